Background: an optimization exercise with open tools, aiming at a short achievable clock period. Do not read the settings as production practice.
RTL that was checked went through simulation tests only; none was proved equivalent to the original.
The runs stand in the order in which they began. Some may have run side by side, so a run need not build on the results above it, and the first need not be the original design.
The series may have gaps, and a smaller design here may also do less where the tests do not look.
Function not checked in runs 6, 10, 14 to 17, 19 and 21: the RTL went through the layout flow alone.
The clock port is modelled as an ideal driver, which makes a skipped or thinned clock tree look cheaper than it is; a real chip needs a root buffer or a tree.
No activity file was given, so power comes from the tool's default toggle rates.

## design/flow/run.sh

```bash
#!/bin/bash
# synth_recipe.tcl (not shown) runs the flow's synth.tcl, then flattens the netlist and writes it again
# the make line also repeats each setting of config.mk as NAME=value (left out here)
make -C /OpenROAD-flow-scripts/flow DESIGN_CONFIG=/design/flow/config.mk WORK_HOME=/design/flow/orfs CLKGATE_MAP_FILE= SYNTH_SCRIPT=/design/flow/synth_recipe.tcl finish
```

## design/flow/config.mk

```make
export PLATFORM = sky130hd
export DESIGN_NAME = GPU
export DESIGN_NICKNAME = GPU
export VERILOG_FILES = /design/flow/design.v
export SDC_FILE = /design/flow/constraint.sdc
export NUM_CORES = 4
export LEC_CHECK = 0
export CAP_MARGIN = 20
export CORE_AREA = 5 5 245 245
export DIE_AREA = 0 0 250 250
export SETUP_SLACK_MARGIN = 1.5
export SLEW_MARGIN = 20
```

## design/flow/constraint.sdc

```tcl
create_clock -name core_clock -period 3.4 [get_ports {gpu_clk}]
set_input_delay 0.6800 -clock core_clock [delete_from_list [all_inputs] [get_ports {gpu_clk}]]
set_output_delay 0.6800 -clock core_clock [all_outputs]
set_load 0.01 [all_outputs]
```

## design/flow/design.v

```verilog
module GPU(
    input gpu_clk,
    input rst,
    output reg h_sync,
    output reg v_sync,
    output reg color,
    output reg [8:0] address,
    input [639:0] data
    );
    reg [11:0] h_sync_counter;
    reg [11:0] v_sync_counter;
    always @ (posedge gpu_clk) begin
        if (rst) begin
            h_sync_counter <= 1;
            v_sync_counter <= 1;
            address <= 0;
            h_sync <= 0;
            v_sync <= 0;
            color <= 0;
        end else begin
        if(h_sync_counter > 656 && h_sync_counter <= 720)
            h_sync <= 0;
        else
            h_sync <= 1;
        if (v_sync_counter > 481 && v_sync_counter <= 484)
           v_sync <= 1;
        else
           v_sync <= 0;
        if (h_sync_counter <= 639) begin
            color <= data[h_sync_counter[9:0]];
        end else
            color <= 0;  
        if (h_sync_counter > 840) begin
            h_sync_counter <= 1;
            if (v_sync_counter > 500) begin
                v_sync_counter <= 1;
                address <= 0;
            end else begin
                v_sync_counter <= v_sync_counter + 1;
                address <= address + 1;
            end
        end else
            h_sync_counter <= h_sync_counter + 1;
        end
    end
endmodule
```

==> results of run 1 <==
[layer usage]
layer / track usage / routed length, µm
met4: 0.0299 / 946
met1: 0.213 / 23700
met5: 0 / 115
met2: 0.289 / 27400
met3: 0.0471 / 4410
[critical path, cell delays in order]
cell             delay [ns]
clkdlybuf4s50_1        0.48
mux4_2                 0.55
a22oi_1                0.26
o211ai_1               0.22
and4b_1                0.25
nor4_2                 0.30
buf_4                  0.15
o31ai_2                0.06
[synthesized netlist by cell type, drive strengths merged (3+ instances only)]
library cell	count	share of area
a21oi	18	0.013
buf	34	0.032
or2	3	0.0027
ha	6	0.011
a211o	3	0.0038
inv	11	0.0060
mux4	153	0.50
clkbuf	33	0.018
o211ai	4	0.0043
mux2i	45	0.065
nor2b	11	0.010
nand3	16	0.012
a221oi	12	0.015
nand2	33	0.018
nor3	11	0.0080
nand4	10	0.0091
o21ai	14	0.010
a31oi	11	0.010
xnor2	7	0.0089
nor2	41	0.022
xor2	10	0.013
and2	4	0.0036
nor4	5	0.0045
or3	6	0.0054
o21bai	4	0.0043
a211oi	7	0.0076
dfxtp	36	0.10
nand2b	6	0.0054
a22oi	27	0.029
[power groups by stage]
stage	Combinational (W)	Clock (W)	Sequential (W)
after CTS	0.00184	0.000470	0.000453
after global routing	0.00198	0.000482	0.000456
after global placement	0.00167	0	0.000476
after floorplan	0.000673	0	0.000456
after detailed placement	0.00169	0	0.000477
final	0.00187	0.000453	0.000454
[what timing repair did]
| item | in CTS | in global routing |
|---|---|---|
| pin swaps | 18 | 28 |
| gates resized for setup | 80 | 53 |
| cloned | 7 | 3 |
| hold buffers | 0 | 0 |
| buffers inserted | 33 | 16 |
| hold endpoints to repair | 0 | 0 |
| setup endpoints to repair | 41 | 37 |
[flip-flops by register name, indices dropped and copies added, names as in the netlist]
signal          count
h_sync_counter     12
v_sync_counter     12
address             9
color               1
h_sync              1
v_sync              1
[per-stage QoR]
step	area, µm²	utilization	total power (W)
3_3_place_gp	14600	0.255	0.00215
6_report	16000	0.278	0.00278
2_1_floorplan	6990	-	0.00113
3_5_place_dp	14600	0.255	0.00217
4_1_cts	15500	0.271	0.00276
5_1_grt	16000	0.278	0.00292
[area by class of cell]
| class | instances | area (µm²) | area share |
|---|---|---|---|
| tap | 765 | 957 | 0.0599 |
| timing repair buffer | 769 | 7900 | 0.494 |
| antenna | 6 | 15.0 | 0.000940 |
| multi-input combinational | 506 | 6180 | 0.387 |
| inverter | 11 | 41.3 | 0.00258 |
| clock inverter | 3 | 18.8 | 0.00117 |
| sequential | 36 | 739 | 0.0463 |
| clock buffer | 5 | 125 | 0.00783 |
[worst max path at each step]
stage | from | slack (ns) | end | depth (start not counted)
final | data[84] | 0.63 | color | 8
after global placement | data[133] | -0.05 | color | 10
after CTS | h_sync_counter[0] | 0.65 | color | 12
after global routing | h_sync_counter[0] | 0.60 | color | 9
after floorplan | h_sync_counter[0] | 1.01 | color | 9
after detailed placement | data[271] | 0.08 | color | 8
[logic make-up (layout without fill, tap and decap cells)]
kind of cell / count (synthesis) / after routing
other: 1 / 8
XOR/XNOR: 17 / 17
adder cells (fa/ha/maj): 6 / 6
multiplexers: 199 / 199
buffers and inverters: 78 / 788
AND/OR/NAND/NOR: 152 / 153
flip-flops: 36 / 36
AO/OA/AOI/OAI: 128 / 129
==> results.sh, run 1 <==
export IMPL_syn_area_per_cell_um2=11.2
export IMPL_fin_crit_sh=0.814
export IMPL_synthToLayoutAreaGrowth_pct=131
export IMPL_path_clk_slew_ns=0.06
export IMPL_cp_arrival_ns=2.94
export IMPL_max_freq_mhz=361
export IMPL_end_kind="flip-flop"
export IMPL_synth_top_family_by_area="multiplexers"
export IMPL_synth_compound_area_frac=0.133
export IMPL_hold_viol=0
export IMPL_cts_htree_levels=2
export IMPL_cts_root_buf="clkbuf_16"
export IMPL_status="timing/DRC/antenna clean"
export IMPL_dp_cells=2028
export IMPL_ant_nets=0
export IMPL_cts_sinks=36
export IMPL_n_fill_cell=5943
export IMPL_synth_fa_ha_area_frac=0.0109
export IMPL_setup_ws_ns=0.631
export IMPL_async_flop_share=0
export IMPL_cp_max_fo=1
export IMPL_die_width_um=250
export IMPL_power_share_clock=0.163
export IMPL_grt_pass1_wl_um=76400
export IMPL_r2r_end="color"
export IMPL_synth_edf_count=0
export IMPL_swShare=0.298
export IMPL_drv_slew=0
export IMPL_die_area_mm2=0.0625
export IMPL_place_congestion=0.982
export IMPL_rows=88
export IMPL_ir_drop_mv=0.131
export IMPL_first_global_vias=10200
export IMPL_layout_common_cells="clkdlybuf4s50_1, mux4_2, buf_4"
export IMPL_cap_violations=0
export IMPL_synthCells=617
export IMPL_worstMarginPinSlew_ns=0.774
export IMPL_grt_ovfl_total=0
export IMPL_power_switching_w=0.000830
export IMPL_min_from="v_sync_counter[11]"
export IMPL_critPathKind="input port to flip-flop"
export IMPL_fp_dieH_um=250
export IMPL_synth_seq_area_share=0.104
export IMPL_place_hpwl_um=47400
export IMPL_setup_tns_ns=0
export IMPL_leakage_nw=5.79
export IMPL_grt_usage=0.168
export IMPL_cts_buffer_depth=2
export IMPL_drc=0
export IMPL_regToRegSetupSlack_ns=0.66
export IMPL_ys_warn_count=1
export IMPL_start_util=0.120
export IMPL_synthXorXnorAreaFrac=0.0216
export IMPL_cts_buffers=5
export IMPL_hold_depth=2
export IMPL_wl_per_cell_um=26.9
export IMPL_yosys_area_share_simple=0.108
export IMPL_worstSetupStartpointType="input port"
export IMPL_synthMuxAreaShare=0.566
export IMPL_synth_cell_types=59
export IMPL_rr_worst_depth=10
export IMPL_holdPathEnd="v_sync_counter[11]"
export IMPL_relSlewSlack=0.484
export IMPL_synth_seq_cells=36
export IMPL_synth_area_mm2=0.00691
export IMPL_layout_commonest_cell="clkdlybuf4s50_1"
export IMPL_nets=1977
export IMPL_reg2reg_from="h_sync_counter[0]"
export IMPL_power_density_mw_per_mm2=174
export IMPL_synth_ff_type="dfxtp_1"
export IMPL_hold_path_class="flip-flop to flip-flop"
export IMPL_holdWs_ns=0.468
export IMPL_rsz0062_at_grt="yes"
export IMPL_core_area_mm2=0.0574
export IMPL_clk_latency_ns=0.28
export IMPL_wirelength_um=56600
export IMPL_viasPerCell=4.35
export IMPL_vias=9144
export IMPL_grt_max_degree=39
export IMPL_setup_viol=0
export IMPL_dpl_worst_slack_ns=0.0769
export IMPL_p_int_w=0.00195
export IMPL_io_pins=654
export IMPL_drive_above_1_share=0.265
export IMPL_antenna_found_initial=18
export IMPL_first_iter_violations=526
export IMPL_finClkSkew_ns=0.00375
export IMPL_dr_pass1_iters=5
export IMPL_p_comb_frac=0.674
export IMPL_final_cells=2101
export IMPL_portBuffers=653
export IMPL_period_minus_slack_ns=2.77
export IMPL_cp_required_ns=3.57
export IMPL_cts_tree="done"
export IMPL_seqPwrFrac=0.163
==> run 2, diff against run 1 <==
==> design/flow/design.v (replaced) <==
module GPU(
    input gpu_clk,
    input rst,
    output reg h_sync,
    output reg v_sync,
    output reg color,
    output reg [8:0] address,
    input [639:0] data
    );
    reg [31:0] lo0, lo1, lo2, lo3, lo4;   
    reg [26:0] grp;                       
    reg        le;                        
    reg [8:0]  v;                         
    wire [31:0] lo_init = 32'd2;          
    always @(posedge gpu_clk) begin
        if (rst) begin
            lo0 <= lo_init;
            lo1 <= lo_init;
            lo2 <= lo_init;
            lo3 <= lo_init;
            lo4 <= lo_init;
            grp <= 27'd1;
            le <= 1'b0;
        end else begin
            if (le) begin
                lo0 <= lo_init;
                lo1 <= lo_init;
                lo2 <= lo_init;
                lo3 <= lo_init;
                lo4 <= lo_init;
                grp <= 27'd1;
            end else begin
                lo0 <= {lo0[30:0], lo0[31]};
                lo1 <= {lo1[30:0], lo1[31]};
                lo2 <= {lo2[30:0], lo2[31]};
                lo3 <= {lo3[30:0], lo3[31]};
                lo4 <= {lo4[30:0], lo4[31]};
                if (lo0[31])
                    grp <= {grp[25:0], 1'b0};
            end
            le <= grp[26] & lo0[8];       
        end
    end
    wire [639:0] sel = {lo4, lo4, lo4, lo4, lo3, lo3, lo3, lo3,
                        lo2, lo2, lo2, lo2, lo1, lo1, lo1, lo1,
                        lo0, lo0, lo0, lo0};
    wire [319:0] p_n;
    gpu_nand2 u_p0 (.a(data[1]), .b(sel[1]), .y(p_n[0]));
    genvar i;
    generate
        for (i = 1; i < 320; i = i + 1) begin : g_pair
            gpu_a22oi u (.a1(data[2*i]), .a2(sel[2*i]),
                         .b1(data[2*i+1]), .b2(sel[2*i+1]), .y(p_n[i]));
        end
    endgenerate
    wire [79:0] o8, o8_n;
    generate
        for (i = 0; i < 80; i = i + 1) begin : g_o8
            gpu_nand4 u (.a(p_n[4*i]), .b(p_n[4*i+1]), .c(p_n[4*i+2]),
                         .d(p_n[4*i+3]), .y(o8[i]));
            gpu_inv ui (.a(o8[i]), .y(o8_n[i]));
        end
    endgenerate
    wire [19:0] o32, o32_n;
    generate
        for (i = 0; i < 20; i = i + 1) begin : g_o32
            gpu_a41oi u (.a1(o8_n[4*i]), .a2(o8_n[4*i+1]), .a3(o8_n[4*i+2]),
                         .a4(o8_n[4*i+3]), .b1(~grp[i]), .y(o32[i]));
            gpu_inv ui (.a(o32[i]), .y(o32_n[i]));
        end
    endgenerate
    wire [4:0] o128;
    generate
        for (i = 0; i < 5; i = i + 1) begin : g_o128
            gpu_nand4 u (.a(o32_n[4*i]), .b(o32_n[4*i+1]), .c(o32_n[4*i+2]),
                         .d(o32_n[4*i+3]), .y(o128[i]));
        end
    endgenerate
    wire [3:0] q_n;
    gpu_inv u_q0 (.a(o128[0]), .y(q_n[0]));
    gpu_inv u_q1 (.a(o128[1]), .y(q_n[1]));
    gpu_inv u_q2 (.a(o128[2]), .y(q_n[2]));
    gpu_nor2 u_q3 (.a(o128[3]), .b(o128[4]), .y(q_n[3]));
    wire color_d;
    gpu_a41oi u_c (.a1(q_n[0]), .a2(q_n[1]), .a3(q_n[2]), .a4(q_n[3]),
                   .b1(rst), .y(color_d));
    always @(posedge gpu_clk) begin
        color <= color_d;
        if (rst) begin
            v <= 9'd1;
            address <= 9'd0;
            h_sync <= 1'b0;
            v_sync <= 1'b0;
        end else begin
            h_sync <= (grp[22] & lo0[17]) | (grp[0] & lo0[1]) |
                      (h_sync & ~(grp[20] & lo0[17]));
            v_sync <= (v > 9'd481) && (v <= 9'd484);
            if (le) begin
                if (v == 9'd501) begin
                    v <= 9'd1;
                    address <= 9'd0;
                end else begin
                    v <= v + 9'd1;
                    address <= v;
                end
            end
        end
    end
endmodule
module gpu_a22oi(input a1, input a2, input b1, input b2, output y);
    assign y = ~((a1 & a2) | (b1 & b2));
endmodule
module gpu_nand2(input a, input b, output y);
    assign y = ~(a & b);
endmodule
module gpu_nand4(input a, input b, input c, input d, output y);
    assign y = ~(a & b & c & d);
endmodule
module gpu_inv(input a, output y);
    assign y = ~a;
endmodule
module gpu_nor2(input a, input b, output y);
    assign y = ~(a | b);
endmodule
module gpu_a41oi(input a1, input a2, input a3, input a4, input b1, output y);
    assign y = ~((a1 & a2 & a3 & a4) | b1);
endmodule
==> design/flow/flow/run.sh (new file) <==
#!/bin/bash
# Standard ORFS layout with stronger port buffers, free cell sizing and
# pins packed one track apart.
set -euo pipefail
bash standard.sh finish \
  "BUFFER_PORTS_ARGS=-buffer_cell sky130_fd_sc_hd__buf_4" \
  MATCH_CELL_FOOTPRINT=0 \
  SETUP_SLACK_MARGIN=2.5 \
  "PLACE_PINS_ARGS=-min_distance 1 -min_distance_in_tracks" \
  > run_make.log 2>&1
==> design/flow/standard.sh (new file) <==
#!/bin/bash
# synth_recipe.tcl (not shown) runs the flow's synth.tcl, then flattens the netlist and writes it again
# the make line also repeats each setting of config.mk as NAME=value (left out here)
make -C /OpenROAD-flow-scripts/flow DESIGN_CONFIG=/design/flow/config.mk WORK_HOME=/design/flow/orfs CLKGATE_MAP_FILE= SYNTH_SCRIPT=/design/flow/synth_recipe.tcl "${@:-finish}"
--- a/design/flow/config.mk
+++ b/design/flow/config.mk
@@ -6,7 +6,9 @@
 export NUM_CORES = 4
 export LEC_CHECK = 0
 export CAP_MARGIN = 20
-export CORE_AREA = 5 5 245 245
-export DIE_AREA = 0 0 250 250
+export CORE_AREA = 4 4 196 196
+export DIE_AREA = 0 0 200 200
 export SETUP_SLACK_MARGIN = 1.5
 export SLEW_MARGIN = 20
+export SYNTH_HIERARCHICAL = 1
+export SYNTH_MINIMUM_KEEP_SIZE = 0
removed: design/flow/run.sh
==> results.sh, run 2 <==
export IMPL_yosys_area_top_type_share=0.363
export IMPL_synth_common_cells="a22oi_2, dfxtp_1, and2_1"
export IMPL_synth_ff_type="dfxtp_1"
export IMPL_antenna_found_initial=2
export IMPL_wl_per_cell_um=22.7
export IMPL_grt_pass1_wl_um=72800
export IMPL_worst_path_max_delay_cell="dfxtp_2"
export IMPL_cts_root_buf="clkbuf_16"
export IMPL_fin_util=0.530
export IMPL_dr_pass1_iters=7
export IMPL_grt_max_degree=51
export IMPL_cts_htree_levels=1
export IMPL_layout_commonest_cell="buf_4"
export IMPL_n_fill_cell=3321
export IMPL_cts_buffer_depth=3
export IMPL_path_clk_slew_ns=0.06
export IMPL_cts_sinks=209
export IMPL_die_width_um=200
export IMPL_fp_dieH_um=200
export IMPL_cap_violations=0
export IMPL_grt_usage=0.233
export IMPL_place_congestion=0.926
export IMPL_layout_common_cells="buf_4, a22oi_2, dfxtp_1"
export IMPL_start_util=0.316
export IMPL_holdWs_ns=0.493
export IMPL_place_hpwl_um=40000
export IMPL_p_int_w=0.00466
export IMPL_synth_seq_cells=209
export IMPL_power_switching_w=0.00138
export IMPL_regToRegSetupSlack_ns=1.76
export IMPL_ys_warn_count=7
export IMPL_hold_viol=0
export IMPL_hold_buffers=0
export IMPL_first_iter_violations=466
export IMPL_drv_slew=0
export IMPL_cts_buffers=24
export IMPL_clk_latency_ns=0.52
export IMPL_grt_ovfl_total=0
export IMPL_cp_required_ns=2.72
export IMPL_leakage_nw=7.60
export IMPL_cp_cell_sequence="buf_6"
export IMPL_cts_tree="done"
export IMPL_finClkSkew_ns=0.0194
export IMPL_setup_tns_ns=0
export IMPL_period_minus_slack_ns=1.65
export IMPL_swShare=0.228
export IMPL_status="timing/DRC/antenna clean"
export IMPL_synth_most_common_cell="a22oi_2"
export IMPL_fin_area_mm2=0.0193
export IMPL_seqPwrFrac=0.411
export IMPL_viasPerCell=5.26
export IMPL_synthToLayoutAreaGrowth_pct=67.9
export IMPL_nets=2448
export IMPL_fin_crit_sh=0.486
export IMPL_ant_nets=0
export IMPL_drive_above_1_share=0.688
export IMPL_synth_area_top_cells="dfxtp_1, a22oi_2, and2_1"
export IMPL_synth_area_mm2=0.0115
export IMPL_cp_max_fo=2
export IMPL_synth_seq_area_share=0.363
export IMPL_io_pins=654
export IMPL_critPathKind="flip-flop to output port"
export IMPL_wirelength_um=52000
export IMPL_end_kind="output port"
export IMPL_setup_viol=0
export IMPL_cp_arrival_ns=0.97
export IMPL_rows=70
export IMPL_p_comb_frac=0.149
export IMPL_post_synth_top_area_cell="dfxtp_1"
export IMPL_worstSetupStartpointType="flip-flop"
export IMPL_portBuffers=652
export IMPL_first_global_vias=12600
export IMPL_max_stage_delay_ns=0.35
export IMPL_path_delay_family="flip-flops"
export IMPL_die_area_mm2=0.0400
export IMPL_ir_drop_mv=0.260
export IMPL_core_area_mm2=0.0365
export IMPL_drc=0
export IMPL_rsz0062_at_grt="yes"
export IMPL_vias=12000
export IMPL_synthCells=1085
export IMPL_synth_cell_types=35
export IMPL_syn_area_per_cell_um2=10.6
export IMPL_max_freq_mhz=606
export IMPL_crit_buf_inv=1
export IMPL_power_density_mw_per_mm2=312
export IMPL_relSlewSlack=0.714
export IMPL_diodes=0
export IMPL_synth_edf_count=0
export IMPL_worstMarginPinSlew_ns=0.428
export IMPL_power_share_clock=0.440
export IMPL_hold_path_class="input port to flip-flop"
export IMPL_async_flop_share=0
export IMPL_placed_cell_area_mm2=0.0170
run 2: changes by cell type in the layout (fill, tap and decap cells not counted), sizes merged, moves of 79 or more:
| cell | previous run | this run |
|---|---|---|
| and2 | 4 | 155 |
| nand4 | 10 | 89 |
| a22oi | 27 | 319 |
| inv | 11 | 126 |
| dfxtp | 36 | 209 |
| buf | 110 | 704 |
| clkdlybuf4s50 | 627 | 0 |
| mux4 | 153 | 0 |
run 2: cell families after synthesis:
group | Yosys count | synth area share
flip-flops | 209 | 0.363
AO/OA/AOI/OAI | 365 | 0.391
AND/OR/NAND/NOR | 320 | 0.164
adder cells (fa/ha/maj) | 3 | 0.00326
buffers and inverters | 158 | 0.0528
XOR/XNOR | 3 | 0.00228
multiplexers | 27 | 0.0235
run 2: repair_timing:
item / CTS / global route
gates cloned: 21 / 8
pin swaps: 34 / 38
gates resized for setup: 121 / 86
hold endpoints to repair: 0 / 0
endpoints found under the setup margin: 221 / 220
buffers inserted: 22 / 17
run 2: worst paths after layout:
path | startpoint | end | depth (start not counted)
worst max register to register | lo3[14] | color | 8
worst min-delay path | rst | h_sync | 2
worst min register to register | address[8] | address[8] | 2
worst max-delay path | address[7] | address[7] | 1
run 2: modules after synthesis, one instance, submodules excluded:
module     area, µm²  copies in the design  flip-flops and latches
gpu_nand2       3.75                     1                       0
gpu_inv         3.75                   103                       0
gpu_a41oi       16.3                    21                       0
GPU             6270                     1                     209
gpu_a22oi       12.5                   319                       0
gpu_nand4       6.26                    85                       0
gpu_nor2        3.75                     1                       0
run 2: layout make-up:
class / instances / area (µm²) / share of cell area
Clock buffer: 33 / 717 / 0.0371
Timing Repair inverter: 1 / 7.51 / 0.000388
Timing Repair Buffer: 719 / 5960 / 0.308
Sequential cell: 209 / 4260 / 0.220
Tap cell: 468 / 586 / 0.0303
Clock inverter: 10 / 109 / 0.00563
Multi-Input combinational cell: 721 / 7220 / 0.373
Inverter: 127 / 485 / 0.0251
run 2: per-stage QoR:
stage	std cells	total power (W)	setup slack [ns]
floorplan	1085	0.00266	1.85
CTS	2263	0.00608	1.72
detailed placement	2177	0.00333	1.30
finish	2288	0.00604	1.75
global route	2288	0.00626	1.68
global placement	2177	0.00332	1.32
run 2: routing by layer:
layer	part of all wire	GRT usage	vias up
met5	0.00054	0	-
met4	0.043	0.0845	4
met3	0.075	0.0545	145
met2	0.48	0.403	543
met1	0.40	0.285	5752
li1	-	-	5584
run 2: power by group through the flow:
| stage | Combinational (W) | Clock, W | Sequential [W] |
|---|---|---|---|
| floorplan | 0.000123 | 0 | 0.00254 |
| global placement | 0.000775 | 0 | 0.00254 |
| detailed placement | 0.000789 | 0 | 0.00254 |
| CTS | 0.000869 | 0.00273 | 0.00248 |
| global route | 0.000951 | 0.00283 | 0.00248 |
| finish | 0.000898 | 0.00266 | 0.00248 |
==> run 3, diff against run 2 <==
--- a/design/flow/config.mk
+++ b/design/flow/config.mk
@@ -7,6 +7,8 @@
 export LEC_CHECK = 0
 export CAP_MARGIN = 20
 export CORE_AREA = 4 4 196 196
+export CTS_CLUSTER_DIAMETER = 100
+export CTS_CLUSTER_SIZE = 16
 export DIE_AREA = 0 0 200 200
 export SETUP_SLACK_MARGIN = 1.5
 export SLEW_MARGIN = 20
==> results.sh, run 3 <==
export IMPL_cts_buffers=17
export IMPL_drv_slew=0
export IMPL_cts_tree="done"
export IMPL_grt_usage=0.234
export IMPL_synth_area_mm2=0.0115
export IMPL_max_stage_delay_ns=0.36
export IMPL_path_clk_slew_ns=0.08
export IMPL_hold_path_class="flip-flop to flip-flop"
export IMPL_core_area_mm2=0.0365
export IMPL_yosys_area_top_type_share=0.363
export IMPL_cts_buffer_depth=3
export IMPL_rr_worst_depth=8
export IMPL_rsz0062_at_grt="yes"
export IMPL_cp_required_ns=2.72
export IMPL_worst_path_max_delay_cell="dfxtp_2"
export IMPL_crit_buf_inv=1
export IMPL_grt_max_degree=29
export IMPL_async_flop_share=0
export IMPL_synth_area_top_cells="dfxtp_1, a22oi_2, and2_1"
export IMPL_reg2reg_from="lo3[14]"
export IMPL_synth_top_family_by_area="compound AO/OA/AOI/OAI gates"
export IMPL_drive_above_1_share=0.667
export IMPL_critPathKind="flip-flop to output port"
export IMPL_setup_ws_ns=1.77
export IMPL_dr_pass1_iters=5
export IMPL_rows=70
export IMPL_synth_seq_area_share=0.363
export IMPL_die_area_mm2=0.0400
export IMPL_wl_per_cell_um=23.2
export IMPL_wirelength_um=52500
export IMPL_synthCells=1085
export IMPL_antenna_found_initial=2
export IMPL_cp_max_fo=2
export IMPL_post_synth_top_area_cell="dfxtp_1"
export IMPL_first_global_vias=12500
export IMPL_synth_edf_count=0
export IMPL_holdPathEnd="address[8]"
export IMPL_cap_violations=0
export IMPL_synth_cell_types=35
export IMPL_nets=2440
export IMPL_cp_arrival_ns=0.95
export IMPL_fp_dieH_um=200
export IMPL_layout_common_cells="buf_4, a22oi_2, dfxtp_1"
export IMPL_cts_sinks=209
export IMPL_place_congestion=0.926
export IMPL_worstMarginPinSlew_ns=0.420
export IMPL_finClkSkew_ns=0.0155
export IMPL_drc=0
export IMPL_worstSetupStartpointType="flip-flop"
export IMPL_path_delay_family="flip-flops"
export IMPL_io_pins=654
export IMPL_synth_common_cells="a22oi_2, dfxtp_1, and2_1"
export IMPL_regToRegSetupSlack_ns=1.77
export IMPL_hold_buffers=0
export IMPL_synthXorXnorAreaFrac=0.00228
export IMPL_leakage_nw=7.40
export IMPL_start_util=0.316
export IMPL_grt_pass1_wl_um=72700
export IMPL_period_minus_slack_ns=1.63
export IMPL_place_hpwl_um=40000
export IMPL_portBuffers=652
export IMPL_cts_htree_levels=1
export IMPL_relSlewSlack=0.719
export IMPL_synthMuxAreaShare=0.0235
export IMPL_status="timing/DRC/antenna clean"
export IMPL_yosys_area_share_simple=0.164
export IMPL_die_width_um=200
export IMPL_dpl_worst_slack_ns=1.30
export IMPL_fin_crit_sh=0.480
export IMPL_cts_root_buf="clkbuf_16"
export IMPL_grt_ovfl_total=0
export IMPL_synth_fa_ha_area_frac=0.00326
export IMPL_synthToLayoutAreaGrowth_pct=64.3
export IMPL_end_kind="output port"
export IMPL_holdWs_ns=0.503
export IMPL_synth_ff_type="dfxtp_1"
export IMPL_final_cells=2267
export IMPL_ys_warn_count=7
export IMPL_setup_tns_ns=0
export IMPL_dp_cells=2177
export IMPL_r2r_end="color"
export IMPL_first_iter_violations=494
export IMPL_viasPerCell=5.27
export IMPL_n_fill_cell=3371
export IMPL_max_freq_mhz=612
export IMPL_synth_compound_area_frac=0.391
export IMPL_clk_latency_ns=0.48
export IMPL_ir_drop_mv=0.289
export IMPL_hold_depth=2
export IMPL_cp_cell_sequence="buf_6"
export IMPL_setup_viol=0
export IMPL_synth_most_common_cell="a22oi_2"
export IMPL_vias=11900
export IMPL_synth_seq_cells=209
export IMPL_power_density_mw_per_mm2=279
export IMPL_hold_viol=0
export IMPL_layout_commonest_cell="buf_4"
export IMPL_min_from="address[8]"
export IMPL_ant_nets=0
export IMPL_syn_area_per_cell_um2=10.6
## run 3: repair_timing
action                                 in CTS  in global routing
gates resized for setup                    83                 95
setup buffers                              27                 10
pin swaps                                  21                 25
endpoints found under the hold margin       0                  0
setup endpoints to repair                 221                220
gates cloned                               19                 11
## run 3: how the worst max path moves through the flow
stage / cells after the start / slack [ns] / endpoint / startpoint
floorplan: 8 / 1.85 / color / data[426]
global placement: 9 / 1.32 / color / data[608]
detailed placement: 9 / 1.30 / color / data[608]
CTS: 1 / 1.75 / address[4] / address[4]
global route: 8 / 1.69 / color / lo3[10]
finish: 1 / 1.77 / address[4] / address[4]
## run 3: cells by family (layout without fill, tap and decap cells)
group,count (synthesis),count (layout)
compound gates,365,365
mux,27,27
fa+ha+maj,3,3
simple gates,320,323
other cells,0,1
xor+xnor,3,3
flops,209,209
buf+inv,158,868
## run 3: final cells by class
cell class	instances	area (µm²)	share of cell area
timing repair buffer	718	5990	0.316
tap	468	586	0.0309
sequential	209	4260	0.225
timing repair inverter	1	7.51	0.000396
antenna	1	2.50	0.000132
inverter	127	485	0.0256
clock inverter	2	41.3	0.00218
multi-input combinational	721	7130	0.376
clock buffer	20	447	0.0236
## run 3: where the power goes
part	switching, W	internal, W
logic	0.000323	0.000595
clock network	0.000888	0.00101
registers	0.0000275	0.00245
total	0.00124	0.00405
## run 3: per-module statistics from Yosys, one instance, submodules excluded
module / cell area [µm²] / cells inside
GPU: 6270 / 555
gpu_a22oi: 12.5 / 1
gpu_a41oi: 16.3 / 1
gpu_inv: 3.75 / 1
gpu_nand2: 3.75 / 1
gpu_nand4: 6.26 / 1
gpu_nor2: 3.75 / 1
## run 3: layer usage
layer	GRT usage	wire length, µm
met4	0.0818	2170
met3	0.0522	3970
met5	0	23
met1	0.288	21000
met2	0.403	25300
## run 3: stage by stage
stage	total power, W	utilization	instance area, µm²
floorplan	0.00266	-	11800
global placement	0.00332	0.466	17000
detailed placement	0.00333	0.466	17000
CTS	0.00531	0.501	18300
global route	0.00549	0.518	18900
finish	0.00529	0.519	18900
==> run 4, diff against run 3 <==
--- a/design/flow/config.mk
+++ b/design/flow/config.mk
@@ -7,8 +7,8 @@
 export LEC_CHECK = 0
 export CAP_MARGIN = 20
 export CORE_AREA = 4 4 196 196
-export CTS_CLUSTER_DIAMETER = 100
-export CTS_CLUSTER_SIZE = 16
+export CTS_CLUSTER_DIAMETER = 120
+export CTS_CLUSTER_SIZE = 18
 export DIE_AREA = 0 0 200 200
 export SETUP_SLACK_MARGIN = 1.5
 export SLEW_MARGIN = 20
==> results.sh, run 4 <==
export IMPL_cts_root_buf="clkbuf_16"
export IMPL_yosys_area_top_type_share=0.363
export IMPL_grt_usage=0.229
export IMPL_relSlewSlack=0.769
export IMPL_ant_nets=0
export IMPL_fp_dieH_um=200
export IMPL_clk_latency_ns=0.48
export IMPL_status="timing/DRC/antenna clean"
export IMPL_placed_cell_area_mm2=0.0170
export IMPL_start_util=0.316
export IMPL_rsz0062_at_grt="yes"
export IMPL_power_density_mw_per_mm2=268
export IMPL_cts_htree_levels=1
export IMPL_cp_cell_sequence="buf_6"
export IMPL_synth_most_common_cell="a22oi_2"
export IMPL_post_synth_top_area_cell="dfxtp_1"
export IMPL_worstSetupStartpointType="flip-flop"
export IMPL_layout_commonest_cell="buf_4"
export IMPL_power_total_w=0.00506
export IMPL_first_global_vias=12400
export IMPL_async_flop_share=0
export IMPL_multi_input_area_mm2=0.00717
export IMPL_cp_max_fo=2
export IMPL_synthToLayoutAreaGrowth_pct=63.6
export IMPL_die_width_um=200
export IMPL_wirelength_um=52500
export IMPL_regToRegSetupSlack_ns=1.79
export IMPL_cp_required_ns=2.72
export IMPL_cts_buffers=15
export IMPL_path_delay_family="flip-flops"
export IMPL_leakage_nw=7.36
export IMPL_synth_area_top_cells="dfxtp_1, a22oi_2, and2_1"
export IMPL_syn_area_per_cell_um2=10.6
export IMPL_setup_viol=0
export IMPL_drc=0
export IMPL_core_area_mm2=0.0365
export IMPL_die_area_mm2=0.0400
export IMPL_final_seq_area_mm2=0.00426
export IMPL_portBuffers=652
export IMPL_synth_ff_type="dfxtp_1"
export IMPL_worstMarginPinSlew_ns=0.346
export IMPL_cts_buffer_depth=3
export IMPL_ir_drop_mv=0.283
export IMPL_max_stage_delay_ns=0.36
export IMPL_worst_path_max_delay_cell="dfxtp_2"
export IMPL_grt_max_degree=54
export IMPL_startpoint="address[2]"
export IMPL_synthCells=1085
export IMPL_finClkSkew_ns=0.0158
export IMPL_drv_slew=0
export IMPL_synth_common_cells="a22oi_2, dfxtp_1, and2_1"
export IMPL_rows=70
export IMPL_wl_per_cell_um=23.3
export IMPL_synth_cell_types=35
export IMPL_antenna_found_initial=3
export IMPL_nets=2431
export IMPL_place_congestion=0.926
export IMPL_vias=12000
export IMPL_synth_seq_cells=209
export IMPL_cap_violations=0
export IMPL_cp_arrival_ns=0.95
export IMPL_synth_seq_area_share=0.363
export IMPL_io_pins=654
export IMPL_grt_pass1_wl_um=71500
export IMPL_fin_crit_sh=0.478
export IMPL_min_from="grp[26]"
export IMPL_drive_above_1_share=0.679
export IMPL_first_iter_violations=469
export IMPL_cts_tree="done"
export IMPL_setup_tns_ns=0
export IMPL_grt_ovfl_total=0
export IMPL_max_freq_mhz=615
export IMPL_n_fill_cell=3362
export IMPL_synth_edf_count=0
export IMPL_period_minus_slack_ns=1.63
export IMPL_place_hpwl_um=40000
export IMPL_layout_common_cells="buf_4, a22oi_2, dfxtp_1"
export IMPL_hold_buffers=0
export IMPL_path_clk_slew_ns=0.08
export IMPL_crit_buf_inv=1
export IMPL_ys_warn_count=7
export IMPL_hold_viol=0
export IMPL_viasPerCell=5.29
export IMPL_critPathKind="flip-flop to output port"
export IMPL_end_kind="output port"
export IMPL_dr_pass1_iters=7
export IMPL_cts_sinks=209
export IMPL_hold_path_class="flip-flop to flip-flop"
export IMPL_reg2reg_from="lo1[6]"
export IMPL_fin_area_mm2=0.0189
export IMPL_synth_area_mm2=0.0115
[run 4: per-module statistics from Yosys, one instance, submodules excluded]
module / flip-flops and latches / times used / cells
gpu_nand2: 0 / 1 / 1
gpu_a41oi: 0 / 21 / 1
gpu_inv: 0 / 103 / 1
GPU: 209 / 1 / 555
gpu_nor2: 0 / 1 / 1
gpu_nand4: 0 / 85 / 1
gpu_a22oi: 0 / 319 / 1
[run 4: final timing paths]
| path | end | depth (start not counted) |
|---|---|---|
| worst max-delay path | address[2] | 1 |
| worst max register to register | color | 8 |
| worst min-delay path | le | 1 |
| worst min register to register | le | 1 |
[run 4: per-stage QoR]
step / worst slack (ns) / hold slack (ns) / std cells / utilization
final: 1.77 / 0.500 / 2257 / 0.516
after CTS: 1.75 / 0.477 / 2233 / 0.495
after global routing: 1.68 / 0.488 / 2255 / 0.516
after global placement: 1.32 / 0.457 / 2177 / 0.466
after floorplan: 1.85 / 0.465 / 1085 / -
after detailed placement: 1.30 / 0.467 / 2177 / 0.466
[run 4: logic make-up after synthesis]
kind of cell               after synthesis  synth area share
DFF                                    209             0.363
adders and majority gates                3           0.00326
buffers and inverters                  158            0.0528
xor gates and xnor gates                 3           0.00228
AOI/OAI and AO/OA                      365             0.391
and+or+nand+nor                        320             0.164
muxes                                   27            0.0235
[run 4: layout make-up]
cell class              count  share of cell area
repair buffers            711               0.316
diodes                      2            0.000265
clock buffers              17              0.0203
inverters                 127              0.0256
repair inverters            1            0.000398
well taps                 468              0.0311
multi-input cells         721               0.380
flip-flops and latches    209               0.226
clock inverters             1            0.000465
[run 4: report_power, final]
group / total [W] / switching [W] / internal [W]
clock: 0.00166 / 0.000856 / 0.000803
sequential: 0.00248 / 0.0000274 / 0.00245
combinational: 0.000921 / 0.000325 / 0.000596
[run 4: what timing repair did]
action | in CTS | in global routing
cloned | 17 | 13
buffers inserted | 21 | 9
pin swaps | 17 | 25
setup endpoints to repair | 221 | 221
gates resized for setup | 72 | 126
[run 4: layer usage]
metal | vias to the layer above | track usage | part of all wire
met5 | - | 0 | 0.00061
met4 | 6 | 0.0845 | 0.043
met3 | 146 | 0.0505 | 0.072
met2 | 524 | 0.395 | 0.48
met1 | 5744 | 0.280 | 0.41
li1 | 5530 | - | -
==> run 5, diff against run 4 <==
==> design/flow/flow/run.sh (replaced) <==
#!/bin/bash
# Standard ORFS layout with stronger port buffers, free cell sizing, pins
# packed one track apart and an extra setup repair pass after CTS.
set -euo pipefail
bash standard.sh finish \
  "BUFFER_PORTS_ARGS=-buffer_cell sky130_fd_sc_hd__buf_4" \
  MATCH_CELL_FOOTPRINT=0 \
  SETUP_SLACK_MARGIN=2.5 \
  "PLACE_PINS_ARGS=-min_distance 1 -min_distance_in_tracks" \
  "POST_CTS_TCL=$PWD/flow/post_cts.tcl" \
  > run_make.log 2>&1
==> design/flow/flow/post_cts.tcl (new file) <==
# Extra setup repair after CTS.  The register-to-output paths are set by the
# clock latency and cannot be shortened by sizing, and they stop the standard
# repair early; relax them for this pass only so that the resizer keeps
# working on the pixel-select paths, then restore the design's constraint.
set outs [all_outputs]
set_output_delay 0.0 -clock core_clock $outs
estimate_parasitics -placement
repair_timing -setup -setup_margin 2.5 -repair_tns 100 -verbose
set_output_delay [expr {0.2 * $::env(FLOW_PERIOD_NS)}] -clock core_clock $outs
detailed_placement
estimate_parasitics -placement
report_worst_slack -max
==> results.sh, run 5 <==
export IMPL_status="timing/DRC/antenna clean"
export IMPL_synth_seq_cells=209
export IMPL_post_synth_top_area_cell="dfxtp_1"
export IMPL_synthToLayoutAreaGrowth_pct=64.0
export IMPL_holdPathEnd="le"
export IMPL_synth_top_family_by_area="compound AO/OA/AOI/OAI gates"
export IMPL_end_kind="output port"
export IMPL_first_global_vias=12500
export IMPL_worstSetupStartpointType="flip-flop"
export IMPL_cp_cell_sequence="buf_6"
export IMPL_yosys_area_share_simple=0.164
export IMPL_wl_per_cell_um=22.9
export IMPL_rows=70
export IMPL_worstMarginPinSlew_ns=0.368
export IMPL_fin_crit_sh=0.477
export IMPL_synth_fa_ha_area_frac=0.00326
export IMPL_synth_area_top_cells="dfxtp_1, a22oi_2, and2_1"
export IMPL_wirelength_um=51800
export IMPL_hold_path_class="flip-flop to flip-flop"
export IMPL_max_stage_delay_ns=0.36
export IMPL_min_from="grp[26]"
export IMPL_synth_edf_count=0
export IMPL_period_minus_slack_ns=1.62
export IMPL_cp_required_ns=2.72
export IMPL_ir_drop_mv=0.283
export IMPL_grt_pass1_wl_um=73200
export IMPL_place_hpwl_um=40000
export IMPL_io_pins=654
export IMPL_nets=2436
export IMPL_cp_max_fo=2
export IMPL_dr_pass1_iters=5
export IMPL_async_flop_share=0
export IMPL_start_util=0.316
export IMPL_synth_cell_types=35
export IMPL_grt_max_degree=29
export IMPL_synth_common_cells="a22oi_2, dfxtp_1, and2_1"
export IMPL_synth_most_common_cell="a22oi_2"
export IMPL_setup_tns_ns=0
export IMPL_first_iter_violations=465
export IMPL_power_density_mw_per_mm2=267
export IMPL_clk_latency_ns=0.48
export IMPL_core_area_mm2=0.0365
export IMPL_cts_sinks=209
export IMPL_cap_violations=0
export IMPL_wl_met2_um=24800
export IMPL_ant_nets=0
export IMPL_drc=0
export IMPL_die_width_um=200
export IMPL_synth_compound_area_frac=0.391
export IMPL_synthXorXnorAreaFrac=0.00228
export IMPL_critPathKind="flip-flop to output port"
export IMPL_synthMuxAreaShare=0.0235
export IMPL_layout_commonest_cell="buf_4"
export IMPL_viasPerCell=5.26
export IMPL_max_freq_mhz=617
export IMPL_n_fill_cell=3348
export IMPL_synthCells=1085
export IMPL_dr_max_layer_used="met5"
export IMPL_grt_usage=0.235
export IMPL_leakage_nw=7.39
export IMPL_syn_area_per_cell_um2=10.6
export IMPL_rsz0062_at_grt="yes"
export IMPL_drv_slew=0
export IMPL_finClkSkew_ns=0.0163
export IMPL_crit_buf_inv=1
export IMPL_reg2reg_from="lo3[8]"
export IMPL_synth_ff_type="dfxtp_1"
export IMPL_rr_worst_depth=8
export IMPL_wirelength_met1_um=21000
export IMPL_antenna_found_initial=2
export IMPL_fp_dieH_um=200
export IMPL_path_clk_slew_ns=0.08
export IMPL_ys_warn_count=7
export IMPL_hold_depth=1
export IMPL_worst_path_max_delay_cell="dfxtp_2"
export IMPL_place_congestion=0.926
export IMPL_hold_viol=0
export IMPL_wl_met3_um=3670
export IMPL_setup_viol=0
export IMPL_diodes=0
export IMPL_layout_common_cells="buf_4, a22oi_2, dfxtp_1"
export IMPL_synth_area_mm2=0.0115
export IMPL_cts_tree="done"
export IMPL_grt_ovfl_total=0
export IMPL_die_area_mm2=0.0400
export IMPL_drive_above_1_share=0.674
export IMPL_yosys_area_top_type_share=0.363
export IMPL_regToRegSetupSlack_ns=1.79
export IMPL_portBuffers=652
export IMPL_synth_seq_area_share=0.363
export IMPL_power_total_w=0.00505
export IMPL_r2r_end="color"
export IMPL_path_delay_family="flip-flops"
export IMPL_setup_ws_ns=1.78
export IMPL_dpl_worst_slack_ns=1.30
export IMPL_vias=11900
export IMPL_relSlewSlack=0.755
export IMPL_cp_arrival_ns=0.94
==> run 5: cell counts after synthesis <==
No cell type changed its count.
==> run 5: worst max-delay path by stage <==
stage,from,to,cells after the start
2_1_floorplan,data[426],color,8
3_3_place_gp,data[608],color,9
3_5_place_dp,data[608],color,9
5_1_grt,lo3[10],color,8
6_report,address[4],address[4],1
==> run 5: per-stage QoR <==
step / hold slack (ns) / cells / util / instance area (µm²)
6_report: 0.499 / 2260 / 0.517 / 18900
3_5_place_dp: 0.467 / 2177 / 0.466 / 17000
5_1_grt: 0.488 / 2260 / 0.517 / 18900
3_3_place_gp: 0.457 / 2177 / 0.466 / 17000
2_1_floorplan: 0.465 / 1085 / - / 11800
==> run 5: per-module statistics from Yosys (local to each module, per instance) <==
module / flip-flops and latches / cells inside / copies in the design / cell area, µm²
GPU: 209 / 555 / 1 / 6270
gpu_a41oi: 0 / 1 / 21 / 16.3
gpu_a22oi: 0 / 1 / 319 / 12.5
gpu_nand4: 0 / 1 / 85 / 6.26
gpu_inv: 0 / 1 / 103 / 3.75
gpu_nand2: 0 / 1 / 1 / 3.75
gpu_nor2: 0 / 1 / 1 / 3.75
==> run 5: cell type report <==
class	instances	area [µm²]	share of cell area
clock buffer	17	383	0.0203
clock inverter	1	8.76	0.000463
inverter	127	483	0.0256
multi-input combinational	721	7140	0.378
sequential	209	4260	0.225
tap	468	586	0.0310
timing repair buffer	716	6030	0.319
timing repair inverter	1	7.51	0.000397
==> run 5: routing by layer <==
| layer | vias to the layer above | global-route usage |
|---|---|---|
| met4 | 4 | 0.0830 |
| met2 | 500 | 0.404 |
| met5 | - | 0 |
| met1 | 5697 | 0.291 |
| met3 | 149 | 0.0514 |
| li1 | 5541 | - |
==> run 5: logic make-up (layout without fill, tap and decap cells) <==
logic type	Yosys count	count (layout)
AOI/OAI and AO/OA	365	365
xor gates and xnor gates	3	3
adders and majority gates	3	3
buffers and inverters	158	862
DFF	209	209
muxes	27	27
and+or+nand+nor	320	323
==> run 5: power breakdown <==
group,internal [W],switching [W]
combinational,0.000597,0.000320
clock,0.000802,0.000849
sequential,0.00245,0.0000276
total,0.00385,0.00120
==> run 6, diff against run 5 <==
--- a/design/flow/design.v
+++ b/design/flow/design.v
@@ -7,43 +7,36 @@
     output reg [8:0] address,
     input [639:0] data
     );
-    reg [31:0] lo0, lo1, lo2, lo3, lo4;   
+    reg [319:0] lo;                       
+    wire [31:0] lo0 = lo[31:0];
     reg [26:0] grp;                       
     reg        le;                        
     reg [8:0]  v;                         
     wire [31:0] lo_init = 32'd2;          
+    integer c;
     always @(posedge gpu_clk) begin
         if (rst) begin
-            lo0 <= lo_init;
-            lo1 <= lo_init;
-            lo2 <= lo_init;
-            lo3 <= lo_init;
-            lo4 <= lo_init;
+            for (c = 0; c < 10; c = c + 1)
+                lo[32*c +: 32] <= lo_init;
             grp <= 27'd1;
             le <= 1'b0;
         end else begin
             if (le) begin
-                lo0 <= lo_init;
-                lo1 <= lo_init;
-                lo2 <= lo_init;
-                lo3 <= lo_init;
-                lo4 <= lo_init;
+                for (c = 0; c < 10; c = c + 1)
+                    lo[32*c +: 32] <= lo_init;
                 grp <= 27'd1;
             end else begin
-                lo0 <= {lo0[30:0], lo0[31]};
-                lo1 <= {lo1[30:0], lo1[31]};
-                lo2 <= {lo2[30:0], lo2[31]};
-                lo3 <= {lo3[30:0], lo3[31]};
-                lo4 <= {lo4[30:0], lo4[31]};
+                for (c = 0; c < 10; c = c + 1)
+                    lo[32*c +: 32] <= {lo[32*c +: 31], lo[32*c+31]};
                 if (lo0[31])
                     grp <= {grp[25:0], 1'b0};
             end
             le <= grp[26] & lo0[8];       
         end
     end
-    wire [639:0] sel = {lo4, lo4, lo4, lo4, lo3, lo3, lo3, lo3,
-                        lo2, lo2, lo2, lo2, lo1, lo1, lo1, lo1,
-                        lo0, lo0, lo0, lo0};
+    wire [639:0] sel = {lo[319:288], lo[319:288], lo[287:256], lo[287:256], lo[255:224], lo[255:224], lo[223:192], lo[223:192],
+                        lo[191:160], lo[191:160], lo[159:128], lo[159:128], lo[127:96], lo[127:96], lo[95:64], lo[95:64],
+                        lo[63:32], lo[63:32], lo[31:0], lo[31:0]};
     wire [319:0] p_n;
     gpu_nand2 u_p0 (.a(data[1]), .b(sel[1]), .y(p_n[0]));
     genvar i;
==> design/flow/flow/run.sh (replaced) <==
#!/bin/bash
# Standard ORFS layout with stronger port buffers, free cell sizing and
# pins packed one track apart.
set -euo pipefail
bash standard.sh finish \
  "BUFFER_PORTS_ARGS=-buffer_cell sky130_fd_sc_hd__buf_4" \
  MATCH_CELL_FOOTPRINT=0 \
  SETUP_SLACK_MARGIN=2.5 \
  "PLACE_PINS_ARGS=-min_distance 1 -min_distance_in_tracks" \
  > run_make.log 2>&1
removed: design/flow/flow/post_cts.tcl
==> results.sh, run 6 <==
export IMPL_start_util=0.433
export IMPL_synth_cell_types=36
export IMPL_largest_register="lo"
export IMPL_synth_common_cells="dfxtp_1, a22oi_2, and2_1"
export IMPL_syn_area_per_cell_um2=11.1
export IMPL_viasPerCell=5.39
export IMPL_cp_cell_sequence="buf_6"
export IMPL_portBuffers=652
export IMPL_worstMarginPinSlew_ns=0.262
export IMPL_regToRegSetupSlack_ns=1.77
export IMPL_synthCells=1424
export IMPL_synthMuxAreaShare=0.0171
export IMPL_cp_arrival_ns=1.00
export IMPL_critPathKind="flip-flop to output port"
export IMPL_grt_pass1_wl_um=83900
export IMPL_ys_warn_count=7
export IMPL_dp_cells=2498
export IMPL_end_kind="output port"
export IMPL_clk_latency_ns=0.54
export IMPL_synth_fa_ha_area_frac=0.00237
export IMPL_leakage_nw=9.76
export IMPL_setup_ws_ns=1.72
export IMPL_path_delay_family="flip-flops"
export IMPL_rsz0062_at_grt="yes"
export IMPL_endpoint="address[5]"
export IMPL_crit_buf_inv=1
export IMPL_setup_viol=0
export IMPL_reg2reg_from="lo[266]"
export IMPL_grt_max_degree=33
export IMPL_cp_max_fo=2
export IMPL_max_stage_delay_ns=0.35
export IMPL_cap_violations=0
export IMPL_reg_top3="lo x320, grp x27"
export IMPL_async_flop_share=0
export IMPL_synth_top_family_by_area="compound AO/OA/AOI/OAI gates"
export IMPL_io_pins=654
export IMPL_startpoint="address[5]"
export IMPL_largest_register_ffs=320
export IMPL_cp_num_cells=1
export IMPL_synth_edf_count=0
export IMPL_cts_tree="done"
export IMPL_period_minus_slack_ns=1.68
export IMPL_rr_worst_depth=8
export IMPL_power_density_mw_per_mm2=336
export IMPL_synthXorXnorAreaFrac=0.00166
export IMPL_max_freq_mhz=595
export IMPL_fp_dieH_um=200
export IMPL_layout_common_cells="buf_4, dfxtp_1, a22oi_2"
export IMPL_antenna_found_initial=8
export IMPL_nets=2801
export IMPL_fin_util=0.665
export IMPL_drv_slew=0
export IMPL_grt_ovfl_total=0
export IMPL_r2r_end="color"
export IMPL_dr_pass1_iters=5
export IMPL_die_area_mm2=0.0400
export IMPL_wl_per_cell_um=22.8
export IMPL_placed_cell_area_mm2=0.0212
export IMPL_cts_buffers=24
export IMPL_core_area_mm2=0.0365
export IMPL_synth_most_common_cell="dfxtp_1"
export IMPL_vias=14200
export IMPL_synth_area_mm2=0.0158
export IMPL_cts_buffer_depth=3
export IMPL_place_hpwl_um=41400
export IMPL_final_cells=2630
export IMPL_rows=70
export IMPL_cts_htree_levels=1
export IMPL_cts_root_buf="clkbuf_16"
export IMPL_yosys_area_top_type_share=0.467
export IMPL_synth_seq_cells=369
export IMPL_grt_usage=0.271
export IMPL_first_iter_violations=605
export IMPL_synth_seq_area_share=0.467
export IMPL_worst_path_max_delay_cell="dfxtp_2"
export IMPL_die_width_um=200
export IMPL_post_synth_top_area_cell="dfxtp_1"
export IMPL_finClkSkew_ns=0.0121
export IMPL_layout_commonest_cell="buf_4"
export IMPL_ant_nets=0
export IMPL_cp_required_ns=2.72
export IMPL_hold_viol=0
export IMPL_relSlewSlack=0.820
export IMPL_fin_area_mm2=0.0243
export IMPL_wirelength_um=59900
export IMPL_synth_ff_type="dfxtp_1"
export IMPL_hold_path_class="input port to flip-flop"
export IMPL_yosys_area_share_simple=0.183
export IMPL_ir_drop_mv=0.339
export IMPL_status="timing/DRC/antenna clean"
export IMPL_worstSetupStartpointType="flip-flop"
export IMPL_cts_sinks=369
export IMPL_setup_tns_ns=0
export IMPL_first_global_vias=14700
export IMPL_drive_above_1_share=0.624
export IMPL_synth_compound_area_frac=0.285
export IMPL_fin_crit_sh=0.495
export IMPL_synthToLayoutAreaGrowth_pct=53.7
export IMPL_path_clk_slew_ns=0.08
export IMPL_drc=0
export IMPL_place_congestion=0.882
export IMPL_dpl_worst_slack_ns=1.35
export IMPL_synth_area_top_cells="dfxtp_1, a22oi_2, and2_1"
==> run 6: report_power, final <==
group	internal [W]	switching, W
sequential	0.00434	0.0000339
clock	0.00132	0.00144
combinational	0.000675	0.000376
total	0.00633	0.00184
==> run 6: worst min path at each step <==
stage	from	endpoint	slack, ns	depth (start not counted)
floorplan	lo[0]	lo[1]	0.43	1
global placement	address[8]	address[8]	0.46	2
detailed placement	address[8]	address[8]	0.46	2
CTS	rst	h_sync	0.45	2
global route	rst	color	0.44	2
finish	rst	h_sync	0.44	2
==> run 6: stage by stage <==
step / total power, W / hold WS [ns]
global route: 0.00845 / 0.445
CTS: 0.00817 / 0.449
finish: 0.00817 / 0.440
detailed placement: 0.00529 / 0.458
floorplan: 0.00464 / 0.434
global placement: 0.00527 / 0.459
==> run 6: layout make-up <==
| class | count | area, µm² |
|---|---|---|
| diodes | 4 | 10.0 |
| clock buffers | 27 | 633 |
| clock inverters | 1 | 11.3 |
| fillers | 2937 | 12200 |
| inverters | 127 | 483 |
| multi-input cells | 881 | 8410 |
| flip-flops and latches | 369 | 7460 |
| well taps | 468 | 586 |
| repair buffers | 753 | 6710 |
==> run 6: logic make-up after synthesis <==
group | after synthesis
xor+xnor | 3
fa+ha+maj | 3
compound gates | 365
buf+inv | 177
mux | 27
simple gates | 480
flops | 369
==> run 6: layer usage <==
metal | part of all wire | up-vias | routed length (µm) | track usage
met5 | 0.00058 | - | 35 | 0
met4 | 0.029 | 6 | 1760 | 0.0727
met3 | 0.093 | 114 | 5550 | 0.0831
met2 | 0.47 | 583 | 27900 | 0.449
met1 | 0.41 | 6838 | 24600 | 0.344
li1 | - | 6638 | - | -
==> run 6: modules after synthesis, one instance, submodules excluded <==
| module | times used | flip-flops and latches |
|---|---|---|
| gpu_nand4 | 85 | 0 |
| gpu_nor2 | 1 | 0 |
| gpu_nand2 | 1 | 0 |
| gpu_a22oi | 319 | 0 |
| gpu_inv | 103 | 0 |
| GPU | 1 | 369 |
| gpu_a41oi | 21 | 0 |
==> run 6: what timing repair did <==
action | in CTS | in global routing
pin swaps | 32 | 18
gates resized for setup | 188 | 142
setup endpoints to repair | 381 | 381
buffers inserted | 31 | 15
gates cloned | 40 | 14
hold buffers | 0 | 0
==> run 7, diff against run 6 <==
--- a/design/flow/design.v
+++ b/design/flow/design.v
@@ -7,36 +7,43 @@
     output reg [8:0] address,
     input [639:0] data
     );
-    reg [319:0] lo;                       
-    wire [31:0] lo0 = lo[31:0];
+    reg [31:0] lo0, lo1, lo2, lo3, lo4;   
     reg [26:0] grp;                       
     reg        le;                        
     reg [8:0]  v;                         
     wire [31:0] lo_init = 32'd2;          
-    integer c;
     always @(posedge gpu_clk) begin
         if (rst) begin
-            for (c = 0; c < 10; c = c + 1)
-                lo[32*c +: 32] <= lo_init;
+            lo0 <= lo_init;
+            lo1 <= lo_init;
+            lo2 <= lo_init;
+            lo3 <= lo_init;
+            lo4 <= lo_init;
             grp <= 27'd1;
             le <= 1'b0;
         end else begin
             if (le) begin
-                for (c = 0; c < 10; c = c + 1)
-                    lo[32*c +: 32] <= lo_init;
+                lo0 <= lo_init;
+                lo1 <= lo_init;
+                lo2 <= lo_init;
+                lo3 <= lo_init;
+                lo4 <= lo_init;
                 grp <= 27'd1;
             end else begin
-                for (c = 0; c < 10; c = c + 1)
-                    lo[32*c +: 32] <= {lo[32*c +: 31], lo[32*c+31]};
+                lo0 <= {lo0[30:0], lo0[31]};
+                lo1 <= {lo1[30:0], lo1[31]};
+                lo2 <= {lo2[30:0], lo2[31]};
+                lo3 <= {lo3[30:0], lo3[31]};
+                lo4 <= {lo4[30:0], lo4[31]};
                 if (lo0[31])
                     grp <= {grp[25:0], 1'b0};
             end
             le <= grp[26] & lo0[8];       
         end
     end
-    wire [639:0] sel = {lo[319:288], lo[319:288], lo[287:256], lo[287:256], lo[255:224], lo[255:224], lo[223:192], lo[223:192],
-                        lo[191:160], lo[191:160], lo[159:128], lo[159:128], lo[127:96], lo[127:96], lo[95:64], lo[95:64],
-                        lo[63:32], lo[63:32], lo[31:0], lo[31:0]};
+    wire [639:0] sel = {lo4, lo4, lo4, lo4, lo3, lo3, lo3, lo3,
+                        lo2, lo2, lo2, lo2, lo1, lo1, lo1, lo1,
+                        lo0, lo0, lo0, lo0};
     wire [319:0] p_n;
     gpu_nand2 u_p0 (.a(data[1]), .b(sel[1]), .y(p_n[0]));
     genvar i;
--- a/design/flow/config.mk
+++ b/design/flow/config.mk
@@ -6,10 +6,10 @@
 export NUM_CORES = 4
 export LEC_CHECK = 0
 export CAP_MARGIN = 20
-export CORE_AREA = 4 4 196 196
+export CORE_AREA = 4 4 171 171
 export CTS_CLUSTER_DIAMETER = 120
 export CTS_CLUSTER_SIZE = 18
-export DIE_AREA = 0 0 200 200
+export DIE_AREA = 0 0 175 175
 export SETUP_SLACK_MARGIN = 1.5
 export SLEW_MARGIN = 20
 export SYNTH_HIERARCHICAL = 1
==> results.sh, run 7 <==
export IMPL_synth_common_cells="a22oi_2, dfxtp_1, and2_1"
export IMPL_die_area_mm2=0.0306
export IMPL_hold_viol=0
export IMPL_drc=0
export IMPL_finClkSkew_ns=0.0295
export IMPL_viasPerCell=5.58
export IMPL_cts_htree_levels=1
export IMPL_die_width_um=175
export IMPL_placed_cell_area_mm2=0.0169
export IMPL_drv_slew=0
export IMPL_synth_edf_count=0
export IMPL_crit_buf_inv=1
export IMPL_synth_top_family_by_area="compound AO/OA/AOI/OAI gates"
export IMPL_nets=2447
export IMPL_cts_buffers=15
export IMPL_period_minus_slack_ns=1.62
export IMPL_cts_root_buf="clkbuf_16"
export IMPL_io_pins=654
export IMPL_ant_nets=0
export IMPL_grt_max_degree=29
export IMPL_synth_ff_type="dfxtp_1"
export IMPL_ys_warn_count=7
export IMPL_first_iter_violations=562
export IMPL_worstMarginPinSlew_ns=0.354
export IMPL_layout_commonest_cell="buf_4"
export IMPL_grt_ovfl_total=0
export IMPL_place_hpwl_um=37600
export IMPL_fp_dieH_um=175
export IMPL_synth_seq_area_share=0.363
export IMPL_yosys_area_top_type_share=0.363
export IMPL_vias=12200
export IMPL_path_delay_family="flip-flops"
export IMPL_wl_per_cell_um=22.8
export IMPL_end_kind="output port"
export IMPL_fin_area_mm2=0.0192
export IMPL_cts_sinks=209
export IMPL_yosys_area_share_simple=0.164
export IMPL_critPathKind="flip-flop to output port"
export IMPL_worstSetupStartpointType="flip-flop"
export IMPL_synthXorXnorAreaFrac=0.00228
export IMPL_synth_area_top_cells="dfxtp_1, a22oi_2, and2_1"
export IMPL_core_area_mm2=0.0272
export IMPL_drive_above_1_share=0.724
export IMPL_max_freq_mhz=617
export IMPL_synthMuxAreaShare=0.0235
export IMPL_synth_fa_ha_area_frac=0.00326
export IMPL_path_clk_slew_ns=0.09
export IMPL_cp_max_fo=2
export IMPL_rsz0062_at_grt="yes"
export IMPL_portBuffers=652
export IMPL_antenna_found_initial=3
export IMPL_synthCells=1085
export IMPL_cts_tree="done"
export IMPL_power_density_mw_per_mm2=263
export IMPL_setup_viol=0
export IMPL_async_flop_share=0
export IMPL_cp_required_ns=2.72
export IMPL_synth_area_mm2=0.0115
export IMPL_synth_cell_types=35
export IMPL_syn_area_per_cell_um2=10.6
export IMPL_hold_buffers=0
export IMPL_status="timing/DRC/antenna clean"
export IMPL_rows=60
export IMPL_worst_path_max_delay_cell="dfxtp_2"
export IMPL_layout_common_cells="buf_4, a22oi_2, dfxtp_1"
export IMPL_wirelength_um=49800
export IMPL_fin_crit_sh=0.477
export IMPL_clk_latency_ns=0.49
export IMPL_cts_buffer_depth=3
export IMPL_max_stage_delay_ns=0.35
export IMPL_relSlewSlack=0.764
export IMPL_dr_pass1_iters=5
export IMPL_ir_drop_mv=0.335
export IMPL_synthToLayoutAreaGrowth_pct=66.2
export IMPL_post_synth_top_area_cell="dfxtp_1"
export IMPL_grt_usage=0.290
export IMPL_synth_seq_cells=209
export IMPL_cp_cell_sequence="buf_6"
export IMPL_cap_violations=0
export IMPL_grt_pass1_wl_um=70100
export IMPL_cp_arrival_ns=0.94
export IMPL_synth_most_common_cell="a22oi_2"
export IMPL_synth_compound_area_frac=0.391
export IMPL_hold_path_class="input port to flip-flop"
export IMPL_leakage_nw=7.61
export IMPL_place_congestion=0.931
export IMPL_setup_tns_ns=0
export IMPL_start_util=0.424
export IMPL_first_global_vias=12500
-- run 7: cell types whose count changed after synthesis, sizes merged --
cell,before,now
and2,310,155
buf,14,9
clkbuf,36,22
dfxtp,369,209
or3,14,9
-- run 7: final timing paths --
kind                            startpoint         end  slack (ns)  cells after the start
worst max-delay path            address[8]  address[8]        1.78                      1
worst min register to register     grp[23]     grp[24]        0.51                      2
worst min-delay path                   rst      h_sync        0.50                      2
worst max register to register      lo3[0]       color        1.79                      8
-- run 7: report_power, final --
part / internal [W] / leakage (nW) / switching, W
combinational: 0.000605 / 5.71 / 0.000306
sequential: 0.00245 / 1.71 / 0.0000289
clock: 0.000804 / 0.195 / 0.000836
-- run 7: final cells by class --
type / instances / area (µm²)
flip-flops and latches: 209 / 4270
clock inverters: 2 / 17.5
well taps: 372 / 465
inverters: 127 / 485
multi-input cells: 721 / 7390
fillers: 2175 / 8020
clock buffers: 16 / 379
repair buffers: 727 / 6140
diodes: 3 / 7.51
repair inverters: 1 / 7.51
-- run 7: repair_timing --
action,in CTS,in global routing
hold endpoints to repair,0,0
resized for setup,89,195
endpoints found under the setup margin,221,220
buffers inserted,28,10
cloned,26,12
pin swaps,21,47
-- run 7: cells by family (layout without fill, tap and decap cells) --
logic type / count (synthesis) / after routing
compound gates: 365 / 365
simple gates: 320 / 323
flops: 209 / 209
buf+inv: 158 / 873
mux: 27 / 27
fa+ha+maj: 3 / 3
xor+xnor: 3 / 3
other cells: 0 / 3
-- run 7: per-layer routing --
metal | GRT usage | share of wire | routed length, µm
met1 | 0.315 | 0.35 | 17600
met2 | 0.522 | 0.51 | 25400
met3 | 0.0656 | 0.071 | 3560
met4 | 0.160 | 0.064 | 3190
met5 | 0 | 0 | 0
-- run 7: stage by stage --
stage	worst slack, ns	instances	total power (W)	util	hold WS [ns]
floorplan	1.85	1085	0.00266	-	0.465
global placement	1.33	2081	0.00330	0.621	0.453
detailed placement	1.30	2081	0.00331	0.621	0.456
CTS	1.77	2153	0.00499	0.671	0.459
global route	1.66	2178	0.00520	0.705	0.501
finish	1.78	2178	0.00503	0.705	0.501
-- run 7: modules after synthesis (local to each module, per instance) --
module,times used,flip-flops and latches
gpu_inv,103,0
gpu_nand2,1,0
gpu_nand4,85,0
GPU,1,209
gpu_nor2,1,0
gpu_a41oi,21,0
gpu_a22oi,319,0
==> run 8, diff against run 7 <==
--- a/design/flow/config.mk
+++ b/design/flow/config.mk
@@ -6,10 +6,11 @@
 export NUM_CORES = 4
 export LEC_CHECK = 0
 export CAP_MARGIN = 20
-export CORE_AREA = 4 4 171 171
+export CORE_AREA = 4 4 196 196
 export CTS_CLUSTER_DIAMETER = 120
 export CTS_CLUSTER_SIZE = 18
-export DIE_AREA = 0 0 175 175
+export DIE_AREA = 0 0 200 200
+export PLACE_DENSITY = 0.8
 export SETUP_SLACK_MARGIN = 1.5
 export SLEW_MARGIN = 20
 export SYNTH_HIERARCHICAL = 1
==> results.sh, run 8 <==
export IMPL_synth_seq_cells=209
export IMPL_fp_dieH_um=200
export IMPL_fin_crit_sh=0.487
export IMPL_drv_slew=0
export IMPL_cts_sinks=209
export IMPL_first_global_vias=12600
export IMPL_synth_most_common_cell="a22oi_2"
export IMPL_layout_common_cells="buf_4, a22oi_2, dfxtp_1"
export IMPL_power_density_mw_per_mm2=272
export IMPL_ant_nets=0
export IMPL_setup_viol=0
export IMPL_finClkSkew_ns=0.0126
export IMPL_place_hpwl_um=40600
export IMPL_status="timing/DRC/antenna clean"
export IMPL_grt_pass1_wl_um=73000
export IMPL_synth_edf_count=0
export IMPL_yosys_area_top_type_share=0.363
export IMPL_path_clk_slew_ns=0.08
export IMPL_drc=0
export IMPL_nets=2424
export IMPL_dpl_worst_slack_ns=1.20
export IMPL_viasPerCell=5.39
export IMPL_die_area_mm2=0.0400
export IMPL_rows=70
export IMPL_place_congestion=0.936
export IMPL_portBuffers=652
export IMPL_cts_buffer_depth=3
export IMPL_cts_buffers=15
export IMPL_cts_root_buf="clkbuf_16"
export IMPL_synth_area_top_cells="dfxtp_1, a22oi_2, and2_1"
export IMPL_synth_area_mm2=0.0115
export IMPL_max_freq_mhz=604
export IMPL_cap_violations=0
export IMPL_synth_ff_type="dfxtp_1"
export IMPL_setup_ws_ns=1.74
export IMPL_cts_tree="done"
export IMPL_async_flop_share=0
export IMPL_grt_max_degree=69
export IMPL_ir_drop_mv=0.225
export IMPL_hold_viol=0
export IMPL_synthToLayoutAreaGrowth_pct=61.0
export IMPL_hold_buffers=0
export IMPL_ys_warn_count=7
export IMPL_worstMarginPinSlew_ns=0.359
export IMPL_hold_path_class="flip-flop to flip-flop"
export IMPL_critPathKind="flip-flop to flip-flop"
export IMPL_cp_arrival_ns=2.01
export IMPL_drive_above_1_share=0.660
export IMPL_relSlewSlack=0.760
export IMPL_vias=12100
export IMPL_cp_max_fo=5
export IMPL_synth_seq_area_share=0.363
export IMPL_end_kind="flip-flop"
export IMPL_syn_area_per_cell_um2=10.6
export IMPL_period_minus_slack_ns=1.66
export IMPL_layout_commonest_cell="buf_4"
export IMPL_synth_cell_types=35
export IMPL_setup_tns_ns=0
export IMPL_antenna_found_initial=1
export IMPL_wirelength_um=54000
export IMPL_clk_latency_ns=0.47
export IMPL_grt_usage=0.235
export IMPL_rsz0062_at_grt="yes"
export IMPL_dr_pass1_iters=6
export IMPL_synth_common_cells="a22oi_2, dfxtp_1, and2_1"
export IMPL_synthCells=1085
export IMPL_first_iter_violations=543
export IMPL_core_area_mm2=0.0365
export IMPL_start_util=0.316
export IMPL_io_pins=654
export IMPL_post_synth_top_area_cell="dfxtp_1"
export IMPL_die_width_um=200
export IMPL_worstSetupStartpointType="flip-flop"
export IMPL_grt_ovfl_total=0
export IMPL_cts_htree_levels=1
export IMPL_cp_required_ns=3.76
export IMPL_leakage_nw=7.22
export IMPL_wl_per_cell_um=24.0
run 8: changes by cell type in the layout (fill, tap and decap cells not counted), sizes merged:
cell	delta
inv	-1
clkbuf	-7
buf	-15
run 8: timing repair:
item | in CTS | in global routing
buffers inserted | 17 | 9
cloned | 16 | 11
gates resized for setup | 81 | 76
setup endpoints to repair | 221 | 220
pin swaps | 28 | 23
run 8: final cells by class:
cell class / count / area [µm²]
Fill cell: 3240 / 18000
Multi-Input combinational cell: 721 / 7070
Timing Repair Buffer: 704 / 5770
Sequential cell: 209 / 4250
Tap cell: 468 / 586
Inverter: 127 / 485
Clock buffer: 17 / 383
Clock inverter: 1 / 8.76
Timing Repair inverter: 1 / 7.51
Antenna cell: 3 / 7.51
run 8: final timing paths:
kind / from / end / slack (ns) / depth (start not counted)
min: address[8] / address[8] / 0.48 / 2
min reg2reg: address[8] / address[8] / 0.48 / 2
max reg2reg: lo1[6] / color / 1.74 / 8
max: lo1[6] / color / 1.74 / 8
run 8: where the power goes:
part	internal (W)	switching [W]
registers	0.00245	0.0000284
logic	0.000579	0.000330
clock network	0.000803	0.000849
total	0.00384	0.00121
run 8: modules after synthesis (local to each module, per instance):
module     cells inside  flops+latches  cell area (µm²)  times used
gpu_a22oi             1              0             12.5         319
GPU                 555            209             6270           1
gpu_nand4             1              0             6.26          85
gpu_nor2              1              0             3.75           1
gpu_nand2             1              0             3.75           1
gpu_inv               1              0             3.75         103
gpu_a41oi             1              0             16.3          21
run 8: cells by family after synthesis:
kind of cell             count (synthesis)  share of synthesized area
buffers and inverters                  158                     0.0528
AND/OR/NAND/NOR                        320                      0.164
multiplexers                            27                     0.0235
adder cells (fa/ha/maj)                  3                    0.00326
XOR/XNOR                                 3                    0.00228
AO/OA/AOI/OAI                          365                      0.391
flip-flops                             209                      0.363
run 8: layer usage:
metal  up-vias  wire length [µm]  track usage
met5         -                 0            0
met4         0              2360       0.0893
met3       176              4620       0.0634
met2       592             26200        0.410
met1      5867             20900        0.276
li1       5503                 -            -
run 8: through the flow:
| step | instance area [µm²] | power, W | hold slack, ns | util | std cells |
|---|---|---|---|---|---|
| detailed placement | 17000 | 0.00334 | 0.463 | 0.466 | 2177 |
| finish | 18600 | 0.00504 | 0.483 | 0.508 | 2251 |
| CTS | 18100 | 0.00505 | 0.487 | 0.494 | 2228 |
| floorplan | 11800 | 0.00266 | 0.465 | - | 1085 |
| global route | 18600 | 0.00524 | 0.502 | 0.508 | 2248 |
| global placement | 17000 | 0.00332 | 0.460 | 0.466 | 2177 |
run 8: worst max-delay path: stages, from the launching register on:
cell and delay (ns):
dfxtp_4 0.37, a22oi_2 0.27, nand4_1 0.24, inv_2 0.12, a41oi_2 0.08, inv_1 0.06
nand4_1 0.18, inv_2 0.11, a41oi_2 0.10
==> run 9, diff against run 8 <==
--- a/design/flow/config.mk
+++ b/design/flow/config.mk
@@ -10,7 +10,7 @@
 export CTS_CLUSTER_DIAMETER = 120
 export CTS_CLUSTER_SIZE = 18
 export DIE_AREA = 0 0 200 200
-export PLACE_DENSITY = 0.8
+export GPL_ROUTABILITY_DRIVEN = 0
 export SETUP_SLACK_MARGIN = 1.5
 export SLEW_MARGIN = 20
 export SYNTH_HIERARCHICAL = 1
==> results.sh, run 9 <==
export IMPL_ant_nets=0
export IMPL_synthCells=1085
export IMPL_setup_tns_ns=0
export IMPL_synth_ff_type="dfxtp_1"
export IMPL_post_synth_top_area_cell="dfxtp_1"
export IMPL_worstMarginPinSlew_ns=0.326
export IMPL_power_density_mw_per_mm2=266
export IMPL_cts_root_buf="clkbuf_16"
export IMPL_hold_buffers=0
export IMPL_path_delay_family="flip-flops"
export IMPL_grt_usage=0.232
export IMPL_first_iter_violations=459
export IMPL_syn_area_per_cell_um2=10.6
export IMPL_io_pins=654
export IMPL_layout_commonest_cell="buf_4"
export IMPL_ir_drop_mv=0.242
export IMPL_portBuffers=652
export IMPL_period_minus_slack_ns=1.64
export IMPL_grt_pass1_wl_um=72300
export IMPL_relSlewSlack=0.782
export IMPL_async_flop_share=0
export IMPL_synth_most_common_cell="a22oi_2"
export IMPL_grt_ovfl_total=0
export IMPL_layout_common_cells="buf_4, a22oi_2, dfxtp_1"
export IMPL_drc=0
export IMPL_cts_buffer_depth=3
export IMPL_cts_sinks=209
export IMPL_hold_viol=0
export IMPL_worst_path_max_delay_cell="dfxtp_2"
export IMPL_wl_per_cell_um=22.9
export IMPL_max_stage_delay_ns=0.37
export IMPL_diodes=0
export IMPL_fin_crit_sh=0.482
export IMPL_synth_seq_cells=209
export IMPL_rsz0062_at_grt="yes"
export IMPL_finClkSkew_ns=0.0154
export IMPL_cp_max_fo=2
export IMPL_drv_slew=0
export IMPL_core_area_mm2=0.0365
export IMPL_synth_common_cells="a22oi_2, dfxtp_1, and2_1"
export IMPL_synth_cell_types=35
export IMPL_ys_warn_count=7
export IMPL_drive_above_1_share=0.685
export IMPL_critPathKind="flip-flop to output port"
export IMPL_synth_area_top_cells="dfxtp_1, a22oi_2, and2_1"
export IMPL_cts_tree="done"
export IMPL_hold_path_class="input port to flip-flop"
export IMPL_start_util=0.316
export IMPL_fp_dieH_um=200
export IMPL_fin_util=0.518
export IMPL_viasPerCell=5.30
export IMPL_die_area_mm2=0.0400
export IMPL_grt_max_degree=51
export IMPL_synth_area_mm2=0.0115
export IMPL_vias=12000
export IMPL_end_kind="output port"
export IMPL_first_global_vias=12400
export IMPL_worstSetupStartpointType="flip-flop"
export IMPL_rows=70
export IMPL_die_width_um=200
export IMPL_synthToLayoutAreaGrowth_pct=64.2
export IMPL_status="timing/DRC/antenna clean"
export IMPL_yosys_area_top_type_share=0.363
export IMPL_clk_latency_ns=0.48
export IMPL_nets=2441
export IMPL_synth_seq_area_share=0.363
export IMPL_setup_viol=0
export IMPL_synth_edf_count=0
export IMPL_leakage_nw=7.41
export IMPL_max_freq_mhz=610
export IMPL_wirelength_um=51800
export IMPL_cp_cell_sequence="buf_6"
export IMPL_cts_htree_levels=1
export IMPL_cap_violations=0
export IMPL_cp_arrival_ns=0.96
export IMPL_cp_required_ns=2.72
export IMPL_antenna_found_initial=2
export IMPL_dr_pass1_iters=7
export IMPL_place_hpwl_um=39900
export IMPL_path_clk_slew_ns=0.09
export IMPL_crit_buf_inv=1
export IMPL_cts_buffers=15
run 9: cell families after synthesis:
kind of cell | synth area share
compound gates | 0.391
simple gates | 0.164
flops | 0.363
buf+inv | 0.0528
mux | 0.0235
xor+xnor | 0.00228
fa+ha+maj | 0.00326
run 9: per-module statistics from Yosys, one instance, submodules excluded:
module,flip-flops and latches,area [µm²]
gpu_nor2,0,3.75
gpu_inv,0,3.75
gpu_nand4,0,6.26
gpu_a41oi,0,16.3
gpu_a22oi,0,12.5
GPU,209,6270
gpu_nand2,0,3.75
run 9: final timing paths:
kind                   start  cells past startpoint    endpoint  slack (ns)
setup / recovery  address[8]                      1  address[8]        1.76
hold / removal           rst                      2  address[8]        0.48
setup reg to reg      lo1[6]                      8       color        1.77
hold reg to reg   address[8]                      2  address[8]        0.49
run 9: metrics by stage:
| stage | std cells | instance area (µm²) | hold slack [ns] | setup slack (ns) | power [W] |
|---|---|---|---|---|---|
| 6_report | 2264 | 18900 | 0.481 | 1.76 | 0.00504 |
| 5_1_grt | 2264 | 18900 | 0.475 | 1.66 | 0.00524 |
| 4_1_cts | 2242 | 18400 | 0.478 | 1.75 | 0.00507 |
| 3_5_place_dp | 2177 | 17000 | 0.468 | 1.32 | 0.00333 |
| 3_3_place_gp | 2177 | 17000 | 0.457 | 1.30 | 0.00332 |
| 2_1_floorplan | 1085 | 11800 | 0.465 | 1.85 | 0.00266 |
run 9: power breakdown:
group          internal [W]  switching, W  leakage [nW]
Clock              0.000798      0.000855         0.191
Sequential          0.00245     0.0000280          1.71
Combinational      0.000593      0.000316          5.51
Total               0.00384       0.00120          7.41
run 9: final cells by class:
| class | instances | area [µm²] |
|---|---|---|
| clock inverter | 1 | 8.76 |
| clock buffer | 16 | 379 |
| fill | 3372 | 17600 |
| inverter | 127 | 483 |
| timing repair buffer | 721 | 6050 |
| timing repair inverter | 1 | 7.51 |
| multi-input combinational | 721 | 7130 |
| tap | 468 | 586 |
| sequential | 209 | 4280 |
run 9: timing repair:
action	CTS	global route
endpoints found under the setup margin	221	221
cloned	22	7
gates resized for setup	121	84
buffers inserted	26	15
pin swaps	26	31
run 9: layer usage:
layer | vias up | GRT usage | wire (µm)
met3 | 152 | 0.0545 | 3590
met2 | 517 | 0.399 | 24900
met4 | 4 | 0.0964 | 2540
met5 | - | 0 | 33
met1 | 5766 | 0.278 | 20700
li1 | 5552 | - | -
==> run 10, diff against run 9 <==
--- a/design/flow/design.v
+++ b/design/flow/design.v
@@ -84,6 +84,8 @@
     wire color_d;
     gpu_a41oi u_c (.a1(q_n[0]), .a2(q_n[1]), .a3(q_n[2]), .a4(q_n[3]),
                    .b1(rst), .y(color_d));
+    wire [8:0] v_next = le ? ((v == 9'd501) ? 9'd1 : v + 9'd1) : v;
+    wire h_blank = (grp[20] & |lo0[31:17]) | grp[21] | (grp[22] & |lo0[16:0]);
     always @(posedge gpu_clk) begin
         color <= color_d;
         if (rst) begin
@@ -92,18 +94,10 @@
             h_sync <= 1'b0;
             v_sync <= 1'b0;
         end else begin
-            h_sync <= (grp[22] & lo0[17]) | (grp[0] & lo0[1]) |
-                      (h_sync & ~(grp[20] & lo0[17]));
+            h_sync <= ~h_blank;
             v_sync <= (v > 9'd481) && (v <= 9'd484);
-            if (le) begin
-                if (v == 9'd501) begin
-                    v <= 9'd1;
-                    address <= 9'd0;
-                end else begin
-                    v <= v + 9'd1;
-                    address <= v;
-                end
-            end
+            v <= v_next;
+            address <= v_next - 9'd1;
         end
     end
 endmodule
--- a/design/flow/config.mk
+++ b/design/flow/config.mk
@@ -10,7 +10,6 @@
 export CTS_CLUSTER_DIAMETER = 120
 export CTS_CLUSTER_SIZE = 18
 export DIE_AREA = 0 0 200 200
-export GPL_ROUTABILITY_DRIVEN = 0
 export SETUP_SLACK_MARGIN = 1.5
 export SLEW_MARGIN = 20
 export SYNTH_HIERARCHICAL = 1
==> results.sh, run 10 <==
export IMPL_first_global_vias=12600
export IMPL_critPathKind="flip-flop to flip-flop"
export IMPL_power_share_clock=0.324
export IMPL_clk_latency_ns=0.48
export IMPL_async_flop_share=0
export IMPL_ant_nets=0
export IMPL_rsz0062_at_grt="yes"
export IMPL_antenna_found_initial=11
export IMPL_wirelength_um=52400
export IMPL_max_stage_delay_ns=0.36
export IMPL_cp_max_fo=3
export IMPL_power_switching_w=0.00122
export IMPL_status="timing/DRC/antenna clean"
export IMPL_regToRegSetupSlack_ns=1.22
export IMPL_setup_viol=0
export IMPL_first_iter_violations=522
export IMPL_portBuffers=652
export IMPL_holdWs_ns=0.439
export IMPL_die_width_um=200
export IMPL_cap_violations=0
export IMPL_synth_edf_count=0
export IMPL_p_int_w=0.00388
export IMPL_post_synth_top_area_cell="dfxtp_1"
export IMPL_power_density_mw_per_mm2=266
export IMPL_synth_area_mm2=0.0118
export IMPL_dr_pass1_iters=5
export IMPL_max_freq_mhz=458
export IMPL_hold_buffers=0
export IMPL_swShare=0.239
export IMPL_drc=0
export IMPL_path_clk_slew_ns=0.08
export IMPL_layout_commonest_cell="buf_4"
export IMPL_ys_warn_count=7
export IMPL_cts_sinks=209
export IMPL_fin_area_mm2=0.0191
export IMPL_synth_seq_cells=209
export IMPL_fp_dieH_um=200
export IMPL_synth_seq_area_share=0.355
export IMPL_cp_required_ns=3.76
export IMPL_ir_drop_mv=0.305
export IMPL_endpoint="address[4]"
export IMPL_setup_tns_ns=0
export IMPL_p_comb_frac=0.186
export IMPL_cts_htree_levels=1
export IMPL_synth_common_cells="a22oi_2, dfxtp_1, and2_1"
export IMPL_cts_root_buf="clkbuf_16"
export IMPL_core_area_mm2=0.0365
export IMPL_seqPwrFrac=0.490
export IMPL_start_util=0.323
export IMPL_rows=70
export IMPL_power_total_w=0.00509
export IMPL_fin_util=0.523
export IMPL_nets=2475
export IMPL_cts_buffers=15
export IMPL_wl_per_cell_um=22.7
export IMPL_synth_area_top_cells="dfxtp_1, a22oi_2, and2_1"
export IMPL_worst_path_max_delay_cell="dfxtp_4"
export IMPL_synth_ff_type="dfxtp_1"
export IMPL_placed_cell_area_mm2=0.0172
export IMPL_drive_above_1_share=0.662
export IMPL_grt_max_degree=30
export IMPL_yosys_area_top_type_share=0.355
export IMPL_end_kind="flip-flop"
export IMPL_startpoint="v[1]"
export IMPL_cp_cell_sequence="inv_4 > ha_4 > and3_4 > and2_4 > nand2_4 > a31oi_4 > ha_4 > and3_1 > o31a_1 > buf_4 > nand2_1 > xnor2_1 > nor2_1"
export IMPL_viasPerCell=5.19
export IMPL_io_pins=654
export IMPL_synth_cell_types=51
export IMPL_rr_worst_depth=13
export IMPL_grt_pass1_wl_um=73600
export IMPL_r2r_end="address[4]"
export IMPL_synthToLayoutAreaGrowth_pct=62.2
export IMPL_worstSetupStartpointType="flip-flop"
export IMPL_fin_crit_sh=0.642
export IMPL_place_congestion=0.920
export IMPL_grt_usage=0.239
export IMPL_period_minus_slack_ns=2.18
export IMPL_synth_most_common_cell="a22oi_2"
export IMPL_cp_arrival_ns=2.54
export IMPL_vias=12000
export IMPL_hold_viol=0
export IMPL_syn_area_per_cell_um2=10.6
export IMPL_cts_buffer_depth=3
export IMPL_drv_slew=0
export IMPL_crit_top_cell="ha_4"
export IMPL_grt_ovfl_total=0
export IMPL_finClkSkew_ns=0.0103
export IMPL_synthCells=1115
export IMPL_die_area_mm2=0.0400
export IMPL_place_hpwl_um=39700
export IMPL_layout_common_cells="buf_4, a22oi_2, dfxtp_1"
export IMPL_hold_path_class="flip-flop to flip-flop"
export IMPL_relSlewSlack=0.712
export IMPL_reg2reg_from="v[1]"
export IMPL_worstMarginPinSlew_ns=0.432
export IMPL_cts_tree="done"
export IMPL_leakage_nw=7.53
## run 10: worst min-delay path by stage
stage                  from  endpoint  slack (ns)  cells past startpoint
detailed placement  grp[26]        le        0.43                      2
CTS                 grp[26]        le        0.44                      2
global route        grp[26]        le        0.47                      2
global placement    grp[26]        le        0.43                      2
floorplan           grp[26]        le        0.41                      2
finish              grp[26]        le        0.44                      2
## run 10: worst max-delay path, delay by kind of cell (launching register included)
| family | cells | cell delay (ns) |
|---|---|---|
| and+or+nand+nor | 6 | 0.64 |
| AOI/OAI and AO/OA | 2 | 0.42 |
| DFF | 1 | 0.36 |
| adders and majority gates | 2 | 0.28 |
| buffers and inverters | 2 | 0.20 |
| xor gates and xnor gates | 1 | 0.15 |
## run 10: logic make-up after synthesis
kind of cell / synth area share
compound gates: 0.386
mux: 0.0234
buf+inv: 0.0529
flops: 0.355
xor+xnor: 0.00595
fa+ha+maj: 0.00425
simple gates: 0.172
## run 10: area by class of cell
class / count / area (µm²)
multi-input combinational: 745 / 7310
antenna: 9 / 22.5
sequential: 209 / 4260
fill: 3371 / 17400
inverter: 129 / 487
timing repair buffer: 729 / 6060
clock buffer: 16 / 379
clock inverter: 1 / 8.76
tap: 468 / 586
## run 10: power groups by stage
| stage | clock (W) | combinational [W] | sequential [W] |
|---|---|---|---|
| detailed placement | 0 | 0.000808 | 0.00256 |
| global route | 0.00179 | 0.00101 | 0.00250 |
| CTS | 0.00172 | 0.000939 | 0.00250 |
| global placement | 0 | 0.000794 | 0.00256 |
| finish | 0.00165 | 0.000949 | 0.00249 |
| floorplan | 0 | 0.000145 | 0.00255 |
## run 10: layer usage
layer,up-vias,GRT usage,part of all wire
met4,4,0.0868,0.043
met2,487,0.407,0.48
met3,125,0.0551,0.074
met5,-,0,0.00042
li1,5655,-,-
met1,5691,0.296,0.40
## run 10: Yosys stat by module, one instance, submodules excluded
| module | cells | flip-flops and latches | area, µm² | copies in the design |
|---|---|---|---|---|
| gpu_a22oi | 1 | 0 | 12.5 | 319 |
| GPU | 585 | 209 | 6530 | 1 |
| gpu_nand2 | 1 | 0 | 3.75 | 1 |
| gpu_nor2 | 1 | 0 | 3.75 | 1 |
| gpu_nand4 | 1 | 0 | 6.26 | 85 |
| gpu_inv | 1 | 0 | 3.75 | 103 |
| gpu_a41oi | 1 | 0 | 16.3 | 21 |
## run 10: stage by stage
| stage | instances | setup WS (ns) |
|---|---|---|
| after floorplan | 1115 | 1.32 |
| after global placement | 2207 | 0.957 |
| after detailed placement | 2207 | 0.902 |
| after CTS | 2287 | 1.20 |
| after global routing | 2305 | 1.12 |
| final | 2306 | 1.22 |
## run 10: what timing repair did
action	CTS	global route
setup buffers	42	8
pin swaps	30	20
hold endpoints to repair	0	0
gates resized for setup	113	50
endpoints found under the setup margin	220	221
gates cloned	21	2
==> run 11, diff against run 10 <==
--- a/design/flow/design.v
+++ b/design/flow/design.v
@@ -84,8 +84,6 @@
     wire color_d;
     gpu_a41oi u_c (.a1(q_n[0]), .a2(q_n[1]), .a3(q_n[2]), .a4(q_n[3]),
                    .b1(rst), .y(color_d));
-    wire [8:0] v_next = le ? ((v == 9'd501) ? 9'd1 : v + 9'd1) : v;
-    wire h_blank = (grp[20] & |lo0[31:17]) | grp[21] | (grp[22] & |lo0[16:0]);
     always @(posedge gpu_clk) begin
         color <= color_d;
         if (rst) begin
@@ -94,10 +92,18 @@
             h_sync <= 1'b0;
             v_sync <= 1'b0;
         end else begin
-            h_sync <= ~h_blank;
+            h_sync <= (grp[22] & lo0[17]) | (grp[0] & lo0[1]) |
+                      (h_sync & ~(grp[20] & lo0[17]));
             v_sync <= (v > 9'd481) && (v <= 9'd484);
-            v <= v_next;
-            address <= v_next - 9'd1;
+            if (le) begin
+                if (v == 9'd501) begin
+                    v <= 9'd1;
+                    address <= 9'd0;
+                end else begin
+                    v <= v + 9'd1;
+                    address <= v;
+                end
+            end
         end
     end
 endmodule
==> design/flow/flow/run.sh (replaced) <==
#!/bin/bash
# Standard ORFS layout with stronger port buffers, free cell sizing, pins
# packed one track apart and an extra setup repair pass after CTS.
set -euo pipefail
bash standard.sh finish \
  "BUFFER_PORTS_ARGS=-buffer_cell sky130_fd_sc_hd__buf_4" \
  MATCH_CELL_FOOTPRINT=0 \
  SETUP_SLACK_MARGIN=2.5 \
  "PLACE_PINS_ARGS=-min_distance 1 -min_distance_in_tracks" \
  "POST_CTS_TCL=$PWD/flow/post_cts.tcl" \
  > run_make.log 2>&1
==> design/flow/flow/post_cts.tcl (new file) <==
# Useful skew for the pixel-select registers (lo*): they launch the select
# lines of the pixel multiplexer, a register-to-register path into color.
# Give them a clock subtree of their own, straight from the clock port, so
# their clock arrives earlier than the balanced tree's.  Only lo registers
# move; they have no input or output port paths.
set blk [ord::get_db_block]
set db [ord::get_db]
set buf_master [$db findMaster sky130_fd_sc_hd__clkbuf_16]
set clk_net [$blk findNet gpu_clk]

proc centroid {insts} {
  set x 0; set y 0
  foreach i $insts { set l [$i getLocation]; set x [expr {$x + [lindex $l 0]}]; set y [expr {$y + [lindex $l 1]}] }
  set n [llength $insts]
  return [list [expr {int($x / $n)}] [expr {int($y / $n)}]]
}
# split a list of instances into groups of at most max by halving along the longer side
proc bisect {insts max} {
  if {[llength $insts] <= $max} { return [list $insts] }
  set xs {}; set ys {}
  foreach i $insts { set l [$i getLocation]; lappend xs [lindex $l 0]; lappend ys [lindex $l 1] }
  set dx [expr {[tcl::mathfunc::max {*}$xs] - [tcl::mathfunc::min {*}$xs]}]
  set dy [expr {[tcl::mathfunc::max {*}$ys] - [tcl::mathfunc::min {*}$ys]}]
  set k [expr {$dx >= $dy ? 0 : 1}]
  set sorted [lsort -command [list cmp_loc $k] $insts]
  set h [expr {[llength $sorted] / 2}]
  return [concat [bisect [lrange $sorted 0 [expr {$h - 1}]] $max] [bisect [lrange $sorted $h end] $max]]
}
proc cmp_loc {k a b} {
  set va [lindex [$a getLocation] $k]; set vb [lindex [$b getLocation] $k]
  return [expr {$va < $vb ? -1 : ($va > $vb ? 1 : 0)}]
}

set flops {}
foreach inst [$blk getInsts] {
  if {[regexp {^lo} [$inst getName]] && [[$inst getMaster] isSequential]} { lappend flops $inst }
}
puts "skew: [llength $flops] lo registers"

set old_leaf_nets {}
set leaves {}
set n 0
foreach grp [bisect $flops 16] {
  set b [odb::dbInst_create $blk $buf_master "clkbuf_lo_leaf_$n"]
  set net [odb::dbNet_create $blk "clknet_lo_leaf_$n"]
  $net setSigType CLOCK
  [$b findITerm X] connect $net
  foreach f $grp {
    set it [$f findITerm CLK]
    set on [$it getNet]
    if {$on ne "NULL"} { dict set old_leaf_nets [$on getName] 1 }
    $it disconnect
    $it connect $net
  }
  set c [centroid $grp]
  $b setLocation [lindex $c 0] [lindex $c 1]
  $b setPlacementStatus PLACED
  lappend leaves $b
  incr n
}
puts "skew: $n leaf buffers"

set m 0
foreach grp [bisect $leaves [expr {int(ceil($n / 2.0))}]] {
  set b [odb::dbInst_create $blk $buf_master "clkbuf_lo_mid_$m"]
  set net [odb::dbNet_create $blk "clknet_lo_mid_$m"]
  $net setSigType CLOCK
  [$b findITerm X] connect $net
  [$b findITerm A] connect $clk_net
  foreach l $grp { [$l findITerm A] connect $net }
  set c [centroid $grp]
  $b setLocation [lindex $c 0] [lindex $c 1]
  $b setPlacementStatus PLACED
  incr m
}
puts "skew: $m mid buffers"

# drop clock buffers of the balanced tree left without loads
set changed 1
while {$changed} {
  set changed 0
  foreach inst [$blk getInsts] {
    if {![string match "clkbuf_*" [$inst getName]] && ![string match "clkload*" [$inst getName]]} { continue }
    set x [$inst findITerm X]
    if {$x eq "NULL"} { continue }
    set on [$x getNet]
    if {$on eq "NULL"} { continue }
    set loads 0
    foreach it [$on getITerms] { if {[$it isInputSignal] || [$it getIoType] eq "INPUT"} { incr loads } }
    if {$loads == 0 && [llength [$on getBTerms]] == 0} {
      puts "skew: removing [$inst getName]"
      odb::dbInst_destroy $inst
      odb::dbNet_destroy $on
      set changed 1
    }
  }
}

detailed_placement
estimate_parasitics -placement
report_clock_min_period
report_worst_slack -max
report_worst_slack -min
==> results.sh, run 11 <==
export IMPL_status="timing/DRC/antenna clean"
export IMPL_post_synth_top_area_cell="dfxtp_1"
export IMPL_die_area_mm2=0.0400
export IMPL_ir_drop_mv=0.237
export IMPL_worst_path_max_delay_cell="dfxtp_2"
export IMPL_max_stage_delay_ns=0.36
export IMPL_rsz0062_at_grt="yes"
export IMPL_cp_cell_sequence="buf_6"
export IMPL_cp_required_ns=2.72
export IMPL_synth_seq_area_share=0.363
export IMPL_io_pins=654
export IMPL_max_freq_mhz=623
export IMPL_drc=0
export IMPL_layout_commonest_cell="buf_4"
export IMPL_period_minus_slack_ns=1.61
export IMPL_synth_fa_ha_area_frac=0.00326
export IMPL_synth_area_top_cells="dfxtp_1, a22oi_2, and2_1"
export IMPL_synth_edf_count=0
export IMPL_grt_pass1_wl_um=72400
export IMPL_core_area_mm2=0.0365
export IMPL_synthToLayoutAreaGrowth_pct=66.7
export IMPL_portBuffers=652
export IMPL_dr_pass1_iters=5
export IMPL_worstMarginPinSlew_ns=0.348
export IMPL_yosys_area_top_type_share=0.363
export IMPL_drive_above_1_share=0.683
export IMPL_ant_nets=0
export IMPL_ys_warn_count=7
export IMPL_setup_viol=0
export IMPL_synth_compound_area_frac=0.391
export IMPL_synthCells=1085
export IMPL_hold_path_class="flip-flop to flip-flop"
export IMPL_wirelength_um=52700
export IMPL_synthMuxAreaShare=0.0235
export IMPL_fp_dieH_um=200
export IMPL_rows=70
export IMPL_async_flop_share=0
export IMPL_path_delay_family="flip-flops"
export IMPL_synth_ff_type="dfxtp_1"
export IMPL_setup_tns_ns=0
export IMPL_end_kind="output port"
export IMPL_synth_top_family_by_area="compound AO/OA/AOI/OAI gates"
export IMPL_antenna_found_initial=2
export IMPL_cp_max_fo=2
export IMPL_yosys_area_share_simple=0.164
export IMPL_drv_slew=0
export IMPL_vias=12000
export IMPL_worstSetupStartpointType="flip-flop"
export IMPL_place_congestion=0.926
export IMPL_power_density_mw_per_mm2=309
export IMPL_grt_usage=0.232
export IMPL_clk_latency_ns=0.46
export IMPL_synth_common_cells="a22oi_2, dfxtp_1, and2_1"
export IMPL_grt_ovfl_total=0
export IMPL_regToRegSetupSlack_ns=1.86
export IMPL_die_width_um=200
export IMPL_grt_max_degree=54
export IMPL_synthXorXnorAreaFrac=0.00228
export IMPL_crit_buf_inv=1
export IMPL_leakage_nw=7.55
export IMPL_first_iter_violations=465
export IMPL_path_clk_slew_ns=0.08
export IMPL_viasPerCell=5.28
export IMPL_synth_most_common_cell="a22oi_2"
export IMPL_start_util=0.316
export IMPL_critPathKind="flip-flop to output port"
export IMPL_fin_crit_sh=0.472
export IMPL_synth_area_mm2=0.0115
export IMPL_holdWs_ns=0.459
export IMPL_finClkSkew_ns=0.128
export IMPL_nets=2447
export IMPL_synth_seq_cells=209
export IMPL_layout_common_cells="buf_4, a22oi_2, dfxtp_1"
export IMPL_wl_per_cell_um=23.2
export IMPL_cap_violations=0
export IMPL_relSlewSlack=0.768
export IMPL_fin_util=0.526
export IMPL_cp_arrival_ns=0.93
export IMPL_cts_sinks=209
export IMPL_syn_area_per_cell_um2=10.6
export IMPL_place_hpwl_um=40000
export IMPL_hold_viol=0
export IMPL_synth_cell_types=35
export IMPL_first_global_vias=12600
-- run 11: changes by cell type after synthesis, moves of 6 or more --
cell | previous run | this run
nand2_1 | 9 | 15
nand3b_1 | 1 | 7
o31ai_1 | 1 | 7
xnor2_1 | 7 | 0
nor2_1 | 47 | 34
nor4_1 | 7 | 0
-- run 11: cell families after synthesis --
| group | count (synthesis) |
|---|---|
| AO/OA/AOI/OAI | 365 |
| AND/OR/NAND/NOR | 320 |
| flip-flops | 209 |
| buffers and inverters | 158 |
| multiplexers | 27 |
| XOR/XNOR | 3 |
| adder cells (fa/ha/maj) | 3 |
-- run 11: layout make-up, without the clock buffers --
| class | count | area (µm²) |
|---|---|---|
| diodes | 1 | 2.50 |
| plain buffers | 18 | 450 |
| clock inverters | 1 | 8.76 |
| fillers | 3324 | 17300 |
| inverters | 127 | 483 |
| multi-input cells | 721 | 7190 |
| flip-flops and latches | 209 | 4250 |
| well taps | 468 | 586 |
| repair buffers | 713 | 5950 |
| repair inverters | 1 | 7.51 |
-- run 11: path summary, 6_finish.rpt --
| path | startpoint | endpoint | cells past startpoint |
|---|---|---|---|
| hold reg to reg | grp[26] | le | 1 |
| hold / removal | grp[26] | le | 1 |
| setup reg to reg | lo3[12] | color | 8 |
| setup / recovery | address[4] | address[4] | 1 |
-- run 11: power breakdown --
group	internal (W)	switching (W)	total, W	leakage [nW]
registers	0.00246	0.0000273	0.00249	1.71
logic	0.000595	0.000320	0.000915	5.48
clock network	0.00151	0.00102	0.00253	0.364
total	0.00456	0.00137	0.00593	7.55
-- run 11: per-stage QoR --
stage | instance area [µm²] | instances | power [W] | setup slack [ns]
global placement | 17000 | 2177 | 0.00332 | 1.32
global route | 19200 | 2271 | 0.00616 | 1.74
floorplan | 11800 | 1085 | 0.00266 | 1.85
detailed placement | 17000 | 2177 | 0.00333 | 1.30
finish | 19200 | 2272 | 0.00593 | 1.79
-- run 11: routing by layer --
metal	global-route usage	vias to the layer above	part of all wire
met5	0	-	0.00042
met4	0.0926	4	0.046
met3	0.0596	154	0.078
met2	0.398	554	0.48
met1	0.279	5715	0.40
li1	-	5566	-
-- run 11: Yosys stat by module, one instance, submodules excluded, a selection --
module	cells	times used	area, µm²
gpu_nand4	1	85	6.26
gpu_a22oi	1	319	12.5
GPU	555	1	6270
gpu_nand2	1	1	3.75
gpu_a41oi	1	21	16.3
gpu_inv	1	103	3.75
==> run 12, diff against run 11 <==
--- a/design/flow/flow/post_cts.tcl
+++ b/design/flow/flow/post_cts.tcl
@@ -96,6 +96,67 @@
   }
 }
 
+estimate_parasitics -placement
+
+# Greedy sizing of the cells on the worst paths into color: try each drive
+# strength of each cell on those paths and keep the one that helps most.
+proc size_variants {master_name} {
+  if {![regexp {^(sky130_fd_sc_hd__[a-z0-9]+)_([0-9]+)$} $master_name -> base sz]} { return {} }
+  set out {}
+  foreach s {1 2 4 6 8 12 16} {
+    set m [[ord::get_db] findMaster "${base}_$s"]
+    if {$m ne "NULL"} { lappend out "${base}_$s" }
+  }
+  return $out
+}
+proc endpoint_slack {pin} {
+  return [get_property [get_pins $pin] slack_max]
+}
+proc worst_color_slack {} {
+  set p [find_timing_paths -to [get_pins color*/D] -sort_by_slack]
+  return [get_property $p slack]
+}
+proc size_pass {} {
+  set improved 0
+  set paths [find_timing_paths -to [get_pins color*/D] -sort_by_slack -group_path_count 20 -endpoint_path_count 20 -unique_paths_to_endpoint]
+  set cells {}
+  foreach p $paths {
+    foreach ref [get_property $p points] {
+      set pin [get_property $ref pin]
+      set inst [get_property $pin full_name]
+      set c [get_cells -of_objects $pin]
+      if {$c eq ""} continue
+      set cn [get_full_name $c]
+      if {[lsearch -exact $cells $cn] < 0} { lappend cells $cn }
+    }
+  }
+  foreach cn $cells {
+    set cell [get_cells $cn]
+    set lc [get_property $cell ref_name]
+    if {[string match "*df*" $lc] || [string match "*clkbuf*" $lc]} continue
+    set vars [size_variants $lc]
+    if {[llength $vars] < 2} continue
+    set base [worst_color_slack]
+    set best $lc; set bestv $base
+    foreach v $vars {
+      if {$v eq $lc} continue
+      replace_cell $cell $v
+      estimate_parasitics -placement
+      set s [worst_color_slack]
+      if {$s > $bestv + 0.0005} { set best $v; set bestv $s }
+    }
+    replace_cell $cell $best
+    estimate_parasitics -placement
+    if {$best ne $lc} { incr improved; puts "size: $cn $lc -> $best  [format %.3f $base] -> [format %.3f $bestv]" }
+  }
+  return $improved
+}
+for {set i 0} {$i < 3} {incr i} {
+  set n [size_pass]
+  puts "size: pass $i changed $n, color slack [format %.3f [worst_color_slack]]"
+  if {$n == 0} break
+}
+
 detailed_placement
 estimate_parasitics -placement
 report_clock_min_period
==> results.sh, run 12 <==
export IMPL_synth_ff_type="dfxtp_1"
export IMPL_portBuffers=652
export IMPL_die_width_um=200
export IMPL_end_kind="output port"
export IMPL_synth_edf_count=0
export IMPL_cp_cell_sequence="buf_6"
export IMPL_setup_ws_ns=1.80
export IMPL_setup_tns_ns=0
export IMPL_fin_util=0.520
export IMPL_dr_pass1_iters=6
export IMPL_holdPathEnd="le"
export IMPL_place_congestion=0.926
export IMPL_viasPerCell=5.25
export IMPL_synth_area_mm2=0.0115
export IMPL_fp_dieH_um=200
export IMPL_hold_depth=1
export IMPL_rr_worst_depth=8
export IMPL_rows=70
export IMPL_synthToLayoutAreaGrowth_pct=64.9
export IMPL_synth_common_cells="a22oi_2, dfxtp_1, and2_1"
export IMPL_synth_seq_cells=209
export IMPL_clk_latency_ns=0.46
export IMPL_grt_ovfl_total=0
export IMPL_drc=0
export IMPL_dpl_worst_slack_ns=1.30
export IMPL_crit_buf_inv=1
export IMPL_antenna_found_initial=2
export IMPL_wirelength_um=52000
export IMPL_hold_viol=0
export IMPL_first_iter_violations=524
export IMPL_diodes=0
export IMPL_worstMarginPinSlew_ns=0.329
export IMPL_r2r_end="color"
export IMPL_async_flop_share=0
export IMPL_fin_area_mm2=0.0190
export IMPL_critPathKind="flip-flop to output port"
export IMPL_grt_max_degree=54
export IMPL_power_density_mw_per_mm2=311
export IMPL_reg2reg_from="lo1[6]"
export IMPL_layout_common_cells="buf_4, a22oi_2, dfxtp_1"
export IMPL_layout_commonest_cell="buf_4"
export IMPL_worstSetupStartpointType="flip-flop"
export IMPL_cp_required_ns=2.72
export IMPL_grt_pass1_wl_um=72500
export IMPL_die_area_mm2=0.0400
export IMPL_max_freq_mhz=624
export IMPL_start_util=0.316
export IMPL_synth_area_top_cells="dfxtp_1, a22oi_2, and2_1"
export IMPL_path_delay_family="flip-flops"
export IMPL_cp_max_fo=2
export IMPL_path_clk_slew_ns=0.08
export IMPL_setup_viol=0
export IMPL_n_fill_cell=3352
export IMPL_min_from="grp[26]"
export IMPL_relSlewSlack=0.781
export IMPL_place_hpwl_um=40000
export IMPL_drv_slew=0
export IMPL_period_minus_slack_ns=1.60
export IMPL_vias=11900
export IMPL_ir_drop_mv=0.244
export IMPL_core_area_mm2=0.0365
export IMPL_finClkSkew_ns=0.126
export IMPL_yosys_area_top_type_share=0.363
export IMPL_cp_arrival_ns=0.92
export IMPL_nets=2443
export IMPL_status="timing/DRC/antenna clean"
export IMPL_placed_cell_area_mm2=0.0170
export IMPL_synth_most_common_cell="a22oi_2"
export IMPL_drive_above_1_share=0.669
export IMPL_io_pins=654
export IMPL_ys_warn_count=7
export IMPL_hold_path_class="flip-flop to flip-flop"
export IMPL_regToRegSetupSlack_ns=1.93
export IMPL_cap_violations=0
export IMPL_synthCells=1085
export IMPL_post_synth_top_area_cell="dfxtp_1"
export IMPL_rsz0062_at_grt="yes"
export IMPL_first_global_vias=12600
export IMPL_grt_usage=0.233
export IMPL_leakage_nw=7.46
export IMPL_fin_crit_sh=0.471
export IMPL_syn_area_per_cell_um2=10.6
export IMPL_synth_seq_area_share=0.363
export IMPL_cts_sinks=209
export IMPL_worst_path_max_delay_cell="dfxtp_2"
export IMPL_ant_nets=0
export IMPL_wl_per_cell_um=22.9
export IMPL_synth_cell_types=35
export IMPL_max_stage_delay_ns=0.35
run 12: cell counts after synthesis:
No cell type changed its count.
run 12: worst max-delay path by stage:
| stage | startpoint | endpoint | cells past startpoint |
|---|---|---|---|
| after global placement | data[608] | color | 9 |
| after global routing | address[4] | address[4] | 1 |
| after floorplan | data[426] | color | 8 |
| final | address[2] | address[2] | 1 |
| after detailed placement | data[608] | color | 9 |
run 12: cell families (layout without fill, tap and decap cells):
group	after synthesis	count (layout)	share of synthesized area
compound gates	365	365	0.391
flops	209	209	0.363
fa+ha+maj	3	3	0.00326
xor+xnor	3	3	0.00228
mux	27	27	0.0235
buf+inv	158	869	0.0528
simple gates	320	323	0.164
run 12: area by class of cell, without the clock buffers:
class | instances | area (µm²) | share of cell area
Tap cell | 468 | 586 | 0.0308
Timing Repair Buffer | 709 | 5810 | 0.306
Multi-Input combinational cell | 721 | 7120 | 0.374
Buffer | 18 | 450 | 0.0237
Inverter | 127 | 483 | 0.0254
Timing Repair inverter | 1 | 7.51 | 0.000395
Sequential cell | 209 | 4270 | 0.224
Clock inverter | 1 | 8.76 | 0.000461
run 12: modules after synthesis (local to each module, per instance):
module	cells	flops+latches	copies in the design
GPU	555	209	1
gpu_a41oi	1	0	21
gpu_a22oi	1	0	319
gpu_nand4	1	0	85
gpu_inv	1	0	103
gpu_nand2	1	0	1
gpu_nor2	1	0	1
run 12: metal layers:
metal,track usage,vias up,wire length [µm]
li1,-,5549,-
met1,0.279,5696,20900
met2,0.399,516,24900
met3,0.0592,148,3800
met4,0.0926,4,2400
met5,0,-,22
run 12: stage by stage:
stage                     power (W)  instances  hold slack [ns]
after global routing        0.00613       2267            0.479
after floorplan             0.00266       1085            0.465
final                       0.00590       2267            0.454
after global placement      0.00332       2177            0.457
after detailed placement    0.00333       2177            0.467
run 12: power by group:
group / leakage, nW / switching [W] / internal, W
sequential: 1.71 / 0.0000273 / 0.00246
clock: 0.364 / 0.00102 / 0.00151
combinational: 5.39 / 0.000313 / 0.000579
total: 7.46 / 0.00136 / 0.00454
==> run 13, diff against run 12 <==
--- a/design/flow/design.v
+++ b/design/flow/design.v
@@ -84,6 +84,8 @@
     wire color_d;
     gpu_a41oi u_c (.a1(q_n[0]), .a2(q_n[1]), .a3(q_n[2]), .a4(q_n[3]),
                    .b1(rst), .y(color_d));
+    wire [8:0] v_next = le ? ((v == 9'd501) ? 9'd1 : v + 9'd1) : v;
+    wire h_blank = (grp[20] & |lo0[31:17]) | grp[21] | (grp[22] & |lo0[16:0]);
     always @(posedge gpu_clk) begin
         color <= color_d;
         if (rst) begin
@@ -92,18 +94,10 @@
             h_sync <= 1'b0;
             v_sync <= 1'b0;
         end else begin
-            h_sync <= (grp[22] & lo0[17]) | (grp[0] & lo0[1]) |
-                      (h_sync & ~(grp[20] & lo0[17]));
+            h_sync <= ~h_blank;
             v_sync <= (v > 9'd481) && (v <= 9'd484);
-            if (le) begin
-                if (v == 9'd501) begin
-                    v <= 9'd1;
-                    address <= 9'd0;
-                end else begin
-                    v <= v + 9'd1;
-                    address <= v;
-                end
-            end
+            v <= v_next;
+            address <= le ? ((v == 9'd501) ? 9'd0 : v) : v - 9'd1;
         end
     end
 endmodule
==> results.sh, run 13 <==
export IMPL_status="timing/DRC/antenna clean"
export IMPL_r2r_end="color"
export IMPL_hold_depth=2
export IMPL_ant_nets=0
export IMPL_startpoint="h_sync"
export IMPL_dr_pass1_iters=5
export IMPL_drv_slew=0
export IMPL_cp_arrival_ns=0.92
export IMPL_place_hpwl_um=38500
export IMPL_nets=2474
export IMPL_leakage_nw=7.73
export IMPL_regToRegSetupSlack_ns=1.92
export IMPL_worstMarginPinSlew_ns=0.350
export IMPL_synth_most_common_cell="a22oi_2"
export IMPL_fp_dieH_um=200
export IMPL_synth_common_cells="a22oi_2, dfxtp_1, and2_1"
export IMPL_hold_viol=0
export IMPL_rsz0062_at_grt="yes"
export IMPL_place_congestion=0.856
export IMPL_worstSetupStartpointType="flip-flop"
export IMPL_reg2reg_from="lo3[0]"
export IMPL_synth_area_mm2=0.0116
export IMPL_holdWs_ns=0.437
export IMPL_cp_max_fo=1
export IMPL_cp_cell_sequence="buf_6"
export IMPL_portBuffers=652
export IMPL_ir_drop_mv=0.259
export IMPL_start_util=0.318
export IMPL_relSlewSlack=0.766
export IMPL_final_cells=2299
export IMPL_ys_warn_count=7
export IMPL_critPathKind="flip-flop to output port"
export IMPL_io_pins=654
export IMPL_rr_worst_depth=8
export IMPL_core_area_mm2=0.0365
export IMPL_async_flop_share=0
export IMPL_dp_cells=2189
export IMPL_syn_area_per_cell_um2=10.6
export IMPL_synth_seq_cells=209
export IMPL_n_fill_cell=3255
export IMPL_rows=70
export IMPL_grt_ovfl_total=0
export IMPL_synth_cell_types=41
export IMPL_grt_max_degree=22
export IMPL_worst_path_max_delay_cell="dfxtp_2"
export IMPL_synth_ff_type="dfxtp_1"
export IMPL_max_stage_delay_ns=0.32
export IMPL_post_synth_top_area_cell="dfxtp_1"
export IMPL_cap_violations=0
export IMPL_layout_common_cells="buf_4, a22oi_2, dfxtp_1"
export IMPL_period_minus_slack_ns=1.60
export IMPL_layout_commonest_cell="buf_4"
export IMPL_cts_sinks=209
export IMPL_vias=12000
export IMPL_holdPathEnd="le"
export IMPL_end_kind="output port"
export IMPL_finClkSkew_ns=0.129
export IMPL_path_clk_slew_ns=0.06
export IMPL_setup_tns_ns=0
export IMPL_wirelength_um=53800
export IMPL_first_iter_violations=486
export IMPL_hold_path_class="flip-flop to flip-flop"
export IMPL_first_global_vias=12300
export IMPL_grt_usage=0.242
export IMPL_drive_above_1_share=0.692
export IMPL_setup_viol=0
export IMPL_max_freq_mhz=625
export IMPL_yosys_area_top_type_share=0.360
export IMPL_drc=0
export IMPL_cts_tree="done"
export IMPL_min_from="grp[26]"
export IMPL_synth_area_top_cells="dfxtp_1, a22oi_2, and2_1"
export IMPL_path_delay_family="flip-flops"
export IMPL_fin_util=0.540
export IMPL_grt_pass1_wl_um=74400
export IMPL_crit_buf_inv=1
export IMPL_viasPerCell=5.24
export IMPL_wl_per_cell_um=23.4
export IMPL_fin_crit_sh=0.470
export IMPL_synth_edf_count=0
export IMPL_die_width_um=200
export IMPL_power_density_mw_per_mm2=310
export IMPL_clk_latency_ns=0.47
export IMPL_synthCells=1098
export IMPL_die_area_mm2=0.0400
export IMPL_synth_seq_area_share=0.360
export IMPL_cp_required_ns=2.72
export IMPL_synthToLayoutAreaGrowth_pct=69.5
export IMPL_antenna_found_initial=1
==> run 13: area by class of cell, without the clock buffers <==
type | instances | area [µm²] | share of cell area
multi-input combinational | 732 | 7350 | 0.373
inverter | 125 | 474 | 0.0241
sequential | 209 | 4270 | 0.217
clock inverter | 1 | 8.76 | 0.000444
timing repair buffer | 729 | 6230 | 0.316
buffer | 18 | 450 | 0.0229
antenna | 3 | 7.51 | 0.000381
tap | 468 | 586 | 0.0297
==> run 13: logic make-up after synthesis <==
logic type,count (synthesis),synth area share
buffers and inverters,158,0.0527
muxes,26,0.0224
adders and majority gates,4,0.00430
xor gates and xnor gates,10,0.00753
AOI/OAI and AO/OA,353,0.381
and+or+nand+nor,338,0.172
DFF,209,0.360
==> run 13: modules after synthesis (local to each module, per instance), excerpt <==
module     cells  flip-flops and latches  area (µm²)  times used
GPU          568                     209        6370           1
gpu_a41oi      1                       0        16.3          21
gpu_nand2      1                       0        3.75           1
gpu_a22oi      1                       0        12.5         319
gpu_nor2       1                       0        3.75           1
gpu_nand4      1                       0        6.26          85
==> run 13: power breakdown <==
part	total [W]	internal, W	switching (W)
combinational	0.000954	0.000622	0.000332
sequential	0.00249	0.00246	0.0000281
clock	0.00267	0.00160	0.00107
==> run 13: per-stage QoR <==
stage | setup WS (ns) | cell area (µm²) | total power [W]
after floorplan | 1.85 | 11900 | 0.00266
after global placement | 1.10 | 17100 | 0.00332
after detailed placement | 1.10 | 17100 | 0.00333
after global routing | 1.77 | 19700 | 0.00634
final | 1.80 | 19700 | 0.00611
==> run 13: worst min-delay path, delay by kind of cell (launching register included) <==
family           cells  cell delay [ns]
DFF                  1             0.31
and+or+nand+nor      2             0.09
==> run 13: worst max-delay path by stage <==
| stage | end | cells after the start |
|---|---|---|
| final | h_sync | 1 |
| after global routing | h_sync | 1 |
| after detailed placement | color | 9 |
| after global placement | color | 9 |
| after floorplan | color | 8 |
==> run 13: per-layer routing <==
layer | wire (µm) | track usage | vias to the layer above
met5 | 0 | 0 | -
met4 | 2390 | 0.0989 | 0
met3 | 4010 | 0.0653 | 146
met2 | 26200 | 0.407 | 534
met1 | 21200 | 0.295 | 5738
li1 | - | - | 5631
==> run 14, diff against run 13 <==
--- a/design/flow/design.v
+++ b/design/flow/design.v
@@ -61,11 +61,12 @@
             gpu_inv ui (.a(o8[i]), .y(o8_n[i]));
         end
     endgenerate
+    wire [19:0] gate_n = ~grp[19:0] | {20{rst}};
     wire [19:0] o32, o32_n;
     generate
         for (i = 0; i < 20; i = i + 1) begin : g_o32
             gpu_a41oi u (.a1(o8_n[4*i]), .a2(o8_n[4*i+1]), .a3(o8_n[4*i+2]),
-                         .a4(o8_n[4*i+3]), .b1(~grp[i]), .y(o32[i]));
+                         .a4(o8_n[4*i+3]), .b1(gate_n[i]), .y(o32[i]));
             gpu_inv ui (.a(o32[i]), .y(o32_n[i]));
         end
     endgenerate
@@ -76,14 +77,12 @@
                          .d(o32_n[4*i+3]), .y(o128[i]));
         end
     endgenerate
-    wire [3:0] q_n;
-    gpu_inv u_q0 (.a(o128[0]), .y(q_n[0]));
-    gpu_inv u_q1 (.a(o128[1]), .y(q_n[1]));
-    gpu_inv u_q2 (.a(o128[2]), .y(q_n[2]));
-    gpu_nor2 u_q3 (.a(o128[3]), .b(o128[4]), .y(q_n[3]));
+    wire [2:0] q_n;
+    gpu_nor2 u_q0 (.a(o128[0]), .b(o128[1]), .y(q_n[0]));
+    gpu_nor2 u_q1 (.a(o128[2]), .b(o128[3]), .y(q_n[1]));
+    gpu_inv  u_q2 (.a(o128[4]), .y(q_n[2]));
     wire color_d;
-    gpu_a41oi u_c (.a1(q_n[0]), .a2(q_n[1]), .a3(q_n[2]), .a4(q_n[3]),
-                   .b1(rst), .y(color_d));
+    gpu_nand3 u_c (.a(q_n[0]), .b(q_n[1]), .c(q_n[2]), .y(color_d));
     wire [8:0] v_next = le ? ((v == 9'd501) ? 9'd1 : v + 9'd1) : v;
     wire h_blank = (grp[20] & |lo0[31:17]) | grp[21] | (grp[22] & |lo0[16:0]);
     always @(posedge gpu_clk) begin
@@ -107,6 +106,9 @@
 module gpu_nand2(input a, input b, output y);
     assign y = ~(a & b);
 endmodule
+module gpu_nand3(input a, input b, input c, output y);
+    assign y = ~(a & b & c);
+endmodule
 module gpu_nand4(input a, input b, input c, input d, output y);
     assign y = ~(a & b & c & d);
 endmodule
==> design/flow/flow/run.sh (replaced) <==
#!/bin/bash
# Standard ORFS layout with stronger port buffers, free cell sizing and
# extra steps after CTS (flow/post_cts.tcl).
set -euo pipefail
bash standard.sh finish \
  "BUFFER_PORTS_ARGS=-buffer_cell sky130_fd_sc_hd__buf_4" \
  MATCH_CELL_FOOTPRINT=0 \
  SETUP_SLACK_MARGIN=2.5 \
  "POST_CTS_TCL=$PWD/flow/post_cts.tcl" \
  > run_make.log 2>&1
--- a/design/flow/flow/post_cts.tcl
+++ b/design/flow/flow/post_cts.tcl
@@ -1,3 +1,6 @@
+# Extra steps after CTS: useful skew for the pixel-select registers, output
+# registers pulled next to their pins, and greedy sizing of the pixel path.
+#
 # Useful skew for the pixel-select registers (lo*): they launch the select
 # lines of the pixel multiplexer, a register-to-register path into color.
 # Give them a clock subtree of their own, straight from the clock port, so
@@ -96,6 +99,40 @@
   }
 }
 
+
+# Pull the output registers that feed only an output buffer, and those
+# buffers, next to their pins: their inputs come from the counters, which
+# have slack to spare, while the clock-to-output path has none.
+proc pin_center {bt} {
+  set bb [$bt getBBox]
+  return [list [expr {([$bb xMin] + [$bb xMax]) / 2}] [expr {([$bb yMin] + [$bb yMax]) / 2}]]
+}
+set die [$blk getDieArea]
+set cx [expr {([$die xMin] + [$die xMax]) / 2}]
+set cy [expr {([$die yMin] + [$die yMax]) / 2}]
+foreach bt [$blk getBTerms] {
+  if {[$bt getIoType] ne "OUTPUT"} continue
+  set name [$bt getName]
+  if {$name eq "color"} continue
+  set onet [$bt getNet]
+  set buf ""
+  foreach it [$onet getITerms] { if {[$it isOutputSignal]} { set buf [$it getInst] } }
+  if {$buf eq ""} continue
+  set ff ""
+  set bnet [[$buf findITerm A] getNet]
+  foreach it [$bnet getITerms] { if {[$it isOutputSignal]} { set ff [$it getInst] } }
+  if {$ff eq "" || ![[$ff getMaster] isSequential]} continue
+  if {[llength [$bnet getITerms]] != 2} continue
+  lassign [pin_center $bt] px py
+  # unit step from the pin toward the die centre
+  set dx [expr {$cx - $px}]; set dy [expr {$cy - $py}]
+  set d [expr {sqrt($dx*$dx + $dy*$dy)}]
+  set ux [expr {$dx / $d}]; set uy [expr {$dy / $d}]
+  $buf setLocation [expr {int($px + $ux * 15000)}] [expr {int($py + $uy * 15000)}]
+  $ff setLocation [expr {int($px + $ux * 22000)}] [expr {int($py + $uy * 22000)}]
+  puts "pull: $name [$buf getName] [$ff getName]"
+}
+detailed_placement
 estimate_parasitics -placement
 
 # Greedy sizing of the cells on the worst paths into color: try each drive
==> results.sh, run 14 <==
export IMPL_placed_cell_area_mm2=0.0171
export IMPL_die_area_mm2=0.0400
export IMPL_worstMarginPinSlew_ns=0.437
export IMPL_synth_cell_types=40
export IMPL_min_from="grp[0]"
export IMPL_synth_common_cells="a22oi_2, dfxtp_1, and2_1"
export IMPL_wl_per_cell_um=25.7
export IMPL_core_area_mm2=0.0365
export IMPL_drive_above_1_share=0.690
export IMPL_startpoint="data[336]"
export IMPL_grt_pass1_wl_um=76700
export IMPL_grt_usage=0.257
export IMPL_dpl_worst_slack_ns=1.09
export IMPL_cp_required_ns=3.65
export IMPL_fin_area_mm2=0.0194
export IMPL_ir_drop_mv=0.280
export IMPL_synthCells=1100
export IMPL_rows=70
export IMPL_nets=2450
export IMPL_wirelength_um=58400
export IMPL_cts_sinks=209
export IMPL_syn_area_per_cell_um2=10.6
export IMPL_die_width_um=200
export IMPL_setup_tns_ns=0
export IMPL_cp_arrival_ns=1.95
export IMPL_dp_cells=2187
export IMPL_leakage_nw=7.65
export IMPL_layout_common_cells="buf_4, a22oi_2, dfxtp_1"
export IMPL_setup_ws_ns=1.71
export IMPL_final_cells=2274
export IMPL_yosys_area_top_type_share=0.358
export IMPL_rr_worst_depth=8
export IMPL_first_iter_violations=495
export IMPL_cap_violations=0
export IMPL_post_synth_top_area_cell="dfxtp_1"
export IMPL_use_met1=0.302
export IMPL_finClkSkew_ns=0.127
export IMPL_critPathKind="input port to flip-flop"
export IMPL_synth_area_mm2=0.0117
export IMPL_layout_commonest_cell="buf_4"
export IMPL_fp_dieH_um=200
export IMPL_regToRegSetupSlack_ns=1.72
export IMPL_synthToLayoutAreaGrowth_pct=65.5
export IMPL_grt_use_met3=0.0626
export IMPL_ys_warn_count=7
export IMPL_synth_area_top_cells="dfxtp_1, a22oi_2, and2_1"
export IMPL_synth_seq_area_share=0.358
export IMPL_vias=11800
export IMPL_drc=0
export IMPL_synth_most_common_cell="a22oi_2"
export IMPL_hold_viol=0
export IMPL_dr_pass1_iters=5
export IMPL_setup_viol=0
export IMPL_status="timing/DRC/antenna clean"
export IMPL_clk_latency_ns=0.47
export IMPL_async_flop_share=0
export IMPL_power_density_mw_per_mm2=310
export IMPL_hold_path_class="flip-flop to flip-flop"
export IMPL_busiest_layer="met2"
export IMPL_r2r_end="color"
export IMPL_grt_max_degree=48
export IMPL_synth_edf_count=0
export IMPL_period_minus_slack_ns=1.69
export IMPL_drv_slew=0
export IMPL_start_util=0.320
export IMPL_rsz0062_at_grt="yes"
export IMPL_io_pins=654
export IMPL_ant_nets=0
export IMPL_synth_ff_type="dfxtp_1"
export IMPL_end_kind="flip-flop"
export IMPL_relSlewSlack=0.708
export IMPL_viasPerCell=5.20
export IMPL_first_global_vias=12300
export IMPL_portBuffers=652
export IMPL_endpoint="color"
export IMPL_place_hpwl_um=44600
export IMPL_path_clk_slew_ns=0.04
export IMPL_synth_seq_cells=209
export IMPL_worstSetupStartpointType="input port"
export IMPL_place_congestion=0.925
export IMPL_max_freq_mhz=591
export IMPL_fin_crit_sh=0.498
export IMPL_grt_ovfl_total=0
export IMPL_use_met2=0.470
export IMPL_reg2reg_from="lo4[24]"
export IMPL_antenna_found_initial=4
export IMPL_cp_max_fo=1
## run 14: layout make-up, without the clock buffers
cell class | count | area (µm²)
Multi-Input combinational cell | 754 | 7550
Inverter | 105 | 402
Tap cell | 468 | 586
Clock inverter | 2 | 17.5
Timing Repair Buffer | 705 | 5830
Sequential cell | 209 | 4250
Buffer | 18 | 450
Antenna cell | 1 | 2.50
Fill cell | 3372 | 17200
## run 14: worst max-delay path, cell delays in order
cell and delay [ns]:
buf_4 0.11, a22oi_2 0.17, nand4_1 0.18, inv_1 0.11, a41oi_2 0.11, inv_1 0.06
nand4_1 0.20, nor2_2 0.24, nand3_2 0.07
## run 14: kinds of logic (layout without fill, tap and decap cells)
| logic type | Yosys count | in the layout | share of synthesized area |
|---|---|---|---|
| AOI/OAI and AO/OA | 354 | 354 | 0.377 |
| adders and majority gates | 4 | 4 | 0.00428 |
| muxes | 26 | 26 | 0.0222 |
| and+or+nand+nor | 356 | 360 | 0.183 |
| xor gates and xnor gates | 10 | 10 | 0.00749 |
| other | 0 | 1 | 0 |
| DFF | 209 | 209 | 0.358 |
| buffers and inverters | 141 | 842 | 0.0479 |
## run 14: metrics by stage
| step | hold WS (ns) | total power, W | utilization |
|---|---|---|---|
| after detailed placement | 0.466 | 0.00336 | 0.469 |
| after global placement | 0.454 | 0.00335 | 0.469 |
| final | 0.482 | 0.00601 | 0.530 |
| after global routing | 0.507 | 0.00623 | 0.530 |
| after floorplan | 0.431 | 0.00266 | - |
## run 14: worst min path at each step
stage	slack [ns]	endpoint	cells after the start
2_1_floorplan	0.43	h_sync	1
3_3_place_gp	0.45	grp[0]	2
3_5_place_dp	0.47	h_sync	1
5_1_grt	0.51	h_sync	1
6_report	0.48	grp[0]	2
## run 14: layer usage
layer / up-vias / share of wire
li1: 5591 / -
met1: 5704 / 0.39
met2: 459 / 0.52
met3: 75 / 0.074
met4: 2 / 0.025
met5: - / 0.00022
## run 14: Yosys stat by module, one instance, submodules excluded, excerpt
module	cells inside	times used	area, µm²	flip-flops and latches
GPU	571	1	6460	209
gpu_nand2	1	1	3.75	0
gpu_a22oi	1	319	12.5	0
gpu_a41oi	1	20	16.3	0
gpu_nor2	1	2	3.75	0
gpu_nand3	1	1	5.00	0
gpu_inv	1	101	3.75	0
## run 14: power by group
| group | switching (W) | internal (W) | leakage, nW |
|---|---|---|---|
| clock | 0.00106 | 0.00151 | 0.368 |
| combinational | 0.000351 | 0.000597 | 5.57 |
| sequential | 0.0000295 | 0.00246 | 1.71 |
==> run 15, diff against run 14 <==
--- a/design/flow/flow/post_cts.tcl
+++ b/design/flow/flow/post_cts.tcl
@@ -1,5 +1,5 @@
-# Extra steps after CTS: useful skew for the pixel-select registers, output
-# registers pulled next to their pins, and greedy sizing of the pixel path.
+# Extra steps after CTS: useful skew for the pixel-select registers and
+# greedy sizing of the pixel path.
 #
 # Useful skew for the pixel-select registers (lo*): they launch the select
 # lines of the pixel multiplexer, a register-to-register path into color.
@@ -99,40 +99,6 @@
   }
 }
 
-
-# Pull the output registers that feed only an output buffer, and those
-# buffers, next to their pins: their inputs come from the counters, which
-# have slack to spare, while the clock-to-output path has none.
-proc pin_center {bt} {
-  set bb [$bt getBBox]
-  return [list [expr {([$bb xMin] + [$bb xMax]) / 2}] [expr {([$bb yMin] + [$bb yMax]) / 2}]]
-}
-set die [$blk getDieArea]
-set cx [expr {([$die xMin] + [$die xMax]) / 2}]
-set cy [expr {([$die yMin] + [$die yMax]) / 2}]
-foreach bt [$blk getBTerms] {
-  if {[$bt getIoType] ne "OUTPUT"} continue
-  set name [$bt getName]
-  if {$name eq "color"} continue
-  set onet [$bt getNet]
-  set buf ""
-  foreach it [$onet getITerms] { if {[$it isOutputSignal]} { set buf [$it getInst] } }
-  if {$buf eq ""} continue
-  set ff ""
-  set bnet [[$buf findITerm A] getNet]
-  foreach it [$bnet getITerms] { if {[$it isOutputSignal]} { set ff [$it getInst] } }
-  if {$ff eq "" || ![[$ff getMaster] isSequential]} continue
-  if {[llength [$bnet getITerms]] != 2} continue
-  lassign [pin_center $bt] px py
-  # unit step from the pin toward the die centre
-  set dx [expr {$cx - $px}]; set dy [expr {$cy - $py}]
-  set d [expr {sqrt($dx*$dx + $dy*$dy)}]
-  set ux [expr {$dx / $d}]; set uy [expr {$dy / $d}]
-  $buf setLocation [expr {int($px + $ux * 15000)}] [expr {int($py + $uy * 15000)}]
-  $ff setLocation [expr {int($px + $ux * 22000)}] [expr {int($py + $uy * 22000)}]
-  puts "pull: $name [$buf getName] [$ff getName]"
-}
-detailed_placement
 estimate_parasitics -placement
 
 # Greedy sizing of the cells on the worst paths into color: try each drive
==> results.sh, run 15 <==
export IMPL_post_synth_top_area_cell="dfxtp_1"
export IMPL_ant_nets=0
export IMPL_setup_tns_ns=0
export IMPL_synthCells=1100
export IMPL_cp_cell_sequence="buf_6 > a22oi_2 > nand4_1 > inv_1 > a41oi_2 > inv_2 > nand4_4 > nor2_4 > nand3_2"
export IMPL_multi_input_area_mm2=0.00750
export IMPL_dr_pass1_iters=4
export IMPL_yosys_area_top_type_share=0.358
export IMPL_synth_common_cells="a22oi_2, dfxtp_1, and2_1"
export IMPL_cts_sinks=209
export IMPL_synth_cell_types=40
export IMPL_die_area_mm2=0.0400
export IMPL_fin_crit_sh=0.499
export IMPL_layout_common_cells="buf_4, a22oi_2, dfxtp_1"
export IMPL_end_kind="flip-flop"
export IMPL_worstSetupStartpointType="input port"
export IMPL_hold_viol=0
export IMPL_drive_above_1_share=0.689
export IMPL_status="timing/DRC/antenna clean"
export IMPL_ys_warn_count=7
export IMPL_first_iter_violations=518
export IMPL_holdPathEnd="h_sync"
export IMPL_power_density_mw_per_mm2=309
export IMPL_holdWs_ns=0.441
export IMPL_path_delay_family="simple AND/OR/NAND/NOR gates"
export IMPL_drc=0
export IMPL_io_pins=654
export IMPL_path_clk_slew_ns=0.07
export IMPL_finClkSkew_ns=0.124
export IMPL_critPathKind="input port to flip-flop"
export IMPL_fp_dieH_um=200
export IMPL_crit_buf_inv=3
export IMPL_synth_most_common_cell="a22oi_2"
export IMPL_start_util=0.320
export IMPL_core_area_mm2=0.0365
export IMPL_min_from="grp[21]"
export IMPL_syn_area_per_cell_um2=10.6
export IMPL_rsz0062_at_grt="yes"
export IMPL_place_congestion=0.925
export IMPL_max_freq_mhz=589
export IMPL_synth_seq_cells=209
export IMPL_drv_slew=0
export IMPL_synth_ff_type="dfxtp_1"
export IMPL_wirelength_um=57900
export IMPL_final_seq_area_mm2=0.00425
export IMPL_setup_viol=0
export IMPL_regToRegSetupSlack_ns=1.73
export IMPL_worstMarginPinSlew_ns=0.429
export IMPL_layout_commonest_cell="buf_4"
export IMPL_cp_required_ns=3.65
export IMPL_async_flop_share=0
export IMPL_grt_pass1_wl_um=76200
export IMPL_synth_area_mm2=0.0117
export IMPL_cap_violations=0
export IMPL_viasPerCell=5.17
export IMPL_portBuffers=652
export IMPL_cp_max_fo=1
export IMPL_vias=11800
export IMPL_die_width_um=200
export IMPL_synthToLayoutAreaGrowth_pct=65.1
export IMPL_relSlewSlack=0.714
export IMPL_antenna_found_initial=3
export IMPL_nets=2449
export IMPL_ir_drop_mv=0.281
export IMPL_rows=70
export IMPL_rr_worst_depth=8
export IMPL_clk_latency_ns=0.46
export IMPL_first_global_vias=12200
export IMPL_grt_max_degree=48
export IMPL_hold_depth=1
export IMPL_wl_per_cell_um=25.5
export IMPL_grt_usage=0.256
export IMPL_place_hpwl_um=44600
export IMPL_synth_seq_area_share=0.358
export IMPL_hold_path_class="flip-flop to flip-flop"
export IMPL_period_minus_slack_ns=1.70
export IMPL_r2r_end="color"
export IMPL_max_stage_delay_ns=0.33
export IMPL_cp_arrival_ns=1.95
export IMPL_reg2reg_from="lo1[18]"
export IMPL_n_fill_cell=3376
export IMPL_grt_ovfl_total=0
export IMPL_synth_area_top_cells="dfxtp_1, a22oi_2, and2_1"
export IMPL_leakage_nw=7.64
export IMPL_worst_path_max_delay_cell="a22oi_2"
export IMPL_synth_edf_count=0
[run 15: cell counts after synthesis]
No cell type changed its count.
[run 15: kinds of logic (layout without fill, tap and decap cells)]
logic type                 Yosys count  count (layout)  synth area share
xor gates and xnor gates            10              10           0.00749
adders and majority gates            4               4           0.00428
other                                0               2                 0
buffers and inverters              141             841            0.0479
DFF                                209             209             0.358
muxes                               26              26            0.0222
AOI/OAI and AO/OA                  354             354             0.377
and+or+nand+nor                    356             360             0.183
[run 15: routing by layer]
metal  global-route usage  share of wire  vias up
li1                     -              -     5592
met1                0.301           0.39     5665
met2                0.468           0.52      437
met3               0.0626          0.071       70
met4               0.0616          0.024        0
met5                    0              0        -
[run 15: worst reg2reg max path, delay by kind of cell (launching register included)]
family	cells	cell delay (ns)
DFF	1	0.38
AOI/OAI and AO/OA	2	0.51
and+or+nand+nor	4	0.51
buffers and inverters	2	0.19
[run 15: worst max-delay path by stage]
stage / depth (start not counted) / to / start / slack, ns
3_5_place_dp: 9 / color / data[148] / 1.09
3_3_place_gp: 9 / color / data[148] / 1.11
6_report: 9 / color / data[146] / 1.70
2_1_floorplan: 5 / address[6] / v[1] / 1.86
5_1_grt: 9 / color / data[146] / 1.66
[run 15: final cells by class, without the clock buffers]
cell class	instances	share of cell area
repair buffers	704	0.302
plain buffers	18	0.0233
well taps	468	0.0303
clock inverters	2	0.000907
inverters	105	0.0208
diodes	2	0.000259
flip-flops and latches	209	0.220
multi-input cells	754	0.388
[run 15: report_power, final]
group,switching [W],internal [W],total [W]
logic,0.000349,0.000598,0.000947
registers,0.0000298,0.00246,0.00249
clock network,0.00103,0.00151,0.00254
[run 15: per-module statistics from Yosys (local to each module, per instance)]
module	cells inside	flip-flops and latches	cell area [µm²]	times used
GPU	571	209	6460	1
gpu_nand2	1	0	3.75	1
gpu_inv	1	0	3.75	101
gpu_a41oi	1	0	16.3	20
gpu_nand3	1	0	5.00	1
gpu_nand4	1	0	6.26	85
gpu_nor2	1	0	3.75	2
gpu_a22oi	1	0	12.5	319
[run 15: per-stage QoR]
stage / util / area (µm²) / std cells / power (W) / setup slack (ns)
2_1_floorplan: - / 12000 / 1100 / 0.00266 / 1.86
3_3_place_gp: 0.469 / 17100 / 2187 / 0.00335 / 1.11
3_5_place_dp: 0.469 / 17100 / 2187 / 0.00336 / 1.09
5_1_grt: 0.529 / 19300 / 2272 / 0.00620 / 1.66
6_report: 0.529 / 19300 / 2274 / 0.00597 / 1.70
==> run 16, diff against run 15 <==
==> design/flow/flow/run.sh (replaced) <==
#!/bin/bash
# Standard ORFS layout with stronger port buffers, free cell sizing, data
# pins kept in order (flow/pre_io.tcl) and extra steps after CTS
# (flow/post_cts.tcl).
set -euo pipefail
bash standard.sh finish \
  "BUFFER_PORTS_ARGS=-buffer_cell sky130_fd_sc_hd__buf_4" \
  MATCH_CELL_FOOTPRINT=0 \
  SETUP_SLACK_MARGIN=2.5 \
  "PRE_IO_PLACEMENT_TCL=$PWD/flow/pre_io.tcl" \
  "POST_CTS_TCL=$PWD/flow/post_cts.tcl" \
  > run_make.log 2>&1
==> design/flow/flow/pre_io.tcl (new file) <==
# Keep the data pins of each 32-pixel group together and in order, so that
# each branch of the pixel-select tree sits by a stretch of the die edge.
for {set g 0} {$g < 20} {incr g} {
  set pins {}
  for {set i [expr {32 * $g}]} {$i < 32 * ($g + 1)} {incr i} { lappend pins [get_ports "data\[$i\]"] }
  set_io_pin_constraint -group -order -pin_names $pins
}
==> results.sh, run 16 <==
export IMPL_dp_cells=2188
export IMPL_viasPerCell=5.45
export IMPL_synthMuxAreaShare=0.0222
export IMPL_cp_max_fo=7
export IMPL_power_density_mw_per_mm2=317
export IMPL_async_flop_share=0
export IMPL_cap_violations=0
export IMPL_yosys_area_share_simple=0.183
export IMPL_syn_area_per_cell_um2=10.6
export IMPL_hold_path_class="flip-flop to flip-flop"
export IMPL_ant_nets=0
export IMPL_layout_commonest_cell="buf_4"
export IMPL_worstMarginPinSlew_ns=0.603
export IMPL_synthToLayoutAreaGrowth_pct=65.4
export IMPL_holdWs_ns=0.506
export IMPL_synth_compound_area_frac=0.377
export IMPL_drc=0
export IMPL_relSlewSlack=0.597
export IMPL_cp_cell_sequence="buf_6 > buf_12 > nor2_4 > buf_12 > buf_6 > buf_8 > buf_6 > and2_1"
export IMPL_io_pins=654
export IMPL_start_util=0.320
export IMPL_place_hpwl_um=47700
export IMPL_worst_path_max_delay_cell="dfxtp_4"
export IMPL_status="timing/DRC/antenna clean"
export IMPL_synth_edf_count=0
export IMPL_final_cells=2289
export IMPL_synth_top_family_by_area="compound AO/OA/AOI/OAI gates"
export IMPL_synth_area_top_cells="dfxtp_1, a22oi_2, and2_1"
export IMPL_place_congestion=0.938
export IMPL_setup_viol=0
export IMPL_dr_pass1_iters=5
export IMPL_grt_max_degree=63
export IMPL_synth_cell_types=40
export IMPL_vias=12500
export IMPL_setup_tns_ns=0
export IMPL_synthXorXnorAreaFrac=0.00749
export IMPL_grt_pass1_wl_um=83100
export IMPL_critPathKind="flip-flop to flip-flop"
export IMPL_reg2reg_from="le"
export IMPL_max_stage_delay_ns=0.37
export IMPL_wl_per_cell_um=27.6
export IMPL_nets=2466
export IMPL_synth_area_mm2=0.0117
export IMPL_cts_sinks=209
export IMPL_dpl_worst_slack_ns=1.37
export IMPL_wirelength_um=63100
export IMPL_path_delay_family="buffers and inverters"
export IMPL_hold_depth=2
export IMPL_finClkSkew_ns=0.126
export IMPL_synth_common_cells="a22oi_2, dfxtp_1, and2_1"
export IMPL_first_global_vias=12900
export IMPL_crit_buf_inv=6
export IMPL_die_area_mm2=0.0400
export IMPL_rr_worst_depth=8
export IMPL_end_kind="flip-flop"
export IMPL_drv_slew=0
export IMPL_crit_top_cell="buf_6"
export IMPL_setup_ws_ns=1.76
export IMPL_cp_arrival_ns=1.92
export IMPL_synth_most_common_cell="a22oi_2"
export IMPL_portBuffers=652
export IMPL_clk_latency_ns=0.47
export IMPL_synth_seq_cells=209
export IMPL_antenna_found_initial=1
export IMPL_drive_above_1_share=0.681
export IMPL_max_freq_mhz=611
export IMPL_holdPathEnd="grp[0]"
export IMPL_grt_ovfl_total=0
export IMPL_min_from="grp[0]"
export IMPL_rows=70
export IMPL_post_synth_top_area_cell="dfxtp_1"
export IMPL_fin_crit_sh=0.481
export IMPL_die_width_um=200
export IMPL_ir_drop_mv=0.277
export IMPL_n_fill_cell=3359
export IMPL_fp_dieH_um=200
export IMPL_cp_required_ns=3.68
export IMPL_worstSetupStartpointType="flip-flop"
export IMPL_layout_common_cells="buf_4, a22oi_2, dfxtp_1"
export IMPL_placed_cell_area_mm2=0.0171
export IMPL_first_iter_violations=640
export IMPL_rsz0062_at_grt="yes"
export IMPL_synth_ff_type="dfxtp_1"
export IMPL_diodes=0
export IMPL_regToRegSetupSlack_ns=1.76
export IMPL_period_minus_slack_ns=1.64
export IMPL_fin_area_mm2=0.0194
export IMPL_ys_warn_count=7
export IMPL_synthCells=1100
export IMPL_r2r_end="lo0[28]"
export IMPL_cts_tree="done"
export IMPL_leakage_nw=7.64
export IMPL_path_clk_slew_ns=0.05
export IMPL_yosys_area_top_type_share=0.358
export IMPL_core_area_mm2=0.0365
export IMPL_synth_seq_area_share=0.358
export IMPL_grt_usage=0.282
export IMPL_synth_fa_ha_area_frac=0.00428
export IMPL_hold_viol=0
==> run 16: cell counts after synthesis <==
Identical to the previous run, type by type.
==> run 16: worst max path at each step <==
| stage | end | cells after the start | startpoint |
|---|---|---|---|
| after floorplan | address[6] | 5 | v[1] |
| after global placement | color | 7 | rst |
| after global routing | color | 8 | lo4[11] |
| after detailed placement | color | 7 | rst |
| final | lo0[28] | 8 | le |
==> run 16: worst reg2reg max path: stages (launching register included) <==
cell and delay [ns]:
dfxtp_4 0.37, buf_6 0.13, buf_12 0.12, nor2_4 0.23, buf_12 0.18, buf_6 0.10
buf_8 0.11, buf_6 0.12, and2_1 0.11
==> run 16: layout make-up, without the clock buffers <==
| class | instances | area [µm²] | share of cell area |
|---|---|---|---|
| sequential | 209 | 4270 | 0.221 |
| inverter | 105 | 402 | 0.0207 |
| clock inverter | 2 | 17.5 | 0.000905 |
| buffer | 18 | 450 | 0.0233 |
| timing repair buffer | 718 | 5940 | 0.307 |
| tap | 468 | 586 | 0.0303 |
| multi-input combinational | 754 | 7330 | 0.379 |
==> run 16: stage by stage <==
stage | power (W) | util
global route | 0.00635 | 0.530
detailed placement | 0.00334 | 0.469
finish | 0.00614 | 0.530
floorplan | 0.00266 | -
global placement | 0.00332 | 0.469
==> run 16: where the power goes <==
group	switching, W	internal (W)	leakage, nW	total [W]
clock network	0.00107	0.00166	0.405	0.00273
registers	0.0000463	0.00246	1.72	0.00251
logic	0.000308	0.000591	5.52	0.000899
total	0.00142	0.00471	7.64	0.00614
==> run 16: routing by layer <==
metal | GRT usage | routed length, µm | vias to the layer above
met5 | 0 | 0 | -
met4 | 0.173 | 4320 | 0
met3 | 0.0512 | 4400 | 202
met2 | 0.501 | 31800 | 660
met1 | 0.312 | 22500 | 5976
li1 | - | - | 5640
==> run 16: per-module statistics from Yosys (local to each module, per instance) <==
module,cells inside,times used,area (µm²),flip-flops and latches
gpu_inv,1,101,3.75,0
GPU,571,1,6460,209
gpu_nor2,1,2,3.75,0
gpu_a22oi,1,319,12.5,0
gpu_nand2,1,1,3.75,0
gpu_nand3,1,1,5.00,0
gpu_a41oi,1,20,16.3,0
gpu_nand4,1,85,6.26,0
==> run 16: kinds of logic after synthesis <==
logic type / after synthesis
adders and majority gates: 4
AOI/OAI and AO/OA: 354
muxes: 26
buffers and inverters: 141
xor gates and xnor gates: 10
and+or+nand+nor: 356
DFF: 209
==> run 17, diff against run 16 <==
==> design/flow/flow/pre_io.tcl (replaced) <==
# Keep the data pins of each 128-pixel branch together and in order, so that
# each branch of the pixel-select tree sits by a stretch of the die edge.
for {set g 0} {$g < 5} {incr g} {
  set pins {}
  for {set i [expr {128 * $g}]} {$i < 128 * ($g + 1)} {incr i} { lappend pins [get_ports "data\[$i\]"] }
  set_io_pin_constraint -group -order -pin_names $pins
}
==> results.sh, run 17 <==
export IMPL_stop_stage="I/O pin placement"
export IMPL_ys_warn_count=7
export IMPL_synth_area_mm2=0.0117
export IMPL_fp_dieH_um=200
export IMPL_rows=70
export IMPL_synth_seq_cells=209
export IMPL_die_width_um=200
export IMPL_synth_most_common_cell="a22oi_2"
export IMPL_synthCells=1100
export IMPL_synth_common_cells="a22oi_2, dfxtp_1, and2_1"
export IMPL_synth_ff_type="dfxtp_1"
export IMPL_syn_area_per_cell_um2=10.6
export IMPL_synth_seq_area_share=0.358
export IMPL_start_util=0.320
export IMPL_yosys_area_top_type_share=0.358
export IMPL_status="aborted with a tool error"
export IMPL_async_flop_share=0
export IMPL_tool_error="[ERROR PPL-0039] Assigned 526 pins out of 654 IO pins."
export IMPL_synth_cell_types=40
export IMPL_post_synth_top_area_cell="dfxtp_1"
export IMPL_synth_area_top_cells="dfxtp_1, a22oi_2, and2_1"
export IMPL_synth_edf_count=0
==> run 17: cell counts after synthesis <==
Identical to the previous run, type by type.
==> run 17: logic make-up after synthesis <==
kind of cell	after synthesis	share of synthesized area
fa+ha+maj	4	0.00428
simple gates	356	0.183
flops	209	0.358
mux	26	0.0222
buf+inv	141	0.0479
xor+xnor	10	0.00749
compound gates	354	0.377
==> run 17: per-module statistics from Yosys (local to each module, per instance), a selection <==
module	times used	area, µm²
gpu_nor2	2	3.75
gpu_nand4	85	6.26
gpu_a41oi	20	16.3
gpu_nand3	1	5.00
gpu_nand2	1	3.75
gpu_inv	101	3.75
GPU	1	6460
==> run 18, diff against run 17 <==
--- a/design/flow/design.v
+++ b/design/flow/design.v
@@ -61,12 +61,11 @@
             gpu_inv ui (.a(o8[i]), .y(o8_n[i]));
         end
     endgenerate
-    wire [19:0] gate_n = ~grp[19:0] | {20{rst}};
     wire [19:0] o32, o32_n;
     generate
         for (i = 0; i < 20; i = i + 1) begin : g_o32
             gpu_a41oi u (.a1(o8_n[4*i]), .a2(o8_n[4*i+1]), .a3(o8_n[4*i+2]),
-                         .a4(o8_n[4*i+3]), .b1(gate_n[i]), .y(o32[i]));
+                         .a4(o8_n[4*i+3]), .b1(~grp[i]), .y(o32[i]));
             gpu_inv ui (.a(o32[i]), .y(o32_n[i]));
         end
     endgenerate
@@ -77,12 +76,14 @@
                          .d(o32_n[4*i+3]), .y(o128[i]));
         end
     endgenerate
-    wire [2:0] q_n;
-    gpu_nor2 u_q0 (.a(o128[0]), .b(o128[1]), .y(q_n[0]));
-    gpu_nor2 u_q1 (.a(o128[2]), .b(o128[3]), .y(q_n[1]));
-    gpu_inv  u_q2 (.a(o128[4]), .y(q_n[2]));
+    wire [3:0] q_n;
+    gpu_inv u_q0 (.a(o128[0]), .y(q_n[0]));
+    gpu_inv u_q1 (.a(o128[1]), .y(q_n[1]));
+    gpu_inv u_q2 (.a(o128[2]), .y(q_n[2]));
+    gpu_nor2 u_q3 (.a(o128[3]), .b(o128[4]), .y(q_n[3]));
     wire color_d;
-    gpu_nand3 u_c (.a(q_n[0]), .b(q_n[1]), .c(q_n[2]), .y(color_d));
+    gpu_a41oi u_c (.a1(q_n[0]), .a2(q_n[1]), .a3(q_n[2]), .a4(q_n[3]),
+                   .b1(rst), .y(color_d));
     wire [8:0] v_next = le ? ((v == 9'd501) ? 9'd1 : v + 9'd1) : v;
     wire h_blank = (grp[20] & |lo0[31:17]) | grp[21] | (grp[22] & |lo0[16:0]);
     always @(posedge gpu_clk) begin
@@ -106,9 +107,6 @@
 module gpu_nand2(input a, input b, output y);
     assign y = ~(a & b);
 endmodule
-module gpu_nand3(input a, input b, input c, output y);
-    assign y = ~(a & b & c);
-endmodule
 module gpu_nand4(input a, input b, input c, input d, output y);
     assign y = ~(a & b & c & d);
 endmodule
--- a/design/flow/flow/post_cts.tcl
+++ b/design/flow/flow/post_cts.tcl
@@ -103,6 +103,12 @@
 
 # Greedy sizing of the cells on the worst paths into color: try each drive
 # strength of each cell on those paths and keep the one that helps most.
+# Wire loads are estimated from a trial global route, which is closer to
+# the routed layout than the placement estimate; the flow's own global
+# route runs again afterwards.
+source $::env(FASTROUTE_TCL)
+global_route -allow_congestion
+estimate_parasitics -global_routing
 proc size_variants {master_name} {
   if {![regexp {^(sky130_fd_sc_hd__[a-z0-9]+)_([0-9]+)$} $master_name -> base sz]} { return {} }
   set out {}
@@ -144,12 +150,12 @@
     foreach v $vars {
       if {$v eq $lc} continue
       replace_cell $cell $v
-      estimate_parasitics -placement
+      estimate_parasitics -global_routing
       set s [worst_color_slack]
       if {$s > $bestv + 0.0005} { set best $v; set bestv $s }
     }
     replace_cell $cell $best
-    estimate_parasitics -placement
+    estimate_parasitics -global_routing
     if {$best ne $lc} { incr improved; puts "size: $cn $lc -> $best  [format %.3f $base] -> [format %.3f $bestv]" }
   }
   return $improved
==> design/flow/flow/pre_io.tcl (replaced) <==
# Keep the data pins of each 32-pixel group together and in order, so that
# each branch of the pixel-select tree sits by a stretch of the die edge.
for {set g 0} {$g < 20} {incr g} {
  set pins {}
  for {set i [expr {32 * $g}]} {$i < 32 * ($g + 1)} {incr i} { lappend pins [get_ports "data\[$i\]"] }
  set_io_pin_constraint -group -order -pin_names $pins
}
==> results.sh, run 18 <==
export IMPL_status="aborted with a tool error"
export IMPL_stop_stage="clock tree synthesis"
export IMPL_tool_error="Error: cts.tcl, 90 can't read \"::env(MIN_ROUTING_LAYER)\": no such variable"
export IMPL_ys_warn_count=7
export IMPL_syn_area_per_cell_um2=10.6
export IMPL_place_hpwl_um=42500
export IMPL_portBuffers=652
export IMPL_synth_common_cells="a22oi_2, dfxtp_1, and2_1"
export IMPL_synthCells=1098
export IMPL_synth_edf_count=0
export IMPL_synth_area_top_cells="dfxtp_1, a22oi_2, and2_1"
export IMPL_cts_sinks=209
export IMPL_die_width_um=200
export IMPL_synth_seq_area_share=0.360
export IMPL_post_synth_top_area_cell="dfxtp_1"
export IMPL_rows=70
export IMPL_synth_most_common_cell="a22oi_2"
export IMPL_fp_dieH_um=200
export IMPL_yosys_area_top_type_share=0.360
export IMPL_async_flop_share=0
export IMPL_start_util=0.318
export IMPL_synth_ff_type="dfxtp_1"
export IMPL_place_congestion=0.870
export IMPL_synth_cell_types=41
export IMPL_synth_area_mm2=0.0116
export IMPL_io_pins=654
export IMPL_synth_seq_cells=209
-- run 18: Yosys stat by module (local to each module, per instance) --
| module | cells inside | area, µm² |
|---|---|---|
| gpu_a22oi | 1 | 12.5 |
| gpu_nor2 | 1 | 3.75 |
| gpu_nand2 | 1 | 3.75 |
| gpu_nand4 | 1 | 6.26 |
| GPU | 568 | 6370 |
| gpu_inv | 1 | 3.75 |
| gpu_a41oi | 1 | 16.3 |
-- run 18: stage by stage --
| stage | area, µm² | utilization | setup slack (ns) | cells | power, W |
|---|---|---|---|---|---|
| detailed placement | 17100 | 0.468 | 1.16 | 2189 | 0.00333 |
| global placement | 17100 | 0.468 | 1.15 | 2189 | 0.00331 |
| floorplan | 11900 | - | 1.85 | 1098 | 0.00266 |
-- run 18: worst max path at each step --
stage	slack, ns	depth (start not counted)	startpoint	endpoint
after floorplan	1.85	8	data[426]	color
after global placement	1.15	9	data[388]	color
after detailed placement	1.16	9	data[440]	color
-- run 18: cell families after synthesis --
group	count (synthesis)	synth area share
adders and majority gates	4	0.00430
and+or+nand+nor	338	0.172
DFF	209	0.360
xor gates and xnor gates	10	0.00753
muxes	26	0.0224
buffers and inverters	158	0.0527
AOI/OAI and AO/OA	353	0.381
-- run 18: power groups by stage --
stage / Combinational [W] / Sequential, W / Clock, W
floorplan: 0.000125 / 0.00254 / 0
detailed placement: 0.000771 / 0.00256 / 0
global placement: 0.000756 / 0.00256 / 0
==> run 19, diff against run 18 <==
--- a/design/flow/design.v
+++ b/design/flow/design.v
@@ -61,11 +61,12 @@
             gpu_inv ui (.a(o8[i]), .y(o8_n[i]));
         end
     endgenerate
+    wire [19:0] gate_n = ~grp[19:0] | {20{rst}};
     wire [19:0] o32, o32_n;
     generate
         for (i = 0; i < 20; i = i + 1) begin : g_o32
             gpu_a41oi u (.a1(o8_n[4*i]), .a2(o8_n[4*i+1]), .a3(o8_n[4*i+2]),
-                         .a4(o8_n[4*i+3]), .b1(~grp[i]), .y(o32[i]));
+                         .a4(o8_n[4*i+3]), .b1(gate_n[i]), .y(o32[i]));
             gpu_inv ui (.a(o32[i]), .y(o32_n[i]));
         end
     endgenerate
@@ -76,14 +77,12 @@
                          .d(o32_n[4*i+3]), .y(o128[i]));
         end
     endgenerate
-    wire [3:0] q_n;
-    gpu_inv u_q0 (.a(o128[0]), .y(q_n[0]));
-    gpu_inv u_q1 (.a(o128[1]), .y(q_n[1]));
-    gpu_inv u_q2 (.a(o128[2]), .y(q_n[2]));
-    gpu_nor2 u_q3 (.a(o128[3]), .b(o128[4]), .y(q_n[3]));
+    wire [2:0] q_n;
+    gpu_nor2 u_q0 (.a(o128[0]), .b(o128[1]), .y(q_n[0]));
+    gpu_nor2 u_q1 (.a(o128[2]), .b(o128[3]), .y(q_n[1]));
+    gpu_inv  u_q2 (.a(o128[4]), .y(q_n[2]));
     wire color_d;
-    gpu_a41oi u_c (.a1(q_n[0]), .a2(q_n[1]), .a3(q_n[2]), .a4(q_n[3]),
-                   .b1(rst), .y(color_d));
+    gpu_nand3 u_c (.a(q_n[0]), .b(q_n[1]), .c(q_n[2]), .y(color_d));
     wire [8:0] v_next = le ? ((v == 9'd501) ? 9'd1 : v + 9'd1) : v;
     wire h_blank = (grp[20] & |lo0[31:17]) | grp[21] | (grp[22] & |lo0[16:0]);
     always @(posedge gpu_clk) begin
@@ -107,6 +106,9 @@
 module gpu_nand2(input a, input b, output y);
     assign y = ~(a & b);
 endmodule
+module gpu_nand3(input a, input b, input c, output y);
+    assign y = ~(a & b & c);
+endmodule
 module gpu_nand4(input a, input b, input c, input d, output y);
     assign y = ~(a & b & c & d);
 endmodule
==> results.sh, run 19 <==
export IMPL_synthMuxAreaShare=0.0222
export IMPL_synth_cell_types=40
export IMPL_ys_warn_count=7
export IMPL_synth_common_cells="a22oi_2, dfxtp_1, and2_1"
export IMPL_synth_top_family_by_area="compound AO/OA/AOI/OAI gates"
export IMPL_io_pins=654
export IMPL_synth_area_mm2=0.0117
export IMPL_fp_dieH_um=200
export IMPL_synth_seq_cells=209
export IMPL_place_congestion=0.938
export IMPL_rows=70
export IMPL_placed_cell_area_mm2=0.0171
export IMPL_dpl_worst_slack_ns=1.37
export IMPL_place_hpwl_um=47700
export IMPL_start_util=0.320
export IMPL_synth_compound_area_frac=0.377
export IMPL_dp_cells=2188
export IMPL_synthXorXnorAreaFrac=0.00749
export IMPL_post_synth_top_area_cell="dfxtp_1"
export IMPL_die_width_um=200
export IMPL_yosys_area_top_type_share=0.358
export IMPL_async_flop_share=0
export IMPL_synth_edf_count=0
export IMPL_synth_fa_ha_area_frac=0.00428
export IMPL_status="aborted with a tool error"
export IMPL_synth_most_common_cell="a22oi_2"
export IMPL_synthCells=1100
export IMPL_synth_area_top_cells="dfxtp_1, a22oi_2, and2_1"
export IMPL_tool_error="Error: cts.tcl, 90 can't read \"::env(MIN_ROUTING_LAYER)\": no such variable"
export IMPL_cts_sinks=209
export IMPL_yosys_area_share_simple=0.183
export IMPL_synth_seq_area_share=0.358
export IMPL_stop_stage="clock tree synthesis"
export IMPL_synth_ff_type="dfxtp_1"
export IMPL_portBuffers=652
export IMPL_syn_area_per_cell_um2=10.6
## run 19: changes by cell type after synthesis, moves of 2 or more
cell / change
nor2_1: -3
buf_1: +2
nand2_1: -2
or3_1: +2
clkbuf_1: +5
nand2b_1: +20
buf_6: +3
or2_2: +4
inv_1: -20
buf_2: -6
o211ai_1: +3
## run 19: how the worst min path moves through the flow
stage | cells past startpoint | slack [ns] | end
2_1_floorplan | 1 | 0.43 | h_sync
3_3_place_gp | 1 | 0.46 | h_sync
3_5_place_dp | 1 | 0.46 | h_sync
## run 19: Yosys stat by module, one instance, submodules excluded
module	flip-flops and latches	copies in the design
GPU	209	1
gpu_a41oi	0	20
gpu_a22oi	0	319
gpu_nand4	0	85
gpu_nand3	0	1
gpu_inv	0	101
gpu_nand2	0	1
gpu_nor2	0	2
## run 19: power groups by stage
stage	clock [W]	combinational, W	sequential, W
detailed placement	0	0.000779	0.00256
global placement	0	0.000763	0.00256
floorplan	0	0.000128	0.00254
## run 19: logic make-up after synthesis
kind of cell               count (synthesis)
AOI/OAI and AO/OA                        354
xor gates and xnor gates                  10
adders and majority gates                  4
buffers and inverters                    141
DFF                                      209
muxes                                     26
and+or+nand+nor                          356
## run 19: metrics by stage
| stage | utilization | hold slack (ns) |
|---|---|---|
| 2_1_floorplan | - | 0.431 |
| 3_3_place_gp | 0.469 | 0.462 |
| 3_5_place_dp | 0.469 | 0.464 |
==> run 20, diff against run 19 <==
--- a/design/flow/design.v
+++ b/design/flow/design.v
@@ -61,12 +61,11 @@
             gpu_inv ui (.a(o8[i]), .y(o8_n[i]));
         end
     endgenerate
-    wire [19:0] gate_n = ~grp[19:0] | {20{rst}};
     wire [19:0] o32, o32_n;
     generate
         for (i = 0; i < 20; i = i + 1) begin : g_o32
             gpu_a41oi u (.a1(o8_n[4*i]), .a2(o8_n[4*i+1]), .a3(o8_n[4*i+2]),
-                         .a4(o8_n[4*i+3]), .b1(gate_n[i]), .y(o32[i]));
+                         .a4(o8_n[4*i+3]), .b1(~grp[i]), .y(o32[i]));
             gpu_inv ui (.a(o32[i]), .y(o32_n[i]));
         end
     endgenerate
@@ -77,12 +76,14 @@
                          .d(o32_n[4*i+3]), .y(o128[i]));
         end
     endgenerate
-    wire [2:0] q_n;
-    gpu_nor2 u_q0 (.a(o128[0]), .b(o128[1]), .y(q_n[0]));
-    gpu_nor2 u_q1 (.a(o128[2]), .b(o128[3]), .y(q_n[1]));
-    gpu_inv  u_q2 (.a(o128[4]), .y(q_n[2]));
+    wire [3:0] q_n;
+    gpu_inv u_q0 (.a(o128[0]), .y(q_n[0]));
+    gpu_inv u_q1 (.a(o128[1]), .y(q_n[1]));
+    gpu_inv u_q2 (.a(o128[2]), .y(q_n[2]));
+    gpu_nor2 u_q3 (.a(o128[3]), .b(o128[4]), .y(q_n[3]));
     wire color_d;
-    gpu_nand3 u_c (.a(q_n[0]), .b(q_n[1]), .c(q_n[2]), .y(color_d));
+    gpu_a41oi u_c (.a1(q_n[0]), .a2(q_n[1]), .a3(q_n[2]), .a4(q_n[3]),
+                   .b1(rst), .y(color_d));
     wire [8:0] v_next = le ? ((v == 9'd501) ? 9'd1 : v + 9'd1) : v;
     wire h_blank = (grp[20] & |lo0[31:17]) | grp[21] | (grp[22] & |lo0[16:0]);
     always @(posedge gpu_clk) begin
@@ -106,9 +107,6 @@
 module gpu_nand2(input a, input b, output y);
     assign y = ~(a & b);
 endmodule
-module gpu_nand3(input a, input b, input c, output y);
-    assign y = ~(a & b & c);
-endmodule
 module gpu_nand4(input a, input b, input c, input d, output y);
     assign y = ~(a & b & c & d);
 endmodule
--- a/design/flow/flow/post_cts.tcl
+++ b/design/flow/flow/post_cts.tcl
@@ -106,7 +106,11 @@
 # Wire loads are estimated from a trial global route, which is closer to
 # the routed layout than the placement estimate; the flow's own global
 # route runs again afterwards.
-source $::env(FASTROUTE_TCL)
+# the platform's routing layers (fastroute.tcl; its variables are not set
+# in the CTS step)
+set_global_routing_layer_adjustment met1-met5 0.2
+set_routing_layers -clock met3-met5
+set_routing_layers -signal met1-met5
 global_route -allow_congestion
 estimate_parasitics -global_routing
 proc size_variants {master_name} {
==> results.sh, run 20 <==
export IMPL_status="timing/DRC/antenna clean"
export IMPL_cts_tree="done"
export IMPL_place_congestion=0.870
export IMPL_end_kind="output port"
export IMPL_die_width_um=200
export IMPL_grt_pass1_wl_um=79000
export IMPL_synth_most_common_cell="a22oi_2"
export IMPL_cp_arrival_ns=0.90
export IMPL_fin_area_mm2=0.0199
export IMPL_nets=2485
export IMPL_path_clk_slew_ns=0.05
export IMPL_use_met1=0.329
export IMPL_cp_required_ns=2.72
export IMPL_power_share_clock=0.450
export IMPL_period_minus_slack_ns=1.58
export IMPL_cap_violations=0
export IMPL_clk_latency_ns=0.44
export IMPL_wl_per_cell_um=25.1
export IMPL_grt_ovfl_total=0
export IMPL_power_density_mw_per_mm2=310
export IMPL_power_switching_w=0.00141
export IMPL_synth_cell_types=41
export IMPL_syn_area_per_cell_um2=10.6
export IMPL_die_area_mm2=0.0400
export IMPL_first_global_vias=12700
export IMPL_use_met2=0.451
export IMPL_crit_buf_inv=1
export IMPL_setup_tns_ns=0
export IMPL_worstMarginPinSlew_ns=0.592
export IMPL_rows=70
export IMPL_cp_max_fo=1
export IMPL_layout_common_cells="buf_4, a22oi_2, dfxtp_1"
export IMPL_drv_slew=0
export IMPL_layout_commonest_cell="buf_4"
export IMPL_swShare=0.228
export IMPL_synthCells=1098
export IMPL_final_cells=2309
export IMPL_synthToLayoutAreaGrowth_pct=71.1
export IMPL_drc=0
export IMPL_synth_area_mm2=0.0116
export IMPL_max_stage_delay_ns=0.33
export IMPL_seqPwrFrac=0.404
export IMPL_cp_cell_sequence="buf_6"
export IMPL_cts_sinks=209
export IMPL_drive_above_1_share=0.709
export IMPL_ant_nets=0
export IMPL_synth_ff_type="dfxtp_1"
export IMPL_synth_area_top_cells="dfxtp_1, a22oi_2, and2_1"
export IMPL_place_hpwl_um=42500
export IMPL_leakage_nw=7.81
export IMPL_placed_cell_area_mm2=0.0171
export IMPL_grt_usage=0.264
export IMPL_diodes=0
export IMPL_viasPerCell=5.24
export IMPL_relSlewSlack=0.605
export IMPL_start_util=0.318
export IMPL_async_flop_share=0
export IMPL_yosys_area_top_type_share=0.360
export IMPL_fp_dieH_um=200
export IMPL_worst_path_max_delay_cell="dfxtp_2"
export IMPL_grt_use_met3=0.0569
export IMPL_holdWs_ns=0.421
export IMPL_synth_seq_cells=209
export IMPL_setup_viol=0
export IMPL_grt_max_degree=23
export IMPL_wirelength_um=57800
export IMPL_vias=12100
export IMPL_hold_viol=0
export IMPL_rsz0062_at_grt="yes"
export IMPL_worstSetupStartpointType="flip-flop"
export IMPL_ir_drop_mv=0.249
export IMPL_fin_crit_sh=0.464
export IMPL_core_area_mm2=0.0365
export IMPL_ys_warn_count=7
export IMPL_p_comb_frac=0.147
export IMPL_io_pins=654
export IMPL_p_int_w=0.00476
export IMPL_synth_seq_area_share=0.360
export IMPL_dp_cells=2189
export IMPL_antenna_found_initial=0
export IMPL_synth_edf_count=0
export IMPL_critPathKind="flip-flop to output port"
export IMPL_fin_util=0.545
export IMPL_busiest_layer="met2"
export IMPL_max_freq_mhz=633
export IMPL_synth_common_cells="a22oi_2, dfxtp_1, and2_1"
export IMPL_first_iter_violations=509
export IMPL_portBuffers=652
export IMPL_finClkSkew_ns=0.104
export IMPL_dr_pass1_iters=4
export IMPL_hold_path_class="flip-flop to flip-flop"
export IMPL_path_delay_family="flip-flops"
export IMPL_post_synth_top_area_cell="dfxtp_1"
[run 20: final cells by class, without the clock buffers]
cell class	instances	area [µm²]
inverter	125	472
fill	3248	16600
clock inverter	2	17.5
multi-input combinational	732	7450
sequential	209	4350
tap	468	586
timing repair buffer	738	6190
buffer	18	450
[run 20: metal layers]
metal	vias to the layer above	routed length, µm
li1	5637	-
met1	5731	23000
met2	599	28400
met3	122	4470
met4	0	2040
met5	-	0
[run 20: final timing paths]
check             start         end  slack [ns]  depth (start not counted)
min reg2reg     grp[26]          le        0.42                          2
min             grp[26]          le        0.42                          2
max reg2reg     lo0[30]       color        1.83                          8
max          address[8]  address[8]        1.82                          1
[run 20: worst reg2reg max path, cell delays in order, from the launching register on]
cell and delay (ns):
dfxtp_1 0.64, a22oi_2 0.15, nand4_1 0.11, inv_1 0.06
a41oi_2 0.16, inv_1 0.11, nand4_1 0.15, inv_1 0.08
a41oi_2 0.12
[run 20: per-module statistics from Yosys, one instance, submodules excluded]
module | flops+latches | cells inside
gpu_nor2 | 0 | 1
GPU | 209 | 568
gpu_nand2 | 0 | 1
gpu_nand4 | 0 | 1
gpu_inv | 0 | 1
gpu_a41oi | 0 | 1
gpu_a22oi | 0 | 1
[run 20: per-stage QoR]
| step | setup WS [ns] | total power [W] |
|---|---|---|
| after floorplan | 1.85 | 0.00266 |
| after global placement | 1.15 | 0.00331 |
| after detailed placement | 1.16 | 0.00333 |
| after global routing | 1.79 | 0.00639 |
| final | 1.82 | 0.00616 |
[run 20: cell families after synthesis]
kind of cell / synth area share
multiplexers: 0.0224
XOR/XNOR: 0.00753
AO/OA/AOI/OAI: 0.381
adder cells (fa/ha/maj): 0.00430
buffers and inverters: 0.0527
flip-flops: 0.360
AND/OR/NAND/NOR: 0.172
[run 20: power groups by stage]
stage	clock network [W]	registers, W	logic (W)
floorplan	0	0.00254	0.000125
global placement	0	0.00256	0.000756
detailed placement	0	0.00256	0.000771
global route	0.00294	0.00249	0.000955
finish	0.00277	0.00249	0.000903
==> run 21, diff against run 20 <==
--- a/design/flow/design.v
+++ b/design/flow/design.v
@@ -61,11 +61,12 @@
             gpu_inv ui (.a(o8[i]), .y(o8_n[i]));
         end
     endgenerate
+    wire [19:0] gate_n = ~grp[19:0] | {20{rst}};
     wire [19:0] o32, o32_n;
     generate
         for (i = 0; i < 20; i = i + 1) begin : g_o32
             gpu_a41oi u (.a1(o8_n[4*i]), .a2(o8_n[4*i+1]), .a3(o8_n[4*i+2]),
-                         .a4(o8_n[4*i+3]), .b1(~grp[i]), .y(o32[i]));
+                         .a4(o8_n[4*i+3]), .b1(gate_n[i]), .y(o32[i]));
             gpu_inv ui (.a(o32[i]), .y(o32_n[i]));
         end
     endgenerate
@@ -76,14 +77,12 @@
                          .d(o32_n[4*i+3]), .y(o128[i]));
         end
     endgenerate
-    wire [3:0] q_n;
-    gpu_inv u_q0 (.a(o128[0]), .y(q_n[0]));
-    gpu_inv u_q1 (.a(o128[1]), .y(q_n[1]));
-    gpu_inv u_q2 (.a(o128[2]), .y(q_n[2]));
-    gpu_nor2 u_q3 (.a(o128[3]), .b(o128[4]), .y(q_n[3]));
+    wire [2:0] q_n;
+    gpu_nor2 u_q0 (.a(o128[0]), .b(o128[1]), .y(q_n[0]));
+    gpu_nor2 u_q1 (.a(o128[2]), .b(o128[3]), .y(q_n[1]));
+    gpu_inv  u_q2 (.a(o128[4]), .y(q_n[2]));
     wire color_d;
-    gpu_a41oi u_c (.a1(q_n[0]), .a2(q_n[1]), .a3(q_n[2]), .a4(q_n[3]),
-                   .b1(rst), .y(color_d));
+    gpu_nand3 u_c (.a(q_n[0]), .b(q_n[1]), .c(q_n[2]), .y(color_d));
     wire [8:0] v_next = le ? ((v == 9'd501) ? 9'd1 : v + 9'd1) : v;
     wire h_blank = (grp[20] & |lo0[31:17]) | grp[21] | (grp[22] & |lo0[16:0]);
     always @(posedge gpu_clk) begin
@@ -107,6 +106,9 @@
 module gpu_nand2(input a, input b, output y);
     assign y = ~(a & b);
 endmodule
+module gpu_nand3(input a, input b, input c, output y);
+    assign y = ~(a & b & c);
+endmodule
 module gpu_nand4(input a, input b, input c, input d, output y);
     assign y = ~(a & b & c & d);
 endmodule
==> results.sh, run 21 <==
export IMPL_status="timing/DRC/antenna clean"
export IMPL_rsz0062_at_grt="yes"
export IMPL_fin_util=0.537
export IMPL_p_comb_frac=0.148
export IMPL_ant_nets=0
export IMPL_place_hpwl_um=47700
export IMPL_hold_path_class="flip-flop to flip-flop"
export IMPL_max_freq_mhz=618
export IMPL_drive_above_1_share=0.736
export IMPL_dp_cells=2188
export IMPL_drv_slew=0
export IMPL_syn_area_per_cell_um2=10.6
export IMPL_crit_buf_inv=1
export IMPL_synth_common_cells="a22oi_2, dfxtp_1, and2_1"
export IMPL_synthCells=1100
export IMPL_die_width_um=200
export IMPL_nets=2467
export IMPL_grt_max_degree=63
export IMPL_clk_latency_ns=0.47
export IMPL_cp_cell_sequence="inv_4 > ha_4 > or4b_4 > nor4_4 > xnor2_1 > nor2_1"
export IMPL_swShare=0.233
export IMPL_power_share_clock=0.445
export IMPL_synth_edf_count=0
export IMPL_die_area_mm2=0.0400
export IMPL_yosys_area_top_type_share=0.358
export IMPL_critPathKind="flip-flop to flip-flop"
export IMPL_viasPerCell=5.44
export IMPL_layout_common_cells="buf_4, a22oi_2, and2_1"
export IMPL_core_area_mm2=0.0365
export IMPL_start_util=0.320
export IMPL_cts_sinks=209
export IMPL_worst_path_max_delay_cell="or4b_4"
export IMPL_ys_warn_count=7
export IMPL_wirelength_um=63300
export IMPL_synth_most_common_cell="a22oi_2"
export IMPL_fin_crit_sh=0.476
export IMPL_first_global_vias=12900
export IMPL_path_delay_family="simple AND/OR/NAND/NOR gates"
export IMPL_hold_viol=0
export IMPL_setup_tns_ns=0
export IMPL_post_synth_top_area_cell="dfxtp_1"
export IMPL_final_cells=2291
export IMPL_synthToLayoutAreaGrowth_pct=67.8
export IMPL_synth_area_top_cells="dfxtp_1, a22oi_2, and2_1"
export IMPL_cp_max_fo=5
export IMPL_synth_seq_area_share=0.358
export IMPL_grt_usage=0.282
export IMPL_grt_ovfl_total=0
export IMPL_ir_drop_mv=0.280
export IMPL_p_int_w=0.00471
export IMPL_setup_viol=0
export IMPL_cap_violations=0
export IMPL_synth_area_mm2=0.0117
export IMPL_place_congestion=0.938
export IMPL_antenna_found_initial=1
export IMPL_period_minus_slack_ns=1.62
export IMPL_synth_ff_type="dfxtp_1"
export IMPL_async_flop_share=0
export IMPL_power_switching_w=0.00143
export IMPL_cts_tree="done"
export IMPL_cp_required_ns=3.71
export IMPL_worstMarginPinSlew_ns=0.515
export IMPL_grt_pass1_wl_um=83200
export IMPL_dr_pass1_iters=7
export IMPL_layout_commonest_cell="buf_4"
export IMPL_end_kind="flip-flop"
export IMPL_max_stage_delay_ns=0.50
export IMPL_synth_cell_types=40
export IMPL_rows=70
export IMPL_portBuffers=652
export IMPL_fp_dieH_um=200
export IMPL_power_density_mw_per_mm2=313
export IMPL_relSlewSlack=0.656
export IMPL_cp_arrival_ns=1.93
export IMPL_seqPwrFrac=0.407
export IMPL_vias=12500
export IMPL_leakage_nw=7.73
export IMPL_finClkSkew_ns=0.123
export IMPL_drc=0
export IMPL_worstSetupStartpointType="flip-flop"
export IMPL_wl_per_cell_um=27.6
export IMPL_path_clk_slew_ns=0.05
export IMPL_io_pins=654
export IMPL_first_iter_violations=702
export IMPL_synth_seq_cells=209
-- run 21: cell types whose count changed after synthesis, moves of 4 or more --
cell	previous run	this run
inv_1	125	105
nand2b_1	5	25
buf_2	10	4
clkbuf_1	21	26
or2_2	0	4
-- run 21: cell families (layout without fill, tap and decap cells) --
family | count (synthesis) | count (layout) | share of synthesized area
AND/OR/NAND/NOR | 356 | 360 | 0.183
AO/OA/AOI/OAI | 354 | 354 | 0.377
flip-flops | 209 | 209 | 0.358
buffers and inverters | 141 | 859 | 0.0479
multiplexers | 26 | 26 | 0.0222
XOR/XNOR | 10 | 10 | 0.00749
adder cells (fa/ha/maj) | 4 | 4 | 0.00428
other | 0 | 1 | 0
-- run 21: layout make-up, without the clock buffers --
type / count / area [µm²]
inverters: 105 / 402
well taps: 468 / 586
multi-input cells: 754 / 7400
diodes: 1 / 2.50
flip-flops and latches: 209 / 4400
clock inverters: 2 / 17.5
repair buffers: 719 / 6020
fillers: 3341 / 16900
plain buffers: 18 / 450
-- run 21: power by group through the flow --
stage / clock [W] / combinational (W) / sequential, W
2_1_floorplan: 0 / 0.000128 / 0.00254
3_3_place_gp: 0 / 0.000763 / 0.00256
3_5_place_dp: 0 / 0.000779 / 0.00256
5_1_grt: 0.00290 / 0.000961 / 0.00250
6_report: 0.00273 / 0.000911 / 0.00250
-- run 21: worst paths after layout --
kind | startpoint | endpoint | slack, ns | cells past startpoint
worst max-delay path | v[0] | address[8] | 1.78 | 6
worst min-delay path | grp[21] | h_sync | 0.48 | 1
worst max register to register | v[0] | address[8] | 1.78 | 6
worst min register to register | grp[21] | h_sync | 0.48 | 1
-- run 21: modules after synthesis (local to each module, per instance) --
module	area, µm²	cells
GPU	6460	571
gpu_a22oi	12.5	1
gpu_a41oi	16.3	1
gpu_inv	3.75	1
gpu_nand2	3.75	1
gpu_nand3	5.00	1
gpu_nand4	6.26	1
gpu_nor2	3.75	1
-- run 21: per-layer routing --
| layer | share of wire | track usage | vias to the layer above |
|---|---|---|---|
| met4 | 0.065 | 0.173 | 0 |
| met3 | 0.071 | 0.0505 | 202 |
| met1 | 0.36 | 0.313 | 5954 |
| met2 | 0.51 | 0.502 | 671 |
| li1 | - | - | 5634 |
| met5 | 0 | 0 | - |
-- run 21: through the flow --
step / setup slack, ns / total power (W) / hold slack [ns] / area (µm²)
after floorplan: 1.86 / 0.00266 / 0.431 / 12000
after global placement: 1.37 / 0.00332 / 0.462 / 17100
after detailed placement: 1.37 / 0.00334 / 0.464 / 17100
after global routing: 1.74 / 0.00636 / 0.519 / 19600
final: 1.78 / 0.00615 / 0.478 / 19600
==> run 22, diff against run 21 <==
--- a/design/flow/design.v
+++ b/design/flow/design.v
@@ -61,12 +61,11 @@
             gpu_inv ui (.a(o8[i]), .y(o8_n[i]));
         end
     endgenerate
-    wire [19:0] gate_n = ~grp[19:0] | {20{rst}};
     wire [19:0] o32, o32_n;
     generate
         for (i = 0; i < 20; i = i + 1) begin : g_o32
             gpu_a41oi u (.a1(o8_n[4*i]), .a2(o8_n[4*i+1]), .a3(o8_n[4*i+2]),
-                         .a4(o8_n[4*i+3]), .b1(gate_n[i]), .y(o32[i]));
+                         .a4(o8_n[4*i+3]), .b1(~grp[i]), .y(o32[i]));
             gpu_inv ui (.a(o32[i]), .y(o32_n[i]));
         end
     endgenerate
@@ -77,12 +76,14 @@
                          .d(o32_n[4*i+3]), .y(o128[i]));
         end
     endgenerate
-    wire [2:0] q_n;
-    gpu_nor2 u_q0 (.a(o128[0]), .b(o128[1]), .y(q_n[0]));
-    gpu_nor2 u_q1 (.a(o128[2]), .b(o128[3]), .y(q_n[1]));
-    gpu_inv  u_q2 (.a(o128[4]), .y(q_n[2]));
+    wire [3:0] q_n;
+    gpu_inv u_q0 (.a(o128[0]), .y(q_n[0]));
+    gpu_inv u_q1 (.a(o128[1]), .y(q_n[1]));
+    gpu_inv u_q2 (.a(o128[2]), .y(q_n[2]));
+    gpu_nor2 u_q3 (.a(o128[3]), .b(o128[4]), .y(q_n[3]));
     wire color_d;
-    gpu_nand3 u_c (.a(q_n[0]), .b(q_n[1]), .c(q_n[2]), .y(color_d));
+    gpu_a41oi u_c (.a1(q_n[0]), .a2(q_n[1]), .a3(q_n[2]), .a4(q_n[3]),
+                   .b1(rst), .y(color_d));
     wire [8:0] v_next = le ? ((v == 9'd501) ? 9'd1 : v + 9'd1) : v;
     wire h_blank = (grp[20] & |lo0[31:17]) | grp[21] | (grp[22] & |lo0[16:0]);
     always @(posedge gpu_clk) begin
@@ -106,9 +107,6 @@
 module gpu_nand2(input a, input b, output y);
     assign y = ~(a & b);
 endmodule
-module gpu_nand3(input a, input b, input c, output y);
-    assign y = ~(a & b & c);
-endmodule
 module gpu_nand4(input a, input b, input c, input d, output y);
     assign y = ~(a & b & c & d);
 endmodule
--- a/design/flow/flow/post_cts.tcl
+++ b/design/flow/flow/post_cts.tcl
@@ -146,7 +146,9 @@
   foreach cn $cells {
     set cell [get_cells $cn]
     set lc [get_property $cell ref_name]
-    if {[string match "*df*" $lc] || [string match "*clkbuf*" $lc]} continue
+    if {[string match "*clkbuf*" $lc]} continue
+    # of the registers, only the select registers are sized here
+    if {[string match "*df*" $lc] && ![string match "lo*" $cn]} continue
     set vars [size_variants $lc]
     if {[llength $vars] < 2} continue
     set base [worst_color_slack]
==> results.sh, run 22 <==
export IMPL_synth_common_cells="a22oi_2, dfxtp_1, and2_1"
export IMPL_viasPerCell=5.25
export IMPL_multi_input_area_mm2=0.00742
export IMPL_die_area_mm2=0.0400
export IMPL_die_width_um=200
export IMPL_synth_seq_cells=209
export IMPL_max_freq_mhz=633
export IMPL_grt_pass1_wl_um=78900
export IMPL_syn_area_per_cell_um2=10.6
export IMPL_wl_per_cell_um=25.0
export IMPL_cp_required_ns=2.72
export IMPL_end_kind="output port"
export IMPL_wirelength_um=57800
export IMPL_dp_cells=2189
export IMPL_synthMuxAreaShare=0.0224
export IMPL_period_minus_slack_ns=1.58
export IMPL_final_seq_area_mm2=0.00435
export IMPL_drc=0
export IMPL_synth_area_top_cells="dfxtp_1, a22oi_2, and2_1"
export IMPL_portBuffers=652
export IMPL_final_cells=2310
export IMPL_start_util=0.318
export IMPL_rr_worst_depth=8
export IMPL_status="timing/DRC/antenna clean"
export IMPL_first_global_vias=12700
export IMPL_reg2reg_from="lo0[30]"
export IMPL_dr_pass1_iters=5
export IMPL_path_delay_family="flip-flops"
export IMPL_layout_common_cells="buf_4, a22oi_2, dfxtp_1"
export IMPL_hold_viol=0
export IMPL_nets=2485
export IMPL_synthXorXnorAreaFrac=0.00753
export IMPL_synth_most_common_cell="a22oi_2"
export IMPL_first_iter_violations=442
export IMPL_max_stage_delay_ns=0.33
export IMPL_regToRegSetupSlack_ns=1.82
export IMPL_core_area_mm2=0.0365
export IMPL_io_pins=654
export IMPL_n_fill_cell=3248
export IMPL_rows=70
export IMPL_synth_fa_ha_area_frac=0.00430
export IMPL_synth_top_family_by_area="compound AO/OA/AOI/OAI gates"
export IMPL_synth_compound_area_frac=0.381
export IMPL_worstSetupStartpointType="flip-flop"
export IMPL_vias=12100
export IMPL_hold_path_class="flip-flop to flip-flop"
export IMPL_hold_depth=2
export IMPL_cap_violations=0
export IMPL_synth_edf_count=0
export IMPL_antenna_found_initial=0
export IMPL_r2r_end="color"
export IMPL_clk_latency_ns=0.44
export IMPL_worstMarginPinSlew_ns=0.607
export IMPL_drive_above_1_share=0.708
export IMPL_leakage_nw=7.79
export IMPL_ir_drop_mv=0.249
export IMPL_yosys_area_top_type_share=0.360
export IMPL_place_congestion=0.870
export IMPL_ys_warn_count=7
export IMPL_ant_nets=0
export IMPL_cp_arrival_ns=0.90
export IMPL_synthCells=1098
export IMPL_grt_max_degree=23
export IMPL_synth_cell_types=41
export IMPL_synth_area_mm2=0.0116
export IMPL_relSlewSlack=0.595
export IMPL_path_clk_slew_ns=0.05
export IMPL_cts_sinks=209
export IMPL_yosys_area_share_simple=0.172
export IMPL_synth_ff_type="dfxtp_1"
export IMPL_cts_tree="done"
export IMPL_layout_commonest_cell="buf_4"
export IMPL_power_density_mw_per_mm2=310
export IMPL_post_synth_top_area_cell="dfxtp_1"
export IMPL_synthToLayoutAreaGrowth_pct=70.9
export IMPL_crit_buf_inv=1
export IMPL_drv_slew=0
export IMPL_fp_dieH_um=200
export IMPL_fin_crit_sh=0.464
export IMPL_setup_tns_ns=0
export IMPL_finClkSkew_ns=0.104
export IMPL_critPathKind="flip-flop to output port"
export IMPL_holdPathEnd="le"
export IMPL_cp_cell_sequence="buf_6"
export IMPL_place_hpwl_um=42500
export IMPL_grt_usage=0.264
export IMPL_worst_path_max_delay_cell="dfxtp_2"
export IMPL_setup_viol=0
export IMPL_min_from="grp[26]"
export IMPL_grt_ovfl_total=0
export IMPL_async_flop_share=0
export IMPL_cp_max_fo=1
export IMPL_rsz0062_at_grt="yes"
export IMPL_synth_seq_area_share=0.360
-- run 22: cell count changes after synthesis, sizes merged, moves of 2 or more --
cell,previous run,this run
o211ai,3,0
inv,105,125
or2,5,2
a21oi,7,5
clkbuf,26,21
nand2b,25,5
nor2,41,44
or3,8,6
buf,10,12
nand2,7,9
-- run 22: modules after synthesis (local to each module, per instance) --
module     cells inside  copies in the design  flops+latches
gpu_a41oi             1                    21              0
gpu_nand4             1                    85              0
GPU                 568                     1            209
gpu_a22oi             1                   319              0
gpu_inv               1                   103              0
gpu_nor2              1                     1              0
gpu_nand2             1                     1              0
-- run 22: layout make-up, without the clock buffers --
cell class / count / share of cell area
Multi-Input combinational cell: 732 / 0.374
Timing Repair Buffer: 738 / 0.312
Sequential cell: 209 / 0.219
Tap cell: 468 / 0.0295
Inverter: 125 / 0.0237
Buffer: 18 / 0.0227
Clock inverter: 2 / 0.000881
Antenna cell: 1 / 0.000126
-- run 22: worst max path at each step --
stage / from / to / slack [ns] / depth (start not counted)
6_report: address[8] / address[8] / 1.82 / 1
2_1_floorplan: data[426] / color / 1.85 / 8
3_3_place_gp: data[388] / color / 1.15 / 9
3_5_place_dp: data[440] / color / 1.16 / 9
5_1_grt: address[3] / address[3] / 1.79 / 1
-- run 22: cell families (layout without fill, tap and decap cells) --
| group | after synthesis | in the layout |
|---|---|---|
| AO/OA/AOI/OAI | 353 | 353 |
| AND/OR/NAND/NOR | 338 | 339 |
| flip-flops | 209 | 209 |
| buffers and inverters | 158 | 900 |
| multiplexers | 26 | 26 |
| XOR/XNOR | 10 | 10 |
| adder cells (fa/ha/maj) | 4 | 4 |
| other | 0 | 1 |
-- run 22: through the flow --
| stage | instance area (µm²) | total power (W) | worst slack [ns] | hold slack, ns | utilization |
|---|---|---|---|---|---|
| floorplan | 11900 | 0.00266 | 1.85 | 0.414 | - |
| global placement | 17100 | 0.00331 | 1.15 | 0.420 | 0.468 |
| detailed placement | 17100 | 0.00333 | 1.16 | 0.425 | 0.468 |
| global route | 19900 | 0.00639 | 1.79 | 0.450 | 0.544 |
| finish | 19900 | 0.00616 | 1.82 | 0.421 | 0.544 |
-- run 22: report_power, final --
group	total (W)	switching [W]	internal, W
Clock	0.00277	0.00106	0.00171
Sequential	0.00249	0.0000412	0.00245
Combinational	0.000902	0.000302	0.000600
-- run 22: routing by layer --
layer / share of wire / wire length [µm] / global-route usage / vias to the layer above
li1: - / - / - / 5643
met2: 0.49 / 28400 / 0.450 / 572
met3: 0.076 / 4370 / 0.0566 / 129
met4: 0.036 / 2090 / 0.0981 / 0
met5: 0 / 0 / 0 / -
met1: 0.40 / 23000 / 0.329 / 5795
==> run 23, diff against run 22 <==
--- a/design/flow/design.v
+++ b/design/flow/design.v
@@ -7,43 +7,38 @@
     output reg [8:0] address,
     input [639:0] data
     );
-    reg [31:0] lo0, lo1, lo2, lo3, lo4;   
+    reg [319:0] lo;                       
+    wire [31:0] lo0 = lo[31:0];
     reg [26:0] grp;                       
     reg        le;                        
     reg [8:0]  v;                         
     wire [31:0] lo_init = 32'd2;          
+    integer c;
     always @(posedge gpu_clk) begin
         if (rst) begin
-            lo0 <= lo_init;
-            lo1 <= lo_init;
-            lo2 <= lo_init;
-            lo3 <= lo_init;
-            lo4 <= lo_init;
+            for (c = 0; c < 10; c = c + 1)
+                lo[32*c +: 32] <= lo_init;
             grp <= 27'd1;
             le <= 1'b0;
         end else begin
             if (le) begin
-                lo0 <= lo_init;
-                lo1 <= lo_init;
-                lo2 <= lo_init;
-                lo3 <= lo_init;
-                lo4 <= lo_init;
+                for (c = 0; c < 10; c = c + 1)
+                    lo[32*c +: 32] <= lo_init;
                 grp <= 27'd1;
             end else begin
-                lo0 <= {lo0[30:0], lo0[31]};
-                lo1 <= {lo1[30:0], lo1[31]};
-                lo2 <= {lo2[30:0], lo2[31]};
-                lo3 <= {lo3[30:0], lo3[31]};
-                lo4 <= {lo4[30:0], lo4[31]};
+                for (c = 0; c < 10; c = c + 1)
+                    lo[32*c +: 32] <= {lo[32*c +: 31], lo[32*c+31]};
                 if (lo0[31])
                     grp <= {grp[25:0], 1'b0};
             end
             le <= grp[26] & lo0[8];       
         end
     end
-    wire [639:0] sel = {lo4, lo4, lo4, lo4, lo3, lo3, lo3, lo3,
-                        lo2, lo2, lo2, lo2, lo1, lo1, lo1, lo1,
-                        lo0, lo0, lo0, lo0};
+    wire [639:0] sel = {lo[319:288], lo[319:288], lo[287:256], lo[287:256],
+                        lo[255:224], lo[255:224], lo[223:192], lo[223:192],
+                        lo[191:160], lo[191:160], lo[159:128], lo[159:128],
+                        lo[127:96], lo[127:96], lo[95:64], lo[95:64],
+                        lo[63:32], lo[63:32], lo[31:0], lo[31:0]};
     wire [319:0] p_n;
     gpu_nand2 u_p0 (.a(data[1]), .b(sel[1]), .y(p_n[0]));
     genvar i;
@@ -61,11 +56,12 @@
             gpu_inv ui (.a(o8[i]), .y(o8_n[i]));
         end
     endgenerate
+    wire [19:0] gate_n = ~grp[19:0] | {20{rst}};
     wire [19:0] o32, o32_n;
     generate
         for (i = 0; i < 20; i = i + 1) begin : g_o32
             gpu_a41oi u (.a1(o8_n[4*i]), .a2(o8_n[4*i+1]), .a3(o8_n[4*i+2]),
-                         .a4(o8_n[4*i+3]), .b1(~grp[i]), .y(o32[i]));
+                         .a4(o8_n[4*i+3]), .b1(gate_n[i]), .y(o32[i]));
             gpu_inv ui (.a(o32[i]), .y(o32_n[i]));
         end
     endgenerate
@@ -76,14 +72,12 @@
                          .d(o32_n[4*i+3]), .y(o128[i]));
         end
     endgenerate
-    wire [3:0] q_n;
-    gpu_inv u_q0 (.a(o128[0]), .y(q_n[0]));
-    gpu_inv u_q1 (.a(o128[1]), .y(q_n[1]));
-    gpu_inv u_q2 (.a(o128[2]), .y(q_n[2]));
-    gpu_nor2 u_q3 (.a(o128[3]), .b(o128[4]), .y(q_n[3]));
+    wire [2:0] q_n;
+    gpu_nor2 u_q0 (.a(o128[0]), .b(o128[1]), .y(q_n[0]));
+    gpu_nor2 u_q1 (.a(o128[2]), .b(o128[3]), .y(q_n[1]));
+    gpu_inv  u_q2 (.a(o128[4]), .y(q_n[2]));
     wire color_d;
-    gpu_a41oi u_c (.a1(q_n[0]), .a2(q_n[1]), .a3(q_n[2]), .a4(q_n[3]),
-                   .b1(rst), .y(color_d));
+    gpu_nand3 u_c (.a(q_n[0]), .b(q_n[1]), .c(q_n[2]), .y(color_d));
     wire [8:0] v_next = le ? ((v == 9'd501) ? 9'd1 : v + 9'd1) : v;
     wire h_blank = (grp[20] & |lo0[31:17]) | grp[21] | (grp[22] & |lo0[16:0]);
     always @(posedge gpu_clk) begin
@@ -107,6 +101,9 @@
 module gpu_nand2(input a, input b, output y);
     assign y = ~(a & b);
 endmodule
+module gpu_nand3(input a, input b, input c, output y);
+    assign y = ~(a & b & c);
+endmodule
 module gpu_nand4(input a, input b, input c, input d, output y);
     assign y = ~(a & b & c & d);
 endmodule
==> results.sh, run 23 <==
export IMPL_status="timing/DRC/antenna clean"
export IMPL_power_density_mw_per_mm2=372
export IMPL_synthCells=1440
export IMPL_holdPathEnd="h_sync"
export IMPL_setup_viol=0
export IMPL_placed_cell_area_mm2=0.0213
export IMPL_async_flop_share=0
export IMPL_largest_register="lo"
export IMPL_dr_pass1_iters=5
export IMPL_end_kind="output port"
export IMPL_first_iter_violations=707
export IMPL_yosys_area_top_type_share=0.463
export IMPL_cp_max_fo=1
export IMPL_min_from="grp[21]"
export IMPL_synth_most_common_cell="dfxtp_1"
export IMPL_hold_depth=1
export IMPL_place_hpwl_um=46200
export IMPL_p_comb_frac=0.117
export IMPL_wirelength_um=67700
export IMPL_wl_per_cell_um=25.2
export IMPL_fp_dieH_um=200
export IMPL_synth_seq_cells=369
export IMPL_drc=0
export IMPL_diodes=0
export IMPL_viasPerCell=5.48
export IMPL_rr_worst_depth=8
export IMPL_synth_seq_area_share=0.463
export IMPL_leakage_nw=10.5
export IMPL_antenna_found_initial=1
export IMPL_reg2reg_from="lo[254]"
export IMPL_fin_area_mm2=0.0257
export IMPL_grt_ovfl_total=0
export IMPL_synth_cell_types=41
export IMPL_power_switching_w=0.00211
export IMPL_n_fill_cell=2684
export IMPL_grt_max_degree=50
export IMPL_worstMarginPinSlew_ns=0.312
export IMPL_seqPwrFrac=0.458
export IMPL_place_congestion=0.920
export IMPL_rows=70
export IMPL_swShare=0.220
export IMPL_synth_edf_count=0
export IMPL_cp_required_ns=2.72
export IMPL_holdWs_ns=0.467
export IMPL_drive_above_1_share=0.709
export IMPL_period_minus_slack_ns=1.58
export IMPL_ant_nets=0
export IMPL_p_int_w=0.00747
export IMPL_path_delay_family="flip-flops"
export IMPL_synth_common_cells="dfxtp_1, a22oi_2, and2_1"
export IMPL_reg_top3="lo x320, grp x27"
export IMPL_ir_drop_mv=0.367
export IMPL_worst_path_max_delay_cell="dfxtp_2"
export IMPL_cap_violations=0
export IMPL_core_area_mm2=0.0365
export IMPL_setup_tns_ns=0
export IMPL_relSlewSlack=0.792
export IMPL_cp_arrival_ns=0.90
export IMPL_layout_commonest_cell="buf_4"
export IMPL_cts_sinks=369
export IMPL_final_cells=2683
export IMPL_cp_cell_sequence="buf_6"
export IMPL_first_global_vias=15600
export IMPL_die_width_um=200
export IMPL_layout_common_cells="buf_4, dfxtp_1, a22oi_2"
export IMPL_max_freq_mhz=632
export IMPL_dp_cells=2508
export IMPL_start_util=0.437
export IMPL_ys_warn_count=7
export IMPL_hold_path_class="flip-flop to flip-flop"
export IMPL_grt_usage=0.307
export IMPL_synth_ff_type="dfxtp_1"
export IMPL_post_synth_top_area_cell="dfxtp_1"
export IMPL_die_area_mm2=0.0400
export IMPL_fin_crit_sh=0.465
export IMPL_drv_slew=0
export IMPL_path_clk_slew_ns=0.06
export IMPL_clk_latency_ns=0.45
export IMPL_critPathKind="flip-flop to output port"
export IMPL_worstSetupStartpointType="flip-flop"
export IMPL_crit_buf_inv=1
export IMPL_power_share_clock=0.425
export IMPL_grt_pass1_wl_um=94500
export IMPL_nets=2861
export IMPL_synthToLayoutAreaGrowth_pct=61.5
export IMPL_hold_viol=0
export IMPL_synth_area_top_cells="dfxtp_1, a22oi_2, and2_1"
export IMPL_max_stage_delay_ns=0.33
export IMPL_rsz0062_at_grt="yes"
export IMPL_finClkSkew_ns=0.0337
export IMPL_io_pins=654
export IMPL_r2r_end="color"
export IMPL_regToRegSetupSlack_ns=1.85
export IMPL_multi_input_area_mm2=0.00906
export IMPL_portBuffers=652
export IMPL_syn_area_per_cell_um2=11.1
export IMPL_vias=14700
export IMPL_final_seq_area_mm2=0.00747
export IMPL_largest_register_ffs=320
export IMPL_synth_area_mm2=0.0159
[run 23: cell types whose count changed after synthesis, moves of 4 or more]
| cell | delta |
|---|---|
| dfxtp_1 | +160 |
| and2_1 | +155 |
| inv_1 | -21 |
| nand2b_1 | +20 |
| clkbuf_1 | +19 |
| nand3_1 | +4 |
| or3_1 | +4 |
[run 23: worst max-delay path by stage]
stage                          start         end  slack (ns)  cells after the start
after floorplan            data[298]       color        1.91                      8
after global placement           rst       color        1.23                      7
after detailed placement         rst       color        1.22                      7
after global routing           lo[6]       color        1.79                      8
final                     address[7]  address[7]        1.82                      1
[run 23: area by class of cell, without the clock buffers]
cell class / count / share of cell area
Clock inverter: 2 / 0.00107
Tap cell: 468 / 0.0227
Inverter: 104 / 0.0154
Multi-Input combinational cell: 916 / 0.352
Sequential cell: 369 / 0.290
Buffer: 34 / 0.0330
Timing Repair Buffer: 777 / 0.273
[run 23: layer usage]
metal  wire, µm  GRT usage  vias to the layer above
met5          0          0                        -
met4       1370     0.0694                        0
met3       4320     0.0522                       98
met2      35000      0.556                      577
met1      27000      0.384                     7241
li1           -          -                     6779
[run 23: power groups by stage]
stage / combinational [W] / clock [W] / sequential [W]
after floorplan: 0.000146 / 0 / 0.00447
after global routing: 0.00117 / 0.00432 / 0.00439
after global placement: 0.000819 / 0 / 0.00448
final: 0.00112 / 0.00408 / 0.00439
after detailed placement: 0.000829 / 0 / 0.00448
[run 23: cell families (layout without fill, tap and decap cells)]
logic type / after synthesis / after routing / synth area share
AND/OR/NAND/NOR: 519 / 523 / 0.196
flip-flops: 369 / 369 / 0.463
AO/OA/AOI/OAI: 353 / 353 / 0.277
buffers and inverters: 159 / 930 / 0.0391
multiplexers: 26 / 26 / 0.0163
XOR/XNOR: 10 / 10 / 0.00549
adder cells (fa/ha/maj): 4 / 4 / 0.00314
[run 23: through the flow]
step	utilization	setup slack [ns]	power, W
2_1_floorplan	-	1.91	0.00461
3_3_place_gp	0.584	1.23	0.00530
3_5_place_dp	0.584	1.22	0.00531
5_1_grt	0.705	1.79	0.00988
6_report	0.705	1.82	0.00959
[run 23: Yosys stat by module (local to each module, per instance)]
module	flops+latches	copies in the design	cell area [µm²]
GPU	369	1	10700
gpu_inv	0	101	3.75
gpu_a41oi	0	20	16.3
gpu_a22oi	0	319	12.5
gpu_nand2	0	1	3.75
gpu_nor2	0	2	3.75
gpu_nand4	0	85	6.26
gpu_nand3	0	1	5.00
==> run 24, diff against run 23 <==
--- a/design/flow/config.mk
+++ b/design/flow/config.mk
@@ -6,10 +6,10 @@
 export NUM_CORES = 4
 export LEC_CHECK = 0
 export CAP_MARGIN = 20
-export CORE_AREA = 4 4 196 196
+export CORE_AREA = 4 4 181 181
 export CTS_CLUSTER_DIAMETER = 120
 export CTS_CLUSTER_SIZE = 18
-export DIE_AREA = 0 0 200 200
+export DIE_AREA = 0 0 185 185
 export SETUP_SLACK_MARGIN = 1.5
 export SLEW_MARGIN = 20
 export SYNTH_HIERARCHICAL = 1
==> results.sh, run 24 <==
export IMPL_status="timing/DRC/antenna clean"
export IMPL_power_density_mw_per_mm2=376
export IMPL_worstMarginPinSlew_ns=0.444
export IMPL_synth_edf_count=0
export IMPL_viasPerCell=5.82
export IMPL_grt_usage=0.336
export IMPL_ant_nets=0
export IMPL_cp_arrival_ns=1.93
export IMPL_layout_commonest_cell="buf_4"
export IMPL_synth_common_cells="dfxtp_1, a22oi_2, and2_1"
export IMPL_cp_required_ns=3.69
export IMPL_core_area_mm2=0.0307
export IMPL_max_freq_mhz=613
export IMPL_seqPwrFrac=0.466
export IMPL_fin_util=0.815
export IMPL_p_int_w=0.00735
export IMPL_synth_seq_area_share=0.463
export IMPL_drive_above_1_share=0.678
export IMPL_end_kind="flip-flop"
export IMPL_synth_most_common_cell="dfxtp_1"
export IMPL_setup_viol=0
export IMPL_worstSetupStartpointType="input port"
export IMPL_drv_slew=0
export IMPL_syn_area_per_cell_um2=11.1
export IMPL_relSlewSlack=0.704
export IMPL_path_clk_slew_ns=0.05
export IMPL_cap_violations=0
export IMPL_vias=15000
export IMPL_post_synth_top_area_cell="dfxtp_1"
export IMPL_synth_area_top_cells="dfxtp_1, a22oi_2, and2_1"
export IMPL_first_global_vias=15300
export IMPL_portBuffers=652
export IMPL_diodes=0
export IMPL_io_pins=654
export IMPL_reg_top3="lo x320, grp x27"
export IMPL_leakage_nw=10.2
export IMPL_power_total_w=0.00942
export IMPL_swShare=0.220
export IMPL_layout_common_cells="buf_4, dfxtp_1, a22oi_2"
export IMPL_first_iter_violations=1163
export IMPL_die_width_um=185
export IMPL_place_congestion=0.968
export IMPL_async_flop_share=0
export IMPL_fp_dieH_um=185
export IMPL_hold_viol=0
export IMPL_drc=0
export IMPL_die_area_mm2=0.0342
export IMPL_rsz0062_at_grt="yes"
export IMPL_antenna_found_initial=1
export IMPL_period_minus_slack_ns=1.63
export IMPL_power_share_clock=0.418
export IMPL_synthCells=1440
export IMPL_p_comb_frac=0.117
export IMPL_grt_pass1_wl_um=89200
export IMPL_clk_latency_ns=0.45
export IMPL_critPathKind="input port to flip-flop"
export IMPL_ys_warn_count=7
export IMPL_cp_max_fo=1
export IMPL_cts_sinks=369
export IMPL_rows=64
export IMPL_start_util=0.519
export IMPL_grt_max_degree=50
export IMPL_synth_seq_cells=369
export IMPL_grt_ovfl_total=0
export IMPL_synth_ff_type="dfxtp_1"
export IMPL_ir_drop_mv=0.447
export IMPL_power_switching_w=0.00208
export IMPL_wl_per_cell_um=26.3
export IMPL_synthToLayoutAreaGrowth_pct=57.2
export IMPL_synth_cell_types=41
export IMPL_wirelength_um=67900
export IMPL_dr_pass1_iters=6
export IMPL_nets=2829
export IMPL_setup_tns_ns=0
export IMPL_yosys_area_top_type_share=0.463
export IMPL_largest_register="lo"
export IMPL_place_hpwl_um=45700
export IMPL_fin_crit_sh=0.480
export IMPL_finClkSkew_ns=0.0597
export IMPL_largest_register_ffs=320
export IMPL_synth_area_mm2=0.0159
export IMPL_hold_path_class="flip-flop to flip-flop"
run 24: changes by cell type in the layout (fill, tap and decap cells not counted), moves of 6 or more:
cell     previous run  this run
dfxtp_2            39        32
dfxtp_1           321       330
and2_4            279       244
buf_8              23        17
buf_6              36        23
buf_4             661       652
and2_1             30        66
run 24: kinds of logic after synthesis:
group	synth area share
fa+ha+maj	0.00314
compound gates	0.277
mux	0.0163
flops	0.463
buf+inv	0.0391
xor+xnor	0.00549
simple gates	0.196
run 24: power by group through the flow:
stage                     Clock (W)  Combinational [W]  Sequential [W]
after floorplan                   0           0.000146         0.00447
after global placement            0           0.000810         0.00448
after detailed placement          0           0.000823         0.00448
after global routing        0.00410            0.00114         0.00439
final                       0.00393            0.00110         0.00439
run 24: Yosys stat by module (local to each module, per instance):
module     cells inside  cell area [µm²]  flip-flops and latches
gpu_inv               1             3.75                       0
gpu_nand2             1             3.75                       0
gpu_a22oi             1             12.5                       0
gpu_a41oi             1             16.3                       0
gpu_nor2              1             3.75                       0
gpu_nand4             1             6.26                       0
gpu_nand3             1             5.00                       0
GPU                 911            10700                     369
run 24: layout make-up, without the clock buffers:
cell class | instances | area [µm²]
plain buffers | 34 | 851
clock inverters | 1 | 11.3
fillers | 1811 | 5680
inverters | 104 | 398
multi-input cells | 916 | 8880
flip-flops and latches | 369 | 7450
well taps | 396 | 495
repair buffers | 748 | 6710
run 24: critical path: stages:
cell     delay, ns
buf_4         0.12
a22oi_2       0.17
nand4_1       0.16
inv_1         0.10
a41oi_2       0.11
inv_1         0.07
nand4_1       0.23
nor2_4        0.20
nand3_2       0.08
run 24: per-stage QoR:
stage                     area (µm²)  setup WS [ns]  hold WS, ns  std cells
after floorplan                16200           1.91        0.432       1440
after global placement         21200           1.26        0.458       2437
after detailed placement       21200           1.21        0.466       2437
after global routing           25100           1.72        0.518       2579
final                          25100           1.77        0.495       2579
run 24: metal layers:
layer | track usage | up-vias | wire length [µm]
met5 | 0 | - | 0
met4 | 0.0984 | 0 | 2690
met3 | 0.0709 | 191 | 5050
met2 | 0.601 | 823 | 34400
met1 | 0.408 | 7304 | 25800
li1 | - | 6702 | -
run 24: path summary, 6_finish.rpt:
| path | start | cells after the start | endpoint | slack (ns) |
|---|---|---|---|---|
| setup / recovery | data[216] | 9 | color | 1.77 |
| hold reg to reg | grp[21] | 1 | h_sync | 0.50 |
| setup reg to reg | lo[68] | 8 | color | 1.78 |
| hold / removal | grp[21] | 1 | h_sync | 0.50 |
==> run 25, diff against run 24 <==
--- a/design/flow/flow/post_cts.tcl
+++ b/design/flow/flow/post_cts.tcl
@@ -131,7 +131,7 @@
 }
 proc size_pass {} {
   set improved 0
-  set paths [find_timing_paths -to [get_pins color*/D] -sort_by_slack -group_path_count 20 -endpoint_path_count 20 -unique_paths_to_endpoint]
+  set paths [find_timing_paths -to [get_pins color*/D] -sort_by_slack -group_path_count 60 -endpoint_path_count 60 -unique_paths_to_endpoint]
   set cells {}
   foreach p $paths {
     foreach ref [get_property $p points] {
@@ -166,7 +166,7 @@
   }
   return $improved
 }
-for {set i 0} {$i < 3} {incr i} {
+for {set i 0} {$i < 6} {incr i} {
   set n [size_pass]
   puts "size: pass $i changed $n, color slack [format %.3f [worst_color_slack]]"
   if {$n == 0} break
--- a/design/flow/config.mk
+++ b/design/flow/config.mk
@@ -6,10 +6,10 @@
 export NUM_CORES = 4
 export LEC_CHECK = 0
 export CAP_MARGIN = 20
-export CORE_AREA = 4 4 181 181
+export CORE_AREA = 4 4 196 196
 export CTS_CLUSTER_DIAMETER = 120
 export CTS_CLUSTER_SIZE = 18
-export DIE_AREA = 0 0 185 185
+export DIE_AREA = 0 0 200 200
 export SETUP_SLACK_MARGIN = 1.5
 export SLEW_MARGIN = 20
 export SYNTH_HIERARCHICAL = 1
==> results.sh, run 25 <==
export IMPL_status="timing/DRC/antenna clean"
export IMPL_die_width_um=200
export IMPL_first_global_vias=15500
export IMPL_antenna_found_initial=1
export IMPL_synth_most_common_cell="dfxtp_1"
export IMPL_fin_crit_sh=0.465
export IMPL_cts_sinks=369
export IMPL_r2r_end="color"
export IMPL_cp_max_fo=1
export IMPL_worstSetupStartpointType="flip-flop"
export IMPL_nets=2861
export IMPL_first_iter_violations=663
export IMPL_rows=70
export IMPL_vias=14800
export IMPL_synthToLayoutAreaGrowth_pct=61.5
export IMPL_layout_common_cells="buf_4, dfxtp_1, a22oi_2"
export IMPL_synth_seq_cells=369
export IMPL_rr_worst_depth=8
export IMPL_die_area_mm2=0.0400
export IMPL_path_delay_family="flip-flops"
export IMPL_min_from="grp[21]"
export IMPL_hold_path_class="flip-flop to flip-flop"
export IMPL_synth_edf_count=0
export IMPL_viasPerCell=5.50
export IMPL_drc=0
export IMPL_post_synth_top_area_cell="dfxtp_1"
export IMPL_synth_ff_type="dfxtp_1"
export IMPL_start_util=0.437
export IMPL_max_freq_mhz=632
export IMPL_grt_pass1_wl_um=94500
export IMPL_rsz0062_at_grt="yes"
export IMPL_synth_area_top_cells="dfxtp_1, a22oi_2, and2_1"
export IMPL_critPathKind="flip-flop to output port"
export IMPL_relSlewSlack=0.791
export IMPL_crit_buf_inv=1
export IMPL_clk_latency_ns=0.45
export IMPL_drive_above_1_share=0.710
export IMPL_reg2reg_from="lo[191]"
export IMPL_yosys_area_top_type_share=0.463
export IMPL_synth_cell_types=41
export IMPL_hold_viol=0
export IMPL_wl_per_cell_um=25.2
export IMPL_place_congestion=0.920
export IMPL_ir_drop_mv=0.366
export IMPL_regToRegSetupSlack_ns=1.85
export IMPL_portBuffers=652
export IMPL_final_cells=2683
export IMPL_ant_nets=0
export IMPL_syn_area_per_cell_um2=11.1
export IMPL_grt_max_degree=50
export IMPL_period_minus_slack_ns=1.58
export IMPL_power_density_mw_per_mm2=372
export IMPL_synthCells=1440
export IMPL_synth_common_cells="dfxtp_1, a22oi_2, and2_1"
export IMPL_largest_register="lo"
export IMPL_holdPathEnd="h_sync"
export IMPL_layout_commonest_cell="buf_4"
export IMPL_cp_required_ns=2.72
export IMPL_end_kind="output port"
export IMPL_setup_viol=0
export IMPL_dr_pass1_iters=5
export IMPL_dp_cells=2508
export IMPL_holdWs_ns=0.466
export IMPL_grt_ovfl_total=0
export IMPL_worstMarginPinSlew_ns=0.313
export IMPL_core_area_mm2=0.0365
export IMPL_synth_area_mm2=0.0159
export IMPL_drv_slew=0
export IMPL_hold_depth=1
export IMPL_place_hpwl_um=46200
export IMPL_path_clk_slew_ns=0.06
export IMPL_diodes=0
export IMPL_cp_arrival_ns=0.90
export IMPL_synth_seq_area_share=0.463
export IMPL_grt_usage=0.307
export IMPL_finClkSkew_ns=0.0359
export IMPL_async_flop_share=0
export IMPL_max_stage_delay_ns=0.33
export IMPL_cap_violations=0
export IMPL_fp_dieH_um=200
export IMPL_io_pins=654
export IMPL_ys_warn_count=7
export IMPL_setup_tns_ns=0
export IMPL_reg_top3="lo x320, grp x27"
export IMPL_worst_path_max_delay_cell="dfxtp_2"
export IMPL_wirelength_um=67600
export IMPL_leakage_nw=10.5
export IMPL_largest_register_ffs=320
export IMPL_cp_cell_sequence="buf_6"
==> run 25: metal layers <==
metal / wire length (µm) / track usage / vias up / share of wire
li1: - / - / 6781 / -
met1: 27000 / 0.385 / 7265 / 0.40
met2: 35000 / 0.556 / 615 / 0.52
met3: 4210 / 0.0522 / 99 / 0.062
met4: 1380 / 0.0694 / 0 / 0.020
met5: 0 / 0 / - / 0
==> run 25: power breakdown <==
group | total (W) | internal [W] | switching (W)
sequential | 0.00439 | 0.00435 | 0.0000409
clock | 0.00407 | 0.00241 | 0.00166
combinational | 0.00113 | 0.000718 | 0.000407
==> run 25: metrics by stage <==
stage	cell area, µm²	setup slack, ns	util	total power (W)
global route	25800	1.78	0.705	0.00988
global placement	21300	1.23	0.584	0.00530
floorplan	16200	1.91	-	0.00461
finish	25800	1.82	0.705	0.00958
detailed placement	21300	1.22	0.584	0.00531
==> run 25: area by class of cell, without the clock buffers <==
cell class	instances	area, µm²
Multi-Input combinational cell	916	9070
Inverter	104	395
Timing Repair Buffer	777	7040
Clock inverter	2	27.5
Fill cell	2680	10800
Sequential cell	369	7470
Buffer	34	851
Tap cell	468	586
==> run 25: how the worst max path moves through the flow <==
stage | startpoint | endpoint | slack, ns | cells past startpoint
2_1_floorplan | data[298] | color | 1.91 | 8
5_1_grt | lo[191] | color | 1.78 | 8
6_report | address[7] | address[7] | 1.82 | 1
3_5_place_dp | rst | color | 1.22 | 7
3_3_place_gp | rst | color | 1.23 | 7
==> run 25: worst reg2reg max path: cells and delay by family (launching register included) <==
| family | cells | cell delay (ns) |
|---|---|---|
| simple gates | 4 | 0.54 |
| buf+inv | 2 | 0.24 |
| compound gates | 2 | 0.26 |
| flops | 1 | 0.38 |
==> run 25: cells by family after synthesis <==
group,synth area share
xor+xnor,0.00549
buf+inv,0.0391
simple gates,0.196
fa+ha+maj,0.00314
mux,0.0163
flops,0.463
compound gates,0.277
==> run 25: modules after synthesis (local to each module, per instance) <==
module,area (µm²),cells
GPU,10700,911
gpu_nand2,3.75,1
gpu_a41oi,16.3,1
gpu_nand4,6.26,1
gpu_nand3,5.00,1
gpu_nor2,3.75,1
gpu_inv,3.75,1
gpu_a22oi,12.5,1
==> run 26, diff against run 25 <==
--- a/design/flow/flow/post_cts.tcl
+++ b/design/flow/flow/post_cts.tcl
@@ -131,7 +131,7 @@
 }
 proc size_pass {} {
   set improved 0
-  set paths [find_timing_paths -to [get_pins color*/D] -sort_by_slack -group_path_count 60 -endpoint_path_count 60 -unique_paths_to_endpoint]
+  set paths [find_timing_paths -to [get_pins color*/D] -sort_by_slack -group_path_count 20 -endpoint_path_count 20 -unique_paths_to_endpoint]
   set cells {}
   foreach p $paths {
     foreach ref [get_property $p points] {
@@ -166,7 +166,7 @@
   }
   return $improved
 }
-for {set i 0} {$i < 6} {incr i} {
+for {set i 0} {$i < 3} {incr i} {
   set n [size_pass]
   puts "size: pass $i changed $n, color slack [format %.3f [worst_color_slack]]"
   if {$n == 0} break
--- a/design/flow/config.mk
+++ b/design/flow/config.mk
@@ -7,8 +7,8 @@
 export LEC_CHECK = 0
 export CAP_MARGIN = 20
 export CORE_AREA = 4 4 196 196
-export CTS_CLUSTER_DIAMETER = 120
-export CTS_CLUSTER_SIZE = 18
+export CTS_CLUSTER_DIAMETER = 80
+export CTS_CLUSTER_SIZE = 12
 export DIE_AREA = 0 0 200 200
 export SETUP_SLACK_MARGIN = 1.5
 export SLEW_MARGIN = 20
==> results.sh, run 26 <==
export IMPL_min_from="grp[20]"
export IMPL_post_synth_top_area_cell="dfxtp_1"
export IMPL_dr_max_layer_used="met4"
export IMPL_die_area_mm2=0.0400
export IMPL_dr_pass1_iters=6
export IMPL_die_width_um=200
export IMPL_rsz0062_at_grt="yes"
export IMPL_leakage_nw=10.3
export IMPL_grt_ovfl_total=0
export IMPL_wl_met3_um=4570
export IMPL_setup_tns_ns=0
export IMPL_core_area_mm2=0.0365
export IMPL_cp_arrival_ns=0.92
export IMPL_critPathKind="flip-flop to output port"
export IMPL_synth_ff_type="dfxtp_1"
export IMPL_reg_top3="lo x320, grp x27"
export IMPL_hold_viol=0
export IMPL_end_kind="output port"
export IMPL_first_iter_violations=672
export IMPL_max_stage_delay_ns=0.32
export IMPL_cp_max_fo=1
export IMPL_max_freq_mhz=624
export IMPL_synth_area_mm2=0.0159
export IMPL_fp_dieH_um=200
export IMPL_power_total_w=0.00986
export IMPL_synth_most_common_cell="dfxtp_1"
export IMPL_regToRegSetupSlack_ns=1.84
export IMPL_n_fill_cell=2733
export IMPL_synth_seq_area_share=0.463
export IMPL_synthToLayoutAreaGrowth_pct=59.5
export IMPL_r2r_end="color"
export IMPL_io_pins=654
export IMPL_yosys_area_top_type_share=0.463
export IMPL_path_delay_family="flip-flops"
export IMPL_hold_path_class="flip-flop to flip-flop"
export IMPL_first_global_vias=15700
export IMPL_nets=2861
export IMPL_synth_common_cells="dfxtp_1, a22oi_2, and2_1"
export IMPL_drive_above_1_share=0.632
export IMPL_ant_nets=0
export IMPL_synth_seq_cells=369
export IMPL_synth_area_top_cells="dfxtp_1, a22oi_2, and2_1"
export IMPL_power_density_mw_per_mm2=388
export IMPL_holdPathEnd="h_sync"
export IMPL_syn_area_per_cell_um2=11.1
export IMPL_dp_cells=2508
export IMPL_multi_input_area_mm2=0.00866
export IMPL_status="timing/DRC/antenna clean"
export IMPL_portBuffers=652
export IMPL_worst_path_max_delay_cell="dfxtp_2"
export IMPL_place_hpwl_um=46200
export IMPL_setup_viol=0
export IMPL_worstMarginPinSlew_ns=0.326
export IMPL_viasPerCell=5.51
export IMPL_async_flop_share=0
export IMPL_wl_met2_um=34600
export IMPL_worstSetupStartpointType="flip-flop"
export IMPL_synth_cell_types=41
export IMPL_ir_drop_mv=0.445
export IMPL_antenna_found_initial=1
export IMPL_grt_usage=0.315
export IMPL_finClkSkew_ns=0.0654
export IMPL_start_util=0.437
export IMPL_cp_required_ns=2.72
export IMPL_diodes=0
export IMPL_cap_violations=0
export IMPL_final_cells=2685
export IMPL_grt_max_degree=27
export IMPL_relSlewSlack=0.782
export IMPL_crit_buf_inv=1
export IMPL_rr_worst_depth=8
export IMPL_drc=0
export IMPL_path_clk_slew_ns=0.06
export IMPL_cp_cell_sequence="buf_6"
export IMPL_layout_commonest_cell="buf_4"
export IMPL_period_minus_slack_ns=1.60
export IMPL_largest_register="lo"
export IMPL_fin_crit_sh=0.471
export IMPL_largest_register_ffs=320
export IMPL_wirelength_um=67600
export IMPL_place_congestion=0.920
export IMPL_hold_depth=1
export IMPL_wirelength_met1_um=26600
export IMPL_wl_per_cell_um=25.2
export IMPL_reg2reg_from="lo[142]"
export IMPL_vias=14800
export IMPL_rows=70
export IMPL_synthCells=1440
export IMPL_startpoint="address[3]"
export IMPL_final_seq_area_mm2=0.00746
export IMPL_grt_pass1_wl_um=96200
export IMPL_ys_warn_count=7
export IMPL_clk_latency_ns=0.47
export IMPL_layout_common_cells="buf_4, dfxtp_1, a22oi_2"
export IMPL_drv_slew=0
export IMPL_synth_edf_count=0
export IMPL_cts_sinks=369
==> run 26: cell count changes in the layout (fill, tap and decap cells not counted), moves of 5 or more <==
| cell | previous run | this run |
|---|---|---|
| buf_6 | 36 | 31 |
| nor2_2 | 25 | 19 |
| and2_4 | 280 | 113 |
| dfxtp_2 | 42 | 35 |
| clkbuf_16 | 82 | 89 |
| dfxtp_1 | 319 | 325 |
| and2_1 | 29 | 197 |
==> run 26: stage by stage <==
stage / hold slack [ns] / cell area [µm²] / setup slack, ns / utilization
final: 0.478 / 25400 / 1.80 / 0.696
after floorplan: 0.432 / 16200 / 1.91 / -
after detailed placement: 0.461 / 21300 / 1.22 / 0.584
after global placement: 0.459 / 21300 / 1.23 / 0.584
after global routing: 0.491 / 25400 / 1.78 / 0.696
==> run 26: cells by family (layout without fill, tap and decap cells) <==
kind of cell               Yosys count  after routing  share of synthesized area
and+or+nand+nor                    519            523                      0.196
DFF                                369            369                      0.463
AOI/OAI and AO/OA                  353            353                      0.277
buffers and inverters              159            932                     0.0391
muxes                               26             26                     0.0163
xor gates and xnor gates            10             10                    0.00549
adders and majority gates            4              4                    0.00314
==> run 26: layer usage <==
layer,GRT usage,vias to the layer above
met3,0.0634,136
li1,-,6781
met5,0,-
met4,0.0881,0
met2,0.560,639
met1,0.389,7239
==> run 26: power by group <==
part / total (W) / switching (W) / internal [W] / leakage, nW
Clock: 0.00437 / 0.00171 / 0.00266 / 0.654
Combinational: 0.00110 / 0.000399 / 0.000704 / 6.64
Sequential: 0.00439 / 0.0000393 / 0.00435 / 3.00
Total: 0.00986 / 0.00215 / 0.00771 / 10.3
==> run 26: worst max path at each step <==
stage	end	slack, ns	cells past startpoint
after floorplan	color	1.91	8
after global placement	color	1.23	7
after detailed placement	color	1.22	7
after global routing	address[3]	1.78	1
final	address[3]	1.80	1
==> run 26: Yosys stat by module (local to each module, per instance) <==
module     flops+latches  copies in the design  cells
gpu_nand4              0                    85      1
GPU                  369                     1    911
gpu_nand2              0                     1      1
gpu_inv                0                   101      1
gpu_a41oi              0                    20      1
gpu_nand3              0                     1      1
gpu_nor2               0                     2      1
gpu_a22oi              0                   319      1
==> run 26: cell type report, without the clock buffers <==
class / count / share of cell area
multi-input cells: 916 / 0.341
flip-flops and latches: 369 / 0.294
repair buffers: 773 / 0.275
plain buffers: 34 / 0.0335
well taps: 468 / 0.0230
inverters: 104 / 0.0155
clock inverters: 3 / 0.000886
==> run 27, diff against run 26 <==
--- a/design/flow/flow/pre_io.tcl
+++ b/design/flow/flow/pre_io.tcl
@@ -5,3 +5,11 @@
   for {set i [expr {32 * $g}]} {$i < 32 * ($g + 1)} {incr i} { lappend pins [get_ports "data\[$i\]"] }
   set_io_pin_constraint -group -order -pin_names $pins
 }
+
+# Keep the output pins (but color, whose register sits by the pixel-select
+# tree) together on one edge, so that their registers and output buffers
+# are placed next to them rather than in the middle of the die.
+set outs {}
+foreach p {h_sync v_sync} { lappend outs [get_ports $p] }
+for {set i 0} {$i < 9} {incr i} { lappend outs [get_ports "address\[$i\]"] }
+set_io_pin_constraint -pin_names $outs -region left:90-110
--- a/design/flow/config.mk
+++ b/design/flow/config.mk
@@ -7,8 +7,8 @@
 export LEC_CHECK = 0
 export CAP_MARGIN = 20
 export CORE_AREA = 4 4 196 196
-export CTS_CLUSTER_DIAMETER = 80
-export CTS_CLUSTER_SIZE = 12
+export CTS_CLUSTER_DIAMETER = 120
+export CTS_CLUSTER_SIZE = 18
 export DIE_AREA = 0 0 200 200
 export SETUP_SLACK_MARGIN = 1.5
 export SLEW_MARGIN = 20
==> results.sh, run 27 <==
export IMPL_clk_latency_ns=0.45
export IMPL_synthToLayoutAreaGrowth_pct=61.6
export IMPL_critPathKind="flip-flop to output port"
export IMPL_power_share_clock=0.423
export IMPL_portBuffers=652
export IMPL_synth_most_common_cell="dfxtp_1"
export IMPL_reg2reg_from="lo[4]"
export IMPL_place_hpwl_um=46100
export IMPL_yosys_area_top_type_share=0.463
export IMPL_startpoint="address[3]"
export IMPL_synth_edf_count=0
export IMPL_wirelength_um=66900
export IMPL_grt_ovfl_total=0
export IMPL_min_from="grp[0]"
export IMPL_synth_area_top_cells="dfxtp_1, a22oi_2, and2_1"
export IMPL_drv_slew=0
export IMPL_fin_area_mm2=0.0258
export IMPL_io_pins=654
export IMPL_layout_commonest_cell="buf_4"
export IMPL_max_freq_mhz=627
export IMPL_setup_ws_ns=1.81
export IMPL_core_area_mm2=0.0365
export IMPL_leakage_nw=10.5
export IMPL_finClkSkew_ns=0.0459
export IMPL_max_stage_delay_ns=0.34
export IMPL_fin_util=0.705
export IMPL_syn_area_per_cell_um2=11.1
export IMPL_viasPerCell=5.43
export IMPL_p_int_w=0.00747
export IMPL_cts_sinks=369
export IMPL_period_minus_slack_ns=1.59
export IMPL_worstSetupStartpointType="flip-flop"
export IMPL_seqPwrFrac=0.458
export IMPL_end_kind="output port"
export IMPL_synth_ff_type="dfxtp_1"
export IMPL_fp_dieH_um=200
export IMPL_swShare=0.220
export IMPL_relSlewSlack=0.756
export IMPL_ir_drop_mv=0.370
export IMPL_setup_tns_ns=0
export IMPL_drive_above_1_share=0.723
export IMPL_p_comb_frac=0.118
export IMPL_worst_path_max_delay_cell="dfxtp_2"
export IMPL_reg_top3="lo x320, grp x27"
export IMPL_synth_area_mm2=0.0159
export IMPL_rsz0062_at_grt="yes"
export IMPL_path_delay_family="flip-flops"
export IMPL_synthCells=1440
export IMPL_power_total_w=0.00957
export IMPL_grt_max_degree=50
export IMPL_post_synth_top_area_cell="dfxtp_1"
export IMPL_n_fill_cell=2673
export IMPL_largest_register="lo"
export IMPL_worstMarginPinSlew_ns=0.364
export IMPL_synth_cell_types=41
export IMPL_path_clk_slew_ns=0.06
export IMPL_cp_max_fo=1
export IMPL_cp_required_ns=2.72
export IMPL_dpl_worst_slack_ns=1.27
export IMPL_layout_common_cells="buf_4, a22oi_2, dfxtp_1"
export IMPL_largest_register_ffs=320
export IMPL_grt_pass1_wl_um=91700
export IMPL_die_width_um=200
export IMPL_hold_viol=0
export IMPL_drc=0
export IMPL_multi_input_area_mm2=0.00911
export IMPL_synth_seq_cells=369
export IMPL_setup_viol=0
export IMPL_wl_per_cell_um=25.0
export IMPL_async_flop_share=0
export IMPL_dr_pass1_iters=7
export IMPL_final_seq_area_mm2=0.00749
export IMPL_cp_cell_sequence="buf_6"
export IMPL_vias=14500
export IMPL_start_util=0.437
export IMPL_fin_crit_sh=0.469
export IMPL_first_iter_violations=586
export IMPL_power_density_mw_per_mm2=372
export IMPL_cap_violations=0
export IMPL_nets=2852
export IMPL_cp_arrival_ns=0.91
export IMPL_hold_path_class="flip-flop to flip-flop"
export IMPL_synth_seq_area_share=0.463
export IMPL_antenna_found_initial=2
export IMPL_ant_nets=0
export IMPL_die_area_mm2=0.0400
export IMPL_status="timing/DRC/antenna clean"
export IMPL_crit_buf_inv=1
export IMPL_placed_cell_area_mm2=0.0213
export IMPL_synth_common_cells="dfxtp_1, a22oi_2, and2_1"
export IMPL_place_congestion=0.925
export IMPL_rows=70
export IMPL_first_global_vias=15300
export IMPL_ys_warn_count=7
export IMPL_power_switching_w=0.00210
export IMPL_grt_usage=0.298
run 27: power by group through the flow:
stage / Sequential, W / Clock (W) / Combinational (W)
after floorplan: 0.00447 / 0 / 0.000146
after global placement: 0.00448 / 0 / 0.000818
after detailed placement: 0.00448 / 0 / 0.000832
after global routing: 0.00439 / 0.00426 / 0.00118
final: 0.00439 / 0.00405 / 0.00113
run 27: final cells by class, without the clock buffers:
| class | instances | area share |
|---|---|---|
| antenna | 1 | 0.0000971 |
| sequential | 369 | 0.291 |
| clock inverter | 1 | 0.000437 |
| inverter | 104 | 0.0153 |
| buffer | 34 | 0.0330 |
| multi-input combinational | 916 | 0.353 |
| timing repair buffer | 769 | 0.271 |
| tap | 468 | 0.0227 |
run 27: cells by family (layout without fill, tap and decap cells):
group / Yosys count / count (layout) / synth area share
buffers and inverters: 159 / 921 / 0.0391
AO/OA/AOI/OAI: 353 / 353 / 0.277
other: 0 / 1 / 0
XOR/XNOR: 10 / 10 / 0.00549
multiplexers: 26 / 26 / 0.0163
flip-flops: 369 / 369 / 0.463
AND/OR/NAND/NOR: 519 / 523 / 0.196
adder cells (fa/ha/maj): 4 / 4 / 0.00314
run 27: modules after synthesis, one instance, submodules excluded, excerpt:
module | cells | area (µm²)
gpu_inv | 1 | 3.75
gpu_nand2 | 1 | 3.75
gpu_nand3 | 1 | 5.00
gpu_nand4 | 1 | 6.26
gpu_a41oi | 1 | 16.3
gpu_nor2 | 1 | 3.75
run 27: worst paths after layout:
check | to | slack [ns] | cells past startpoint
setup / recovery | address[3] | 1.81 | 1
hold reg to reg | grp[0] | 0.50 | 2
setup reg to reg | h_sync | 1.86 | 4
hold / removal | grp[0] | 0.50 | 2
run 27: layer usage:
layer / share of wire / track usage
met1: 0.39 / 0.364
met2: 0.52 / 0.531
met3: 0.070 / 0.0722
met4: 0.025 / 0.0752
met5: 0 / 0
run 27: stage by stage:
stage               std cells  hold WS (ns)
floorplan                1440         0.432
detailed placement       2509         0.463
global placement         2509         0.461
finish                   2675         0.502
global route             2675         0.504
==> run 28, diff against run 27 <==
--- a/design/flow/flow/post_cts.tcl
+++ b/design/flow/flow/post_cts.tcl
@@ -1,5 +1,5 @@
-# Extra steps after CTS: useful skew for the pixel-select registers and
-# greedy sizing of the pixel path.
+# Extra steps after CTS: useful skew for the pixel-select registers, placement
+# of the color register, and greedy sizing of the pixel path.
 #
 # Useful skew for the pixel-select registers (lo*): they launch the select
 # lines of the pixel multiplexer, a register-to-register path into color.
@@ -100,6 +100,58 @@
 }
 
 estimate_parasitics -placement
+
+
+# Place the color register (and the gate that feeds it) on the line from the
+# pixel-select tree's last stage to the color output buffer, at the point
+# that gives the best worst slack of the paths into and out of it.
+proc inst_xy {inst} { set l [$inst getLocation]; return [list [lindex $l 0] [lindex $l 1]] }
+proc color_slack {} {
+  set a [get_property [find_timing_paths -to [get_pins color*/D] -sort_by_slack] slack]
+  set b [get_property [find_timing_paths -to [get_ports color] -sort_by_slack] slack]
+  return [expr {min($a, $b)}]
+}
+set cff ""
+foreach inst [$blk getInsts] { if {[string match "color*" [$inst getName]] && [[$inst getMaster] isSequential]} { set cff $inst } }
+if {$cff ne ""} {
+  set dgate ""
+  foreach it [[[$cff findITerm D] getNet] getITerms] { if {[$it isOutputSignal]} { set dgate [$it getInst] } }
+  set obuf ""
+  foreach it [[[$cff findITerm Q] getNet] getITerms] { if {[$it isInputSignal]} { set obuf [$it getInst] } }
+  set srcs {}
+  foreach it [$dgate getITerms] {
+    if {![$it isInputSignal]} continue
+    set n [$it getNet]
+    if {$n eq "NULL"} continue
+    foreach jt [$n getITerms] { if {[$jt isOutputSignal]} { lappend srcs [$jt getInst] } }
+  }
+  if {$dgate ne "" && $obuf ne "" && [llength $srcs] > 0} {
+    lassign [centroid $srcs] x0 y0
+    lassign [inst_xy $obuf] x1 y1
+    lassign [inst_xy $cff] fx fy
+    lassign [inst_xy $dgate] gx gy
+    estimate_parasitics -placement
+    set best_xy [list $fx $fy $gx $gy]
+    set best [color_slack]
+    puts "color place: now [format %.3f $best]"
+    for {set k 0} {$k <= 10} {incr k} {
+      set t [expr {$k / 10.0}]
+      set px [expr {int($x0 + $t * ($x1 - $x0))}]
+      set py [expr {int($y0 + $t * ($y1 - $y0))}]
+      $dgate setLocation $px $py
+      $cff setLocation [expr {$px + 3000}] $py
+      estimate_parasitics -placement
+      set s [color_slack]
+      if {$s > $best + 0.001} { set best $s; set best_xy [list [expr {$px + 3000}] $py $px $py] }
+    }
+    lassign $best_xy fx fy gx gy
+    $cff setLocation $fx $fy
+    $dgate setLocation $gx $gy
+    puts "color place: best [format %.3f $best]"
+    detailed_placement
+    estimate_parasitics -placement
+  }
+}
 
 # Greedy sizing of the cells on the worst paths into color: try each drive
 # strength of each cell on those paths and keep the one that helps most.
==> results.sh, run 28 <==
export IMPL_status="timing/DRC/antenna clean"
export IMPL_cap_violations=0
export IMPL_io_pins=654
export IMPL_largest_register_ffs=320
export IMPL_worstSetupStartpointType="flip-flop"
export IMPL_async_flop_share=0
export IMPL_layout_common_cells="buf_4, dfxtp_1, a22oi_2"
export IMPL_busiest_layer="met2"
export IMPL_first_iter_violations=542
export IMPL_grt_max_degree=50
export IMPL_power_switching_w=0.00209
export IMPL_power_density_mw_per_mm2=373
export IMPL_worstMarginPinSlew_ns=0.340
export IMPL_seqPwrFrac=0.459
export IMPL_fp_dieH_um=200
export IMPL_hold_path_class="flip-flop to flip-flop"
export IMPL_rows=70
export IMPL_synth_common_cells="dfxtp_1, a22oi_2, and2_1"
export IMPL_largest_register="lo"
export IMPL_vias=14400
export IMPL_rsz0062_at_grt="yes"
export IMPL_viasPerCell=5.41
export IMPL_grt_pass1_wl_um=91800
export IMPL_place_congestion=0.925
export IMPL_use_met2=0.531
export IMPL_place_hpwl_um=46100
export IMPL_synth_cell_types=41
export IMPL_relSlewSlack=0.772
export IMPL_path_clk_slew_ns=0.05
export IMPL_synthCells=1440
export IMPL_nets=2850
export IMPL_swShare=0.219
export IMPL_grt_usage=0.299
export IMPL_setup_viol=0
export IMPL_setup_tns_ns=0
export IMPL_synth_area_top_cells="dfxtp_1, a22oi_2, and2_1"
export IMPL_drv_slew=0
export IMPL_die_area_mm2=0.0400
export IMPL_synth_area_mm2=0.0159
export IMPL_first_global_vias=15300
export IMPL_start_util=0.437
export IMPL_layout_commonest_cell="buf_4"
export IMPL_final_seq_area_mm2=0.00745
export IMPL_end_kind="flip-flop"
export IMPL_leakage_nw=10.4
export IMPL_synth_most_common_cell="dfxtp_1"
export IMPL_synthToLayoutAreaGrowth_pct=60.8
export IMPL_wl_per_cell_um=24.9
export IMPL_dr_pass1_iters=5
export IMPL_drive_above_1_share=0.705
export IMPL_n_fill_cell=2684
export IMPL_antenna_found_initial=2
export IMPL_clk_latency_ns=0.45
export IMPL_use_met1=0.364
export IMPL_multi_input_area_mm2=0.00905
export IMPL_synth_ff_type="dfxtp_1"
export IMPL_power_share_clock=0.423
export IMPL_cp_required_ns=3.70
export IMPL_grt_use_met3=0.0727
export IMPL_ant_nets=0
export IMPL_period_minus_slack_ns=1.60
export IMPL_drc=0
export IMPL_critPathKind="flip-flop to flip-flop"
export IMPL_p_comb_frac=0.118
export IMPL_cp_max_fo=4
export IMPL_cts_sinks=369
export IMPL_p_int_w=0.00747
export IMPL_grt_ovfl_total=0
export IMPL_yosys_area_top_type_share=0.463
export IMPL_ys_warn_count=7
export IMPL_ir_drop_mv=0.368
export IMPL_dp_cells=2509
export IMPL_die_width_um=200
export IMPL_cp_arrival_ns=1.90
export IMPL_core_area_mm2=0.0365
export IMPL_synth_edf_count=0
export IMPL_fin_crit_sh=0.472
export IMPL_final_cells=2673
export IMPL_wirelength_um=66600
export IMPL_synth_seq_cells=369
export IMPL_reg_top3="lo x320, grp x27"
export IMPL_post_synth_top_area_cell="dfxtp_1"
export IMPL_portBuffers=652
export IMPL_max_freq_mhz=623
export IMPL_synth_seq_area_share=0.463
export IMPL_finClkSkew_ns=0.0447
export IMPL_syn_area_per_cell_um2=11.1
export IMPL_hold_viol=0
run 28: cell count changes in the layout (fill, tap and decap cells not counted), sizes merged:
cell	delta
buf	-2
run 28: final timing paths:
kind	cells after the start	startpoint	to	slack (ns)
max	8	lo[24]	color	1.80
min	2	grp[0]	grp[0]	0.50
max reg2reg	8	lo[24]	color	1.80
min reg2reg	2	grp[0]	grp[0]	0.50
run 28: modules after synthesis (local to each module, per instance):
module     copies in the design  flip-flops and latches  cells  cell area (µm²)
GPU                           1                     369    911            10700
gpu_a41oi                    20                       0      1             16.3
gpu_a22oi                   319                       0      1             12.5
gpu_nand4                    85                       0      1             6.26
gpu_nand3                     1                       0      1             5.00
gpu_inv                     101                       0      1             3.75
gpu_nand2                     1                       0      1             3.75
gpu_nor2                      2                       0      1             3.75
run 28: layer usage:
metal  wire, µm  share of wire
met4       1810          0.027
met5          0              0
met2      34100           0.51
met3       4670          0.070
met1      26000           0.39
run 28: critical path, stage by stage, from the launching register on:
cell and delay (ns):
dfxtp_1 0.36, a22oi_2 0.20, nand4_1 0.15, inv_1 0.12
a41oi_2 0.12, inv_1 0.07, nand4_1 0.19, nor2_4 0.18
nand3_2 0.09
run 28: layout make-up, without the clock buffers:
| class | instances | share of cell area |
|---|---|---|
| multi-input combinational | 916 | 0.353 |
| sequential | 369 | 0.291 |
| timing repair buffer | 767 | 0.272 |
| buffer | 34 | 0.0332 |
| tap | 468 | 0.0228 |
| inverter | 104 | 0.0154 |
| clock inverter | 1 | 0.000439 |
| antenna | 1 | 0.0000976 |
run 28: kinds of logic after synthesis:
family,Yosys count,synth area share
mux,26,0.0163
compound gates,353,0.277
simple gates,519,0.196
buf+inv,159,0.0391
flops,369,0.463
xor+xnor,10,0.00549
fa+ha+maj,4,0.00314
run 28: stage by stage:
stage	total power [W]	hold WS (ns)	utilization	setup WS, ns	cell area, µm²
floorplan	0.00461	0.432	-	1.91	16200
finish	0.00956	0.497	0.702	1.80	25600
detailed placement	0.00532	0.463	0.584	1.27	21300
global placement	0.00530	0.461	0.584	1.28	21300
global route	0.00983	0.504	0.702	1.77	25600
run 28: power groups by stage:
stage	logic, W	registers [W]	clock network, W
finish	0.00112	0.00439	0.00404
global route	0.00118	0.00439	0.00426
detailed placement	0.000832	0.00448	0
global placement	0.000818	0.00448	0
floorplan	0.000146	0.00447	0

-- separate check: timing with driven ports --
In the flow no input, the clock included, has a driving cell. The finished layouts below were timed again as built, in two steps. Step 1 (the two cells are an assumption about what drives the block):
set clk [get_ports {gpu_clk}]
set_driving_cell -lib_cell sky130_fd_sc_hd__clkbuf_16 $clk
set_driving_cell -lib_cell sky130_fd_sc_hd__buf_2 [delete_from_list [all_inputs] $clk]
Step 2, shift: input delay + t, output delay - t, t = (earliest + latest rising clock arrival at the registers) / 2. This alone moves slack from input paths to output paths. Slacks: ideal ports / drivers / drivers and shift; pairs: ideal ports / drivers.
run | t (ns) | setup WS [ns] | worst setup path after step 2 | worst data-port slew with drivers (ns)
run 1 | 0.318 | 0.631 / 0.639 / 0.322 | input to register | 0.16
run 2 | 0.559 | 1.749 / 1.697 / 1.329 | input to register | 0.11
run 3 | 0.526 | 1.767 / 1.715 / 1.323 | input to register | 0.11
run 4 | 0.522 | 1.774 / 1.724 / 1.347 | input to register | 0.12
run 5 | 0.519 | 1.779 / 1.729 / 1.342 | input to register | 0.11
run 6 | 0.590 | 1.718 / 1.661 / 1.354 | input to register | 0.12
run 7 | 0.520 | 1.779 / 1.731 / 1.334 | input to register | 0.10
run 8 | 0.516 | 1.744 / 1.735 / 1.277 | input to register | 0.14
run 9 | 0.517 | 1.760 / 1.710 / 1.332 | input to register | 0.12
run 10 | 0.526 | 1.217 / 1.217 / 1.217 | register to register | 0.16
run 11 | 0.480 | 1.795 / 1.714 / 1.417 | input to register | 0.12
run 12 | 0.480 | 1.797 / 1.717 / 1.457 | input to register | 0.12
run 13 | 0.481 | 1.801 / 1.722 / 1.433 | input to register | 0.11
run 14 | 0.483 | 1.708 / 1.723 / 1.276 | input to register | 0.15
run 15 | 0.481 | 1.702 / 1.698 / 1.258 | input to register | 0.14
run 16 | 0.484 | 1.764 / 1.707 / 1.380 | input to register | 0.08
run 20 | 0.480 | 1.821 / 1.739 / 1.464 | input to register | 0.09
run 21 | 0.488 | 1.782 / 1.719 / 1.380 | input to register | 0.08
run 22 | 0.479 | 1.821 / 1.740 / 1.461 | input to register | 0.09
run 23 | 0.522 | 1.819 / 1.734 / 1.338 | input to register | 0.36
run 24 | 0.500 | 1.768 / 1.726 / 1.317 | input to register | 0.24
run 25 | 0.521 | 1.818 / 1.733 / 1.337 | input to register | 0.36
run 26 | 0.520 | 1.797 / 1.710 / 1.378 | input to register | 0.23
run 27 | 0.502 | 1.806 / 1.732 / 1.382 | input to register | 0.33
run 28 | 0.494 | 1.796 / 1.739 / 1.362 | input to register | 0.30
After both steps every run listed still meets setup and hold.
